This is an optimization exercise on Yosys and OpenROAD, whose aim is small area, not a production implementation. In this exercise RTL edits were held to simulation tests only and were not proved equivalent to the original. Runs are listed by start time; runs that overlapped did not see each other's results, and the first one shown may already differ from the original design. The series may have gaps, and a smaller design here may also do less where the tests do not look. The clock port is modelled as an ideal driver; clocking choices that lean on that would not hold on a real chip. No activity file was given, so power comes from the tool's default toggle rates.

<file path="design.v">
module mux_gen_21 (out, s0, in1, in2);
output reg [15:0] out;
input [15:0] in1, in2;
input s0;
always @(*)
begin
	case(s0)
	1'b0	: out = in1;
	1'b1	: out = in2;
	endcase
end
endmodule
module mux_sp_21 (out, s0, in1, in2);
output reg [3:0] out;
input [3:0] in1;
input [1:0] in2;
input s0;
always @(*)
begin
	case(s0)
	1'b0	: out = in1;
	1'b1	: out = {2'b11,in2};
	endcase
end
endmodule
module mux_sp_32 (out, s, in1, in2, in3);
output reg [3:0] out;
input [3:0] in1, in2;
input [1:0] in3;
input [1:0] s;
always @(*)
begin
	case(s)
	2'b00	: out = in1;
	2'b01	: out = in2;
	2'b10	: out = {2'b10,in3};
	default	: out = in1;
	endcase
end
endmodule
module mux_sp_53 (out, s, in0, in2, in3, in4, in5);
output reg [15:0] out;
input [15:0] in0;
input [7:0] in2, in3, in4;
input [11:0] in5;
input [2:0] s;
always @(*)
begin
	case(s)
	3'b000	: out = in0;
	3'b001 	: out = 16'h0002;
	3'b010	: out = {{8{in2[7]}},in2};
	3'b011	: out = {8'b0,in3};
	3'b100	: out = {{7{in4[7]}},in4,1'b0};
	3'b101	: out = {{4{in5[11]}},in5};
	default	: out = in0;
	endcase
end
endmodule
module ALU (ALU_out, zero, in1, in2, ALU_OP);
output reg [15:0] ALU_out;
output reg zero;
input [15:0] in1, in2;
input [2:0]ALU_OP;
reg [3:0] shift_number, shift_OP;
always @(in1 or in2 or ALU_OP)
begin
	shift_number = in2[7:4];
	shift_OP = in2[3:0];
	case(ALU_OP)
	3'b000	: ALU_out = in1 + in2;
	3'b001	: ALU_out = in1 - in2;
	3'b010	: 	begin
					ALU_out = in1;
					case(shift_OP)
					4'b0001	: ALU_out = in1 << shift_number;
					4'b0010	: ALU_out = in1 >> shift_number;
					4'b0011	: ALU_out = $signed(in1) >>> shift_number;
					default	: ALU_out = in1;
					endcase
				end
	3'b011	: ALU_out = ~(in1 & in2);
	3'b100	: ALU_out = in1 | in2;
	default	: ALU_out = 16'b0;
	endcase
	if(in1 == in2)
		zero = 1'b1;
	else
		zero = 1'b0;
end
endmodule
module PC (PC_out, address, PC_write, BPC_write, NBPC_write, zero, clk, reset);
output reg [15:0] PC_out;
input [15:0] address;
input PC_write, BPC_write, zero, NBPC_write, clk, reset; 
wire write;
assign write = PC_write | (BPC_write & zero) | (NBPC_write & ~zero);
always @(posedge clk)
begin
	if(reset)
		PC_out <= 16'h0000; 
	else if(write)
		PC_out <= address; 
end
endmodule
module registers (dout1, dout2, dout3, din, address1, address2, address3, wen, clk, reset);
output reg [15:0] dout1, dout2, dout3;
input [15:0] din;
input [3:0] address1, address2, address3;
input wen, clk, reset;
reg [15:0] register [0:15];
always @(posedge clk)
begin
	if(reset)
	begin
		register[4'b0000] <= 16'h0;
		register[4'b0001] <= 16'h09e4;
		register[4'b0010] <= 16'hc61b;
		register[4'b0011] <= 16'hff49;
		register[4'b0100] <= 16'h756e;
		register[4'b0101] <= 16'h0014;
		register[4'b0110] <= 16'h0032;
		register[4'b0111] <= 16'hb7a1;
		register[4'b1000] <= 16'hff49;
		register[4'b1001] <= 16'h5878;
		register[4'b1010] <= 16'h08eb;
		register[4'b1011] <= 16'hca09;
		register[4'b1100] <= 16'ha24b;
		register[4'b1101] <= 16'h8aa9;
		register[4'b1110] <= 16'h2ab2;
		register[4'b1111] <= 16'h7814;
	end
	else if(wen)
		register[address3] <= din;
end
always @(posedge clk)
begin
	dout1 <= register[address1];
	dout2 <= register[address2];
	dout3 <= register[address3];
end
endmodule
module control_path(PC_write,BPC_write,NBPC_write,Instr_ren,Reg3_select,Reg_wen,ALU_srcA,MemtoReg,Mem_ren,
				    Mem_wen,PC_select,Reg1_select,ALU_srcB,ALU_OP,clk,rst,Opcode);
output reg PC_write,BPC_write,NBPC_write,Instr_ren,Reg3_select,Reg_wen,ALU_srcA,MemtoReg,Mem_ren,Mem_wen, PC_select;
output reg [1:0] Reg1_select;
output reg [2:0] ALU_srcB,ALU_OP; 
input clk, rst;
input [3:0] Opcode;
localparam S0=5'd0,S1=5'd1,S2=5'd2,S3=5'd3,S4=5'd4,S5=5'd5,S6=5'd6,S7=5'd7,S8=5'd8,S9=5'd9,S10=5'd10,S11=5'd11,S12=5'd12,S13=5'd13,S14=5'd14,
		   S15=5'd15,S16=5'd16,S17=5'd17,S18=5'd18,S19=5'd19,S20=5'd20,S21=5'd21,S22=5'd22,S23=5'd23,S24=5'd24;
reg [4:0] present_state,next_state;
reg h_Reg3_select, h_ALU_srcA, h_MemtoReg;
reg [1:0] h_Reg1_select;
reg [2:0] h_ALU_srcB, h_ALU_OP;
always @(posedge clk)
begin
	if(rst)
		{h_Reg3_select,h_ALU_srcA,h_MemtoReg,h_Reg1_select,h_ALU_srcB,h_ALU_OP} <= 11'd0;
	else
		{h_Reg3_select,h_ALU_srcA,h_MemtoReg,h_Reg1_select,h_ALU_srcB,h_ALU_OP} <= {Reg3_select,ALU_srcA,MemtoReg,Reg1_select,ALU_srcB,ALU_OP};
end
always @(posedge clk)
begin
	if(rst)
		present_state<=S0;
	else
		present_state<=next_state;
end
always @(*)
begin
	PC_select=1'b0;PC_write=1'b0;BPC_write=1'b0;NBPC_write=1'b0;Instr_ren=1'b0;Reg_wen=1'b0;Mem_ren=1'b0;Mem_wen=1'b0;
	Reg1_select=h_Reg1_select;Reg3_select=h_Reg3_select;ALU_srcA=h_ALU_srcA;ALU_srcB=h_ALU_srcB;ALU_OP=h_ALU_OP;MemtoReg=h_MemtoReg;
	case(present_state)
	S0: begin PC_select=1'b0;PC_write=1'b1;BPC_write=1'b0;NBPC_write=1'b0;Instr_ren=1'b1;Reg1_select=2'b00;Reg3_select=1'b0;Reg_wen=1'b0;ALU_srcA=1'b0;
			ALU_srcB=3'b001;ALU_OP=3'b000;MemtoReg=1'b0;Mem_ren=1'b0;Mem_wen=1'b0; end
	S1: begin PC_select=1'b0;PC_write=1'b0;BPC_write=1'b0;NBPC_write=1'b0;Instr_ren=1'b0;Reg1_select=2'b00;Reg3_select=1'b0;Reg_wen=1'b0;
			Mem_ren=1'b0;Mem_wen=1'b0; end
	S2: begin PC_select=1'b0;PC_write=1'b0;BPC_write=1'b0;NBPC_write=1'b0;Instr_ren=1'b0;Reg1_select=2'b01;Reg3_select=1'b0;Reg_wen=1'b0;
		  Mem_ren=1'b0;Mem_wen=1'b0; end
	S3: begin PC_select=1'b0;PC_write=1'b0;BPC_write=1'b0;NBPC_write=1'b0;Instr_ren=1'b0;Reg1_select=2'b10;Reg3_select=1'b1;Reg_wen=1'b0;
		  Mem_ren=1'b0;Mem_wen=1'b0; end
	S4: begin PC_select=1'b0;PC_write=1'b0;BPC_write=1'b0;NBPC_write=1'b0;Instr_ren=1'b0;Reg1_select=2'b00;Reg3_select=1'b0;Reg_wen=1'b0;ALU_srcA=1'b1;
		  ALU_srcB=3'b000;ALU_OP=3'b000;Mem_ren=1'b0;Mem_wen=1'b0; end
	S5: begin PC_select=1'b0;PC_write=1'b0;BPC_write=1'b0;NBPC_write=1'b0;Instr_ren=1'b0;Reg1_select=2'b01;Reg3_select=1'b0;Reg_wen=1'b0;ALU_srcA=1'b1;
		  ALU_srcB=3'b010;ALU_OP=3'b000;Mem_ren=1'b0;Mem_wen=1'b0; end	
	S6: begin PC_select=1'b0;PC_write=1'b0;BPC_write=1'b0;NBPC_write=1'b0;Instr_ren=1'b0;Reg1_select=2'b01;Reg3_select=1'b0;Reg_wen=1'b0;ALU_srcA=1'b1;
		  ALU_srcB=3'b011;ALU_OP=3'b000;Mem_ren=1'b0;Mem_wen=1'b0; end		
	S7: begin PC_select=1'b0;PC_write=1'b0;BPC_write=1'b0;NBPC_write=1'b0;Instr_ren=1'b0;Reg1_select=2'b00;Reg3_select=1'b0;Reg_wen=1'b0;ALU_srcA=1'b1;
		  ALU_srcB=3'b000;ALU_OP=3'b001;Mem_ren=1'b0;Mem_wen=1'b0; end		
	S8: begin PC_select=1'b0;PC_write=1'b0;BPC_write=1'b0;NBPC_write=1'b0;Instr_ren=1'b0;Reg1_select=2'b01;Reg3_select=1'b0;Reg_wen=1'b0;ALU_srcA=1'b1;
		  ALU_srcB=3'b010;ALU_OP=3'b001;Mem_ren=1'b0;Mem_wen=1'b0; end
	S9: begin PC_select=1'b0;PC_write=1'b0;BPC_write=1'b0;NBPC_write=1'b0;Instr_ren=1'b0;Reg1_select=2'b01;Reg3_select=1'b0;Reg_wen=1'b0;ALU_srcA=1'b1;
		  ALU_srcB=3'b011;ALU_OP=3'b001;Mem_ren=1'b0;Mem_wen=1'b0; end
	S10: begin PC_select=1'b0;PC_write=1'b0;BPC_write=1'b0;NBPC_write=1'b0;Instr_ren=1'b0;Reg1_select=2'b01;Reg3_select=1'b0;Reg_wen=1'b0;ALU_srcA=1'b1;
		  ALU_srcB=3'b011;ALU_OP=3'b010;Mem_ren=1'b0;Mem_wen=1'b0; end
	S11: begin PC_select=1'b0;PC_write=1'b0;BPC_write=1'b0;NBPC_write=1'b0;Instr_ren=1'b0;Reg1_select=2'b00;Reg3_select=1'b0;Reg_wen=1'b0;ALU_srcA=1'b1;
		  ALU_srcB=3'b000;ALU_OP=3'b011;Mem_ren=1'b0;Mem_wen=1'b0; end		
	S12: begin PC_select=1'b0;PC_write=1'b0;BPC_write=1'b0;NBPC_write=1'b0;Instr_ren=1'b0;Reg1_select=2'b00;Reg3_select=1'b0;Reg_wen=1'b0;ALU_srcA=1'b1;
		  ALU_srcB=3'b000;ALU_OP=3'b100;Mem_ren=1'b0;Mem_wen=1'b0; end	
	S13: begin PC_select=1'b0;PC_write=1'b0;BPC_write=1'b0;NBPC_write=1'b0;Instr_ren=1'b0;Reg1_select=2'b01;Reg3_select=1'b0;Reg_wen=1'b0;ALU_srcA=1'b1;
		  ALU_srcB=3'b010;ALU_OP=3'b011;Mem_ren=1'b0;Mem_wen=1'b0; end	
	S14: begin PC_select=1'b0;PC_write=1'b0;BPC_write=1'b0;NBPC_write=1'b0;Instr_ren=1'b0;Reg1_select=2'b01;Reg3_select=1'b0;Reg_wen=1'b0;ALU_srcA=1'b1;
		  ALU_srcB=3'b010;ALU_OP=3'b100;Mem_ren=1'b0;Mem_wen=1'b0; end	
	S15: begin PC_select=1'b1;PC_write=1'b0;BPC_write=1'b1;NBPC_write=1'b0;Instr_ren=1'b0;Reg1_select=2'b00;Reg3_select=1'b0;Reg_wen=1'b0;ALU_srcA=1'b1;
		  ALU_srcB=3'b000;ALU_OP=3'b001;Mem_ren=1'b0;Mem_wen=1'b0; end	
	S16: begin PC_select=1'b1;PC_write=1'b0;BPC_write=1'b0;NBPC_write=1'b1;Instr_ren=1'b0;Reg1_select=2'b00;Reg3_select=1'b0;Reg_wen=1'b0;ALU_srcA=1'b1;
		  ALU_srcB=3'b000;ALU_OP=3'b001;Mem_ren=1'b0;Mem_wen=1'b0; end	
	S17: begin PC_select=1'b0;PC_write=1'b1;BPC_write=1'b0;NBPC_write=1'b0;Instr_ren=1'b0;Reg1_select=2'b10;Reg3_select=1'b1;Reg_wen=1'b0;ALU_srcA=1'b0;
		  ALU_srcB=3'b101;ALU_OP=3'b000;Mem_ren=1'b0;Mem_wen=1'b0; end		
	S18: begin PC_select=1'b0;PC_write=1'b0;BPC_write=1'b0;NBPC_write=1'b0;Instr_ren=1'b0;Reg1_select=2'b10;Reg3_select=1'b1;Reg_wen=1'b0;ALU_srcA=1'b1;
		  ALU_srcB=3'b100;ALU_OP=3'b000;Mem_ren=1'b0;Mem_wen=1'b0; end	
	S19: begin PC_select=1'b0;PC_write=1'b0;BPC_write=1'b0;NBPC_write=1'b0;Instr_ren=1'b0;Reg1_select=2'b10;Reg3_select=1'b1;Reg_wen=1'b0;ALU_srcA=1'b1;
		  ALU_srcB=3'b100;ALU_OP=3'b000;Mem_ren=1'b0;Mem_wen=1'b0; end	
	S20: begin PC_select=1'b0;PC_write=1'b0;BPC_write=1'b0;NBPC_write=1'b0;Instr_ren=1'b0;Reg_wen=1'b1;MemtoReg=1'b0;Mem_ren=1'b0;Mem_wen=1'b0; end			  
	S21: begin PC_select=1'b0;PC_write=1'b0;BPC_write=1'b0;NBPC_write=1'b0;Instr_ren=1'b0;Reg1_select=2'b10;Reg3_select=1'b1;Reg_wen=1'b0;ALU_srcA=1'b1;
		  ALU_srcB=3'b100;ALU_OP=3'b000;Mem_ren=1'b1;Mem_wen=1'b0; end	
	S22: begin PC_select=1'b0;PC_write=1'b0;BPC_write=1'b0;NBPC_write=1'b0;Instr_ren=1'b0;Reg1_select=2'b10;Reg3_select=1'b1;Reg_wen=1'b1;MemtoReg=1'b1;
		  Mem_ren=1'b1;Mem_wen=1'b0; end
	S23: begin PC_select=1'b0;PC_write=1'b0;BPC_write=1'b0;NBPC_write=1'b0;Instr_ren=1'b0;Reg1_select=2'b10;Reg3_select=1'b1;Reg_wen=1'b0;
		  Mem_ren=1'b0;Mem_wen=1'b1; end	
	S24: begin PC_select=1'b0;PC_write=1'b0;BPC_write=1'b0;NBPC_write=1'b0;Instr_ren=1'b0;Reg_wen=1'b0;Mem_ren=1'b0;Mem_wen=1'b0; end
	default: ;
	endcase
end
always @(*)
begin
	next_state=S0;
	case(present_state)
	S0:	 next_state=S24;
	S24: begin 
		if(Opcode==4'b1000||Opcode==4'b1100||Opcode==4'b1011||Opcode==4'b1111||Opcode==4'b0100||Opcode==4'b0101)
			next_state=S1;
		else if(Opcode==4'b1001||Opcode==4'b1010||Opcode==4'b1101||Opcode==4'b1110||Opcode==4'b0000||Opcode==4'b0111||Opcode==4'b0110)
			next_state=S2;
		else if(Opcode==4'b0001||Opcode==4'b0010||Opcode==4'b0011)
			next_state=S3;
		end
	S1: begin
		if(Opcode==4'b1000)
			next_state=S4;
		else if(Opcode==4'b1100)
			next_state=S7;
		else if(Opcode==4'b1011)
			next_state=S11;
		else if(Opcode==4'b1111)
			next_state=S12;
		else if(Opcode==4'b0100)
			next_state=S15;
		else if(Opcode==4'b0101)
			next_state=S16;
	end
	S2: begin
		if(Opcode==4'b1001)
			next_state=S5;
		else if(Opcode==4'b1010)
			next_state=S6;
		else if(Opcode==4'b1101)
			next_state=S8;
		else if(Opcode==4'b1110)
			next_state=S9;
		else if(Opcode==4'b0000)
			next_state=S10;
		else if(Opcode==4'b0111)
			next_state=S13;
		else if(Opcode==4'b0110)
			next_state=S14;
	end
	S3: begin
		if(Opcode==4'b0011)
			next_state=S17;
		else if(Opcode==4'b0001)
			next_state=S18;
		else if(Opcode==4'b0010)
			next_state=S19;
	end
	S4:	 next_state=S20;
	S5:	 next_state=S20;
	S6:	 next_state=S20;
	S7:	 next_state=S20;
	S8:	 next_state=S20;
	S9:	 next_state=S20;
	S10: next_state=S20;
	S11: next_state=S20;
	S12: next_state=S20;
	S13: next_state=S20;
	S14: next_state=S20;
	S15: next_state=S0;
	S16: next_state=S0;
	S17: next_state=S0;
	S18: next_state=S21;
	S19: next_state=S23;		  
	S20: next_state=S0;
	S21: next_state=S22;
	S22: next_state=S0;
	S23: next_state=S0;
	default: next_state=S0;
	endcase
end
endmodule	
module custom_MuP (clk, rst, imem_req, imem_addr, imem_rdata, dmem_re, dmem_we, dmem_addr, dmem_wdata, dmem_rdata);
input clk, rst;
output imem_req, dmem_re, dmem_we;
output [15:0] imem_addr, dmem_addr, dmem_wdata;
input [15:0] imem_rdata, dmem_rdata;
wire [15:0] instruction, PC_out, reg_in, reg1, reg2, reg3, ALUA, ALUB, ALU_out, mem_data, PC_in;
wire [3:0] reg1_address, reg3_address;
wire PC_write, BPC_write, NBPC_write, Instr_ren, Reg3_select, Reg_wen, ALU_srcA, MemtoReg, Mem_ren, Mem_wen, zero, PC_select;
wire [1:0]  Reg1_select;
wire [2:0] ALU_srcB, ALU_OP;
assign instruction = imem_rdata;
assign mem_data = dmem_rdata;
mux_sp_32 		module2  (reg1_address, Reg1_select, instruction[7:4], instruction[11:8], instruction[9:8]);
mux_sp_21 		module3  (reg3_address, Reg3_select, instruction[11:8], instruction[11:10]);
registers 		module4  (reg1, reg2, reg3, reg_in, reg1_address, instruction[3:0], reg3_address, Reg_wen, clk, rst);
mux_gen_21 		module5  (ALUA, ALU_srcA, PC_out, reg1);
mux_sp_53 		module6  (ALUB, ALU_srcB, reg2, instruction[7:0], instruction[7:0], instruction[7:0], instruction[11:0]);
ALU 			module7  (ALU_out, zero, ALUA, ALUB, ALU_OP);
mux_gen_21 		module9  (reg_in, MemtoReg, ALU_out, mem_data);
mux_gen_21 		module10 (PC_in, PC_select, ALU_out, reg3);
PC 				module11 (PC_out, PC_in, PC_write, BPC_write, NBPC_write, zero, clk, rst);
control_path 	module13 (PC_write, BPC_write, NBPC_write, Instr_ren, Reg3_select, Reg_wen, ALU_srcA, MemtoReg, Mem_ren, Mem_wen, PC_select, Reg1_select, ALU_srcB, ALU_OP, clk, rst, instruction[15:12]);
assign imem_req = Instr_ren;
assign imem_addr = PC_out;
assign dmem_re = Mem_ren;
assign dmem_we = Mem_wen;
assign dmem_addr = ALU_out;
assign dmem_wdata = reg3;
endmodule
</file>
<file path="run.sh">
#!/bin/bash
# synth_recipe.tcl (not shown) runs the flow's synth.tcl, then flattens the netlist and writes it again
# the make line also repeats each setting of config.mk as NAME=value (left out here)
make -C /OpenROAD-flow-scripts/flow DESIGN_CONFIG=/design/flow/config.mk WORK_HOME=/design/flow/orfs CLKGATE_MAP_FILE= SYNTH_SCRIPT=/design/flow/synth_recipe.tcl finish
</file>
<file path="config.mk">
export PLATFORM = sky130hd
export DESIGN_NAME = custom_MuP
export DESIGN_NICKNAME = custom_MuP
export VERILOG_FILES = /design/flow/design.v
export SDC_FILE = /design/flow/constraint.sdc
export NUM_CORES = 4
export LEC_CHECK = 0
export CAP_MARGIN = 20
export CORE_MARGIN = 2
export CORE_UTILIZATION = 40
export SLEW_MARGIN = 20
</file>
<file path="constraint.sdc">
create_clock -name core_clock -period 10.0 [get_ports {clk}]
set_input_delay 2.0000 -clock core_clock [delete_from_list [all_inputs] [get_ports {clk}]]
set_output_delay 2.0000 -clock core_clock [all_outputs]
set_load 0.01 [all_outputs]
</file>
==> run summary, run 1 <==
status timing/DRC/antenna clean; Critical Path RT 8.00 ns; gr usage total 31.2%; Synth Area in Compound Gates 14.9%; I/O pins 85; EDFF count, synth 256; max-cap viol count 0; number of synthesized register bits 336; CTS sink cnt ~340; final setup vio count 0; Clock Path Buffers 3; Slew Limit Fails 0; Remaining Overflow, GRT 0; Die Wd 245 um; vias per cell 6.91; crit path time final 9.44 ns; CP Cell Sequence o22ai_1 > o41a_1 > o41ai_4 > a22o_1 > ha_1 > a21oi_1 > o21ai_0 > a2111oi_0 > o41ai_1 > nor3_1 > a21oi_1 > o22ai_1 > o21ai_0 > o2111ai_1 > nor2_1 > inv_1 > clkdlybuf4s50_1; mux contribution to synthesized area about a quarter; final wirelength between 90000 and 100000 um; Critical-path top delay cell dfxtp_1; Worst-Margin Slew 1.25 ns; Worst slew margin 16.5%; Num CTS Buffers 39; Post-Synth Simple-Gate Area 13.4%; # port buffers 84; hold crit path type reg -> reg; number of DRC markers in iteration 0 2912; largest family of logic cells by synthesized area multiplexers; Clk pin slew, worst setup/hold paths 0.06 ns; Startpoint Class flop; Global Route met3 Usage 7.91%; effective utilization at floorplan between 40% and 50%; residual DRC count 0; First-pass DRT Iterations 6; GPL Wtd Cong 0.966; Setup TNS Final 0 ns; Synth-to-Final Area Change 12.7%; post-synthesis xor/xnor area fraction 0.526%; YS warnings 8; largest net degree at the start of global routing 65; # resized after CTS 0; most frequent cells in the layout nor2_1 (256), edfxtp_1 (256), nand2_1 (247), mux4_2 (208), clkdlybuf4s50_1 (82); buffers and inverters on the worst path 2; vias in the first global route 19398; Worst path max stage delay 0.94 ns; Final period util approximately 94%; area share of fa/ha/maj cells after synthesis just under 3%; GR Util met1 40.3%; Cells after Synth ~2100; Hold Buf Count CTS 0; critical path's top delay family compound AO/OA/AOI/OAI gates; first-pass GRT wire length between 100000 and 150000 um; share of cells above drive strength 1 19.8%; root buffer cell clkbuf_16; RSZ-0062 raised after global routing no; CTS tree built; Vias 20186; initial antenna violation count 5; ys async rst share 0%; Final ANT Viol Nets 0; Net Count, Synth 2191; Most Crowded Layer GR met2; M2 GR Usage 48.2%; fin nets 2215; Clock Skew between 0.02 and 0.025 ns; CP Max Fanout 26; Netlist cell types 103; Post-CTS Setup Inserts 0; Synth Flop Type edfxtp_1; HPWL reported at the end of detailed placement 65700 um; sequential area share after synthesis 39.9%; Clock Latency Late Sink approximately 0.58 ns; syn avg cell area approximately 11 um2; Worst EP arrival 7.44 ns; Fmax 106 MHz; Core ar. 57600 um2; critical path class reg -> out; Worst setup EP type output port; H-tree depth 2; # rows 88; Mapped Area 23300 um2; DR WL/cell approximately 33 um; Die Ht 245 um; die area ~60000 um2; endpoints failing hold 0
-- state kept, by name, summed over array words and instances, names as in the netlist --
signal                  count
module11.PC_out            16
module13.h_ALU_OP           3
module13.h_ALU_srcA         1
module13.h_ALU_srcB         3
module13.h_MemtoReg         1
module13.h_Reg1_select      2
module13.h_Reg3_select      1
module13.present_state      5
module4.dout1              16
module4.dout2              16
module4.dout3              16
module4.register          256
-- through the flow --
step           hold slack (ns)  worst slack (ns)  instances  area (um2)  util (%)
6_report                 0.478             0.558       2920       26300      45.6
5_1_grt                  0.526             0.254       2919       26300      45.6
4_1_cts                  0.476             0.788       2917       26200      45.5
3_5_place_dp             0.475              1.22       2850       25000      43.4
3_3_place_gp             0.465              1.42       2850       25000      43.4
2_1_floorplan            0.485              2.54       2104       23300         -
-- layer usage --
| layer | up-vias | part of all wire [%] |
|---|---|---|
| met4 | 4 | 6.3 |
| li1 | 8261 | - |
| met3 | 365 | 12 |
| met2 | 1542 | 45 |
| met5 | - | 0.027 |
| met1 | 10014 | 37 |
-- logic make-up (layout without fill, tap and decap cells) --
| family | Yosys count | count (layout) |
|---|---|---|
| AOI/OAI and AO/OA | 461 | 461 |
| adders and majority gates | 53 | 53 |
| muxes | 296 | 296 |
| DFF | 336 | 336 |
| and+or+nand+nor | 711 | 711 |
| other | 0 | 1 |
| xor gates and xnor gates | 14 | 14 |
| buffers and inverters | 233 | 283 |
-- synthesized netlist by cell type, drive strengths merged (7+ instances only) --
| library cell | count | area share [%] |
|---|---|---|
| a2111oi | 12 | 0.67 |
| a211oi | 32 | 1.1 |
| a21o | 12 | 0.39 |
| a21oi | 67 | 1.4 |
| a221oi | 8 | 0.38 |
| a22oi | 28 | 0.90 |
| a31o | 7 | 0.30 |
| a31oi | 35 | 0.97 |
| a32oi | 7 | 0.33 |
| and2 | 24 | 0.67 |
| buf | 72 | 1.6 |
| clkbuf | 96 | 1.5 |
| dfxtp | 80 | 6.9 |
| edfxtp | 256 | 33 |
| ha | 51 | 2.7 |
| inv | 63 | 1.0 |
| mux2 | 20 | 0.97 |
| mux2i | 68 | 3.1 |
| mux4 | 208 | 20 |
| nand2 | 250 | 4.0 |
| nand2b | 21 | 0.56 |
| nand3 | 42 | 0.92 |
| nand4 | 11 | 0.30 |
| nor2 | 260 | 4.2 |
| nor2b | 14 | 0.38 |
| nor3 | 55 | 1.2 |
| nor4 | 7 | 0.28 |
| o2111ai | 7 | 0.26 |
| o211ai | 22 | 0.77 |
| o21a | 12 | 0.39 |
| o21ai | 67 | 1.4 |
| o21bai | 8 | 0.26 |
| o221ai | 12 | 0.48 |
| o22ai | 38 | 1.1 |
| o31ai | 7 | 0.31 |
| o32ai | 10 | 0.38 |
| o41ai | 7 | 0.46 |
| xnor2 | 7 | 0.26 |
| xor2 | 7 | 0.26 |
-- worst min-delay path, stage by stage (launching register included) --
cell and delay, ns:
dfxtp_1 0.32, nand2_1 0.06, a21oi_1 0.05
-- final timing paths --
kind / from / end / slack [ns] / cells past startpoint
max: module13.present_state[0] / dmem_addr[13] / 0.56 / 17
min: module11.PC_out[12] / module11.PC_out[12] / 0.48 / 2
min reg2reg: module11.PC_out[12] / module11.PC_out[12] / 0.48 / 2
max reg2reg: module13.present_state[0] / module4.register[14][9] / 2.66 / 16
-- final cells by class --
cell class / instances / area [um2]
fill: 5286 / 31300
multi-input combinational: 1535 / 13200
sequential: 336 / 9290
timing repair buffer: 151 / 1370
clock buffer: 48 / 1040
tap: 765 / 957
inverter: 65 / 244
clock inverter: 19 / 140
antenna: 1 / 2.50
Power of run 1 is not shown: the default activity estimate is doubtful for this run.
==> run 2, diff against run 1 <==
==> design.v (replaced) <==
module custom_MuP (clk, rst, imem_req, imem_addr, imem_rdata, dmem_re, dmem_we, dmem_addr, dmem_wdata, dmem_rdata);
input clk, rst;
output imem_req, dmem_re, dmem_we;
output [15:0] imem_addr, dmem_addr, dmem_wdata;
input [15:0] imem_rdata, dmem_rdata;
localparam S_INIT = 3'd0, S_FETCH = 3'd1, S_EXEC = 3'd2, S_SH2 = 3'd3,
           S_BR2 = 3'd4, S_LD2 = 3'd5, S_LD3 = 3'd6, S_ST2 = 3'd7;
reg [3:0] cnt;
reg [2:0] st;
reg       cy;       
reg       ne;       
reg       sgn;      
reg [15:0] pc, x, y;
wire c0   = (cnt == 4'd0);
wire last = (cnt == 4'd15);
wire [15:0] ir = imem_rdata;
wire [3:0]  op = ir[15:12];
wire [3:0]  fa = ir[11:8];
wire [3:0]  fb = ir[7:4];
wire [3:0]  fc = ir[3:0];
wire op_rr  = (op == 4'h8) | (op == 4'hC) | (op == 4'hB) | (op == 4'hF);
wire op_br  = (op == 4'h4) | (op == 4'h5);
wire op_mem = (op == 4'h1) | (op == 4'h2);
wire sh_ok  = (op == 4'h0) & (fc == 4'd1 | fc == 4'd2 | fc == 4'd3);
wire ex  = (st == S_EXEC);
wire [15:0] r0bits;              
wire [15:0] rin;                 
wire [3:0]  pa = op_mem ? {2'b10, ir[9:8]} : ((ex & (op_rr | op_br)) ? fb : fa);
wire [3:0]  qa = (op == 4'h2) ? {2'b11, ir[11:10]} : fc;
wire P = r0bits[pa];
wire Q = r0bits[qa];
wire [3:0] i8  = (cnt > 4'd7) ? 4'd7 : cnt;
wire [3:0] i12 = (cnt > 4'd11) ? 4'd11 : cnt;
wire [3:0] im1 = cnt - 4'd1;
wire [3:0] i8m = (im1 > 4'd7) ? 4'd7 : im1;
wire s8   = ir[i8];
wire z8   = (cnt > 4'd7) ? 1'b0 : ir[cnt[2:0]];
wire s12  = ir[i12];
wire s8x2 = c0 ? 1'b0 : ir[i8m];
wire fetch = (st == S_FETCH);
wire use_pc = fetch | (ex & (op == 4'h3));
wire A = use_pc ? pc[0] : P;
reg  B;
always @(*) begin
	if (fetch) B = (cnt == 4'd1);
	else case (op)
		4'h8, 4'hC, 4'hB, 4'hF, 4'h4, 4'h5: B = Q;
		4'hA, 4'hE: B = z8;
		4'h3: B = s12;
		4'h1, 4'h2: B = s8x2;
		default: B = s8;
	endcase
end
wire sub  = ex & ((op == 4'hC) | (op == 4'hD) | (op == 4'hE));
wire Bx   = B ^ sub;
wire cin  = c0 ? sub : cy;
wire sum  = A ^ Bx ^ cin;
wire cout = (A & Bx) | (A & cin) | (Bx & cin);
reg  alu;
always @(*) begin
	if (fetch) alu = sum;
	else case (op)
		4'hB, 4'h7: alu = ~(A & B);
		4'hF, 4'h6: alu = A | B;
		4'h0: alu = A;
		default: alu = sum;
	endcase
end
wire left  = (fc == 4'd1);
wire arith = (fc == 4'd3);
wire [3:0] sn = fb;
wire [3:0] sidx = left ? (4'd0 - sn) : sn;
wire xs = x[sidx];
wire [4:0] ksum = {1'b0, cnt} + {1'b0, sn};
wire shv = left ? ((cnt >= sn) ? xs : 1'b0)
                : (ksum[4] ? (arith & sgn) : xs);
reg wen;
reg [3:0] wa;
reg wbit;
always @(*) begin
	wen = 1'b0; wa = fa; wbit = alu;
	case (st)
		S_EXEC: wen = op_rr | (op == 4'h9) | (op == 4'hA) | (op == 4'hD) | (op == 4'hE) | (op == 4'h7) | (op == 4'h6);
		S_SH2: begin wen = 1'b1; wbit = shv; end
		S_LD3: begin wen = 1'b1; wa = {2'b11, ir[11:10]}; wbit = dmem_rdata[cnt]; end
		default: ;
	endcase
end
wire init = (st == S_INIT);
localparam [255:0] RV = {16'h7814, 16'h2ab2, 16'h8aa9, 16'ha24b, 16'hca09, 16'h08eb, 16'h5878, 16'hff49,
                         16'hb7a1, 16'h0032, 16'h0014, 16'h756e, 16'hff49, 16'hc61b, 16'h09e4, 16'h0000};
genvar gi;
generate for (gi = 0; gi < 16; gi = gi + 1) begin : rf
	reg [15:0] r;
	wire [15:0] rv = RV[gi*16 +: 16];
	assign r0bits[gi] = r[0];
	assign rin[gi] = init ? rv[cnt] : ((wen & (wa == gi)) ? wbit : r[0]);
	always @(posedge clk) r <= {rin[gi], r[15:1]};
end endgenerate
wire take = ne ^ ~op[0];
reg pcin;
always @(*) begin
	pcin = pc[0];
	if (init) pcin = 1'b0;
	else if (fetch | (ex & (op == 4'h3))) pcin = sum;
	else if ((st == S_BR2) & take) pcin = P;
end
always @(posedge clk) begin
	pc <= {pcin, pc[15:1]};
	x  <= {alu, x[15:1]};
	y  <= {Q, y[15:1]};
end
always @(posedge clk) begin
	cy <= cout;
	if (ex) ne <= (c0 ? 1'b0 : ne) | (P ^ Q);
	if (ex & last) sgn <= P;
	if (rst) begin
		cnt <= 4'd0;
		st  <= S_INIT;
	end else begin
		cnt <= cnt + 4'd1;
		if (last) case (st)
			S_INIT:  st <= S_FETCH;
			S_FETCH: st <= S_EXEC;
			S_EXEC:  st <= sh_ok ? S_SH2 : op_br ? S_BR2 : (op == 4'h1) ? S_LD2 : (op == 4'h2) ? S_ST2 : S_FETCH;
			S_LD2:   st <= S_LD3;
			default: st <= S_FETCH;
		endcase
	end
end
assign imem_req  = fetch & c0;
assign imem_addr = pc;
assign dmem_re   = (st == S_LD2) & c0;
assign dmem_we   = (st == S_ST2) & c0;
assign dmem_addr = x;
assign dmem_wdata = y;
endmodule
==> run 2 against run 1 <==
Against the previous run: utilization rose by 4.2 points; routed wire length is 79% lower; via count is 70% lower; critical path type is now in -> reg.
==> run summary, run 2 <==
Fmax 165 MHz (+55%); crit path time final 6.07 ns (-3.37 ns); largest reg by FF count rf.r; Startpoint Class primary input; Setup TNS Final 0 ns (unchanged); Worst setup EP type flop; Final period util 60.7% (-34 points); largest net degree at the start of global routing 31 (-52%); Reg power frac 51.8%; final setup vio count 0 (unchanged); top-count cell post-synth dfxtp_1; Die Ht 159 um (-35%); Worst EP arrival 6.50 ns (-0.94 ns); H-tree depth 1 (-1); final wirelength 19700 um (-79%); HPWL reported at the end of detailed placement 13800 um (-79%); initial antenna violation count 0 (-5); placed cell count 1173 (-59%); combinational power share 11.4%; Worst R2R Setup Slack 5.84 ns (+3.18 ns); CTS tree built; Worst slew margin 30.7% (+14 points); Yosys top cell by area dfxtp_1; Slew Limit Fails 0 (unchanged); effective utilization at floorplan 41.0% (+0.50 points); vias per cell 4.91 (-29%); Final ANT Viol Nets 0 (unchanged); Antenna Cells 0 (-1); Clock Latency Late Sink 0.55 ns (-0.03 ns); CP Cell Sequence clkdlybuf4s50_1 > nor4bb_1 > a31oi_1 > a211o_1 > o211ai_1 > a211oi_1 > or3_4 > nand2_1 > xor2_1 > fa_1 > nor2b_1 > a21oi_1 > a211oi_4 > a22oi_1; Mapped Area 9640 um2 (-59%); Critical Path RT 10.43 ns (+2.43 ns); gr usage total 15.2% (-16 points); ys async rst share 0% (unchanged); first-pass GRT wire length 30900 um (-77%); Pwr Density 257 nW/um2; Synth-to-Final Area Change 21.7%; Finished Layout Cells 1226 (-58%); most frequent cells in the layout dfxtp_1 (312), clkdlybuf4s50_1 (84), nor2_1 (66), nand2_1 (54), a21oi_1 (51); CP Max Fanout 20 (-23%); CTS sink cnt 314 (-6.5%); Net Count, Synth 858 (-61%); top cells by count, synth dfxtp_1 (312), nor2_1 (66), nand2_1 (54); Worst path max stage delay 1.02 ns (+0.08 ns); First-pass DRT Iterations 5 (-1); syn avg cell area 11.9 um2 (+7.9%); max-cap viol count 0 (unchanged); vias in the first global route 5669 (-71%); RSZ-0062 raised after global routing no; maximum vdd ir drop 0.000141 V; Critical-path top delay cell nor4bb_1; Largest register FFs 256 (unchanged); Vias 6022 (-70%); residual DRC count 0 (unchanged); Remaining Overflow, GRT 0 (unchanged); Lkg Pwr 4.64 nW; GPL Wtd Cong 0.875 (-9.4%); hold crit path type reg -> reg; fin nets 936 (-58%); Clock Path Buffers 3 (unchanged); clock power share 36.8%; root buffer cell clkbuf_16; # resized after CTS 0 (unchanged); die area 25400 um2 (-58%); status timing/DRC/antenna clean; Netlist cell types 73 (-29%); Die Wd 159 um (-35%); P_sw 0.709 mW; # port buffers 84 (unchanged); commonest non-fill, non-tap cell in the layout dfxtp_1; EDFF count, synth 2 (-99%); Area contributors post-synth dfxtp_1 (65%), mux4_2 (3.3%), mux2i_1 (2.7%); Int Pwr 2.30 mW; share of cells above drive strength 1 9.92% (-9.9 points); I/O pins 85 (unchanged); critical path class in -> reg; Post-CTS Setup Inserts 0 (unchanged); Worst-Margin Slew 1.03 ns (-0.224 ns); share of the synthesized area in the top cell type 64.8% (+32 points); # fillers 2128 (-60%); switching share of power 23.5%; sequential area share after synthesis 65.4% (+26 points); Clk pin slew, worst setup/hold paths 0.07 ns (about the same); number of DRC markers in iteration 0 541 (-81%); endpoints failing hold 0 (unchanged); Synth Flop Type dfxtp_1; Hold Buf Count CTS 0 (unchanged); YS warnings 1 (-7); Cells after Synth 807 (-62%); Clock Skew 0.0226 ns (-0.00158 ns); # rows 56 (-36%); Core ar. 23500 um2 (-59%); DR WL/cell 16.1 um (-51%); Num CTS Buffers 29 (-26%); number of synthesized register bits 314 (-6.5%)
run 2: cell types whose count changed after synthesis, moves of 74 or more:
| cell | before | now |
|---|---|---|
| mux4_2 | 208 | 14 |
| edfxtp_1 | 256 | 2 |
| clkbuf_1 | 96 | 22 |
| nand2_1 | 250 | 54 |
| nor2_1 | 256 | 66 |
| dfxtp_1 | 80 | 312 |
run 2: routing by layer:
metal,vias up,track usage (%),wire (um)
met3,26,3.54,1250
met4,0,3.47,330
met1,2834,21.7,9440
met5,-,0,0
met2,175,23.5,8680
li1,2987,-,-
run 2: power groups by stage:
| stage | combinational [mW] | clock, mW | sequential (mW) |
|---|---|---|---|
| after floorplan | 0.170 | 0 | 1.57 |
| after global placement | 0.341 | 0 | 1.59 |
| after detailed placement | 0.344 | 0 | 1.59 |
| after CTS | 0.345 | 1.14 | 1.56 |
| after global routing | 0.370 | 1.19 | 1.58 |
| final | 0.343 | 1.11 | 1.56 |
run 2: layout make-up:
type                       count  area (um2)  area share [%]
tap                          319         399            3.40
timing repair buffer          90         886            7.55
inverter                      16        60.1           0.512
clock buffer                  40         817            6.96
sequential                   314        6310            53.7
multi-input combinational    434        3090            26.3
clock inverter                13         179            1.52
run 2: worst max-delay path, delay by kind of cell:
family | cells | cell delay (ns)
adders and majority gates | 1 | 0.46
AOI/OAI and AO/OA | 7 | 1.30
buffers and inverters | 1 | 0.78
and+or+nand+nor | 4 | 1.75
xor gates and xnor gates | 1 | 0.20
run 2: through the flow:
stage | hold WS [ns] | cell area [um2] | utilization, % | setup slack (ns) | power (mW)
2_1_floorplan | 0.310 | 9640 | - | 4.72 | 1.74
3_3_place_gp | 0.310 | 10700 | 45.6 | 3.54 | 1.93
3_5_place_dp | 0.312 | 10700 | 45.6 | 3.44 | 1.93
4_1_cts | 0.321 | 11700 | 49.8 | 4.02 | 3.05
5_1_grt | 0.325 | 11700 | 49.8 | 3.57 | 3.15
6_report | 0.319 | 11700 | 49.8 | 3.93 | 3.01
run 2: path summary, 6_finish.rpt:
check	start	end	depth (start not counted)
worst max-delay path	imem_rdata[15]	rf[14].r[15]	14
worst min-delay path	rf[7].r[2]	rf[7].r[1]	0
worst max register to register	cnt[2]	rf[14].r[15]	13
worst min register to register	rf[7].r[2]	rf[7].r[1]	0
run 2: cell families (layout without fill, tap and decap cells):
kind of cell               after synthesis  count (layout)  share of synthesized area (%)
AOI/OAI and AO/OA                      156             156                           11.2
xor gates and xnor gates                12              12                           1.09
adders and majority gates               17              17                           2.28
buffers and inverters                   59             159                           2.57
DFF                                    314             314                           65.4
muxes                                   51              51                           7.57
and+or+nand+nor                        198             198                           9.90
==> run 3, diff against run 2 <==
--- a/config.mk
+++ b/config.mk
@@ -7,5 +7,7 @@
 export LEC_CHECK = 0
+export ABC_AREA = 1
 export CAP_MARGIN = 20
 export CORE_MARGIN = 2
-export CORE_UTILIZATION = 40
+export CORE_UTILIZATION = 60
+export CTS_BUF_LIST = sky130_fd_sc_hd__clkbuf_4
 export SLEW_MARGIN = 20
==> run 3 against run 2 <==
Against the previous run: routed wire length grew 15%; critical path depth shrank 7; sequential share of layout area is 2.4 points higher; final cell count is 4.9% higher; clock-buffer cell count grew 64; largest power group unchanged; first-iteration DRC count fell by 19%; clock power is 8% lower; utilization grew 24 points; largest cell class unchanged.
==> run summary, run 3 <==
# resized after CTS 0 (unchanged); mux contribution to synthesized area 0% (-7.6 points); vias in the first global route 6902 (+22%); Net Count, Synth 950 (+11%); CTS sink cnt 314 (unchanged); Setup TNS Final 0 ns (unchanged); Netlist cell types 47 (-36%); largest family of logic cells by synthesized area simple AND/OR/NAND/NOR gates; R2R Path End rf[8].r[15]; commonest non-fill, non-tap cell in the layout dfxtp_1; Critical-path top delay cell dfxtp_1; Largest register FFs 256 (unchanged); worst hold margin 0.288 ns (-0.0306 ns); Fmax 180 MHz (+9.2%); Critical Path RT 8.00 ns (-2.43 ns); vias per cell 5.24 (+6.7%); Worst EP arrival 3.56 ns (-2.94 ns); critical path class reg -> out; Die Wd 128 um (-19%); number of synthesized register bits 314 (unchanged); H-tree depth 3 (+2); YS warnings 1 (unchanged); Final ANT Viol Nets 0 (unchanged); Worst path max stage delay 0.90 ns (-0.12 ns); Synth Flop Type dfxtp_1; Synth-to-Final Area Change 20.8%; largest reg by FF count rf.r; first-pass GRT wire length 35600 um (+15%); gr usage total 28.3% (+13 points); Die Ht 128 um (-19%); post-synthesis xor/xnor area fraction 0.565% (-0.52 points); Cells after Synth 899 (+11%); Worst-Margin Slew 0.879 ns (-0.147 ns); hold path cells 0 (unchanged); hold crit path type reg -> reg; Yosys top cell by area dfxtp_1; I/O pins 85 (unchanged); status timing/DRC/antenna clean; maximum vdd ir drop 0.000183 V (+29%); residual DRC count 0 (unchanged); effective utilization at floorplan 61.4% (+20 points); largest net degree at the start of global routing 28 (-9.7%); final setup vio count 0 (unchanged); CTS tree built; syn avg cell area 10.3 um2 (-13%); Vias 6741 (+12%); First-pass DRT Iterations 5 (unchanged); Hold Buf Count CTS 0 (unchanged); max-cap viol count 0 (unchanged); die area 16500 um2 (-35%); final wirelength 22700 um (+15%); Core ar. 15100 um2 (-36%); Worst R2R Setup Slack 5.53 ns (-0.31 ns); worst r2r src cnt[0]; CP Cell Sequence inv_1 > ha_1 > inv_1 > nor2_1 > inv_1 > nor2_1 > clkdlybuf4s50_1; area share of fa/ha/maj cells after synthesis 2.37% (+0.085 points); top cells by count, synth dfxtp_1 (312), nand2_1 (120), nor2_1 (88); Area contributors post-synth dfxtp_1 (67%), nand2_1 (4.8%), nand3_1 (4.7%); # port buffers 84 (unchanged); # rows 45 (-20%); pre-CTS WS 4.29 ns (+0.841 ns); initial antenna violation count 3 (+3); Remaining Overflow, GRT 0 (unchanged); endpoints failing hold 0 (unchanged); Slew Limit Fails 0 (unchanged); top-count cell post-synth dfxtp_1; share of the synthesized area in the top cell type 67.2% (+2.4 points); most frequent cells in the layout dfxtp_1 (312), nand2_1 (120), clkbuf_4 (104), nor2_1 (88), nand3_1 (87); Worst slew margin 41.3% (+11 points); Clock Latency Late Sink 0.72 ns (+0.17 ns); critical path's top delay family buffers and inverters; root buffer cell clkbuf_4; Crit. path cell count 7 (-7); Worst setup EP type output port; number of DRC markers in iteration 0 440 (-19%); HPWL reported at the end of detailed placement 14500 um (+5.4%); Lkg Pwr 4.95 nW (+6.7%); Synth Area in Compound Gates 6.39% (-4.8 points); crit path time final 5.56 ns (-0.511 ns); share of cells above drive strength 1 16.1% (+6.2 points); # fillers 948 (-55%); buffers and inverters on the worst path 4 (+3); Post-CTS Setup Inserts 0 (unchanged); DR WL/cell 17.6 um (+9.7%); hold_sp rf[7].r[15]; Total Power 2.87 mW (-4.8%); RSZ-0062 raised after global routing no; sequential area share after synthesis 67.8% (+2.4 points); CP Max Fanout 27 (+35%); worst hold endpoint rf[7].r[14]; Clock Path Buffers 3 (unchanged); EDFF count, synth 2 (unchanged); Num CTS Buffers 74 (+160%); Final period util 55.6% (-5.1 points); ys async rst share 0% (unchanged); Post-Synth Simple-Gate Area 18.5% (+8.6 points); final core occ 74.2% (+24 points); Mapped Area 9300 um2 (-3.6%); r2r worst-path depth 17 (+4); Startpoint Class flop; GPL Wtd Cong 0.970 (+11%); Final Worst Setup Slack 4.44 ns (+0.511 ns); fin nets 1096 (+17%); CP most frequent cell inv_1; Clk pin slew, worst setup/hold paths 0.07 ns (about the same); Clock Skew 0.0723 ns (+0.0496 ns); Pwr Density 255 nW/um2 (-0.58%)
run 3: cell types whose count changed in the layout (fill, tap and decap cells not counted), moves of 29 or more:
cell       delta
inv_1        +64
clkbuf_16    -29
nand2_1      +66
a21oi_1      -34
nand3_1      +76
clkbuf_4    +104
run 3: cell families after synthesis:
group | count (synthesis)
compound gates | 100
xor+xnor | 6
buf+inv | 101
flops | 314
fa+ha+maj | 17
simple gates | 361
run 3: stage by stage:
| stage | std cells | cell area, um2 |
|---|---|---|
| floorplan | 899 | 9300 |
| global placement | 1157 | 10300 |
| detailed placement | 1157 | 10300 |
| CTS | 1284 | 11200 |
| global route | 1285 | 11200 |
| finish | 1286 | 11200 |
run 3: area by class of cell:
class	count	area, um2	area share [%]
Antenna cell	2	5.00	0.0445
Clock buffer	104	781	6.95
Clock inverter	23	140	1.25
Inverter	86	323	2.87
Multi-Input combinational cell	484	2600	23.1
Sequential cell	314	6310	56.1
Tap cell	188	235	2.09
Timing Repair Buffer	85	848	7.55
run 3: worst max path at each step:
stage                     slack, ns            from      endpoint
final                          4.44          cnt[0]      imem_req
after global routing           4.16          cnt[0]      imem_req
after global placement         4.44   imem_rdata[4]   rf[0].r[15]
after floorplan                5.51  imem_rdata[12]   rf[5].r[15]
after detailed placement       4.29   imem_rdata[4]  rf[10].r[15]
after CTS                      4.42          cnt[0]      imem_req
run 3: power by group:
part	switching [mW]	internal [mW]	leakage [nW]
Clock	0.505	0.512	0.554
Combinational	0.166	0.137	1.78
Sequential	0.0843	1.46	2.62
Total	0.756	2.11	4.95
run 3: metal layers:
| metal | wire (um) | up-vias | GRT usage (%) |
|---|---|---|---|
| met4 | 854 | 2 | 14.4 |
| met1 | 9340 | 3141 | 34.0 |
| met2 | 10900 | 284 | 46.7 |
| li1 | - | 3249 | - |
| met3 | 1540 | 65 | 7.78 |
| met5 | 7 | - | 0 |
==> run 4, diff against run 3 <==
--- a/config.mk
+++ b/config.mk
@@ -11,3 +11,4 @@
 export CORE_UTILIZATION = 60
-export CTS_BUF_LIST = sky130_fd_sc_hd__clkbuf_4
+export CTS_BUF_LIST = sky130_fd_sc_hd__clkbuf_2 sky130_fd_sc_hd__clkbuf_8
+export CTS_CLUSTER_SIZE = 30
 export SLEW_MARGIN = 20
==> run 4 against run 3 <==
Against the previous run: die area is the same; utilization fell by 0.35 points; total power shrank 0.92%; clock power about the same; first-iteration DRC count up 11%; global-route usage shrank 0.82 points; area after synthesis unchanged.
==> run summary, run 4 <==
mux contribution to synthesized area 0% (unchanged); Post-CTS Setup Inserts 0 (unchanged); post-synthesis xor/xnor area fraction 0.565% (unchanged); CP Cell Sequence inv_1 > ha_1 > inv_1 > nor2_1 > inv_1 > nor2_1 > clkdlybuf4s50_1; H-tree depth 2 (-1); EDFF count, synth 2 (unchanged); largest net degree at the start of global routing 28 (unchanged); Reg power frac 54.4% (+0.5 points); status timing/DRC/antenna clean; # port buffers 84 (unchanged); Final Worst Setup Slack 4.56 ns (+0.125 ns); Mapped Area 9300 um2 (unchanged); crit path time final 5.44 ns (-0.125 ns); top cells by count, synth dfxtp_1 (312), nand2_1 (120), nor2_1 (88); Final period util 54.4% (-1.2 points); top-count cell post-synth dfxtp_1; final setup vio count 0 (unchanged); fin nets 1066 (-2.7%); top layer in use met4; largest reg by FF count rf.r; Clock Latency Late Sink 0.57 ns (-0.15 ns); # resized after CTS 0 (unchanged); endpoints failing hold 0 (unchanged); Die Wd 128 um (unchanged); CTS sink cnt 314 (unchanged); Worst EP arrival 3.44 ns (-0.12 ns); DR WL/cell 18.0 um (+2.1%); Final ANT Viol Nets 0 (unchanged); Critical Path RT 8.00 ns (about the same); Pwr Density 254 nW/um2 (-0.46%); HPWL reported at the end of detailed placement 14500 um (unchanged); first-pass GRT wire length 34600 um (-2.6%); number of DRC markers in iteration 0 487 (+11%); YS warnings 1 (unchanged); Area contributors post-synth dfxtp_1 (67%), nand2_1 (4.8%), nand3_1 (4.7%); CTS tree built; critical path class reg -> out; CP most frequent cell inv_1; Synth Flop Type dfxtp_1; Hold Buf Count CTS 0 (unchanged); switching share of power 25.5% (-0.84 points); max-cap viol count 0 (unchanged); gr usage total 27.4% (-0.82 points); Startpoint Class flop; WL met1 9590 um (+2.7%); share of the synthesized area in the top cell type 67.2% (unchanged); Fmax 184 MHz (+2.3%); Worst setup EP type output port; Largest register FFs 256 (unchanged); met2 wire len 10400 um (-5.2%); sequential area share after synthesis 67.8% (unchanged); Lkg Pwr 4.86 nW (-1.8%); Cells after Synth 899 (unchanged); Die Ht 128 um (unchanged); effective utilization at floorplan 61.4% (unchanged); WL met3 1530 um (-0.65%); Yosys top cell by area dfxtp_1; ys async rst share 0% (unchanged); combinational power share 10.7% (about the same); First-pass DRT Iterations 5 (unchanged); RSZ-0062 raised after global routing no; Remaining Overflow, GRT 0 (unchanged); share of cells above drive strength 1 13.0% (-3.1 points); # fillers 955 (+0.74%); Synth Area in Compound Gates 6.39% (unchanged); Worst path max stage delay 0.91 ns (about the same); vias in the first global route 6627 (-4.0%); root buffer cell clkbuf_8; Int Pwr 2.12 mW (+0.21%); area occupied by multi-input gates 2600 um2 (unchanged); CP Max Fanout 27 (unchanged); Worst slew margin 40.0% (-1.4 points); Core ar. 15100 um2 (unchanged); Clk pin slew, worst setup/hold paths 0.07 ns (about the same); worst hold margin 0.305 ns (+0.0172 ns); vias per cell 5.38 (+2.5%); pre-CTS WS 4.29 ns (unchanged); final wirelength 22200 um (-2.2%); most frequent cells in the layout dfxtp_1 (312), nand2_1 (120), nor2_1 (88), nand3_1 (87), clkdlybuf4s50_1 (84); hold crit path type reg -> reg; residual DRC count 0 (unchanged); Post-Synth Simple-Gate Area 18.5% (unchanged); number of synthesized register bits 314 (unchanged); Synth-to-Final Area Change 20.3%; commonest non-fill, non-tap cell in the layout dfxtp_1; Net Count, Synth 950 (unchanged); Netlist cell types 47 (unchanged); syn avg cell area 10.3 um2 (unchanged); maximum vdd ir drop 0.000171 V (-6.5%); clock power share 34.8% (-0.7 points); die area 16500 um2 (unchanged); P_sw 0.725 mW (-4.1%); initial antenna violation count 1 (-2); Total Power 2.84 mW (-0.92%); Slew Limit Fails 0 (unchanged); Num CTS Buffers 44 (-41%); register area 6310 um2 (unchanged); area share of fa/ha/maj cells after synthesis 2.37% (unchanged); # rows 45 (unchanged); GPL Wtd Cong 0.970 (unchanged); Clock Path Buffers 3 (unchanged); I/O pins 85 (unchanged); Setup TNS Final 0 ns (unchanged); Clock Skew 0.0291 ns (-0.0432 ns); largest family of logic cells by synthesized area simple AND/OR/NAND/NOR gates; Worst-Margin Slew 0.899 ns (+0.0207 ns); Vias 6622 (-1.8%); Critical-path top delay cell dfxtp_1
run 4: stage by stage:
step                      cell area, um2  instances  util, %
after global placement             10300       1157     68.1
after CTS                          11200       1231     73.8
final                              11200       1232     73.8
after detailed placement           10300       1157     68.1
after floorplan                     9300        899        -
after global routing               11200       1231     73.8
run 4: kinds of logic after synthesis:
family                     Yosys count
AOI/OAI and AO/OA                  100
xor gates and xnor gates             6
adders and majority gates           17
buffers and inverters              101
DFF                                314
and+or+nand+nor                    361
run 4: power by group through the flow:
stage	Combinational, mW	Sequential [mW]	Clock (mW)
final	0.305	1.55	0.990
after global placement	0.295	1.55	0
after CTS	0.303	1.55	1.01
after global routing	0.330	1.56	1.06
after detailed placement	0.299	1.57	0
after floorplan	0.138	1.55	0
run 4: layout make-up:
type	count	share of cell area [%]
antenna	1	0.0224
clock buffer	60	6.68
clock inverter	14	1.11
inverter	86	2.89
multi-input combinational	484	23.2
sequential	314	56.4
tap	188	2.10
timing repair buffer	85	7.59
run 4: worst max-delay path: cells and delay by family, from the launching register on:
kind	cells	cell delay [ns]
buffers and inverters	4	1.37
DFF	1	0.91
adders and majority gates	1	0.39
and+or+nand+nor	2	0.19
run 4: final timing paths:
check	start	end	slack [ns]	cells past startpoint
setup / recovery	cnt[0]	imem_req	4.56	7
setup reg to reg	cnt[0]	rf[1].r[15]	5.42	17
hold reg to reg	rf[13].r[12]	rf[13].r[11]	0.31	0
hold / removal	rf[13].r[12]	rf[13].r[11]	0.31	0
run 4: layer usage:
layer / vias to the layer above / track usage [%]
li1: 3146 / -
met3: 60 / 5.82
met1: 3102 / 35.2
met5: - / 0
met4: 0 / 13.4
met2: 314 / 44.5
==> run 5, diff against run 4 <==
--- a/design.v
+++ b/design.v
@@ -10,5 +10,4 @@
 reg       cy;       
-reg       ne;       
-reg       sgn;      
-reg [15:0] pc, x, y;
+reg       aux;      
+reg [15:0] pc, y;
 wire c0   = (cnt == 4'd0);
@@ -31,10 +30,8 @@
 wire Q = r0bits[qa];
-wire [3:0] i8  = (cnt > 4'd7) ? 4'd7 : cnt;
-wire [3:0] i12 = (cnt > 4'd11) ? 4'd11 : cnt;
-wire [3:0] im1 = cnt - 4'd1;
-wire [3:0] i8m = (im1 > 4'd7) ? 4'd7 : im1;
-wire s8   = ir[i8];
-wire z8   = (cnt > 4'd7) ? 1'b0 : ir[cnt[2:0]];
-wire s12  = ir[i12];
-wire s8x2 = c0 ? 1'b0 : ir[i8m];
+wire j12  = (op == 4'h3);
+wire zx   = (op == 4'hA) | (op == 4'hE);
+wire over = j12 ? (cnt > 4'd11) : cnt[3];
+wire [11:0] irl = ir[11:0];
+wire imm  = over ? (~zx & (j12 ? ir[11] : ir[7])) : irl[cnt];
+wire s8x2 = ~c0 & aux;
 wire fetch = (st == S_FETCH);
@@ -47,6 +44,4 @@
 		4'h8, 4'hC, 4'hB, 4'hF, 4'h4, 4'h5: B = Q;
-		4'hA, 4'hE: B = z8;
-		4'h3: B = s12;
 		4'h1, 4'h2: B = s8x2;
-		default: B = s8;
+		default: B = imm;
 	endcase
@@ -72,6 +67,7 @@
 wire [3:0] sidx = left ? (4'd0 - sn) : sn;
-wire xs = x[sidx];
-wire [4:0] ksum = {1'b0, cnt} + {1'b0, sn};
-wire shv = left ? ((cnt >= sn) ? xs : 1'b0)
-                : (ksum[4] ? (arith & sgn) : xs);
+wire ys = y[sidx];
+wire shv = left ? ((cnt >= sn) ? ys : 1'b0)
+                : ((cnt <= ~sn) ? ys : (arith & aux));
+wire swap = (op == 4'h2) & (ex | (st == S_ST2));    
+wire [3:0] wt = {2'b11, ir[11:10]};
 reg wen;
@@ -82,5 +78,9 @@
 	case (st)
-		S_EXEC: wen = op_rr | (op == 4'h9) | (op == 4'hA) | (op == 4'hD) | (op == 4'hE) | (op == 4'h7) | (op == 4'h6);
+		S_EXEC: begin
+			wen = op_rr | (op == 4'h9) | (op == 4'hA) | (op == 4'hD) | (op == 4'hE) | (op == 4'h7) | (op == 4'h6) | (op == 4'h2);
+			if (op == 4'h2) begin wa = wt; wbit = r0bits[12]; end
+		end
+		S_ST2: begin wen = 1'b1; wa = wt; wbit = r0bits[12]; end
 		S_SH2: begin wen = 1'b1; wbit = shv; end
-		S_LD3: begin wen = 1'b1; wa = {2'b11, ir[11:10]}; wbit = dmem_rdata[cnt]; end
+		S_LD3: begin wen = 1'b1; wa = wt; wbit = dmem_rdata[cnt]; end
 		default: ;
@@ -96,6 +96,10 @@
 	assign r0bits[gi] = r[0];
-	assign rin[gi] = init ? rv[cnt] : ((wen & (wa == gi)) ? wbit : r[0]);
+	if (gi == 12) begin : sw
+		assign rin[gi] = init ? rv[cnt] : swap ? Q : ((wen & (wa == gi)) ? wbit : r[0]);
+	end else begin : nsw
+		assign rin[gi] = init ? rv[cnt] : ((wen & (wa == gi)) ? wbit : r[0]);
+	end
 	always @(posedge clk) r <= {rin[gi], r[15:1]};
 end endgenerate
-wire take = ne ^ ~op[0];
+wire take = aux ^ ~op[0];
 reg pcin;
@@ -104,4 +108,5 @@
 	if (init) pcin = 1'b0;
-	else if (fetch | (ex & (op == 4'h3))) pcin = sum;
+	else if (fetch | (ex & (j12 | op_mem))) pcin = sum;
 	else if ((st == S_BR2) & take) pcin = P;
+	else if ((st == S_LD2) | (st == S_ST2)) pcin = y[0];
 end
@@ -109,4 +114,3 @@
 	pc <= {pcin, pc[15:1]};
-	x  <= {alu, x[15:1]};
-	y  <= {Q, y[15:1]};
+	y  <= {op_mem ? pc[0] : P, y[15:1]};
 end
@@ -114,4 +118,7 @@
 	cy <= cout;
-	if (ex) ne <= (c0 ? 1'b0 : ne) | (P ^ Q);
-	if (ex & last) sgn <= P;
+	if (ex) begin
+		if (op_br) aux <= (~c0 & aux) | (P ^ Q);
+		else if (op == 4'h0) begin if (last) aux <= P; end
+		else aux <= imm;
+	end
 	if (rst) begin
@@ -134,4 +141,4 @@
 assign dmem_we   = (st == S_ST2) & c0;
-assign dmem_addr = x;
-assign dmem_wdata = y;
+assign dmem_addr = pc;
+assign dmem_wdata = rf[12].r;
 endmodule
==> flow/run.sh (new file) <==
#!/bin/bash
# Own layout flow: the standard synthesis, then the combinational logic
# re-mapped by ABC for area (registers kept as they are: same cells, same
# names), then the standard ORFS flow from floorplan to finish with the
# smallest buffer cell on the ports. Every tool writes its own log here.
set -euo pipefail
HERE=$(pwd)
R=$HERE/orfs/results/sky130hd/custom_MuP/base
YOSYS=$FLOW_HOME/../tools/install/yosys/bin/yosys
LIB=$FLOW_HOME/platforms/sky130hd/lib/sky130_fd_sc_hd__tt_025C_1v80.lib

bash standard.sh synth > synth_standard.log 2>&1
cp $R/1_2_yosys.v $HERE/netlist_standard.v

DU=$(sed -n '/DONT_USE_CELLS/,/^$/p' $FLOW_HOME/platforms/sky130hd/config.mk | grep -o "sky130_fd_sc_hd__[a-z0-9_]*" | sed 's/^/-dont_use /' | tr '\n' ' ')
sed -e "s#@LIB@#$LIB#g" -e "s#@DU@#$DU#g" -e "s#@IN@#$HERE/netlist_standard.v#g" \
    -e "s#@OUT@#$HERE/netlist_resynth.v#g" -e "s#@ABC@#$HERE/flow/area.abc#g" flow/resynth.ys > resynth.ys
$YOSYS -s resynth.ys > resynth.log 2>&1

cp $HERE/netlist_resynth.v $R/1_2_yosys.v
rm -f $R/1_synth.odb $R/1_synth.sdc
bash standard.sh "BUFFER_PORTS_ARGS=-buffer_cell sky130_fd_sc_hd__buf_1" finish > flow_finish.log 2>&1
==> flow/area.abc (new file) <==
strash; &get -n; &fraig -x; &put; scorr; dc2; strash; &get -n; &dch -f; &nf -R 1000 -p; &put
==> flow/resynth.ys (new file) <==
read_liberty -ignore_miss_func @LIB@
blackbox sky130_fd_sc_hd__*df* sky130_fd_sc_hd__*dl* sky130_fd_sc_hd__*lpflow*
read_verilog @IN@
hierarchy -top custom_MuP
flatten
opt -purge
abc -liberty @LIB@ @DU@ -script @ABC@
opt_clean -purge
write_verilog -noattr -nohex -nodec @OUT@.tmp.v
design -reset
read_liberty -lib @LIB@
read_verilog @OUT@.tmp.v
hierarchy -top custom_MuP
hilomap -singleton -hicell sky130_fd_sc_hd__conb_1 HI -locell sky130_fd_sc_hd__conb_1 LO
insbuf -buf sky130_fd_sc_hd__buf_1 A X
splitnets
rename -hide w:_*_.*
opt_clean -purge
stat -liberty @LIB@
check -assert -mapped
write_verilog -noattr -nohex -nodec @OUT@
==> standard.sh (new file) <==
#!/bin/bash
# synth_recipe.tcl (not shown) runs the flow's synth.tcl, then flattens the netlist and writes it again
# the make line also repeats each setting of config.mk as NAME=value (left out here)
make -C /OpenROAD-flow-scripts/flow DESIGN_CONFIG=/design/flow/config.mk WORK_HOME=/design/flow/orfs CLKGATE_MAP_FILE= SYNTH_SCRIPT=/design/flow/synth_recipe.tcl "${@:-finish}"
--- a/config.mk
+++ b/config.mk
@@ -7,3 +7,2 @@
 export LEC_CHECK = 0
-export ABC_AREA = 1
 export CAP_MARGIN = 20
@@ -11,4 +10,5 @@
 export CORE_UTILIZATION = 60
-export CTS_BUF_LIST = sky130_fd_sc_hd__clkbuf_2 sky130_fd_sc_hd__clkbuf_8
-export CTS_CLUSTER_SIZE = 30
+export CTS_BUF_LIST = sky130_fd_sc_hd__clkbuf_4
+export CTS_CLUSTER_DIAMETER = 100
+export CTS_CLUSTER_SIZE = 10
 export SLEW_MARGIN = 20
removed: run.sh
==> run 5 against run 4 <==
Against the previous run: register-to-register slack gained 0.40 ns; clock-buffer cell count down 24; sequential share of layout area grew 9.7 points; die area down 11%; area after synthesis decreased by 11%; final cell count decreased by 21%.
==> run summary, run 5 <==
fin nets 828 (-22%); critical path class in -> reg; Worst R2R Setup Slack 5.82 ns (+0.40 ns); vias in the first global route 5374 (-19%); worst hold endpoint rf[15].r[1]; CTS tree built; biggest regs rf.r (256), pc (16), y (16); # rows 42 (-6.7%); Worst setup EP type flop; most frequent cells in the layout dfxtp_1 (296), buf_1 (84), nand2_1 (63), o21ai_0 (46), a21oi_1 (44); DR WL/cell 18.0 um (-0.12%); maximum vdd ir drop 0.000172 V (+0.69%); HPWL reported at the end of detailed placement 12300 um (-15%); Lkg Pwr 3.50 nW (-28%); crit path time final 5.36 ns (-0.0777 ns); Clock Path Buffers 3 (unchanged); RSZ-0062 raised after global routing no; Final Worst Setup Slack 4.64 ns (+0.0777 ns); Largest register FFs 256 (unchanged); gr usage total 24.6% (-2.8 points); R2R Path End rf[13].r[15]; Worst EP arrival 5.87 ns (+2.43 ns); Vias 5541 (-16%); Net Count, Synth 736 (-23%); syn avg cell area 11.8 um2 (+14%); die area 14700 um2 (-11%); final setup vio count 0 (unchanged); # fillers 1006 (+5.3%); # resized after CTS 0 (unchanged); Core ar. 13300 um2 (-12%); hold crit path type reg -> reg; max-cap viol count 0 (unchanged); Worst-Margin Slew 0.973 ns (+0.0739 ns); worst r2r src cnt[3]; endpoints failing hold 0 (unchanged); Hold Buf Count CTS 0 (unchanged); number of DRC markers in iteration 0 470 (-3.5%); Final period util 53.6% (-0.78 points); root buffer cell clkbuf_4; GPL Wtd Cong 0.943 (-2.8%); status timing/DRC/antenna clean; Mapped Area 8250 um2 (-11%); vias per cell 5.69 (+5.8%); residual DRC count 0 (unchanged); Total Power 2.03 mW (-29%); Worst slew margin 34.6% (-5.4 points); Setup TNS Final 0 ns (unchanged); Fmax 187 MHz (+1.5%); Startpoint Class primary input; Critical Path RT 10.51 ns (+2.51 ns); I/O pins 85 (unchanged); Post-CTS Setup Inserts 0 (unchanged); first-pass GRT wire length 27900 um (-20%); Clock Latency Late Sink 0.63 ns (+0.06 ns); Synth-to-Final Area Change 9.23%; Remaining Overflow, GRT 0 (unchanged); hold path cells 0 (unchanged); share of cells above drive strength 1 6.02% (-7.0 points); final wirelength 17500 um (-21%); hold_sp rf[15].r[2]; CTS sink cnt 297 (-5.4%); CP Cell Sequence buf_1 > nor2b_1 > nand2_1 > mux2i_1 > mux2i_1 > a2111oi_0 > o21ai_0 > o21ai_0 > a31oi_1 > xor2_1 > xnor2_1 > o21ai_0 > a31oi_1 > buf_4 > nor2_1 > a211oi_1 > a31oi_1; commonest non-fill, non-tap cell in the layout dfxtp_1; r2r worst-path depth 15 (-2); Cells after Synth 702 (-22%); CP Max Fanout 16 (-41%); largest reg by FF count rf.r; Pwr Density 225 nW/um2 (-12%); Worst path max stage delay 0.46 ns (-0.45 ns); largest net degree at the start of global routing 24 (-14%); initial antenna violation count 1 (unchanged); Slew Limit Fails 0 (unchanged); YS warnings 1 (unchanged); Die Ht 121 um (-5.6%); Clock Skew 0.0475 ns (+0.0184 ns); effective utilization at floorplan 61.8% (+0.44 points); pre-CTS WS 4.20 ns (-0.0822 ns); First-pass DRT Iterations 5 (unchanged); Num CTS Buffers 35 (-20%); H-tree depth 2 (unchanged); Die Wd 121 um (-5.6%); Final ANT Viol Nets 0 (unchanged); Clk pin slew, worst setup/hold paths 0.11 ns (+0.04 ns); Critical-path top delay cell mux2i_1; # port buffers 84 (unchanged)
run 5: area by class of cell:
| cell class | count | area (um2) | area share [%] |
|---|---|---|---|
| Tap cell | 176 | 220 | 2.44 |
| Clock inverter | 4 | 47.5 | 0.527 |
| Inverter | 11 | 41.3 | 0.458 |
| Multi-Input combinational cell | 361 | 2130 | 23.7 |
| Timing Repair Buffer | 88 | 345 | 3.83 |
| Clock buffer | 36 | 270 | 3.00 |
| Antenna cell | 1 | 2.50 | 0.0278 |
| Sequential cell | 297 | 5960 | 66.1 |
run 5: per-stage QoR:
step	cells	util, %	cell area (um2)	hold slack [ns]
after floorplan	702	-	8250	0.310
after global placement	933	65.1	8690	0.309
after detailed placement	933	65.1	8690	0.312
after CTS	973	67.5	9010	0.316
after global routing	974	67.5	9010	0.324
final	974	67.5	9010	0.317
run 5: metal layers:
layer | global-route usage (%) | vias to the layer above | wire (um)
li1 | - | 2636 | -
met1 | 33.8 | 2599 | 7570
met2 | 38.4 | 277 | 8050
met3 | 5.45 | 29 | 1510
met4 | 9.34 | 0 | 365
met5 | 0 | - | 0
run 5: critical path, delay by kind of cell:
kind	cells	cell delay (ns)
compound gates	8	1.65
simple gates	3	0.63
mux	2	0.60
buf+inv	2	0.57
xor+xnor	2	0.41
run 5: power breakdown:
part,switching [mW],internal (mW),leakage (nW)
combinational,0.0822,0.0483,0.836
clock,0.326,0.196,0.192
sequential,0.0539,1.32,2.47
total,0.463,1.56,3.50
run 5: worst max-delay path by stage:
stage,cells past startpoint,startpoint,end
2_1_floorplan,14,imem_rdata[13],rf[4].r[15]
3_3_place_gp,18,imem_rdata[14],rf[13].r[15]
3_5_place_dp,17,imem_rdata[14],rf[4].r[15]
4_1_cts,18,imem_rdata[14],rf[13].r[15]
5_1_grt,18,imem_rdata[14],rf[13].r[15]
6_report,17,imem_rdata[13],rf[13].r[15]
==> run 6, diff against run 5 <==
--- a/config.mk
+++ b/config.mk
@@ -10,5 +10,5 @@
 export CORE_UTILIZATION = 60
-export CTS_BUF_LIST = sky130_fd_sc_hd__clkbuf_4
+export CTS_BUF_LIST = sky130_fd_sc_hd__clkbuf_8
 export CTS_CLUSTER_DIAMETER = 100
-export CTS_CLUSTER_SIZE = 10
+export CTS_CLUSTER_SIZE = 18
 export SLEW_MARGIN = 20
==> run 6 against run 5 <==
Against the previous run: routed wire length about the same; fmax decreased by 2.1%; via count decreased by 0.96%; non-clock buffer count unchanged; synthesized cell count unchanged; utilization decreased by 0.16 points; register-to-register slack improved by 0.03 ns; sequential share of layout area increased by 0.16 points; critical endpoint unchanged; largest cell class unchanged; highest routed layer unchanged.
==> run summary, run 6 <==
CTS sink cnt 297 (unchanged); Pwr Density 225 nW/um2 (about the same); First-pass DRT Iterations 5 (unchanged); residual DRC count 0 (unchanged); Critical Path RT 10.43 ns (-0.08 ns); number of DRC markers in iteration 0 594 (+26%); hold crit path type reg -> reg; Finished Layout Cells 956 (-1.8%); Worst EP arrival 5.90 ns (+0.03 ns); Lkg Pwr 3.47 nW (-0.92%); Clk pin slew, worst setup/hold paths 0.11 ns (about the same); Cells after Synth 702 (unchanged); YS warnings 1 (unchanged); register area 5960 um2 (unchanged); max-cap viol count 0 (unchanged); commonest non-fill, non-tap cell in the layout dfxtp_1; H-tree depth 1 (-1); Worst setup EP type flop; Final ANT Viol Nets 0 (unchanged); gr usage total 24.1% (-0.47 points); CP Cell Sequence buf_1 > nor3b_1 > a21o_1 > and2_0 > nor3_1 > a21oi_1 > a31oi_1 > o21ai_0 > a21oi_1 > or2_0 > xnor2_1 > xnor2_1 > o21ai_0 > a31oi_1 > buf_4 > nor2_1 > a211oi_1 > a31oi_1; # port buffers 84 (unchanged); Vias 5488 (-0.96%); Num CTS Buffers 20 (-43%); status timing/DRC/antenna clean; Hold Buf Count CTS 0 (unchanged); Worst slew margin 35.9% (+1.3 points); endpoints failing hold 0 (unchanged); crit path time final 5.47 ns (+0.112 ns); CP Max Fanout 16 (unchanged); Final period util 54.7% (+1.1 points); Die Wd 121 um (unchanged); area occupied by multi-input gates 2130 um2 (unchanged); root buffer cell clkbuf_8; Total Power 2.02 mW (-0.30%); GPL Wtd Cong 0.943 (unchanged); placed cell area 8690 um2 (unchanged); Startpoint Class primary input; Mapped Area 8250 um2 (unchanged); DR WL/cell 18.3 um (+2.0%); fin nets 813 (-1.8%); Remaining Overflow, GRT 0 (unchanged); die area 14700 um2 (unchanged); final setup vio count 0 (unchanged); Clock Latency Late Sink 0.54 ns (-0.09 ns); effective utilization at floorplan 61.8% (unchanged); Synth-to-Final Area Change 8.98%; CTS tree built; Setup TNS Final 0 ns (unchanged); Die Ht 121 um (unchanged); Fmax 183 MHz (-2.1%); Antenna Cells 0 (-1); final core occ 67.4% (-0.16 points); # fillers 1008 (+0.20%); vias in the first global route 5177 (-3.7%); Worst-Margin Slew 0.954 ns (-0.0197 ns); largest net degree at the start of global routing 24 (unchanged); I/O pins 85 (unchanged); RSZ-0062 raised after global routing no; Core ar. 13300 um2 (unchanged); Post-CTS Setup Inserts 0 (unchanged); post-route cell area 8990 um2 (-0.24%); CP most frequent cell a31oi_1; biggest regs rf.r (256), pc (16), y (16); placed cell count 933 (unchanged); Critical-path top delay cell nor3b_1; Clock Path Buffers 3 (unchanged); Largest register FFs 256 (unchanged); Net Count, Synth 736 (unchanged); vias per cell 5.74 (+0.91%); final wirelength 17500 um (about the same); most frequent cells in the layout dfxtp_1 (296), buf_1 (84), nand2_1 (63), o21ai_0 (46), a21oi_1 (44); # resized after CTS 0 (unchanged); # rows 42 (unchanged); critical path class in -> reg; syn avg cell area 11.8 um2 (unchanged); Slew Limit Fails 0 (unchanged); HPWL reported at the end of detailed placement 12300 um (unchanged); maximum vdd ir drop 0.000224 V (+30%); first-pass GRT wire length 27500 um (-1.1%); largest reg by FF count rf.r; initial antenna violation count 0 (-1); Worst path max stage delay 0.59 ns (+0.13 ns); Clock Skew 0.0254 ns (-0.0221 ns); share of cells above drive strength 1 3.85% (-2.2 points)
## run 6: cell type report
type                       count  share of cell area [%]
sequential                   297                    66.2
inverter                      11                   0.459
clock buffer                  20                    3.06
tap                          176                    2.45
timing repair buffer          88                    3.84
clock inverter                 3                   0.264
multi-input combinational    361                    23.7
## run 6: final timing paths
| check | start | depth (start not counted) | end | slack, ns |
|---|---|---|---|---|
| max | imem_rdata[14] | 18 | rf[13].r[15] | 4.53 |
| min | rf[5].r[4] | 0 | rf[5].r[3] | 0.32 |
| max reg2reg | st[2] | 17 | rf[13].r[15] | 5.85 |
| min reg2reg | rf[5].r[4] | 0 | rf[5].r[3] | 0.32 |
## run 6: stage by stage
stage	setup WS, ns	hold WS (ns)
after floorplan	4.82	0.310
after global placement	4.29	0.309
after detailed placement	4.20	0.312
after CTS	4.75	0.327
after global routing	4.20	0.326
final	4.53	0.316
## run 6: power breakdown
group / switching, mW / total [mW] / internal [mW]
registers: 0.0542 / 1.37 / 1.32
logic: 0.0821 / 0.130 / 0.0483
clock network: 0.330 / 0.516 / 0.187
total: 0.466 / 2.02 / 1.55
## run 6: per-layer routing
metal | up-vias | part of all wire (%) | track usage, %
li1 | 2597 | - | -
met1 | 2550 | 44 | 34.3
met2 | 297 | 44 | 37.9
met3 | 44 | 8.6 | 4.23
met4 | 0 | 2.6 | 7.76
met5 | - | 0 | 0
## run 6: worst max-delay path: cells and delay by family
| kind | cells | cell delay, ns |
|---|---|---|
| compound gates | 9 | 1.41 |
| xor+xnor | 2 | 0.36 |
| buf+inv | 2 | 0.62 |
| simple gates | 5 | 1.49 |
==> run 7, diff against run 6 <==
--- a/design.v
+++ b/design.v
@@ -5,4 +5,4 @@
 input [15:0] imem_rdata, dmem_rdata;
-localparam S_INIT = 3'd0, S_FETCH = 3'd1, S_EXEC = 3'd2, S_SH2 = 3'd3,
-           S_BR2 = 3'd4, S_LD2 = 3'd5, S_LD3 = 3'd6, S_ST2 = 3'd7;
+localparam S_INIT = 3'd0, S_FETCH = 3'd1, S_EXEC = 3'd2, S_TWO = 3'd3,
+           S_ACC = 3'd4, S_LD3 = 3'd5, S_PRE = 3'd6;
 reg [3:0] cnt;
@@ -22,10 +22,17 @@
 wire op_mem = (op == 4'h1) | (op == 4'h2);
-wire sh_ok  = (op == 4'h0) & (fc == 4'd1 | fc == 4'd2 | fc == 4'd3);
+wire sh_ok  = (op == 4'h0) & (fc == 4'd1 | fc == 4'd2 | fc == 4'd3) & (fb != 4'd0);
 wire ex  = (st == S_EXEC);
+wire pre = (st == S_PRE);
+wire store = (op == 4'h2);
 wire [15:0] r0bits;              
 wire [15:0] rin;                 
-wire [3:0]  pa = op_mem ? {2'b10, ir[9:8]} : ((ex & (op_rr | op_br)) ? fb : fa);
-wire [3:0]  qa = (op == 4'h2) ? {2'b11, ir[11:10]} : fc;
+wire [3:0]  wt = {2'b11, ir[11:10]};
+reg  [3:0]  pa;
+always @(*) begin
+	if (pre) pa = store ? wt : fc;
+	else if (ex) pa = op_mem ? {2'b10, ir[9:8]} : (op_rr | op_br) ? fb : fa;
+	else if (st == S_ACC) pa = wt;
+	else pa = fa;
+end
 wire P = r0bits[pa];
-wire Q = r0bits[qa];
 wire j12  = (op == 4'h3);
@@ -43,3 +50,3 @@
 	else case (op)
-		4'h8, 4'hC, 4'hB, 4'hF, 4'h4, 4'h5: B = Q;
+		4'h8, 4'hC, 4'hB, 4'hF, 4'h4, 4'h5: B = y[0];
 		4'h1, 4'h2: B = s8x2;
@@ -67,7 +74,5 @@
 wire [3:0] sidx = left ? (4'd0 - sn) : sn;
-wire ys = y[sidx];
-wire shv = left ? ((cnt >= sn) ? ys : 1'b0)
-                : ((cnt <= ~sn) ? ys : (arith & aux));
-wire swap = (op == 4'h2) & (ex | (st == S_ST2));    
-wire [3:0] wt = {2'b11, ir[11:10]};
+wire shv = y[sidx];    
+wire acc  = (st == S_ACC);
+wire swap = store & (pre | acc);    
 reg wen;
@@ -79,7 +84,7 @@
 		S_EXEC: begin
-			wen = op_rr | (op == 4'h9) | (op == 4'hA) | (op == 4'hD) | (op == 4'hE) | (op == 4'h7) | (op == 4'h6) | (op == 4'h2);
-			if (op == 4'h2) begin wa = wt; wbit = r0bits[12]; end
+			wen = op_rr | (op == 4'h9) | (op == 4'hA) | (op == 4'hD) | (op == 4'hE) | (op == 4'h7) | (op == 4'h6);
 		end
-		S_ST2: begin wen = 1'b1; wa = wt; wbit = r0bits[12]; end
-		S_SH2: begin wen = 1'b1; wbit = shv; end
+		S_PRE: begin wen = store; wa = wt; wbit = r0bits[12]; end
+		S_ACC: begin wen = store; wa = wt; wbit = r0bits[12]; end
+		S_TWO: begin wen = ~op_br; wbit = shv; end
 		S_LD3: begin wen = 1'b1; wa = wt; wbit = dmem_rdata[cnt]; end
@@ -97,3 +102,3 @@
 	if (gi == 12) begin : sw
-		assign rin[gi] = init ? rv[cnt] : swap ? Q : ((wen & (wa == gi)) ? wbit : r[0]);
+		assign rin[gi] = init ? rv[cnt] : swap ? P : ((wen & (wa == gi)) ? wbit : r[0]);
 	end else begin : nsw
@@ -108,5 +113,4 @@
 	if (init) pcin = 1'b0;
-	else if (fetch | (ex & (j12 | op_mem))) pcin = sum;
-	else if ((st == S_BR2) & take) pcin = P;
-	else if ((st == S_LD2) | (st == S_ST2)) pcin = y[0];
+	else if (fetch | (ex & j12)) pcin = sum;
+	else if ((st == S_TWO) & op_br & take) pcin = P;
 end
@@ -114,3 +118,6 @@
 	pc <= {pcin, pc[15:1]};
-	y  <= {op_mem ? pc[0] : P, y[15:1]};
+	if (ex & op_mem) y <= {sum, y[15:1]};
+	else if (ex & (op == 4'h0) & left) y <= {1'b0, y[15:1]};
+	else if ((st == S_TWO) & ~left) y <= {arith & y[15], y[15:1]};
+	else y <= {P, y[15:1]};
 end
@@ -119,4 +126,3 @@
 	if (ex) begin
-		if (op_br) aux <= (~c0 & aux) | (P ^ Q);
-		else if (op == 4'h0) begin if (last) aux <= P; end
+		if (op_br) aux <= (~c0 & aux) | (P ^ y[0]);
 		else aux <= imm;
@@ -130,5 +136,6 @@
 			S_INIT:  st <= S_FETCH;
-			S_FETCH: st <= S_EXEC;
-			S_EXEC:  st <= sh_ok ? S_SH2 : op_br ? S_BR2 : (op == 4'h1) ? S_LD2 : (op == 4'h2) ? S_ST2 : S_FETCH;
-			S_LD2:   st <= S_LD3;
+			S_FETCH: st <= (op_rr | op_br | store) ? S_PRE : S_EXEC;
+			S_PRE:   st <= S_EXEC;
+			S_EXEC:  st <= (sh_ok | op_br) ? S_TWO : op_mem ? S_ACC : S_FETCH;
+			S_ACC:   st <= store ? S_FETCH : S_LD3;
 			default: st <= S_FETCH;
@@ -139,5 +146,5 @@
 assign imem_addr = pc;
-assign dmem_re   = (st == S_LD2) & c0;
-assign dmem_we   = (st == S_ST2) & c0;
-assign dmem_addr = pc;
+assign dmem_re   = acc & c0 & ~store;
+assign dmem_we   = acc & c0 & store;
+assign dmem_addr = y;
 assign dmem_wdata = rf[12].r;
--- a/config.mk
+++ b/config.mk
@@ -7,2 +7,3 @@
 export LEC_CHECK = 0
+export ABC_AREA = 1
 export CAP_MARGIN = 20
@@ -11,4 +12,4 @@
 export CTS_BUF_LIST = sky130_fd_sc_hd__clkbuf_8
-export CTS_CLUSTER_DIAMETER = 100
-export CTS_CLUSTER_SIZE = 18
+export CTS_CLUSTER_DIAMETER = 80
+export CTS_CLUSTER_SIZE = 15
 export SLEW_MARGIN = 20
==> run 7 against run 6 <==
Against the previous run: critical endpoint is now rf[12].r[15]; area after synthesis down 4.5%; register-to-register slack worse by 0.85 ns; die area shrank 4.4%; still clean; utilization up 0.96 points; largest cell class unchanged; worst hold slack worse by 0.0085 ns; total power up 2.5%; sequential share of layout area grew 2.3 points; routed wire length down 14%; first-iteration DRC count fell by 19%.
==> run summary, run 7 <==
Antenna Cells 0 (unchanged); DR WL/cell 17.0 um (-7.3%); maximum vdd ir drop 0.000186 V (-17%); biggest regs rf.r (256), pc (16), y (16); Critical Path RT 10.41 ns (-0.02 ns); Final period util 59.4% (+4.7 points); effective utilization at floorplan 61.9% (+0.11 points); largest reg by FF count rf.r; vias per cell 5.40 (-5.9%); r2r worst-path depth 21 (+4); # port buffers 84 (unchanged); share of cells above drive strength 1 4.45% (+0.60 points); CTS tree built; CTS sink cnt 297 (unchanged); Worst slew margin 48.4% (+12 points); syn avg cell area 12.6 um2 (+7.2%); Clock Path Buffers 3 (unchanged); vias in the first global route 4553 (-12%); Clk pin slew, worst setup/hold paths 0.09 ns (-0.02 ns); CP Max Fanout 16 (unchanged); commonest non-fill, non-tap cell in the layout dfxtp_1; Hold Buf Count CTS 0 (unchanged); Worst EP arrival 6.35 ns (+0.45 ns); first-pass GRT wire length 24100 um (-13%); Core ar. 12700 um2 (-4.7%); Critical-path top delay cell a21oi_1; Synth-to-Final Area Change 10.3%; Die Wd 119 um (-2.2%); HPWL reported at the end of detailed placement 10600 um (-14%); die area 14100 um2 (-4.4%); endpoints failing hold 0 (unchanged); Setup TNS Final 0 ns (unchanged); Clock Skew 0.0471 ns (+0.0217 ns); max-cap viol count 0 (unchanged); Net Count, Synth 659 (-10%); Lkg Pwr 3.34 nW (-3.6%); Cells after Synth 625 (-11%); Fmax 168 MHz (-7.9%); crit path time final 5.94 ns (+0.468 ns); CP most frequent cell o21ai_0; # rows 41 (-2.4%); YS warnings 1 (unchanged); residual DRC count 0 (unchanged); pre-CTS WS 3.59 ns (-0.617 ns); Remaining Overflow, GRT 0 (unchanged); final wirelength 15100 um (-14%); # resized after CTS 0 (unchanged); root buffer cell clkbuf_8; critical path class in -> reg; Pwr Density 238 nW/um2 (+6.0%); status timing/DRC/antenna clean; # fillers 954 (-5.4%); Worst-Margin Slew 0.773 ns (-0.180 ns); Num CTS Buffers 23 (+15%); Final ANT Viol Nets 0 (unchanged); I/O pins 85 (unchanged); gr usage total 21.7% (-2.4 points); GPL Wtd Cong 0.935 (-0.85%); Final Worst Setup Slack 4.06 ns (-0.468 ns); Die Ht 119 um (-2.2%); Slew Limit Fails 0 (unchanged); initial antenna violation count 0 (unchanged); Worst Setup SP imem_rdata[15]; hold crit path type reg -> reg; hold path cells 0 (unchanged); Clock Latency Late Sink 0.57 ns (+0.03 ns); Vias 4815 (-12%); fin nets 752 (-7.5%); Finished Layout Cells 891 (-6.8%); Largest register FFs 256 (unchanged); Worst setup EP type flop; RSZ-0062 raised after global routing no; R2R Path End rf[12].r[15]; Worst R2R Setup Slack 5.00 ns (-0.85 ns); CP Cell Sequence buf_1 > or2_0 > nor2_1 > mux2i_1 > nor2_1 > a21oi_1 > mux2_1 > o21ai_0 > nand2_1 > o21ai_0 > mux2i_1 > mux2i_1 > xnor2_1 > xnor2_1 > o221ai_1 > o21ai_0 > buf_4 > o21ai_0 > a21oi_1 > o22ai_1; Post-CTS Setup Inserts 0 (unchanged); buffers and inverters on the worst path 2 (unchanged); largest net degree at the start of global routing 25 (+4.2%); Crit. path cell count 20 (+2); critical path's top delay family compound AO/OA/AOI/OAI gates; placed cell count 865 (-7.3%); most frequent cells in the layout dfxtp_1 (296), buf_1 (84), nor2_1 (45), a21oi_1 (39), o21ai_0 (36); Setup crit end rf[12].r[15]; number of DRC markers in iteration 0 480 (-19%); First-pass DRT Iterations 6 (+1); Total Power 2.07 mW (+2.5%); H-tree depth 1 (unchanged); Startpoint Class primary input; Worst path max stage delay 0.60 ns (about the same); Mapped Area 7880 um2 (-4.5%); final setup vio count 0 (unchanged); worst r2r src st[1]
-- run 7: power by group --
part / switching (mW) / total [mW] / internal, mW
Sequential: 0.0585 / 1.39 / 1.33
Combinational: 0.0839 / 0.138 / 0.0542
Clock: 0.333 / 0.543 / 0.210
Total: 0.475 / 2.07 / 1.59
-- run 7: per-layer routing --
layer / global-route usage, % / wire [um] / part of all wire [%] / up-vias
met5: 0 / 0 / 0 / -
met4: 7.22 / 452 / 3.0 / 0
met3: 3.72 / 1060 / 7.0 / 44
met2: 33.7 / 6660 / 44 / 226
met1: 31.0 / 6970 / 46 / 2224
li1: - / - / - / 2321
-- run 7: worst min-delay path by stage --
stage                      start           end  slack [ns]
CTS                  rf[3].r[10]    rf[3].r[9]        0.31
finish              rf[13].r[14]  rf[13].r[13]        0.31
detailed placement    rf[0].r[3]    rf[0].r[2]        0.31
global route         rf[3].r[13]   rf[3].r[12]        0.33
global placement     rf[9].r[15]   rf[9].r[14]        0.31
floorplan             rf[0].r[1]    rf[0].r[0]        0.31
-- run 7: per-stage QoR --
stage	util, %	instance area (um2)	hold slack, ns
6_report	68.3	8690	0.308
5_1_grt	68.3	8690	0.328
4_1_cts	68.3	8690	0.312
3_5_place_dp	65.7	8360	0.312
3_3_place_gp	65.7	8360	0.310
2_1_floorplan	-	7880	0.310
-- run 7: layout make-up --
cell class | instances | area (um2) | area share [%]
multi-input cells | 304 | 1830 | 21.1
clock buffers | 23 | 317 | 3.64
well taps | 172 | 215 | 2.48
clock inverters | 3 | 20.0 | 0.230
inverters | 6 | 22.5 | 0.259
repair buffers | 86 | 330 | 3.80
flip-flops and latches | 297 | 5960 | 68.5
==> run 8, diff against run 7 <==
==> design.v (replaced) <==
module custom_MuP (clk, rst, imem_req, imem_addr, imem_rdata, dmem_re, dmem_we, dmem_addr, dmem_wdata, dmem_rdata);
input clk, rst;
output imem_req, dmem_re, dmem_we;
output [15:0] imem_addr, dmem_addr, dmem_wdata;
input [15:0] imem_rdata, dmem_rdata;
localparam S_INIT = 3'd0, S_FETCH = 3'd1, S_R1 = 3'd2, S_R2 = 3'd3,
           S_R3 = 3'd4, S_ACC = 3'd5;
reg [5:0] cnt;
reg [2:0] st;
reg       cy;       
reg       aux;      
reg [15:0] pc, y;
wire [3:0] bc   = cnt[3:0];
wire [1:0] slot = cnt[5:4];
wire c0   = (bc == 4'd0);
wire last = (bc == 4'd15);
wire [15:0] ir = imem_rdata;
wire [3:0]  op = ir[15:12];
wire [3:0]  fa = ir[11:8];
wire [3:0]  fb = ir[7:4];
wire [3:0]  fc = ir[3:0];
wire op_rr  = (op == 4'h8) | (op == 4'hC) | (op == 4'hB) | (op == 4'hF);
wire op_br  = (op == 4'h4) | (op == 4'h5);
wire op_imm = (op == 4'h9) | (op == 4'hA) | (op == 4'hD) | (op == 4'hE) | (op == 4'h7) | (op == 4'h6);
wire load   = (op == 4'h1);
wire store  = (op == 4'h2);
wire op_mem = load | store;
wire j12    = (op == 4'h3);
wire op_sh  = (op == 4'h0) & (fc == 4'd1 | fc == 4'd2 | fc == 4'd3) & (fb != 4'd0);
wire left   = (fc == 4'd1);
wire arith  = (fc == 4'd3);
wire init  = (st == S_INIT);
wire fetch = (st == S_FETCH);
wire r1    = (st == S_R1);
wire r2    = (st == S_R2);
wire r3    = (st == S_R3);
wire acc   = (st == S_ACC);
reg [3:0] need;
always @(*) begin
	if (r1) need = op_sh ? fa : fc;
	else if (r2) need = op_mem ? {2'b10, fa[1:0]} : (op_rr | op_br) ? fb : fa;
	else if (r3) need = op_mem ? {2'b11, fa[3:2]} : fa;
	else need = fa;
end
wire act = (r2 & j12) | (slot == need[1:0]);
wire [3:0] heads;
wire P = heads[need[3:2]];
wire zx   = (op == 4'hA) | (op == 4'hE);
wire over = j12 ? (bc > 4'd11) : bc[3];
wire [11:0] irl = ir[11:0];
wire imm  = over ? (~zx & (j12 ? ir[11] : ir[7])) : irl[bc];
wire s8x2 = ~c0 & aux;
wire use_pc = fetch | (r2 & j12);
wire A = use_pc ? pc[0] : P;
reg  B;
always @(*) begin
	if (fetch) B = (bc == 4'd1);
	else if (op_rr | op_br) B = y[0];
	else if (op_mem) B = s8x2;
	else B = imm;
end
wire sub  = r2 & ((op == 4'hC) | (op == 4'hD) | (op == 4'hE));
wire Bx   = B ^ sub;
wire cin  = c0 ? sub : cy;
wire sum  = A ^ Bx ^ cin;
wire cout = (A & Bx) | (A & cin) | (Bx & cin);
reg  alu;
always @(*) begin
	if (fetch) alu = sum;
	else case (op)
		4'hB, 4'h7: alu = ~(A & B);
		4'hF, 4'h6: alu = A | B;
		default: alu = sum;
	endcase
end
wire [3:0] sn = fb;
wire [3:0] sidx = left ? (4'd0 - sn) : sn;
wire shv = y[sidx];
wire [1:0] wring = (r3 & op_mem) ? 2'b11 : fa[3:2];
wire wen = act & ((r2 & (op_imm | (op_rr & (fa[1:0] == fb[1:0])))) |
                  (r3 & (op_rr | op_sh | load)));
reg wbit;
always @(*) begin
	if (r2) wbit = alu;
	else if (op_rr) wbit = y[0];
	else if (op_sh) wbit = shv;
	else wbit = dmem_rdata[bc];
end
localparam [255:0] RV = {16'h7814, 16'h2ab2, 16'h8aa9, 16'ha24b, 16'hca09, 16'h08eb, 16'h5878, 16'hff49,
                         16'hb7a1, 16'h0032, 16'h0014, 16'h756e, 16'hff49, 16'hc61b, 16'h09e4, 16'h0000};
genvar gi;
generate for (gi = 0; gi < 4; gi = gi + 1) begin : rg
	reg [63:0] g;
	wire [63:0] rv = RV[gi*64 +: 64];
	assign heads[gi] = g[0];
	always @(posedge clk) g <= {init ? rv[cnt] : ((wen & (wring == gi)) ? wbit : g[0]), g[63:1]};
end endgenerate
wire take = aux ^ ~op[0];
reg pcin;
always @(*) begin
	pcin = pc[0];
	if (init) pcin = 1'b0;
	else if (use_pc) pcin = sum;
	else if (r3 & act & op_br & take) pcin = P;
end
reg yin;
always @(*) begin
	yin = y[0];
	if (fetch) yin = 1'b0;
	else if (r1 & act) yin = P;
	else if (r2 & act) yin = alu;
	else if (r3 & act & op_sh) yin = left ? P : (arith & y[15]);
end
always @(posedge clk) begin
	pc <= {pcin, pc[15:1]};
	y  <= {yin, y[15:1]};
end
always @(posedge clk) begin
	cy <= cout;
	if (r2 & act) begin
		if (op_br) aux <= (~c0 & aux) | (P ^ y[0]);
		else aux <= imm;
	end
	if (rst) begin
		cnt <= 6'd0;
		st  <= S_INIT;
	end else begin
		cnt <= cnt + 6'd1;
		if (last) case (st)
			S_INIT:  if (slot == 2'd3) st <= S_FETCH;
			S_FETCH: st <= (op_rr | op_br | (op_sh & ~left)) ? S_R1 : op_sh ? S_R3 :
			               (op_imm | op_mem | j12) ? S_R2 : S_FETCH;
			S_R1:    if (act) st <= op_sh ? S_R3 : S_R2;
			S_R2:    if (act) st <= load ? S_ACC : (op_br | store | (op_rr & (fa[1:0] != fb[1:0]))) ? S_R3 : S_FETCH;
			S_ACC:   st <= S_R3;
			default: if (act) st <= S_FETCH;
		endcase
	end
end
assign imem_req  = fetch & c0;
assign imem_addr = pc;
assign dmem_re   = acc & c0;
assign dmem_we   = r3 & act & c0 & store;
assign dmem_addr = y;
assign dmem_wdata = rg[3].g[15:0];
endmodule
--- a/config.mk
+++ b/config.mk
@@ -11,5 +11,5 @@
 export CORE_UTILIZATION = 60
-export CTS_BUF_LIST = sky130_fd_sc_hd__clkbuf_8
-export CTS_CLUSTER_DIAMETER = 80
-export CTS_CLUSTER_SIZE = 15
+export CTS_BUF_LIST = sky130_fd_sc_hd__clkbuf_16
+export CTS_CLUSTER_DIAMETER = 100
+export CTS_CLUSTER_SIZE = 30
 export SLEW_MARGIN = 20
==> run 8 against run 7 <==
Against the previous run: still clean; global-route usage is 0.068 points lower; sequential power down 6%; final cell count is 2.8% lower; routed wire length grew 0.72%.
==> run summary, run 8 <==
Antenna Cells 0 (unchanged); most frequent cells in the layout dfxtp_1 (298), buf_1 (84), nor2_1 (40), nand2_1 (39), o21ai_0 (33); initial antenna violation count 0 (unchanged); largest net degree at the start of global routing 32 (+28%); share of cells above drive strength 1 3.17% (-1.3 points); Die Wd 118 um (-0.31%); endpoints failing hold 0 (unchanged); Startpoint Class primary input; Num CTS Buffers 14 (-39%); DR WL/cell 17.6 um (+3.6%); Net Count, Synth 658 (-0.15%); Pwr Density 230 nW/um2 (-3.3%); CTS sink cnt 299 (+0.67%); CTS tree built; Vias 4614 (-4.2%); HPWL reported at the end of detailed placement 10300 um (-3.0%); largest reg by FF count rg.g; die area 14000 um2 (-0.61%); max-cap viol count 0 (unchanged); final core occ 68.3% (about the same); Remaining Overflow, GRT 0 (unchanged); Largest register FFs 256 (unchanged); crit path time final 7.31 ns (+1.37 ns); Setup TNS Final 0 ns (unchanged); CP Max Fanout 8 (-8); H-tree depth 1 (unchanged); Cells after Synth 624 (-0.16%); Slew Limit Fails 0 (unchanged); Die Ht 118 um (-0.31%); Clock Latency Late Sink 0.49 ns (-0.08 ns); Hold Buf Count CTS 0 (unchanged); number of DRC markers in iteration 0 326 (-32%); critical path class in -> out; first-pass GRT wire length 23600 um (-2.1%); Final period util 73.1% (+14 points); vias per cell 5.33 (-1.4%); r2r worst-path depth 14 (-33%); Synth-to-Final Area Change 10.5%; hold crit path type reg -> reg; biggest regs rg.g (256), pc (16), y (16); # resized after CTS 0 (unchanged); hold path cells 0 (unchanged); RSZ-0062 raised after global routing no; Mapped Area 7830 um2 (-0.64%); fin nets 726 (-3.5%); maximum vdd ir drop 0.000159 V (-14%); YS warnings 1 (unchanged); commonest non-fill, non-tap cell in the layout dfxtp_1; Lkg Pwr 3.30 nW (-1.2%); residual DRC count 0 (unchanged); register area 6000 um2 (+0.67%); gr usage total 21.6% (-0.068 points); Clock Skew 0.0188 ns (-0.0283 ns); Worst slew margin 42.1% (-6.3 points); GPL Wtd Cong 0.917 (-1.9%); vias in the first global route 4455 (-2.2%); Worst EP arrival 5.31 ns (-1.04 ns); status timing/DRC/antenna clean; Clk pin slew, worst setup/hold paths 0.10 ns (about the same); area occupied by multi-input gates 1680 um2 (-8.4%); effective utilization at floorplan 61.8% (-0.14 points); # fillers 894 (-6.3%); root buffer cell clkbuf_16; Post-CTS Setup Inserts 0 (unchanged); Core ar. 12700 um2 (-0.40%); # port buffers 84 (unchanged); First-pass DRT Iterations 6 (unchanged); # rows 41 (unchanged); Worst-Margin Slew 0.860 ns (+0.0864 ns); Final ANT Viol Nets 0 (unchanged); Clock Path Buffers 3 (unchanged); I/O pins 85 (unchanged); Critical Path RT 8.00 ns (-2.41 ns); final wirelength 15200 um (+0.72%); syn avg cell area 12.5 um2 (-0.48%); Fmax 137 MHz (-19%); final setup vio count 0 (unchanged); Worst setup EP type output port
-- run 8: cell count changes in the layout (fill, tap and decap cells not counted), moves of 6 or more --
cell,previous run,this run
a21oi_1,39,31
clkbuf_16,0,15
clkbuf_8,23,0
nand2_1,31,39
nor2b_1,15,9
o31ai_1,9,1
-- run 8: final timing paths --
path                                     to  slack (ns)            from
worst max-delay path                dmem_we        2.69  imem_rdata[15]
worst min-delay path            rg[1].g[54]        0.33     rg[1].g[55]
worst max register to register  rg[1].g[63]        5.53           st[1]
worst min register to register  rg[1].g[54]        0.33     rg[1].g[55]
-- run 8: layout make-up --
class / instances / share of cell area [%]
flip-flops and latches: 299 / 69.3
well taps: 172 / 2.49
inverters: 8 / 0.347
clock inverters: 3 / 0.419
repair buffers: 85 / 3.73
clock buffers: 15 / 4.34
multi-input cells: 284 / 19.4
-- run 8: through the flow --
stage               instances  total power [mW]  worst slack, ns  instance area [um2]  hold WS, ns
floorplan                 624              1.35             3.84                 7830        0.310
global placement          848              1.39             2.91                 8240        0.312
detailed placement        848              1.39             2.85                 8240        0.312
CTS                       866              2.01             2.85                 8660        0.333
global route              866              2.06             2.49                 8660        0.334
finish                    866              1.99             2.69                 8660        0.334
-- run 8: worst max-delay path: stages --
cell and delay, ns:
buf_1 0.15, or2_0 0.30, nor3_1 0.33, o41ai_1 0.18, o21ai_0 0.72, nand2_1 0.30, o22ai_1 0.20, a21oi_1 0.07
xnor2_1 0.18, a21oi_1 0.16, nor4b_1 0.51, buf_1 0.20
-- run 8: routing by layer --
metal	routed length (um)	GRT usage, %
met5	0	0
met4	416	7.15
met3	759	3.19
met2	7300	36.5
met1	6770	28.7
-- run 8: power breakdown --
part	leakage, nW	internal [mW]	switching (mW)	total [mW]
clock	0.205	0.279	0.347	0.627
combinational	0.635	0.0237	0.0406	0.0644
sequential	2.46	1.27	0.0261	1.30
==> run 9, diff against run 8 <==
==> design.v: back to that of run 7 <==
==> run 9 against run 8 <==
Against the previous run: clock-buffer cell count decreased by 2; still clean on timing, DRC and antenna; register-to-register slack got worse by 0.58 ns; total power increased by 5.1%; sequential power increased by 7%; largest power group unchanged.
==> run summary, run 9 <==
Clock Skew 0.0126 ns (-0.00615 ns); Synth-to-Final Area Change 10.4%; vias in the first global route 4577 (+2.7%); Remaining Overflow, GRT 0 (unchanged); status timing/DRC/antenna clean; Die Ht 119 um (+0.31%); RSZ-0062 raised after global routing no; # resized after CTS 0 (unchanged); number of DRC markers in iteration 0 423 (+30%); CP Max Fanout 16 (+8); effective utilization at floorplan 61.9% (+0.14 points); Num CTS Buffers 13 (-1); CP Cell Sequence buf_1 > or2_0 > nor2_1 > mux2i_1 > nor2_1 > a21oi_1 > mux2_1 > o21ai_0 > nand2_1 > o21ai_0 > mux2i_1 > mux2i_1 > xnor2_1 > xnor2_1 > o221ai_1 > o21ai_0 > buf_4 > o21ai_0 > a21oi_1 > o22ai_1; fin nets 742 (+2.2%); final core occ 68.4% (about the same); gr usage total 22.1% (+0.51 points); Critical Path RT 10.36 ns (+2.36 ns); Worst path max stage delay 0.60 ns (-0.12 ns); switching share of power 22.5% (+1.7 points); I/O pins 85 (unchanged); combinational power share 6.7% (+3.5 points); Finished Layout Cells 880 (+1.6%); Antenna Cells 0 (unchanged); # rows 41 (unchanged); Slew Limit Fails 0 (unchanged); Clock Latency Late Sink 0.48 ns (about the same); Post-CTS Setup Inserts 0 (unchanged); largest reg by FF count rf.r; Critical-path top delay cell a21oi_1; CTS tree built; Worst-Margin Slew 0.760 ns (-0.0995 ns); Pwr Density 241 nW/um2 (+4.6%); largest net degree at the start of global routing 31 (-3.1%); Int Pwr 1.62 mW (+2.8%); Hold Buf Count CTS 0 (unchanged); first-pass GRT wire length 24600 um (+4.3%); Vias 4783 (+3.7%); CTS sink cnt 297 (-0.67%); Die Wd 119 um (+0.31%); Startpoint Class primary input; HPWL reported at the end of detailed placement 10600 um (+3.1%); die area 14100 um2 (+0.62%); # fillers 958 (+7.2%); biggest regs rf.r (256), pc (16), y (16); maximum vdd ir drop 0.000188 V (+18%); post-route cell area 8700 um2 (+0.48%); Net Count, Synth 659 (+0.15%); Reg power frac 66.4% (+1.1 points); crit path time final 6.05 ns (-1.25 ns); Final ANT Viol Nets 0 (unchanged); most frequent cells in the layout dfxtp_1 (296), buf_1 (84), nor2_1 (45), a21oi_1 (39), o21ai_0 (36); critical path class in -> reg; H-tree depth 1 (unchanged); residual DRC count 0 (unchanged); syn avg cell area 12.6 um2 (+0.48%); Clock Path Buffers 3 (unchanged); Worst slew margin 49.3% (+7.2 points); placed cell count 865 (+2.0%); hold crit path type reg -> reg; vias per cell 5.44 (+2.0%); Setup TNS Final 0 ns (unchanged); initial antenna violation count 0 (unchanged); Cells after Synth 625 (+0.16%); Lkg Pwr 3.33 nW (+0.84%); Largest register FFs 256 (unchanged); max-cap viol count 0 (unchanged); Worst EP arrival 6.41 ns (+1.10 ns); # port buffers 84 (unchanged); Final period util 60.5% (-13 points); final wirelength 15600 um (+2.5%); First-pass DRT Iterations 6 (unchanged); YS warnings 1 (unchanged); Worst setup EP type flop; clock power share 27.0% (-4.5 points); Core ar. 12700 um2 (+0.40%); GPL Wtd Cong 0.935 (+2.0%); P_sw 0.471 mW (+14%); root buffer cell clkbuf_16; CP most frequent cell o21ai_0; worst hold margin 0.329 ns (-0.00504 ns); DR WL/cell 17.8 um (+0.90%); placed cell area 8360 um2 (+1.4%); commonest non-fill, non-tap cell in the layout dfxtp_1; Clk pin slew, worst setup/hold paths 0.10 ns (about the same); final setup vio count 0 (unchanged); endpoints failing hold 0 (unchanged); share of cells above drive strength 1 3.11% (-0.063 points); Mapped Area 7880 um2 (+0.64%); Fmax 165 MHz (+21%)
-- run 9: layout make-up --
| type | instances | area (um2) | share of cell area (%) |
|---|---|---|---|
| repair buffers | 86 | 330 | 3.80 |
| well taps | 172 | 215 | 2.47 |
| inverters | 6 | 22.5 | 0.259 |
| multi-input cells | 304 | 1830 | 21.1 |
| clock buffers | 13 | 325 | 3.74 |
| clock inverters | 2 | 13.8 | 0.158 |
| flip-flops and latches | 297 | 5960 | 68.5 |
-- run 9: final timing paths --
path / slack, ns / endpoint / start / cells past startpoint
worst max-delay path: 3.95 / rf[12].r[15] / imem_rdata[15] / 20
worst max register to register: 4.95 / rf[12].r[15] / st[1] / 21
worst min-delay path: 0.33 / rf[3].r[9] / rf[3].r[10] / 0
worst min register to register: 0.33 / rf[3].r[9] / rf[3].r[10] / 0
-- run 9: power groups by stage --
stage | clock, mW | sequential, mW | combinational, mW
2_1_floorplan | 0 | 1.39 | 0.0920
3_3_place_gp | 0 | 1.41 | 0.134
3_5_place_dp | 0 | 1.41 | 0.136
4_1_cts | 0.574 | 1.39 | 0.137
5_1_grt | 0.615 | 1.40 | 0.151
6_report | 0.565 | 1.39 | 0.139
-- run 9: routing by layer --
| metal | wire length (um) | track usage, % | part of all wire, % | vias to the layer above |
|---|---|---|---|---|
| met4 | 405 | 6.18 | 2.6 | 0 |
| met2 | 7060 | 35.1 | 45 | 201 |
| met3 | 912 | 2.99 | 5.8 | 30 |
| li1 | - | - | - | 2296 |
| met5 | 0 | 0 | 0 | - |
| met1 | 7250 | 32.0 | 46 | 2256 |
-- run 9: stage by stage --
step / power [mW] / setup WS [ns]
5_1_grt: 2.17 / 3.57
6_report: 2.09 / 3.95
3_5_place_dp: 1.55 / 3.59
2_1_floorplan: 1.48 / 4.14
4_1_cts: 2.10 / 4.05
3_3_place_gp: 1.54 / 3.86
-- run 9: critical path: cells and delay by family --
kind                      cells  cell delay, ns
AOI/OAI and AO/OA             8            1.47
xor gates and xnor gates      2            0.42
buffers and inverters         2            0.40
muxes                         4            1.17
and+or+nand+nor               4            0.93
==> run 10, diff against run 9 <==
==> design.v: back to that of run 8 <==
==> flow/area.abc (replaced) <==
strash; &get -n; &fraig -x; &put; scorr; dc2; strash; &get -n; &deepsyn -T 40; &put; strash; &get -n; &dch -f; &nf -R 3000 -p -E 1000 -F 200 -A 200; &put
--- a/config.mk
+++ b/config.mk
@@ -11,5 +11,6 @@
 export CORE_UTILIZATION = 60
-export CTS_BUF_LIST = sky130_fd_sc_hd__clkbuf_16
-export CTS_CLUSTER_DIAMETER = 100
-export CTS_CLUSTER_SIZE = 30
+export CTS_BUF_LIST = sky130_fd_sc_hd__clkbuf_8
+export CTS_CLUSTER_DIAMETER = 60
+export CTS_CLUSTER_SIZE = 16
+export PLACE_DENSITY = 0.85
 export SLEW_MARGIN = 20
==> run 10 against run 9 <==
Against the previous run: critical path type is now in -> out; sequential share of layout area is 1.9 points higher; first-iteration DRC count is 26% lower; flip-flop and latch count is 2 higher; still clean on timing, DRC and antenna; largest cell class unchanged; worst hold slack worse by 0.0088 ns; clock skew is 0.0056 ns higher; clock-buffer cell count is 11 higher.
==> run summary, run 10 <==
post-route cell area 8520 um2 (-2.0%); share of cells above drive strength 1 4.50% (+1.4 points); First-pass DRT Iterations 5 (-1); Fmax 148 MHz (-11%); Die Ht 117 um (-0.96%); placed cell area 8140 um2 (-2.6%); Pwr Density 229 nW/um2 (-4.7%); Setup crit end dmem_we; Clock Latency Late Sink 0.53 ns (+0.05 ns); Die Wd 117 um (-0.96%); Synth-to-Final Area Change 10.3% (about the same); GPL Wtd Cong 0.865 (-7.5%); Worst slew margin 27.7% (-22 points); worst r2r src st[2]; vias per cell 5.28 (-2.8%); biggest regs rg.g (256), pc (16), y (16); Worst-Margin Slew 1.08 ns (+0.316 ns); RSZ-0062 raised after global routing no; Setup TNS Final 0 ns (unchanged); status timing/DRC/antenna clean; CTS sink cnt 299 (+0.67%); Critical-path top delay cell o2111ai_1; Hold Buf Count CTS 0 (unchanged); Worst EP arrival 4.76 ns (-1.65 ns); Worst R2R Setup Slack 5.62 ns (+0.67 ns); syn avg cell area 12.7 um2 (+0.76%); DR WL/cell 16.7 um (-6.1%); Remaining Overflow, GRT 0 (unchanged); die area 13800 um2 (-1.9%); Post-CTS Setup Inserts 0 (unchanged); # port buffers 84 (unchanged); CTS tree built; first-pass GRT wire length 23000 um (-6.3%); # fillers 910 (-5.0%); fin nets 720 (-3.0%); Lkg Pwr 3.23 nW (-3.1%); Antenna Cells 0 (unchanged); Largest register FFs 256 (unchanged); initial antenna violation count 0 (unchanged); pre-CTS WS 3.26 ns (-0.326 ns); CP Cell Sequence buf_1 > nor4_1 > nor3_1 > o2111ai_1 > nand2_1 > o22ai_1 > nor3_1 > xnor2_1 > a22oi_1 > nor4_1 > buf_1; Core ar. 12600 um2 (-0.81%); HPWL reported at the end of detailed placement 9720 um (-8.6%); commonest non-fill, non-tap cell in the layout dfxtp_1; H-tree depth 1 (unchanged); Worst Setup SP imem_rdata[5]; I/O pins 85 (unchanged); Mapped Area 7720 um2 (-2.0%); root buffer cell clkbuf_8; vias in the first global route 4410 (-3.6%); Final Worst Setup Slack 3.24 ns (-0.710 ns); Clock Path Buffers 3 (unchanged); Final period util 67.6% (+7.1 points); YS warnings 1 (unchanged); r2r worst-path depth 14 (-33%); # resized after CTS 0 (unchanged); hold crit path type reg -> reg; largest reg by FF count rg.g; critical path class in -> out; crit path time final 6.76 ns (+0.710 ns); residual DRC count 0 (unchanged); Net Count, Synth 642 (-2.6%); R2R Path End rg[0].g[63]; most frequent cells in the layout dfxtp_1 (298), buf_1 (84), nor2_1 (45), nand2_1 (34), clkbuf_8 (24); endpoints failing hold 0 (unchanged); Startpoint Class primary input; Critical Path RT 8.00 ns (-2.36 ns); final core occ 67.5% (-0.83 points); max-cap viol count 0 (unchanged); Slew Limit Fails 0 (unchanged); Worst setup EP type output port; Total Power 1.95 mW (-6.6%); Cells after Synth 608 (-2.7%); CP Max Fanout 9 (-7); final wirelength 14400 um (-8.1%); Vias 4549 (-4.9%); final setup vio count 0 (unchanged); number of DRC markers in iteration 0 315 (-26%); Final ANT Viol Nets 0 (unchanged); # rows 41 (unchanged); Worst path max stage delay 0.46 ns (-0.14 ns); effective utilization at floorplan 61.2% (-0.74 points); largest net degree at the start of global routing 26 (-16%); Clk pin slew, worst setup/hold paths 0.09 ns (about the same); register area 6000 um2 (+0.67%); Num CTS Buffers 24 (+11); gr usage total 20.8% (-1.4 points); maximum vdd ir drop 0.000150 V (-20%); area occupied by multi-input gates 1550 um2 (-15%); Clock Skew 0.0182 ns (+0.00559 ns)
==> run 10: cell count changes in the layout (fill, tap and decap cells not counted), sizes merged, moves of 7 or more <==
cell    delta
clkinv     +8
mux2i      -8
o31ai      -7
o21ai     -17
a21oi     -19
clkbuf    +11
nor2b      -7
nand2b     -7
==> run 10: worst min path at each step <==
stage,startpoint,endpoint,slack [ns],cells past startpoint
global placement,rg[3].g[19],rg[3].g[18],0.31,0
finish,rg[2].g[1],rg[2].g[0],0.32,0
CTS,rg[2].g[47],rg[2].g[46],0.32,0
global route,rg[3].g[56],rg[3].g[55],0.32,0
detailed placement,rg[0].g[19],rg[0].g[18],0.31,0
floorplan,rg[0].g[1],rg[0].g[0],0.31,0
==> run 10: layout make-up <==
cell class | count | area share [%]
tap | 172 | 2.53
timing repair buffer | 85 | 3.79
multi-input combinational | 262 | 18.2
clock buffer | 24 | 3.88
inverter | 14 | 0.617
clock inverter | 5 | 0.631
sequential | 299 | 70.4
==> run 10: through the flow <==
| step | std cells | hold WS [ns] |
|---|---|---|
| 2_1_floorplan | 608 | 0.310 |
| 3_3_place_gp | 832 | 0.313 |
| 3_5_place_dp | 832 | 0.312 |
| 4_1_cts | 861 | 0.324 |
| 5_1_grt | 861 | 0.321 |
| 6_report | 861 | 0.321 |
==> run 10: critical path, delay by kind of cell <==
family,cells,cell delay [ns]
simple gates,5,1.26
compound gates,3,0.79
buf+inv,2,0.56
xor+xnor,1,0.16
==> run 10: power breakdown <==
part | internal, mW | total (mW) | switching (mW) | leakage, nW
registers | 1.28 | 1.31 | 0.0274 | 2.47
clock network | 0.229 | 0.581 | 0.352 | 0.199
logic | 0.0228 | 0.0616 | 0.0388 | 0.563
total | 1.54 | 1.95 | 0.418 | 3.23
==> run 10: metal layers <==
layer	share of wire, %	up-vias	wire length (um)	track usage [%]
li1	-	2220	-	-
met3	5.6	26	801	3.39
met4	2.0	0	291	5.80
met5	0	-	0	0
met1	47	2138	6780	29.9
met2	45	165	6500	32.9
==> run 11, diff against run 10 <==
--- a/config.mk
+++ b/config.mk
@@ -11,5 +11,5 @@
 export CORE_UTILIZATION = 60
-export CTS_BUF_LIST = sky130_fd_sc_hd__clkbuf_8
+export CTS_BUF_LIST = sky130_fd_sc_hd__clkbuf_4
 export CTS_CLUSTER_DIAMETER = 60
-export CTS_CLUSTER_SIZE = 16
+export CTS_CLUSTER_SIZE = 10
 export PLACE_DENSITY = 0.85
==> run 11 against run 10 <==
Against the previous run: synthesized cell count unchanged; clock-buffer cell count up 13; via count up 1.8%; first-iteration DRC count up 18%; still clean; routed wire length down 0.63%; largest power group unchanged.
==> run summary, run 11 <==
CP Max Fanout 7 (-2); Worst-Margin Slew 0.811 ns (-0.266 ns); First-pass DRT Iterations 5 (unchanged); Fmax 147 MHz (-0.42%); post-route cell area 8490 um2 (-0.34%); Lkg Pwr 3.24 nW (+0.32%); # rows 41 (unchanged); H-tree depth 2 (+1); RSZ-0062 raised after global routing no; vias in the first global route 4511 (+2.3%); Final period util 67.9% (+0.28 points); Remaining Overflow, GRT 0 (unchanged); final core occ 67.3% (-0.23 points); Final ANT Viol Nets 0 (unchanged); root buffer cell clkbuf_4; hold crit path type reg -> reg; number of DRC markers in iteration 0 371 (+18%); Mapped Area 7720 um2 (unchanged); endpoints failing hold 0 (unchanged); fin nets 733 (+1.8%); final setup vio count 0 (unchanged); status timing/DRC/antenna clean; syn avg cell area 12.7 um2 (unchanged); placed cell area 8140 um2 (unchanged); share of cells above drive strength 1 6.27% (+1.8 points); Critical Path RT 8.00 ns (about the same); gr usage total 21.1% (+0.38 points); Total Power 1.94 mW (-0.81%); GPL Wtd Cong 0.865 (unchanged); Worst slew margin 45.8% (+18 points); Synth-to-Final Area Change 9.96%; Final Worst Setup Slack 3.21 ns (-0.0285 ns); Antenna Cells 0 (unchanged); Clk pin slew, worst setup/hold paths 0.09 ns (about the same); # port buffers 84 (unchanged); worst hold margin 0.302 ns (-0.0189 ns); max-cap viol count 0 (unchanged); Die Ht 117 um (unchanged); DR WL/cell 16.3 um (-2.1%); Vias 4630 (+1.8%); residual DRC count 0 (unchanged); Clock Path Buffers 3 (unchanged); biggest regs rg.g (256), pc (16), y (16); maximum vdd ir drop 0.000101 V (-33%); initial antenna violation count 0 (unchanged); Clock Skew 0.0530 ns (+0.0348 ns); Hold Buf Count CTS 0 (unchanged); commonest non-fill, non-tap cell in the layout dfxtp_1; Die Wd 117 um (unchanged); HPWL reported at the end of detailed placement 9720 um (unchanged); I/O pins 85 (unchanged); Clock Latency Late Sink 0.63 ns (+0.10 ns); placed cell count 832 (unchanged); Worst setup EP type output port; Startpoint Class primary input; Slew Limit Fails 0 (unchanged); Net Count, Synth 642 (unchanged); CTS tree built; Largest register FFs 256 (unchanged); largest reg by FF count rg.g; # resized after CTS 0 (unchanged); YS warnings 1 (unchanged); most frequent cells in the layout dfxtp_1 (298), buf_1 (84), nor2_1 (45), clkbuf_4 (37), nand2_1 (34); CTS sink cnt 299 (unchanged); Setup TNS Final 0 ns (unchanged); crit path time final 6.79 ns (+0.0285 ns); final wirelength 14300 um (-0.63%); Finished Layout Cells 874 (+1.5%); Cells after Synth 608 (unchanged); Core ar. 12600 um2 (unchanged); pre-CTS WS 3.26 ns (unchanged); critical path class in -> out; Worst EP arrival 4.79 ns (+0.03 ns); first-pass GRT wire length 23100 um (about the same); Pwr Density 228 nW/um2 (-0.47%); die area 13800 um2 (unchanged); Num CTS Buffers 36 (+50%); vias per cell 5.30 (+0.27%); largest net degree at the start of global routing 26 (unchanged); Post-CTS Setup Inserts 0 (unchanged); effective utilization at floorplan 61.2% (unchanged)
## run 11: per-layer routing
metal | track usage (%) | vias to the layer above | wire (um)
li1 | - | 2255 | -
met1 | 29.3 | 2160 | 6610
met2 | 32.1 | 184 | 6390
met3 | 5.57 | 31 | 972
met4 | 8.06 | 0 | 310
met5 | 0 | - | 0
## run 11: area by class of cell
type | instances | area (um2)
clock buffers | 37 | 278
clock inverters | 4 | 72.6
fillers | 931 | 4130
inverters | 14 | 52.6
multi-input cells | 262 | 1550
flip-flops and latches | 299 | 6000
well taps | 172 | 215
repair buffers | 86 | 328
## run 11: power breakdown
part / switching (mW) / internal, mW / leakage (nW)
clock network: 0.338 / 0.227 / 0.207
registers: 0.0273 / 1.28 / 2.47
logic: 0.0388 / 0.0228 / 0.565
total: 0.404 / 1.53 / 3.24
## run 11: critical path: stages
cell	delay, ns
buf_1	0.19
nor2_1	0.10
nand2b_1	0.16
nor3_1	0.37
nand3_1	0.32
nand2_1	0.15
nand2_1	0.09
a21oi_1	0.18
nor2_1	0.05
nor3_1	0.23
xnor2_1	0.16
a22oi_1	0.23
nor4_1	0.36
buf_1	0.19
## run 11: final timing paths
kind	depth (start not counted)	end	slack, ns	from
hold / removal	0	rg[3].g[37]	0.30	rg[3].g[38]
hold reg to reg	0	rg[3].g[37]	0.30	rg[3].g[38]
setup reg to reg	14	rg[0].g[63]	5.63	st[2]
setup / recovery	14	dmem_we	3.21	imem_rdata[12]
==> run 12, diff against run 11 <==
--- a/flow/run.sh
+++ b/flow/run.sh
@@ -4,3 +4,5 @@
 # names), then the standard ORFS flow from floorplan to finish with the
-# smallest buffer cell on the ports. Every tool writes its own log here.
+# smallest buffer cell on the ports; after clock tree synthesis, clock buffers
+# whose sinks would see a slow clock edge are upsized (flow/clkfix.tcl).
+# Every tool writes its own log here.
 set -euo pipefail
@@ -21,2 +23,5 @@
 rm -f $R/1_synth.odb $R/1_synth.sdc
+bash standard.sh "BUFFER_PORTS_ARGS=-buffer_cell sky130_fd_sc_hd__buf_1" cts > flow_cts.log 2>&1
+R=$R LIB=$LIB PLATFORM_DIR=$FLOW_HOME/platforms/sky130hd CLK_SLEW_TARGET=0.115 CLK_SLEW_TARGET_TREE=0.115 \
+  $FLOW_HOME/../tools/install/OpenROAD/bin/openroad -no_init -exit flow/clkfix.tcl > clkfix.log 2>&1
 bash standard.sh "BUFFER_PORTS_ARGS=-buffer_cell sky130_fd_sc_hd__buf_1" finish > flow_finish.log 2>&1
==> flow/clkfix.tcl (new file) <==
# Upsize clock buffers whose sinks see a slow clock edge (estimated from the
# placement), then legalise the placement again.
read_db $::env(R)/4_cts.odb
read_liberty $::env(LIB)
read_sdc $::env(R)/4_cts.sdc
source $::env(PLATFORM_DIR)/setRC.tcl
set_propagated_clock [all_clocks]
set next(sky130_fd_sc_hd__clkbuf_1) sky130_fd_sc_hd__clkbuf_2
set next(sky130_fd_sc_hd__clkbuf_2) sky130_fd_sc_hd__clkbuf_4
set next(sky130_fd_sc_hd__clkbuf_4) sky130_fd_sc_hd__clkbuf_8
set next(sky130_fd_sc_hd__clkbuf_8) sky130_fd_sc_hd__clkbuf_16
proc drives_buffer {net} {
  foreach p [get_pins -of_objects $net -filter "direction==input"] {
    if {[string match "sky130_fd_sc_hd__clkbuf*" [get_property [get_cells -of_objects $p] ref_name]]} { return 1 }
  }
  return 0
}
# first the buffers that drive other clock buffers, then the leaves
foreach {phase target} [list 0 $::env(CLK_SLEW_TARGET_TREE) 1 $::env(CLK_SLEW_TARGET)] {
for {set iter 0} {$iter < 3} {incr iter} {
  estimate_parasitics -placement
  set changed 0
  foreach inst [get_cells *] {
    set ref [get_property $inst ref_name]
    if {![info exists next($ref)]} continue
    set opin [get_pins -of_objects $inst -filter "direction==output"]
    set net [get_nets -of_objects $opin]
    if {[drives_buffer $net] == $phase} continue
    set worst 0
    foreach p [get_pins -of_objects $net -filter "direction==input"] {
      foreach a {slew_max_rise slew_max_fall} {
        set s [get_property $p $a]
        if {$s > $worst} { set worst $s }
      }
    }
    if {$worst > $target} {
      puts "upsize [get_full_name $inst] $ref -> $next($ref) (sink slew $worst)"
      replace_cell $inst $next($ref)
      incr changed
    }
  }
  if {$changed == 0} break
}
}
detailed_placement
check_placement
write_db $::env(R)/4_cts.odb
--- a/config.mk
+++ b/config.mk
@@ -12,4 +12,4 @@
 export CTS_BUF_LIST = sky130_fd_sc_hd__clkbuf_4
-export CTS_CLUSTER_DIAMETER = 60
-export CTS_CLUSTER_SIZE = 10
+export CTS_CLUSTER_DIAMETER = 80
+export CTS_CLUSTER_SIZE = 14
 export PLACE_DENSITY = 0.85
==> run 12 against run 11 <==
Against the previous run: utilization is 0.31 points higher; area after synthesis did not move; clock skew fell by 0.035 ns; global-route usage hardly changed; critical path depth shrank 3; highest routed layer unchanged; largest cell class unchanged; fmax fell by 0.12%; still clean on timing, DRC and antenna; final area grew 0.46%.
==> run summary, run 12 <==
status timing/DRC/antenna clean; Net Count, Synth 642 (unchanged); I/O pins 85 (unchanged); Worst EP arrival 4.80 ns (about the same); First-pass DRT Iterations 7 (+2); CTS sink cnt 299 (unchanged); post-route cell area 8530 um2 (+0.46%); share of cells above drive strength 1 4.50% (-1.8 points); vias in the first global route 4463 (-1.1%); first-pass GRT wire length 23300 um (+0.90%); Clock Skew 0.0179 ns (-0.0351 ns); DR WL/cell 17.1 um (+4.7%); Post-CTS Setup Inserts 0 (unchanged); Fmax 147 MHz (-0.12%); Critical-path top delay cell o2111ai_1; placed cell count 832 (unchanged); Largest register FFs 256 (unchanged); max-cap viol count 0 (unchanged); die area 13800 um2 (unchanged); YS warnings 1 (unchanged); Worst path max stage delay 0.48 ns (+0.11 ns); most frequent cells in the layout dfxtp_1 (298), buf_1 (84), nor2_1 (45), nand2_1 (34), clkbuf_8 (22); Vias 4602 (-0.60%); Finished Layout Cells 862 (-1.4%); Num CTS Buffers 25 (-31%); Mapped Area 7720 um2 (unchanged); register area 6000 um2 (unchanged); Worst slew margin 43.0% (-2.9 points); Clock Latency Late Sink 0.52 ns (-0.11 ns); Pwr Density 230 nW/um2 (+0.98%); Critical Path RT 8.00 ns (about the same); number of DRC markers in iteration 0 247 (-33%); # port buffers 84 (unchanged); Final ANT Viol Nets 0 (unchanged); biggest regs rg.g (256), pc (16), y (16); crit path time final 6.80 ns (+0.00812 ns); hold crit path type reg -> reg; GPL Wtd Cong 0.865 (unchanged); RSZ-0062 raised after global routing no; fin nets 722 (-1.5%); Clk pin slew, worst setup/hold paths 0.09 ns (about the same); # fillers 906 (-2.7%); Hold Buf Count CTS 0 (unchanged); area occupied by multi-input gates 1550 um2 (unchanged); final setup vio count 0 (unchanged); gr usage total 21.1% (about the same); endpoints failing hold 0 (unchanged); Final period util 68.0% (+0.081 points); Setup TNS Final 0 ns (unchanged); CP Cell Sequence buf_1 > nor4_1 > nor3_1 > o2111ai_1 > nand2_1 > o22ai_1 > nor3_1 > xnor2_1 > a22oi_1 > nor4_1 > buf_1; worst hold margin 0.317 ns (+0.0155 ns); H-tree depth 1 (-1); critical path class in -> out; Worst setup EP type output port; Startpoint Class primary input; Core ar. 12600 um2 (unchanged); Remaining Overflow, GRT 0 (unchanged); Synth-to-Final Area Change 10.5%; Die Wd 117 um (unchanged); largest net degree at the start of global routing 26 (unchanged); # rows 41 (unchanged); # resized after CTS 0 (unchanged); vias per cell 5.34 (+0.78%); syn avg cell area 12.7 um2 (unchanged); CTS tree built; Lkg Pwr 3.23 nW (-0.28%); root buffer cell clkbuf_4; Clock Path Buffers 3 (unchanged); residual DRC count 0 (unchanged); Cells after Synth 608 (unchanged); final wirelength 14700 um (+3.3%); placed cell area 8140 um2 (unchanged); HPWL reported at the end of detailed placement 9720 um (unchanged); initial antenna violation count 1 (+1); largest reg by FF count rg.g; effective utilization at floorplan 61.2% (unchanged); Slew Limit Fails 0 (unchanged); maximum vdd ir drop 0.000141 V (+40%); CP Max Fanout 9 (+2); Worst-Margin Slew 0.855 ns (+0.0440 ns); Die Ht 117 um (unchanged); commonest non-fill, non-tap cell in the layout dfxtp_1
==> run 12: changes by cell type in the layout (fill, tap and decap cells not counted), sizes merged <==
cell,change
diode,+1
inv,-1
bufinv,-2
clkbuf,-11
clkinvlp,+1
==> run 12: metal layers <==
metal,GRT usage [%],up-vias,part of all wire [%]
met1,29.8,2189,46
li1,-,2217,-
met5,0,-,0
met4,6.10,0,2.4
met2,34.0,165,46
met3,3.49,31,5.9
==> run 12: final timing paths <==
kind	end	slack (ns)	cells after the start	start
worst max-delay path	dmem_we	3.20	11	imem_rdata[5]
worst min-delay path	rg[0].g[35]	0.32	0	rg[0].g[36]
worst max register to register	rg[0].g[63]	5.62	14	st[2]
worst min register to register	rg[0].g[35]	0.32	0	rg[0].g[36]
==> run 12: power breakdown <==
part / switching (mW) / leakage (nW) / total (mW) / internal, mW
combinational: 0.0391 / 0.565 / 0.0619 / 0.0228
sequential: 0.0272 / 2.47 / 1.31 / 1.28
clock: 0.346 / 0.198 / 0.593 / 0.247
total: 0.412 / 3.23 / 1.97 / 1.55
==> run 12: critical path, delay by kind of cell <==
family	cells	cell delay, ns
and+or+nand+nor	5	1.26
AOI/OAI and AO/OA	3	0.82
buffers and inverters	2	0.56
xor gates and xnor gates	1	0.16
==> run 12: area by class of cell <==
cell class	count	area share, %
flip-flops and latches	299	70.3
multi-input cells	262	18.2
clock buffers	26	4.31
repair buffers	86	3.84
well taps	172	2.52
inverters	14	0.616
clock inverters	2	0.220
diodes	1	0.0293
==> run 12: through the flow <==
step | total power, mW | utilization, % | worst slack (ns)
floorplan | 1.36 | - | 3.99
global placement | 1.39 | 64.5 | 3.30
detailed placement | 1.40 | 64.5 | 3.26
CTS | 1.84 | 66.2 | 3.25
global route | 2.04 | 67.6 | 2.96
finish | 1.97 | 67.6 | 3.20
==> run 13, diff against run 12 <==
--- a/flow/run.sh
+++ b/flow/run.sh
@@ -5,3 +5,4 @@
 # smallest buffer cell on the ports; after clock tree synthesis, clock buffers
-# whose sinks would see a slow clock edge are upsized (flow/clkfix.tcl).
+# whose sinks would see a slow clock edge are upsized (flow/clkfix.tcl), and
+# the clock tree gets no dummy load cells.
 # Every tool writes its own log here.
@@ -23,3 +24,7 @@
 rm -f $R/1_synth.odb $R/1_synth.sdc
-bash standard.sh "BUFFER_PORTS_ARGS=-buffer_cell sky130_fd_sc_hd__buf_1" cts > flow_cts.log 2>&1
+cfg() { sed -n "s/^export $1 = //p" config.mk; }
+CTS="-sink_clustering_enable -repair_clock_nets -dont_use_dummy_load"
+CTS="$CTS -sink_clustering_size $(cfg CTS_CLUSTER_SIZE) -sink_clustering_max_diameter $(cfg CTS_CLUSTER_DIAMETER)"
+CTS="$CTS -buf_list {$(cfg CTS_BUF_LIST)}"
+bash standard.sh "BUFFER_PORTS_ARGS=-buffer_cell sky130_fd_sc_hd__buf_1" "CTS_ARGS=$CTS" cts > flow_cts.log 2>&1
 R=$R LIB=$LIB PLATFORM_DIR=$FLOW_HOME/platforms/sky130hd CLK_SLEW_TARGET=0.115 CLK_SLEW_TARGET_TREE=0.115 \
--- a/config.mk
+++ b/config.mk
@@ -12,4 +12,4 @@
 export CTS_BUF_LIST = sky130_fd_sc_hd__clkbuf_4
-export CTS_CLUSTER_DIAMETER = 80
-export CTS_CLUSTER_SIZE = 14
+export CTS_CLUSTER_DIAMETER = 60
+export CTS_CLUSTER_SIZE = 11
 export PLACE_DENSITY = 0.85
==> run 13 against run 12 <==
Against the previous run: flip-flop and latch count did not move; clock-buffer cell count increased by 8; global-route usage barely moved; non-clock buffer count decreased by 1; area after synthesis is the same; final cell count up 0.46%; final area decreased by 1.2%; synthesized cell count unchanged; critical path type unchanged; largest power group unchanged; highest routed layer unchanged.
==> run summary, run 13 <==
status timing/DRC/antenna clean; residual DRC count 0 (unchanged); Vias 4586 (-0.35%); initial antenna violation count 0 (-1); pre-CTS WS 3.26 ns (unchanged); Finished Layout Cells 866 (+0.46%); commonest non-fill, non-tap cell in the layout dfxtp_1; endpoints failing hold 0 (unchanged); Lkg Pwr 3.20 nW (-0.88%); largest reg by FF count rg.g; gr usage total 21.1% (-0.035 points); buffers and inverters on the worst path 2 (unchanged); YS warnings 1 (unchanged); # fillers 932 (+2.9%); r2r worst-path depth 14 (unchanged); worst hold margin 0.275 ns (-0.0424 ns); Clk pin slew, worst setup/hold paths 0.11 ns (+0.02 ns); most frequent cells in the layout dfxtp_1 (298), buf_1 (84), nor2_1 (45), nand2_1 (34), clkbuf_4 (28); Die Ht 117 um (unchanged); Cells after Synth 608 (unchanged); Worst-Margin Slew 1.05 ns (+0.191 ns); Worst R2R Setup Slack 5.65 ns (+0.03 ns); First-pass DRT Iterations 5 (-2); number of DRC markers in iteration 0 260 (+5.3%); DR WL/cell 16.7 um (-2.6%); final core occ 66.8% (-0.80 points); final wirelength 14400 um (-2.2%); Slew Limit Fails 0 (unchanged); area occupied by multi-input gates 1550 um2 (unchanged); I/O pins 85 (unchanged); Core ar. 12600 um2 (unchanged); Clock Path Buffers 3 (unchanged); Pwr Density 224 nW/um2 (-2.9%); share of cells above drive strength 1 5.19% (+0.69 points); # rows 41 (unchanged); clock power share 27.2% (-3.0 points); root buffer cell clkbuf_4; Synth-to-Final Area Change 9.15%; Clock Skew 0.0663 ns (+0.0484 ns); Critical-path top delay cell nor3_1; effective utilization at floorplan 61.2% (unchanged); CTS tree built; CTS sink cnt 299 (unchanged); Setup crit end dmem_we; Reg power frac 69.5% (+2.8 points); GPL Wtd Cong 0.865 (unchanged); vias in the first global route 4481 (+0.40%); Worst Setup SP imem_rdata[12]; worst r2r src st[2]; Critical Path RT 8.00 ns (about the same); critical path's top delay family simple AND/OR/NAND/NOR gates; fin nets 730 (+1.1%); HPWL reported at the end of detailed placement 9720 um (unchanged); Die Wd 117 um (unchanged); Worst EP arrival 4.78 ns (-0.02 ns); first-pass GRT wire length 23100 um (-0.56%); Crit. path cell count 14 (+3); Hold Buf Count CTS 0 (unchanged); Final Worst Setup Slack 3.22 ns (+0.0208 ns); hold crit path type reg -> reg; die area 13800 um2 (unchanged); combinational power share 3.3% (+0.2 points); largest net degree at the start of global routing 26 (unchanged); Antenna Cells 0 (-1); Largest register FFs 256 (unchanged); critical path class in -> out; crit path time final 6.78 ns (-0.0208 ns); Mapped Area 7720 um2 (unchanged); Fmax 148 MHz (+0.31%); R2R Path End rg[2].g[63]; CP Max Fanout 7 (-2); # resized after CTS 0 (unchanged); register area 6000 um2 (unchanged); Net Count, Synth 642 (unchanged); Int Pwr 1.49 mW (-4.0%); Remaining Overflow, GRT 0 (unchanged); Worst slew margin 29.7% (-13 points); H-tree depth 2 (+1); hold_sp rg[3].g[56]; Final period util 67.8% (-0.21 points); maximum vdd ir drop 0.000111 V (-21%); Num CTS Buffers 34 (+36%); biggest regs rg.g (256), pc (16), y (16); final setup vio count 0 (unchanged); vias per cell 5.30 (-0.81%); Post-CTS Setup Inserts 0 (unchanged); RSZ-0062 raised after global routing no; switching share of power 20.9% (-0.061 points); Clock Latency Late Sink 0.50 ns (-0.02 ns); # port buffers 84 (unchanged); Worst setup EP type output port; placed cell count 832 (unchanged); CP Cell Sequence buf_1 > nor2_1 > nand2b_1 > nor3_1 > nand3_1 > nand2_1 > nand2_1 > a21oi_1 > nor2_1 > nor3_1 > xnor2_1 > a22oi_1 > nor4_1 > buf_1; Setup TNS Final 0 ns (unchanged); max-cap viol count 0 (unchanged); P_sw 0.394 mW (-4.3%); Final ANT Viol Nets 0 (unchanged); syn avg cell area 12.7 um2 (unchanged); Startpoint Class primary input; Worst path max stage delay 0.37 ns (-0.11 ns)
==> run 13: metrics by stage <==
stage | cell area (um2) | power (mW)
final | 8430 | 1.89
after floorplan | 7720 | 1.36
after global placement | 8140 | 1.39
after detailed placement | 8140 | 1.40
after CTS | 8390 | 1.87
after global routing | 8430 | 1.97
==> run 13: how the worst min path moves through the flow <==
stage | slack [ns] | to | cells past startpoint
2_1_floorplan | 0.31 | rg[0].g[0] | 0
3_3_place_gp | 0.31 | rg[3].g[18] | 0
3_5_place_dp | 0.31 | rg[0].g[18] | 0
4_1_cts | 0.24 | rg[3].g[55] | 0
5_1_grt | 0.25 | rg[3].g[55] | 0
6_report | 0.27 | rg[3].g[55] | 0
==> run 13: per-layer routing <==
metal  track usage, %  vias to the layer above  share of wire (%)
met2             32.7                      165                 45
met4             7.23                        0                2.2
met1             29.6                     2156                 46
li1                 -                     2237                  -
met5                0                        -                  0
met3             4.55                       28                7.0
==> run 13: layout make-up <==
type	instances	share of cell area, %
flip-flops and latches	299	71.1
inverters	14	0.623
repair buffers	85	3.83
well taps	172	2.55
clock buffers	34	3.47
multi-input cells	262	18.4
==> run 13: power groups by stage <==
stage                     Sequential [mW]  Combinational [mW]  Clock [mW]
after floorplan                      1.33              0.0381           0
after global placement               1.33              0.0598           0
after detailed placement             1.34              0.0600           0
after CTS                            1.31              0.0604       0.500
after global routing                 1.32              0.0672       0.581
final                                1.31              0.0617       0.513
==> run 14, diff against run 13 <==
--- a/config.mk
+++ b/config.mk
@@ -12,4 +12,4 @@
 export CTS_BUF_LIST = sky130_fd_sc_hd__clkbuf_4
-export CTS_CLUSTER_DIAMETER = 60
-export CTS_CLUSTER_SIZE = 11
+export CTS_CLUSTER_DIAMETER = 70
+export CTS_CLUSTER_SIZE = 12
 export PLACE_DENSITY = 0.85
==> run 14 against run 13 <==
Against the previous run: still clean on timing, DRC and antenna; area after synthesis unchanged; clock-buffer cell count fell by 5; register-to-register slack barely moved; routed wire length fell by 1.3%; global-route usage decreased by 0.35 points; final cell count shrank 0.46%; sequential share of layout area is 0.24 points higher; total power fell by 1.5%; combinational power decreased by 0.8%; synthesized cell count is the same; highest routed layer unchanged.
==> run summary, run 14 <==
Antenna Cells 0 (unchanged); CTS sink cnt 299 (unchanged); buffers and inverters on the worst path 2 (unchanged); HPWL reported at the end of detailed placement 9720 um (unchanged); Worst EP arrival 4.81 ns (+0.03 ns); largest net degree at the start of global routing 26 (unchanged); Critical Path RT 8.00 ns (about the same); Largest register FFs 256 (unchanged); # rows 41 (unchanged); placed cell count 832 (unchanged); pre-CTS WS 3.26 ns (unchanged); fin nets 726 (-0.55%); CP Max Fanout 9 (+2); most frequent cells in the layout dfxtp_1 (298), buf_1 (84), nor2_1 (45), nand2_1 (34), clkbuf_4 (26); maximum vdd ir drop 0.000128 V (+15%); Mapped Area 7720 um2 (unchanged); residual DRC count 0 (unchanged); Worst path max stage delay 0.48 ns (+0.11 ns); Worst slew margin 43.9% (+14 points); YS warnings 1 (unchanged); gr usage total 20.7% (-0.35 points); effective utilization at floorplan 61.2% (unchanged); Clk pin slew, worst setup/hold paths 0.11 ns (about the same); Worst setup EP type output port; Final period util 68.1% (+0.33 points); final setup vio count 0 (unchanged); Clock Latency Late Sink 0.53 ns (+0.03 ns); Core ar. 12600 um2 (unchanged); Pwr Density 221 nW/um2 (-1.2%); Num CTS Buffers 29 (-15%); Synth-to-Final Area Change 8.78%; Setup TNS Final 0 ns (unchanged); CTS tree built; critical path's top delay family simple AND/OR/NAND/NOR gates; crit path time final 6.81 ns (+0.0329 ns); Final ANT Viol Nets 0 (unchanged); RSZ-0062 raised after global routing no; Total Power 1.86 mW (-1.5%); status timing/DRC/antenna clean; root buffer cell clkbuf_4; post-route cell area 8400 um2 (-0.34%); initial antenna violation count 0 (unchanged); Clock Skew 0.0429 ns (-0.0234 ns); DR WL/cell 16.5 um (-0.84%); largest reg by FF count rg.g; commonest non-fill, non-tap cell in the layout dfxtp_1; Die Wd 117 um (unchanged); Hold Buf Count CTS 0 (unchanged); Critical-path top delay cell o2111ai_1; # fillers 946 (+1.5%); max-cap viol count 0 (unchanged); vias per cell 5.31 (+0.33%); CP Cell Sequence buf_1 > nor4_1 > nor3_1 > o2111ai_1 > nand2_1 > o22ai_1 > nor3_1 > xnor2_1 > a22oi_1 > nor4_1 > buf_1; Fmax 147 MHz (-0.48%); Remaining Overflow, GRT 0 (unchanged); number of DRC markers in iteration 0 323 (+24%); # resized after CTS 0 (unchanged); Vias 4580 (-0.13%); # port buffers 84 (unchanged); Cells after Synth 608 (unchanged); Lkg Pwr 3.18 nW (-0.57%); I/O pins 85 (unchanged); share of cells above drive strength 1 4.64% (-0.55 points); Clock Path Buffers 3 (unchanged); Startpoint Class primary input; Net Count, Synth 642 (unchanged); syn avg cell area 12.7 um2 (unchanged); final wirelength 14200 um (-1.3%); die area 13800 um2 (unchanged); Worst-Margin Slew 0.841 ns (-0.205 ns); placed cell area 8140 um2 (unchanged); hold crit path type reg -> reg; Final Worst Setup Slack 3.19 ns (-0.0329 ns); Slew Limit Fails 0 (unchanged); biggest regs rg.g (256), pc (16), y (16); Worst R2R Setup Slack 5.66 ns (about the same); vias in the first global route 4430 (-1.1%); Die Ht 117 um (unchanged); GPL Wtd Cong 0.865 (unchanged); Post-CTS Setup Inserts 0 (unchanged); first-pass GRT wire length 22800 um (-1.4%); First-pass DRT Iterations 5 (unchanged); endpoints failing hold 0 (unchanged); Finished Layout Cells 862 (-0.46%); critical path class in -> out; H-tree depth 1 (-1)
run 14: changes by cell type in the layout (fill, tap and decap cells not counted), sizes merged:
cell    previous run  this run
buf               85        86
clkbuf            34        29
run 14: stage by stage:
step,hold WS [ns],util [%]
global route,0.274,66.6
global placement,0.313,64.5
CTS,0.284,66.2
detailed placement,0.312,64.5
floorplan,0.310,-
finish,0.298,66.6
run 14: area by class of cell:
| class | instances | area, um2 | share of cell area, % |
|---|---|---|---|
| clock buffer | 29 | 259 | 3.08 |
| inverter | 14 | 52.6 | 0.625 |
| multi-input combinational | 262 | 1550 | 18.5 |
| sequential | 299 | 6000 | 71.4 |
| tap | 172 | 215 | 2.56 |
| timing repair buffer | 86 | 328 | 3.90 |
run 14: where the power goes:
part	internal [mW]	switching [mW]
Combinational	0.0228	0.0384
Sequential	1.28	0.0273
Clock	0.167	0.318
run 14: layer usage:
metal	vias to the layer above	part of all wire (%)	GRT usage (%)	wire length [um]
met3	26	7.7	3.44	1100
met2	190	45	32.5	6410
li1	2230	-	-	-
met5	-	0	0	0
met1	2134	45	29.7	6450
met4	0	2.0	6.70	279
run 14: worst register-to-register path, cell delays in order, from the launching register on:
cell      delay, ns
dfxtp_1        0.41
nand2b_1       0.26
nor2b_1        0.55
nand2_1        0.26
o22a_1         0.25
o21ai_0        0.18
mux2i_1        0.14
mux2i_1        0.58
mux2i_1        0.31
xor2_1         0.22
xnor2_1        0.33
o211ai_1       0.12
o211ai_1       0.15
o31a_1         0.29
mux2i_1        0.12
run 14: path summary, 6_finish.rpt:
| check | depth (start not counted) | startpoint | end |
|---|---|---|---|
| max reg2reg | 14 | st[2] | rg[2].g[63] |
| max | 11 | imem_rdata[5] | dmem_we |
| min | 0 | rg[2].g[63] | rg[2].g[62] |
| min reg2reg | 0 | rg[2].g[63] | rg[2].g[62] |
==> run 15, diff against run 14 <==
--- a/config.mk
+++ b/config.mk
@@ -13,3 +13,3 @@
 export CTS_CLUSTER_DIAMETER = 70
-export CTS_CLUSTER_SIZE = 12
+export CTS_CLUSTER_SIZE = 14
 export PLACE_DENSITY = 0.85
==> run 15 against run 14 <==
Against the previous run: still clean on timing, DRC and antenna; clock power increased by 16%; clock-buffer cell count shrank 4; worst hold slack improved by 0.0083 ns; total power grew 4.1%; critical path depth grew 3; area after synthesis unchanged; synthesized cell count is the same; utilization grew 0.71 points; global-route usage is 0.19 points higher; critical path type unchanged; largest power group unchanged.
==> run summary, run 15 <==
Clock Latency Late Sink 0.51 ns (-0.02 ns); gr usage total 20.9% (+0.19 points); Largest register FFs 256 (unchanged); final wirelength 14500 um (+1.8%); Startpoint Class primary input; endpoints failing hold 0 (unchanged); DR WL/cell 16.9 um (+2.4%); Synth-to-Final Area Change 9.95%; Die Ht 117 um (unchanged); fin nets 721 (-0.69%); vias in the first global route 4428 (-0.045%); critical path class in -> out; Pwr Density 228 nW/um2 (+3.0%); # rows 41 (unchanged); r2r worst-path depth 14 (unchanged); # port buffers 84 (unchanged); GPL Wtd Cong 0.865 (unchanged); worst hold endpoint rg[1].g[0]; Setup TNS Final 0 ns (unchanged); Lkg Pwr 3.21 nW (+0.98%); first-pass GRT wire length 23200 um (+1.7%); Vias 4631 (+1.1%); CTS tree built; Reg power frac 67.8% (-2.8 points); Clock Path Buffers 3 (unchanged); final setup vio count 0 (unchanged); Total Power 1.93 mW (+4.1%); Hold Buf Count CTS 0 (unchanged); largest net degree at the start of global routing 26 (unchanged); biggest regs rg.g (256), pc (16), y (16); effective utilization at floorplan 61.2% (unchanged); Critical-path top delay cell nor3_1; Worst-Margin Slew 1.04 ns (+0.200 ns); root buffer cell clkbuf_4; CTS sink cnt 299 (unchanged); clock power share 29.0% (+2.9 points); Fmax 147 MHz (+0.17%); Worst setup EP type output port; largest reg by FF count rg.g; Clk pin slew, worst setup/hold paths 0.08 ns (-0.03 ns); status timing/DRC/antenna clean; worst r2r src st[2]; max-cap viol count 0 (unchanged); commonest non-fill, non-tap cell in the layout dfxtp_1; H-tree depth 1 (unchanged); Final period util 68.0% (-0.12 points); Int Pwr 1.54 mW (+4.5%); share of cells above drive strength 1 3.94% (-0.70 points); switching share of power 20.4% (-0.29 points); Core ar. 12600 um2 (unchanged); Remaining Overflow, GRT 0 (unchanged); combinational power share 3.2% (about the same); Worst EP arrival 4.80 ns (about the same); P_sw 0.394 mW (+2.7%); maximum vdd ir drop 0.000130 V (+1.5%); YS warnings 1 (unchanged); critical path's top delay family simple AND/OR/NAND/NOR gates; # fillers 911 (-3.7%); # resized after CTS 0 (unchanged); hold_sp rg[1].g[1]; RSZ-0062 raised after global routing no; most frequent cells in the layout dfxtp_1 (298), buf_1 (84), nor2_1 (45), nand2_1 (34), clkbuf_8 (21); Worst path max stage delay 0.37 ns (-0.11 ns); Net Count, Synth 642 (unchanged); Worst slew margin 30.1% (-14 points); CP Cell Sequence buf_1 > nor2_1 > nand2b_1 > nor3_1 > nand3_1 > nand2_1 > nand2_1 > a21oi_1 > nor2_1 > nor3_1 > xnor2_1 > a22oi_1 > nor4_1 > buf_1; crit path time final 6.80 ns (-0.0117 ns); die area 13800 um2 (unchanged); vias per cell 5.40 (+1.7%); Cells after Synth 608 (unchanged); Final ANT Viol Nets 0 (unchanged); residual DRC count 0 (unchanged); buffers and inverters on the worst path 2 (unchanged); Num CTS Buffers 25 (-14%); CP Max Fanout 7 (-2); Die Wd 117 um (unchanged); Mapped Area 7720 um2 (unchanged); final core occ 67.3% (+0.71 points); Antenna Cells 0 (unchanged); HPWL reported at the end of detailed placement 9720 um (unchanged); R2R Path End rg[3].g[63]; Clock Skew 0.0306 ns (-0.0123 ns); Worst R2R Setup Slack 5.62 ns (-0.04 ns); Critical Path RT 8.00 ns (about the same); Slew Limit Fails 0 (unchanged); hold path cells 0 (unchanged); First-pass DRT Iterations 5 (unchanged); hold crit path type reg -> reg; syn avg cell area 12.7 um2 (unchanged); number of DRC markers in iteration 0 313 (-3.1%); Post-CTS Setup Inserts 0 (unchanged); initial antenna violation count 0 (unchanged); I/O pins 85 (unchanged)
## run 15: cell count changes in the layout (fill, tap and decap cells not counted), sizes merged
cell,change
buf,-1
clkbuf,-4
## run 15: routing by layer
| layer | share of wire, % | track usage [%] |
|---|---|---|
| met1 | 46 | 30.0 |
| met2 | 45 | 33.2 |
| met3 | 6.4 | 3.39 |
| met4 | 2.5 | 6.10 |
| met5 | 0 | 0 |
## run 15: area by class of cell
class	instances	area (um2)	share of cell area (%)
flip-flops and latches	299	6000	70.6
multi-input cells	262	1550	18.3
clock buffers	25	354	4.17
repair buffers	85	323	3.80
well taps	172	215	2.53
inverters	14	52.6	0.619
## run 15: metrics by stage
| stage | std cells | cell area, um2 | hold slack, ns | worst slack [ns] |
|---|---|---|---|---|
| 2_1_floorplan | 608 | 7720 | 0.310 | 3.99 |
| 3_3_place_gp | 832 | 8140 | 0.313 | 3.30 |
| 3_5_place_dp | 832 | 8140 | 0.312 | 3.26 |
| 4_1_cts | 857 | 8330 | 0.268 | 3.25 |
| 5_1_grt | 857 | 8490 | 0.313 | 2.97 |
| 6_report | 857 | 8490 | 0.306 | 3.20 |
## run 15: worst reg2reg max path, cell delays in order (launching register included)
cell	delay, ns
dfxtp_1	0.40
nand2b_1	0.26
nor2b_1	0.55
nand2_1	0.26
o22a_1	0.24
o21ai_0	0.18
mux2i_1	0.13
mux2i_1	0.59
mux2i_1	0.32
xor2_1	0.23
xnor2_1	0.35
o211ai_1	0.13
o211ai_1	0.15
o31a_1	0.30
o21ai_0	0.13
## run 15: how the worst max path moves through the flow
stage / from / to / slack, ns / cells past startpoint
detailed placement: imem_rdata[5] / dmem_we / 3.26 / 11
floorplan: imem_rdata[12] / dmem_we / 3.99 / 12
global route: imem_rdata[12] / dmem_we / 2.97 / 14
CTS: imem_rdata[5] / dmem_we / 3.25 / 11
finish: imem_rdata[12] / dmem_we / 3.20 / 14
global placement: imem_rdata[5] / dmem_we / 3.30 / 11
## run 15: power groups by stage
stage	clock network (mW)	logic [mW]	registers, mW
after CTS	0.444	0.0604	1.31
final	0.562	0.0616	1.31
after global routing	0.628	0.0672	1.32
after detailed placement	0	0.0600	1.34
after floorplan	0	0.0381	1.33
after global placement	0	0.0598	1.33

## separate check: timing with driven ports
In the flow no input, the clock included, has a driving cell. The finished layouts below were timed again as built, in two steps. Step 1 (the two cells are an assumption about what drives the block):
set clk [get_ports {clk}]
set_driving_cell -lib_cell sky130_fd_sc_hd__clkbuf_16 $clk
set_driving_cell -lib_cell sky130_fd_sc_hd__buf_2 [delete_from_list [all_inputs] $clk]
Step 2, shift: input delay + t, output delay - t, t = (earliest + latest rising clock arrival at the registers) / 2. This alone moves slack from input paths to output paths. Three values: ideal, step 1, step 2; two values: the first two.
run | t (ns) | setup slack, ns | worst hold slack (ns) | worst data-port slew with drivers (ns) | pins driven straight from the clock port
run 1 | 0.615 | 0.558 / 0.507 / 1.122 | 0.478 / 0.478 / 0.478 | 0.05 | 1
run 2 | 0.583 | 3.928 / 3.950 / 3.367 | 0.319 / 0.319 / 0.319 | 0.07 | 1
run 3 | 0.724 | 4.439 / 4.400 / 4.250 | 0.288 / 0.288 / 0.288 | 0.04 | 1
run 4 | 0.593 | 4.564 / 4.525 / 4.153 | 0.305 / 0.305 / 0.305 | 0.04 | 1
run 5 | 0.641 | 4.642 / 4.650 / 4.009 | 0.317 / 0.317 / 0.317 | 0.06 | 1
run 6 | 0.565 | 4.529 / 4.539 / 3.974 | 0.316 / 0.316 / 0.316 | 0.06 | 1
run 7 | 0.581 | 4.062 / 4.080 / 3.499 | 0.308 / 0.308 / 0.308 | 0.04 | 1
run 8 | 0.525 | 2.694 / 2.673 / 2.673 | 0.334 / 0.334 / 0.334 | 0.04 | 1
run 9 | 0.520 | 3.947 / 3.970 / 3.449 | 0.329 / 0.329 / 0.329 | 0.04 | 1
run 10 | 0.554 | 3.236 / 3.201 / 3.201 | 0.321 / 0.321 / 0.321 | 0.04 | 1
run 11 | 0.634 | 3.208 / 3.186 / 3.186 | 0.302 / 0.302 / 0.302 | 0.04 | 1
run 12 | 0.550 | 3.200 / 3.164 / 3.164 | 0.317 / 0.317 / 0.317 | 0.04 | 1
run 13 | 0.500 | 3.221 / 3.191 / 3.191 | 0.275 / 0.275 / 0.275 | 0.04 | 1
run 14 | 0.549 | 3.188 / 3.152 / 3.152 | 0.298 / 0.298 / 0.298 | 0.04 | 1
run 15 | 0.528 | 3.199 / 3.177 / 3.177 | 0.306 / 0.306 / 0.306 | 0.04 | 1
After both steps setup and hold are still met in every run listed. For run 5, which loses most, drivers alone change the setup slack by +0.008 ns; drivers and shift together by -0.633 ns.
